Background: an optimization exercise with open tools, aiming at small area and a short achievable clock period. Do not read the settings as production practice.
Where RTL was checked, it was by simulation tests only, not by an equivalence proof against the original.
Runs are listed by start time; runs that overlapped did not see each other's results, and the first one shown may already differ from the original design.
The series may have gaps, and a smaller design here may also do less where the tests do not look.
No functional check of the RTL was part of runs 3, 4, 10, 16, 20, 22 to 26 and 28 to 30.
Power figures rest on the tool's default switching activity, not on a simulated workload.

==> flow/design.v <==
`timescale 1ns / 1ps
module pcpu(
    input clock,
    input enable,
    input reset,
    input start,
    input [15:0] i_datain,
    input [15:0] d_datain,
    output [7:0] i_addr,
    output [7:0] d_addr,
    output d_we,
    output [15:0] d_dataout
    );
    reg cf_buf;
    reg [15:0] ALUo;
    reg state, next_state;
    reg [7:0] pc1;
    reg zf, nf, cf;
    reg dw;
    reg [15:0] id_ir, ex_ir, mem_ir, wb_ir;
    reg [15:0] reg_A, reg_B, reg_C, reg_C1, smdr, smdr1;
    reg [15:0] gr[0:7];
    wire [7:0] pc;
    wire branch_flag;
    integer i;
    always @(posedge clock)
        begin
            if (reset)
                state <= 1'b0;
            else
                state <= next_state;
        end
    always @(*)
        begin
            case (state)
                1'b0 :
                    if ((enable == 1'b1)
                            && (start == 1'b1))
                        next_state <= 1'b1;
                    else
                        next_state <= 1'b0;
                1'b1 :
                    if ((enable == 1'b0)
                            || (wb_ir[15:11] == 5'b0_0001))
                        next_state <= 1'b0;
                    else
                        next_state <= 1'b1;
            endcase
        end
    always @(posedge clock or posedge reset)
        begin
            if (reset)
                begin
                    id_ir <= {5'b0_0000, 11'b000_0000_0000};
                    pc1 <= 8'b0000_0000;
                end
            else if (state ==1'b1)
                begin
                    id_ir <= i_datain;
                    pc1 <= pc1 + 1'b1;
                    if(branch_flag)
                        pc1 <= reg_C[7:0];
                    else
                        pc1 <= pc + 1'b1;
                end
        end
    always @(posedge clock or posedge reset)
        begin
            if (reset)
                begin
                    ex_ir <= {5'b0_0000, 11'b000_0000_0000};
                    reg_A <= 16'b0000_0000_0000_0000;
                    reg_B <= 16'b0000_0000_0000_0000;
                    smdr <= 16'b0000_0000_0000_0000;
                end
            else if (state == 1'b1)
                begin
                    ex_ir <= id_ir;
                    if (id_ir[15:11] == 5'b0_0011)
                        smdr <= gr[id_ir[10:8]];
                    else
                        smdr <= smdr;
                    if (id_ir[15:11] == 5'b1_1000)
                        reg_A <= 16'b0000_0000_0000_0000;
                    else if (I_R1_TYPE(id_ir[15:11]))
                        reg_A <= gr[id_ir[10:8]];
                    else if (I_R2_TYPE(id_ir[15:11]))
                        reg_A <= gr[id_ir[6:4]];
                    else
                        reg_A <= reg_A;
                    if (I_V3_TYPE(id_ir[15:11]))
                        reg_B <= {12'b0000_0000_0000, id_ir[3:0]};
                    else if (I_ZEROV2V3_TYPE(id_ir[15:11]))
                        reg_B <= {8'b0000_0000, id_ir[7:0]};
                    else if (I_V2V3ZERO_TYPE(id_ir[15:11]))
                        reg_B <= {id_ir[7:0], 8'b0000_0000};
                    else if (I_R3_TYPE(id_ir[15:11]))
                        reg_B <= gr[id_ir[2:0]];
                    else
                        reg_B <= reg_B;
                end
        end
    always @(posedge clock or posedge reset)
        begin
            if (reset)
                begin
                    mem_ir <= {5'b0_0000, 11'b000_0000_0000};
                    reg_C <= 16'b0000_0000_0000_0000;
                    smdr1 <= 16'b0000_0000_0000_0000;
                    dw <= 1'b0;
                    zf <= 1'b0;
                    nf <= 1'b0;
                    cf <= 1'b0;
                end
            else if (state == 1'b1)
                begin
                    reg_C <= ALUo;
                    mem_ir <= ex_ir;
                    if ((ex_ir[15:11] == 5'b1_0000)
                            || (ex_ir[15:11] == 5'b1_0011)
                            || (ex_ir[15:11] == 5'b0_1000)
                            || (ex_ir[15:11] == 5'b0_1001)
                            || (ex_ir[15:11] == 5'b1_0001)
                            || (ex_ir[15:11] == 5'b0_1010)
                            || (ex_ir[15:11] == 5'b0_1011)
                            || (ex_ir[15:11] == 5'b1_0010)
                            || (ex_ir[15:11] == 5'b0_1100)
                            || (ex_ir[15:11] == 5'b0_1101)
                            || (ex_ir[15:11] == 5'b0_1110)
                            || (ex_ir[15:11] == 5'b0_1111)
                            || (ex_ir[15:11] == 5'b0_0100)
                            || (ex_ir[15:11] == 5'b0_0110)
                            || (ex_ir[15:11] == 5'b0_0101)
                            || (ex_ir[15:11] == 5'b0_0111))
                        begin
                            cf <= cf_buf;
                            if (ALUo == 16'b0000_0000_0000_0000)
                                zf <= 1'b1;
                            else
                                zf <= 1'b0;
                            if (ALUo[15] == 1'b1)
                                nf <= 1'b1;
                            else
                                nf <= 1'b0;
                        end
                    else
                        begin
                            zf <= zf;
                            nf <= nf;
                            cf <= cf;
                        end
                    if (ex_ir[15:11] == 5'b0_0011)
                        begin
                            dw <= 1'b1;
                            smdr1 <= smdr;
                        end
                    else
                        begin
                            dw <= 1'b0;
                            smdr1 <= smdr1;
                        end
                end
        end
    always @(*)
        begin
            if (ex_ir[15:11] == 5'b0_1101)
                begin
                    cf_buf <= 1'b0;
                    ALUo <= reg_A & reg_B;
                end
            else if (ex_ir[15:11] == 5'b0_1110)
                begin
                    cf_buf <= 1'b0;
                    ALUo <= reg_A | reg_B;
                end
            else if (ex_ir[15:11] == 5'b0_1111)
                begin
                    cf_buf <= 1'b0;
                    ALUo <= reg_A ^ reg_B;
                end
            else if (ex_ir[15:11] == 5'b0_0100)
                {cf_buf, ALUo[15:0]} <= {cf, reg_A[15:0]} << reg_B[3:0];
            else if (ex_ir[15:11] == 5'b0_0110)
                {ALUo[15:0], cf_buf} <= {reg_A[15:0], cf} >> reg_B[3:0];
            else if (ex_ir[15:11] == 5'b0_0101)
                {cf_buf, ALUo[15:0]} <= {cf, reg_A[15:0]} <<< reg_B[3:0];
            else if (ex_ir[15:11] == 5'b0_0111)
                {ALUo[15:0], cf_buf} <= {reg_A[15:0], cf} >>> reg_B[3:0];
            else if ((ex_ir[15:11] == 5'b0_1010)
                    || (ex_ir[15:11] == 5'b0_1011)
                    || (ex_ir[15:11] == 5'b0_1100)
                    || (ex_ir[15:11] == 5'b1_0011))
                {cf_buf, ALUo} <= reg_A - reg_B;
            else if (ex_ir[15:11] == 5'b1_0010)
                {cf_buf, ALUo} <= reg_A - reg_B - cf;
            else if (ex_ir[15:11] == 5'b1_0001)
                {cf_buf, ALUo} <= reg_A + reg_B + cf;
            else
                {cf_buf, ALUo} <= reg_A + reg_B;
        end
    assign pc=pc1;
    assign i_addr=pc1;
    assign d_addr = reg_C[7:0];
    assign d_we = dw;
    assign d_dataout = smdr1;
    assign branch_flag = ((mem_ir[15:11] == 5'b1_1000)
                        || (mem_ir[15:11] == 5'b1_1001)
                        || ((mem_ir[15:11] == 5'b1_1010) && (zf == 1'b1))
                        || ((mem_ir[15:11] == 5'b1_1011) && (zf == 1'b0))
                        || ((mem_ir[15:11] == 5'b1_1100) && (nf == 1'b1))
                        || ((mem_ir[15:11] == 5'b1_1101) && (nf == 1'b0))
                        || ((mem_ir[15:11] == 5'b1_1110) && (cf == 1'b1))
                        || ((mem_ir[15:11] == 5'b1_1111) && (cf == 1'b0)));
    always @(posedge clock or posedge reset)
		begin	        
            if (reset)
                begin
                    wb_ir <= {5'b0_0000, 11'b000_0000_0000};
                    reg_C1 <= 16'b0000_0000_0000_0000;
                end
            else if (state == 1'b1)
                begin
                    wb_ir <= mem_ir;
                    if (mem_ir[15:11] == 5'b0_0010)
                        reg_C1 <= d_datain;
                    else
                        reg_C1 <= reg_C;
                end
        end
    always @(posedge clock or posedge reset)
        begin
            if (reset)
                begin
                    for (i = 0; i < 8; i = i + 1)
                        gr[i] <= 16'b0000_0000_0000_0000;
                end
            else if (state == 1'b1)
                begin
                    if (I_REG_TYPE(wb_ir[15:11]))
                        gr[wb_ir[10:8]] <= reg_C1;
                end
        end
        function I_REG_TYPE;
            input [4:0] op1;
            begin
                I_REG_TYPE = ((op1 == 5'b0_0010)
                        || (op1 == 5'b1_0000)
                        || (op1 == 5'b0_1000)
                        || (op1 == 5'b0_1001)
                        || (op1 == 5'b1_0001)
                        || (op1 == 5'b1_0011)
                        || (op1 == 5'b0_1010)
                        || (op1 == 5'b0_1011)
                        || (op1 == 5'b1_0010)
                        || (op1 == 5'b0_1101)
                        || (op1 == 5'b0_1110)
                        || (op1 == 5'b0_1111)
                        || (op1 == 5'b0_0100)
                        || (op1 == 5'b0_0110)
                        || (op1 == 5'b0_0101)
                        || (op1 == 5'b0_0111));
            end
        endfunction
        function I_R1_TYPE;
            input [4:0] op1;
            begin
                I_R1_TYPE = ((op1 == 5'b1_0000)
                        || (op1 == 5'b1_0011)
                        || (op1 == 5'b0_1001)
                        || (op1 == 5'b0_1011)
                        || (op1 == 5'b1_1001)
                        || (op1 == 5'b1_1010)
                        || (op1 == 5'b1_1011)
                        || (op1 == 5'b1_1100)
                        || (op1 == 5'b1_1101)
                        || (op1 == 5'b1_1110)
                        || (op1 == 5'b1_1111));
            end
        endfunction
        function I_R2_TYPE;
            input [4:0] op1;
            begin
                I_R2_TYPE = ((op1 == 5'b0_0010)
                        || (op1 == 5'b0_0011)
                        || (op1 == 5'b0_1000)
                        || (op1 == 5'b1_0001)
                        || (op1 == 5'b0_1010)
                        || (op1 == 5'b1_0010)
                        || (op1 == 5'b0_1100)
                        || (op1 == 5'b0_1101)
                        || (op1 == 5'b0_1110)
                        || (op1 == 5'b0_1111)
                        || (op1 == 5'b0_0100)
                        || (op1 == 5'b0_0110)
                        || (op1 == 5'b0_0101)
                        || (op1 == 5'b0_0111));
            end
        endfunction
        function I_R3_TYPE;
            input [4:0] op1;
            begin
                I_R3_TYPE = ((op1 == 5'b0_1000)
                        || (op1 == 5'b1_0001)
                        || (op1 == 5'b0_1010)
                        || (op1 == 5'b1_0010)
                        || (op1 == 5'b0_1100)
                        || (op1 == 5'b0_1101)
                        || (op1 == 5'b0_1110)
                        || (op1 == 5'b0_1111));
            end
        endfunction
        function I_V3_TYPE;
            input [4:0] op1;
            begin
                I_V3_TYPE = ((op1 == 5'b0_0010)
                        || (op1 == 5'b0_0011)
                        || (op1 == 5'b0_0100)
                        || (op1 == 5'b0_0110)
                        || (op1 == 5'b0_0101)
                        || (op1 == 5'b0_0111));
            end
        endfunction
        function I_ZEROV2V3_TYPE;
            input [4:0] op1;
            begin
                I_ZEROV2V3_TYPE = ((op1 == 5'b0_1001)
                        || (op1 == 5'b0_1011)
                        || (op1 == 5'b1_1000)
                        || (op1 == 5'b1_1001)
                        || (op1 == 5'b1_1010)
                        || (op1 == 5'b1_1011)
                        || (op1 == 5'b1_1100)
                        || (op1 == 5'b1_1101)
                        || (op1 == 5'b1_1110)
                        || (op1 == 5'b1_1111));
            end
        endfunction
        function I_V2V3ZERO_TYPE;
            input [4:0] op1;
            begin
                I_V2V3ZERO_TYPE = ((op1 == 5'b1_0000)
                        || (op1 == 5'b1_0011));
            end
        endfunction
endmodule
==> flow/run.sh <==
#!/bin/bash
# synth_recipe.tcl (not shown) runs the flow's synth.tcl, then flattens the netlist and writes it again
# the make line also repeats each setting of config.mk as NAME=value (left out here)
make -C /OpenROAD-flow-scripts/flow DESIGN_CONFIG=/design/flow/config.mk WORK_HOME=/design/flow/orfs CLKGATE_MAP_FILE= SYNTH_SCRIPT=/design/flow/synth_recipe.tcl finish
==> flow/config.mk <==
export PLATFORM = sky130hd
export DESIGN_NAME = pcpu
export DESIGN_NICKNAME = pcpu
export VERILOG_FILES = /design/flow/design.v
export SDC_FILE = /design/flow/constraint.sdc
export NUM_CORES = 4
export LEC_CHECK = 0
export CAP_MARGIN = 20
export CORE_MARGIN = 2
export CORE_UTILIZATION = 40
export SLEW_MARGIN = 20
==> flow/constraint.sdc <==
create_clock -name core_clock -period 5.0 [get_ports {clock}]
set_input_delay 1.0000 -clock core_clock [delete_from_list [all_inputs] [get_ports {clock}]]
set_output_delay 1.0000 -clock core_clock [all_outputs]
set_load 0.01 [all_outputs]
==> run notes, run 1 <==
count of cell types in the netlist 90; unrepaired setup endpoints after global routing no; core area 49900 sq um; Setup Buffers After CTS 0; Synth-to-Final Area Change 13.1%; Inst Count DP 2791; post-DP HPWL 53800 um; worst path arrival time 4.94 ns; Final GP Congestion 1.04; EDFF count, synth 0; PwrDens 701 nW/um^2; clock-pin slew on the worst setup and hold paths 0.06 ns; Yosys reg bits 277; Hold Fails Final Rpt 0; Mapped Cells 2158; largest net degree at the start of global routing 153; Finished Layout Cells 2852; detailed-route via count 18121; worst hold path class reg -> reg; largest fanout on the critical path 13; cts hold-fix bufs 0; area of the multi-input gates 12200 sq um; clock tree sinks 277; initial antenna violation count 1; post-cts resize count 0; Post-Syn Area 20100 sq um; top_reg_cell synth dfrtp_1; Setup WS post-layout 0.537 ns; TritonCTS clock tree built; IO Pins 69; mean area per synthesized cell 9.32 sq um; clk root buf clkbuf_16; fin crit share 89.3%; GRT Total Usage 28.1%; # fillers 4877; IO Port Bufs 68; register area 6940 sq um; Clk Latency, worst-skew pair 0.55 ns; GRT overflow 0; vias per inst 6.35; Remaining DRCs 0; yosys warns 2; antenna diode count 0; type of origin of the critical path flop; Critical Path Sink Type flop; post-synthesis net count 2254; ys async rst share 99.6%; Final nets 2251; Req. time, crit path 5.48 ns; DR WL/cell 26.1 um; Final Max Slew Viols 0; DR iter-0 viols 2241; Final Routed Wirelength 74500 um; Max Clock Freq 0.224 GHz; Routed Antenna Nets 0; Leak Pwr 9.35 nW; Clock Path Buffers 3; measured slew at the worst slew-check pin 1.12 ns; VDD IR max 391 uV; CTS Buf Count 34; H-tree depth 2; Min Clock Period, post-route 4.46 ns; max cap viols 0; Die Y 228 um; WS Path Type reg -> reg; number of global-route vias before repair 17259; Row Count 82; utilization after layout 45.6%; die area 52100 sq um; pre-CTS WS 0.691 ns; register area share after synthesis 34.4%; layout cells sized above 1 18.8%; Initial Util 40.4%; die width 228 um; final setup fails 0; Setup Skew 0.0230 ns; Slew HR 25.3%; TritonRoute pass-1 iters 5; Design Power 0.0160 W; first-pass GRT wire length 113000 um; status complete, no violations
==> synth_stat cells (all sizes together) (19+ instances only) <==
cell / n / area [sq um]
a21oi: 153 / 769
o22ai: 31 / 194
a31oi: 22 / 144
nand2: 164 / 616
nand3: 43 / 215
a211oi: 25 / 198
mux2: 184 / 2070
nor3: 47 / 245
or3: 21 / 131
a22oi: 20 / 150
dfrtp: 276 / 6910
a221oi: 32 / 298
inv: 87 / 327
clkbuf: 124 / 465
ha: 58 / 726
buf: 44 / 238
nor2: 172 / 646
mux2i: 78 / 781
xnor2: 19 / 166
nor2b: 35 / 219
o21ai: 172 / 861
mux4: 63 / 1420
a22o: 34 / 298
==> critical path: stages (launching register included) <==
cell and delay, ns:
dfrtp_1 0.60, inv_1 0.10, ha_1 0.55, inv_1 0.16
or4_1 0.55, a311oi_1 0.41, nand3_1 0.31, nor4_1 0.43
mux2i_1 0.24, o211ai_1 0.23, a21oi_2 0.20, nand4_1 0.12
a2111oi_2 0.30, a32o_2 0.21
==> sequential cells by signal (all words and copies together) (netlist names) <==
register	count
id_ir	16
gr	128
nf	1
smdr	16
pc1	8
zf	1
smdr1	16
reg_C1	16
reg_A	16
dw	1
reg_B	16
wb_ir	8
mem_ir	8
state	1
cf	1
ex_ir	8
reg_C	16
==> per-stage QoR <==
stage | TNS (ns) | area (sq um) | hold slack, ns
floorplan | -0.556 | 20100 | 0.442
global placement | 0 | 21500 | 0.470
detailed placement | 0 | 21500 | 0.481
CTS | 0 | 22800 | 0.493
global route | 0 | 22800 | 0.520
finish | 0 | 22800 | 0.487
==> placed cells by master, fill, tap and decap left out, drive strengths merged, types with 22 or more instances in the layout <==
master         netlist  final
dfrtp              276    276
mux2               184    184
nor2               172    172
o21ai              172    172
nand2              164    164
a21oi              153    153
inv                 87     88
mux2i               78     78
clkdlybuf4s50        0     68
mux4                63     63
buf                 44     61
ha                  58     58
nor3                47     47
nand3               43     43
clkbuf             124     41
nor2b               35     35
a22o                34     34
a221oi              32     32
o22ai               31     31
a211oi              25     25
a31oi               22     22
==> worst paths after layout <==
path	startpoint	to	depth (start not counted)	slack [ns]
min	smdr[1]	smdr[1]	2	0.49
min reg2reg	smdr[1]	smdr[1]	2	0.49
min in group asynchronous	reset	pc1[0]	3	1.04
max in group asynchronous	reset	id_ir[4]	4	3.06
max reg2reg	reg_A[2]	zf	13	0.54
max	reg_A[2]	zf	13	0.54
==> cell families (layout without fill, tap and decap cells) <==
kind of cell    Yosys count  in the layout  synth area share (%)
buf+inv                 259            281                  5.19
flops                   277            277                  34.4
simple gates            591            591                  14.1
mux                     325            325                  21.2
compound gates          613            613                  19.8
fa+ha+maj                60             60                  3.81
xor+xnor                 33             33                  1.44
==> metal layers <==
metal / wire, um / global-route usage, % / vias up
li1: - / - / 7988
met1: 31200 / 37.8 / 9077
met2: 34400 / 44.9 / 847
met3: 5230 / 4.31 / 207
met4: 3720 / 12.4 / 2
met5: 13 / 0 / -
==> power by group <==
| group | internal, W | total (W) | switching [W] |
|---|---|---|---|
| Combinational | 0.00355 | 0.00891 | 0.00537 |
| Sequential | 0.00302 | 0.00421 | 0.00119 |
| Clock | 0.00181 | 0.00283 | 0.00102 |
==> area by class of cell <==
class                      count  area share [%]
clock buffer                  41            4.12
clock inverter                20            1.50
inverter                      91            1.52
multi-input combinational   1622            53.6
sequential                   277            30.5
tap                          672            3.70
timing repair buffer         129            5.06
==> inputs of run 2 (changes only) <==
==> flow/design.v (replaced) <==
`timescale 1ns / 1ps
module pcpu(
    input clock,
    input enable,
    input reset,
    input start,
    input [15:0] i_datain,
    input [15:0] d_datain,
    output [7:0] i_addr,
    output [7:0] d_addr,
    output d_we,
    output [15:0] d_dataout
    );
    reg state;
    wire run = (state == 1'b1);
    reg w_halt;
    always @(posedge clock)
        if (reset)
            state <= 1'b0;
        else if (!run)
            state <= enable & start;
        else
            state <= enable & ~w_halt;
    reg [15:0] gr[0:7];
    reg [15:0] wdata;
    reg w_we;
    reg [2:0] w_dst;
    genvar g;
    generate
        for (g = 0; g < 8; g = g + 1) begin : rf
            always @(posedge clock)
                if (reset | (run & w_we & (w_dst == g)))
                    gr[g] <= wdata;
        end
    endgenerate
    reg [7:0] pc;
    reg [4:0] id_op;
    reg [10:0] id_f;
    reg [15:0] mem_c;
    wire taken;
    always @(posedge clock or posedge reset)
        if (reset) begin
            pc <= 8'b0;
            id_op <= 5'b0_0000;
        end else if (run) begin
            pc <= taken ? mem_c[7:0] : pc + 8'd1;
            id_op <= i_datain[15:11];
        end
    always @(posedge clock)
        if (run)
            id_f <= i_datain[10:0];
    wire [4:0] op = id_op;
    wire [2:0] r1 = id_f[10:8];
    wire [2:0] r2 = id_f[6:4];
    wire [2:0] r3 = id_f[2:0];
    wire [7:0] imm = id_f[7:0];
    wire d_jump  = (op == 5'b1_1000);
    wire d_store = (op == 5'b0_0011);
    wire d_load  = (op == 5'b0_0010);
    wire d_shl   = (op == 5'b0_0100) | (op == 5'b0_0101);
    wire d_shr   = (op == 5'b0_0110) | (op == 5'b0_0111);
    wire d_and   = (op == 5'b0_1101);
    wire d_or    = (op == 5'b0_1110);
    wire d_xor   = (op == 5'b0_1111);
    wire d_subc  = (op == 5'b1_0010);
    wire d_addc  = (op == 5'b1_0001);
    wire d_sub   = (op == 5'b0_1010) | (op == 5'b0_1011) | (op == 5'b0_1100) | (op == 5'b1_0011);
    wire d_r1    = (op == 5'b1_0000) | (op == 5'b1_0011) | (op == 5'b0_1001) | (op == 5'b0_1011)
                 | (op == 5'b1_1001) | (op[4:3] == 2'b11 && op[2:1] != 2'b00);
    wire d_r3    = (op == 5'b0_1000) | (op == 5'b1_0001) | (op == 5'b0_1010) | (op == 5'b1_0010)
                 | (op == 5'b0_1100) | (op == 5'b0_1101) | (op == 5'b0_1110) | (op == 5'b0_1111);
    wire d_hi    = (op == 5'b1_0000) | (op == 5'b1_0011);
    wire d_v3    = d_load | d_store | d_shl | d_shr;
    wire d_fl    = d_shl | d_shr | d_and | d_or | d_xor | d_sub | d_subc | d_addc
                 | (op == 5'b0_1000) | (op == 5'b0_1001) | (op == 5'b1_0000);
    wire d_wr    = d_fl & (op != 5'b0_1100) | d_load;
    wire d_br    = (op[4:3] == 2'b11);
    wire d_halt  = (op == 5'b0_0001);
    wire [2:0] sel_a = d_r1 ? r1 : r2;
    wire [2:0] sel_q = d_store ? r1 : r3;
    wire [15:0] port_a = gr[sel_a];
    wire [15:0] port_q = gr[sel_q];
    wire [15:0] rev_a;
    genvar k;
    generate
        for (k = 0; k < 16; k = k + 1) begin : rv
            assign rev_a[k] = port_a[15 - k];
        end
    endgenerate
    wire [15:0] a_next;
    assign a_next[15:8] = d_shl ? rev_a[15:8] : port_a[15:8];
    assign a_next[7:0]  = d_jump ? 8'b0 : d_shl ? rev_a[7:0] : port_a[7:0];
    wire [15:0] b_val;
    assign b_val[3:0]  = d_r3 ? port_q[3:0] : d_hi ? 4'b0 : imm[3:0];
    assign b_val[7:4]  = d_r3 ? port_q[7:4] : (d_hi | d_v3) ? 4'b0 : imm[7:4];
    assign b_val[15:8] = d_r3 ? port_q[15:8] : d_hi ? imm : 8'b0;
    wire d_neg = d_sub | d_subc;
    reg [15:0] ex_a, ex_b, ex_s;
    reg ex_add, ex_and, ex_or, ex_xor, ex_shl, ex_shr, ex_ca, ex_cb;
    reg ex_ld;
    reg [2:0] ex_brt, ex_dst;
    reg ex_fl, ex_st, ex_br, ex_halt, ex_we;
    always @(posedge clock)
        if (run) begin
            ex_a <= a_next;
            ex_b <= d_neg ? ~b_val : b_val;
            ex_s <= port_q;
            ex_add <= ~(d_and | d_or | d_xor | d_shl | d_shr);
            ex_and <= d_and;
            ex_or <= d_or;
            ex_xor <= d_xor;
            ex_shl <= d_shl;
            ex_shr <= d_shr;
            ex_ca <= d_addc | d_subc;
            ex_cb <= d_neg;
            ex_ld <= d_load;
            ex_brt <= op[2:0];
            ex_dst <= r1;
        end
    always @(posedge clock or posedge reset)
        if (reset) begin
            ex_fl <= 1'b0;
            ex_st <= 1'b0;
            ex_br <= 1'b0;
            ex_halt <= 1'b0;
            ex_we <= 1'b0;
        end else if (run) begin
            ex_fl <= d_fl;
            ex_st <= d_store;
            ex_br <= d_br;
            ex_halt <= d_halt;
            ex_we <= d_wr;
        end
    reg zf, nf, cf;
    wire cin = ex_ca ? (cf ^ ex_cb) : ex_cb;
    wire [17:0] sum18 = {1'b0, ex_a, 1'b1} + {1'b0, ex_b, cin};
    wire [15:0] sum = sum18[16:1];
    wire cout = sum18[17];
    wire [16:0] sh = {ex_a, cf} >> ex_b[3:0];
    reg [15:0] alu;
    integer j;
    always @(*)
        for (j = 0; j < 16; j = j + 1)
            alu[j] = (ex_add & sum[j])
                   | (ex_and & (ex_a[j] & ex_b[j]))
                   | (ex_or  & (ex_a[j] | ex_b[j]))
                   | (ex_xor & (ex_a[j] ^ ex_b[j]))
                   | (ex_shl & sh[16 - j])
                   | (ex_shr & sh[j + 1]);
    wire cf_next = (ex_add & (cout ^ ex_cb)) | ((ex_shl | ex_shr) & sh[0]);
    reg [15:0] smdr1;
    reg m_ld;
    reg [2:0] m_brt, m_dst;
    reg dw, m_fl, m_br, m_halt, m_we;
    always @(posedge clock)
        if (run) begin
            mem_c <= alu;
            smdr1 <= ex_s;
            m_ld <= ex_ld;
            m_brt <= ex_brt;
            m_dst <= ex_dst;
        end
    always @(posedge clock or posedge reset)
        if (reset) begin
            cf <= 1'b0;
            dw <= 1'b0;
            m_fl <= 1'b0;
            m_br <= 1'b0;
            m_halt <= 1'b0;
            m_we <= 1'b0;
        end else if (run) begin
            if (ex_fl)
                cf <= cf_next;
            dw <= ex_st;
            m_fl <= ex_fl;
            m_br <= ex_br;
            m_halt <= ex_halt;
            m_we <= ex_we;
        end
    wire flag = m_brt[2] ? (m_brt[1] ? cf : nf) : zf;
    assign taken = m_br & ((m_brt[2:1] == 2'b00) | (flag ^ m_brt[0]));
    assign i_addr = pc;
    assign d_addr = mem_c[7:0];
    assign d_we = dw;
    assign d_dataout = smdr1;
    always @(posedge clock or posedge reset)
        if (reset) begin
            zf <= 1'b0;
            nf <= 1'b0;
            wdata <= 16'b0;
            w_halt <= 1'b0;
            w_we <= 1'b0;
        end else if (run) begin
            if (m_fl) begin
                zf <= (mem_c == 16'b0);
                nf <= mem_c[15];
            end
            wdata <= m_ld ? d_datain : mem_c;
            w_halt <= m_halt;
            w_we <= m_we;
        end
    always @(posedge clock)
        if (run)
            w_dst <= m_dst;
endmodule
==> run 2 against run 1 <==
Critical path type unchanged. Global-route usage down 4.3 points. Largest power group is now registers. Total power fell by 52%. Fmax rose by 11%. Flip-flop and latch count grew 12. Hold slack lost 0.076 ns. Critical endpoint is now ex_a[13]. Clock skew shrank 0.0047 ns.
==> run notes, run 2 <==
status complete, no violations; area leader, netlist edfxtp_1; Max Clock Freq 0.249 GHz; # fillers 3349; largest fanout on the critical path 24; top_reg_cell synth edfxtp_1; GRT overflow 0; Post-Synth XOR/XNOR Area 1.87%; Finished Layout Cells 1890; Post-Syn Area 15000 sq um; compound-gate portion of the synthesized area 17.9%; Final Max Slew Viols 0; post-DP HPWL 33500 um; Fin Setup TNS 0 ns; PwrDens 444 nW/um^2; Final GP Congestion 0.990; Remaining DRCs 0; register area share after synthesis 56.3%; Final Routed Wirelength 46500 um; Setup Skew 0.0183 ns; dominant combinational cell family by area after synthesis compound AO/OA/AOI/OAI gates; Synth Area in Adders 2.89%; post-cts resize count 0; type of origin of the critical path flop; worst hold path class reg -> reg; Critical Path Sink Type flop; hold path cells 0; TritonRoute pass-1 iters 8; top cells by area, synth edfxtp_1 49%, dfrtp_1 7.3%, nand2_1 3.9%; H-tree depth 1; HP Start ex_s[0]; IO Pins 69; mean area per synthesized cell 11.0 sq um; count of cell types in the netlist 79; CTS Buf Count 31; commonest non-fill, non-tap cells in the layout 244 x edfxtp_1, 157 x nand2_1, 101 x a21oi_1; first-pass GRT wire length 69500 um; Req. time, crit path 5.32 ns; Critical path origin id_op[3]; Min Clock Period, post-route 4.01 ns; Die Y 198 um; Clk Latency, worst-skew pair 0.57 ns; synth cell count leaders 244 x edfxtp_1, 157 x nand2_1, 101 x a21oi_1, 89 x nor2_1, 88 x o21ai_0; unrepaired setup endpoints after global routing no; measured slew at the worst slew-check pin 1.02 ns; reg-to-reg slack, setup 0.99 ns; initial antenna violation count 0; die width 198 um; Slew HR 31.8%; cts hold-fix bufs 0; Synth top area share 48.8%; detailed-route via count 11591; worst path arrival time 4.33 ns; Clock Path Buffers 3; number of global-route vias before repair 10945; ys async rst share 15.2%; Initial Util 40.8%; clock-pin slew on the worst setup and hold paths 0.06 ns; VDD IR max 254 uV; Inst Count DP 1834; Largest register FFs 128; core area 36800 sq um; DR iter-0 viols 1459; die area 39100 sq um; DR WL/cell 24.6 um; Hold EP smdr1[0]; Post-Synth Simple-Gate Area 10.8%; vias per inst 6.13; Setup Buffers After CTS 0; register area 8450 sq um; Mapped Cells 1358; EDFF count, synth 244; post-synthesis mux area share 6.07%; yosys warns 2; Routed Antenna Nets 0; area of the multi-input gates 5960 sq um; final setup fails 0; Reg with most FFs gr; clk root buf clkbuf_16; post-synthesis net count 1428; Hold Fails Final Rpt 0; IO Port Bufs 68; TritonCTS clock tree built; Yosys reg bits 289; WS Path Type reg -> reg; layout cells sized above 1 9.21%; max cap viols 0; Synth-to-Final Area Change 14.4%; GRT Total Usage 23.8%; R2R depth 8; top-count cell post-synth edfxtp_1; antenna diode count 0; fin crit share 80.2%; commonest non-fill, non-tap cell in the layout edfxtp_1; RR Startpoint id_op[3]; Leak Pwr 6.28 nW; Final nets 1469; clock tree sinks 289; Row Count 70; Worst R2R End ex_a[13]; largest net degree at the start of global routing 83
[run 2: cell count changes after synthesis, moves of 28 or more]
| cell | delta |
|---|---|
| mux2_2 | -160 |
| o21ai_0 | -81 |
| edfxtp_1 | +244 |
| mux4_2 | -58 |
| nor2b_1 | -34 |
| nor2_1 | -83 |
| dfrtp_1 | -232 |
| mux2i_1 | -29 |
| inv_1 | -29 |
| nor3_1 | -28 |
| clkbuf_1 | -60 |
| a21oi_1 | -51 |
[run 2: logic make-up (layout without fill, tap and decap cells)]
kind of cell	after synthesis	in the layout
adders and majority gates	34	34
buffers and inverters	151	215
AOI/OAI and AO/OA	404	404
muxes	81	81
and+or+nand+nor	367	367
xor gates and xnor gates	32	32
DFF	289	289
[run 2: stage by stage]
step	utilization, %	total power (W)	hold slack (ns)	setup slack [ns]	area [sq um]
after global routing	46.7	0.00794	0.416	0.783	17200
after floorplan	-	0.00456	0.400	0.642	15000
after detailed placement	43.9	0.00531	0.405	1.12	16100
after CTS	46.7	0.00761	0.410	1.09	17200
after global placement	43.9	0.00529	0.401	1.16	16100
final	46.7	0.00761	0.411	0.990	17200
[run 2: metal layers]
layer	vias up	wire length (um)	GRT usage, %
li1	5229	-	-
met1	5658	18900	32.3
met2	587	21600	38.1
met3	117	3670	3.36
met4	0	2290	10.9
met5	-	0	0
[run 2: worst max-delay path by stage]
stage | cells past startpoint | slack [ns] | end
floorplan | 3 | 0.64 | gr[1][0]
global placement | 9 | 1.16 | ex_a[6]
detailed placement | 9 | 1.12 | ex_a[11]
CTS | 9 | 1.09 | ex_a[9]
global route | 9 | 0.78 | ex_a[9]
finish | 8 | 0.99 | ex_a[13]
[run 2: critical path, cell delays in order, from the launching register on]
cell and delay, ns:
dfrtp_1 0.77, o211ai_1 0.47, mux2_2 0.35, and3_1 0.80, buf_4 0.37, nand2_1 0.33, nor2_1 0.21, a31oi_1 0.13
mux2_2 0.32
[run 2: cell type report]
class | count | area share [%]
well taps | 468 | 3.41
repair buffers | 100 | 5.37
flip-flops and latches | 289 | 49.2
clock inverters | 19 | 1.25
clock buffers | 37 | 4.71
inverters | 59 | 1.29
multi-input cells | 918 | 34.7
[run 2: where the power goes]
group / leakage (nW) / switching [W] / internal, W
sequential: 2.78 / 0.000338 / 0.00301
clock: 0.502 / 0.000944 / 0.00136
combinational: 3.00 / 0.00119 / 0.000762
total: 6.28 / 0.00247 / 0.00514
==> inputs of run 3 (changes only) <==
--- a/flow/design.v
+++ b/flow/design.v
@@ -48,9 +48,15 @@
         end
-    always @(posedge clock)
-        if (run)
+    wire [4:0] f_op = i_datain[15:11];
+    wire f_r1 = (f_op == 5'b1_0000) | (f_op == 5'b1_0011) | (f_op == 5'b0_1001) | (f_op == 5'b0_1011)
+              | (f_op == 5'b1_1001) | (f_op[4:3] == 2'b11 && f_op[2:1] != 2'b00);
+    wire f_store = (f_op == 5'b0_0011);
+    reg [2:0] id_sa, id_sq;
+    always @(posedge clock)
+        if (run) begin
             id_f <= i_datain[10:0];
+            id_sa <= f_r1 ? i_datain[10:8] : i_datain[6:4];
+            id_sq <= f_store ? i_datain[10:8] : i_datain[2:0];
+        end
     wire [4:0] op = id_op;
     wire [2:0] r1 = id_f[10:8];
-    wire [2:0] r2 = id_f[6:4];
-    wire [2:0] r3 = id_f[2:0];
     wire [7:0] imm = id_f[7:0];
@@ -67,4 +73,2 @@
     wire d_sub   = (op == 5'b0_1010) | (op == 5'b0_1011) | (op == 5'b0_1100) | (op == 5'b1_0011);
-    wire d_r1    = (op == 5'b1_0000) | (op == 5'b1_0011) | (op == 5'b0_1001) | (op == 5'b0_1011)
-                 | (op == 5'b1_1001) | (op[4:3] == 2'b11 && op[2:1] != 2'b00);
     wire d_r3    = (op == 5'b0_1000) | (op == 5'b1_0001) | (op == 5'b0_1010) | (op == 5'b1_0010)
@@ -78,6 +82,4 @@
     wire d_halt  = (op == 5'b0_0001);
-    wire [2:0] sel_a = d_r1 ? r1 : r2;
-    wire [2:0] sel_q = d_store ? r1 : r3;
-    wire [15:0] port_a = gr[sel_a];
-    wire [15:0] port_q = gr[sel_q];
+    wire [15:0] port_a = gr[id_sa];
+    wire [15:0] port_q = gr[id_sq];
     wire [15:0] rev_a;
--- a/flow/config.mk
+++ b/flow/config.mk
@@ -7,2 +7,3 @@
 export LEC_CHECK = 0
+export ABC_CLOCK_PERIOD_IN_PS = 2500
 export CAP_MARGIN = 20
@@ -10,2 +11,3 @@
 export CORE_UTILIZATION = 40
+export SETUP_SLACK_MARGIN = 2.0
 export SLEW_MARGIN = 20
==> run 3 against run 2 <==
Critical path depth increased by 2. Global-route usage decreased by 2.1 points. Flip-flop and latch count increased by 6. Critical endpoint is now mem_c[15]. Critical path type unchanged. Combinational power decreased by 33%. Largest power group unchanged. Die area increased by 1.5%.
==> run notes, run 3 <==
status complete, no violations; worst path arrival time 3.18 ns; H-tree depth 1; Slew HR 33.4%; post-route cell area 17300 sq um; TritonRoute pass-1 iters 5; Clk Latency, worst-skew pair 0.56 ns; IO Port Bufs 68; Yosys reg bits 295; first-pass GRT wire length 64400 um; Placed Area 16300 sq um; post-DP HPWL 30100 um; Leak Pwr 6.24 nW; register area share after synthesis 56.6%; top-count cell post-synth edfxtp_1; die width 199 um; ys async rst share 14.9%; Final Routed Wirelength 42600 um; Reg with most FFs gr; post-synthesis net count 1312; cts hold-fix bufs 0; PwrDens 399 nW/um^2; DR WL/cell 23.4 um; commonest non-fill, non-tap cells in the layout 250 x edfxtp_1, 113 x nand2_1, 90 x a21oi_1; Fin Setup TNS 0 ns; Final GP Congestion 0.955; worst hold path class reg -> reg; number of global-route vias before repair 10137; largest net degree at the start of global routing 72; EDFF count, synth 250; Post-Syn Area 15200 sq um; Critical Path Sink Type flop; GRT Total Usage 21.7%; Max Clock Freq 0.346 GHz; Setup Skew 0.0102 ns; Row Count 71; Routed Antenna Nets 0; top cells by area, synth edfxtp_1 49%, dfrtp_1 7.2%, mux4_2 5.5%; Largest register FFs 128; commonest non-fill, non-tap cell in the layout edfxtp_1; max cap viols 0; clock-pin slew on the worst setup and hold paths 0.06 ns; WS Path Type reg -> reg; clock tree sinks 295; top_reg_cell synth edfxtp_1; DR iter-0 viols 820; count of cell types in the netlist 76; detailed-route via count 10484; Req. time, crit path 5.28 ns; initial antenna violation count 1; Clock Path Buffers 3; fin crit share 57.9%; # fillers 3413; clk root buf clkbuf_16; Synth top area share 49.3%; Hold Fails Final Rpt 0; Design Power 0.00692 W; measured slew at the worst slew-check pin 0.998 ns; final setup fails 0; die area 39700 sq um; Final nets 1353; largest fanout on the critical path 4; GRT overflow 0; layout cells sized above 1 12.0%; synth cell count leaders 250 x edfxtp_1, 114 x nand2_1, 90 x a21oi_1, 68 x nor2_1, 63 x mux2i_1; Min Clock Period, post-route 2.89 ns; Synth-to-Final Area Change 13.9%; mean area per synthesized cell 12.3 sq um; TritonCTS clock tree built; yosys warns 2; IO Pins 69; vias per inst 5.77; Final Max Slew Viols 0; VDD IR max 264 uV; Initial Util 40.5%; Remaining DRCs 0; area leader, netlist edfxtp_1; CTS Buf Count 30; core area 37600 sq um; unrepaired setup endpoints after global routing yes; type of origin of the critical path flop; Mapped Cells 1242; Die Y 199 um
## run 3: per-layer routing
metal	up-vias	GRT usage (%)	routed length [um]
met3	77	2.70	2440
li1	4782	-	-
met2	373	34.9	19600
met5	-	0	0
met1	5252	31.1	19300
met4	0	5.89	1250
## run 3: cell families after synthesis
logic type | Yosys count | synth area share (%)
and+or+nand+nor | 304 | 9.49
xor gates and xnor gates | 30 | 1.72
muxes | 131 | 12.0
DFF | 295 | 56.6
adders and majority gates | 34 | 2.84
AOI/OAI and AO/OA | 305 | 13.1
buffers and inverters | 143 | 4.27
## run 3: power by group
part / total, W / internal (W) / leakage, nW / switching (W)
Sequential: 0.00338 / 0.00306 / 2.83 / 0.000326
Clock: 0.00223 / 0.00133 / 0.470 / 0.000906
Combinational: 0.00130 / 0.000586 / 2.94 / 0.000718
## run 3: cell type report
class | count | area (sq um) | area share, %
clock inverters | 9 | 119 | 0.685
repair buffers | 91 | 853 | 4.92
well taps | 511 | 639 | 3.69
multi-input cells | 804 | 6020 | 34.7
clock buffers | 44 | 855 | 4.93
inverters | 61 | 230 | 1.33
flip-flops and latches | 295 | 8630 | 49.8
diodes | 1 | 2.50 | 0.0144
## run 3: final timing paths
path | from | end | slack [ns] | cells past startpoint
worst min-delay path | ex_s[2] | smdr1[2] | 0.42 | 0
max in group asynchronous | reset | cf | 3.47 | 3
worst min register to register | ex_s[2] | smdr1[2] | 0.42 | 0
min in group asynchronous | reset | wdata[6] | 1.09 | 3
worst max register to register | cf | mem_c[15] | 2.11 | 10
worst max-delay path | cf | mem_c[15] | 2.11 | 10
## run 3: timing repair
action | 4_1_cts | 5_1_grt
resized for setup | 1 | 6
cloned | 0 | 0
setup buffers | 1 | 3
pin swaps | 0 | 3
endpoints found under the setup margin | 4 | 7
## run 3: metrics by stage
stage / setup slack, ns / utilization (%) / hold slack (ns) / cells
6_report: 2.11 / 46.2 / 0.418 / 1816
5_1_grt: 1.92 / 46.2 / 0.425 / 1815
4_1_cts: 2.00 / 46.0 / 0.419 / 1812
3_5_place_dp: 1.91 / 43.4 / 0.405 / 1758
3_3_place_gp: 1.94 / 43.4 / 0.402 / 1758
2_1_floorplan: 1.87 / - / 0.400 / 1242
## run 3: critical path: stages, from the launching register on
cell and delay, ns:
dfrtp_2 0.44, nand2_2 0.11, xor2_4 0.20, inv_1 0.08
fa_1 0.42, a211o_1 0.34, a211oi_4 0.30, nor3b_1 0.12
o31ai_1 0.29, xor2_1 0.17, o221ai_1 0.14
==> inputs of run 4 (changes only) <==
--- a/flow/config.mk
+++ b/flow/config.mk
@@ -7,3 +7,2 @@
 export LEC_CHECK = 0
-export ABC_CLOCK_PERIOD_IN_PS = 2500
 export CAP_MARGIN = 20
@@ -11,3 +10,2 @@
 export CORE_UTILIZATION = 40
-export SETUP_SLACK_MARGIN = 2.0
 export SLEW_MARGIN = 20
==> run 4 against run 3 <==
Still clean. Wire length decreased by 1.2%. Total power rose by 1.5%. Clock power rose by 5%. Utilization about the same. Flip-flop and latch count is the same. Synthesized cell count unchanged. Clock-buffer cell count decreased by 3. Die area unchanged. Non-clock buffer count shrank 2. Hold slack got worse by 0.0013 ns. Clock skew up 0.020 ns.
==> run notes, run 4 <==
status complete, no violations; register area 8630 sq um; top-count cell post-synth edfxtp_1; critical path's top delay family compound AO/OA/AOI/OAI gates; commonest non-fill, non-tap cell in the layout edfxtp_1; register area share after synthesis 56.6%; met2 GRT Util 34.7%; Min Clock Period, post-route 3.31 ns; post-DP HPWL 29800 um; yosys warns 2; CP max-delay cell edfxtp_1; H-tree depth 2; unrepaired setup endpoints after global routing no; final setup fails 0; die width 199 um; DR WL/cell 23.1 um; TritonCTS clock tree built; Final Routed Wirelength 42100 um; Post-Syn Area 15200 sq um; Reg with most FFs gr; first-pass GRT wire length 63700 um; Most Crowded Layer GR met2; IO Port Bufs 68; Setup Buffers After CTS 0; # fillers 3343; TritonRoute pass-1 iters 5; Req. time, crit path 5.24 ns; Remaining DRCs 0; Mapped Cells 1242; DR iter-0 viols 976; Die Y 199 um; RR Startpoint ex_b[1]; measured slew at the worst slew-check pin 1.05 ns; fin crit share 66.2%; top_reg_cell synth edfxtp_1; Slew HR 29.7%; worst path arrival time 3.55 ns; clk root buf clkbuf_16; EDFF count, synth 250; HP Start ex_s[14]; WS Path Type reg -> reg; Yosys reg bits 295; mean area per synthesized cell 12.3 sq um; die area 39700 sq um; top cells by area, synth edfxtp_1 49%, dfrtp_1 7.2%, mux4_2 5.5%; worst hold path class reg -> reg; Max Clock Freq 0.302 GHz; type of origin of the critical path flop; Clock Path Buffers 3; PwrDens 405 nW/um^2; area leader, netlist edfxtp_1; vias per inst 5.74; number of global-route vias before repair 10312; post-cts resize count 0; Initial Util 40.5%; Largest register FFs 128; met3 Use GR 3.41%; area of the multi-input gates 5970 sq um; detailed-route via count 10442; post-synthesis net count 1312; layout cells sized above 1 11.8%; Final Max Slew Viols 0; ys async rst share 14.9%; clock-pin slew on the worst setup and hold paths 0.05 ns; Final nets 1355; largest fanout on the critical path 21; IO Pins 69; utilization after layout 46.2%; Critical Path Sink Type flop; commonest non-fill, non-tap cells in the layout 250 x edfxtp_1, 114 x nand2_1, 90 x a21oi_1; initial antenna violation count 1; worst path cell trace inv_1, ha_1, a21oi_1, a2bb2oi_1, o21ai_1, a211oi_1, o41a_1, nand3_1; Setup Skew 0.0303 ns; synth cell count leaders 250 x edfxtp_1, 114 x nand2_1, 90 x a21oi_1, 68 x nor2_1, 63 x mux2i_1; cts hold-fix bufs 0; antenna diode count 0; Clk Latency, worst-skew pair 0.52 ns; count of cell types in the netlist 76; VDD IR max 283 uV; GRT Total Usage 21.7%; CTS Buf Count 34; Routed Antenna Nets 0; Hold Fails Final Rpt 0; Buf/Inv on CP 1; Worst path max stage delay 0.87 ns; Synth-to-Final Area Change 13.9%; max cap viols 0; Leak Pwr 6.27 nW; Fin Setup TNS 0 ns; Synth top area share 49.3%; met1 GRT Util 30.2%; clock tree sinks 295; Final GP Congestion 0.949; GRT overflow 0; core area 37600 sq um; largest net degree at the start of global routing 70; Critical path origin ex_b[1]; Row Count 71
[run 4: cell counts after synthesis]
No cell type changed its count.
[run 4: cell families after synthesis]
| group | synth area share [%] |
|---|---|
| buf+inv | 4.27 |
| mux | 12.0 |
| xor+xnor | 1.72 |
| compound gates | 13.1 |
| simple gates | 9.49 |
| fa+ha+maj | 2.84 |
| flops | 56.6 |
[run 4: path summary, 6_finish.rpt]
path | cells after the start | endpoint | slack (ns)
setup / recovery | 8 | mem_c[14] | 1.69
hold / removal | 0 | smdr1[14] | 0.42
setup reg to reg | 8 | mem_c[14] | 1.69
hold reg to reg | 0 | smdr1[14] | 0.42
max in group asynchronous | 3 | wdata[3] | 3.44
min in group asynchronous | 3 | wdata[5] | 1.16
[run 4: worst register-to-register path: cells and delay by family, from the launching register on]
family                     cells  cell delay, ns
AOI/OAI and AO/OA              5            1.38
and+or+nand+nor                1            0.07
adders and majority gates      1            0.46
DFF                            1            0.87
buffers and inverters          1            0.29
[run 4: layout make-up]
| cell class | count | share of cell area, % |
|---|---|---|
| flip-flops and latches | 295 | 49.7 |
| inverters | 61 | 1.32 |
| clock inverters | 19 | 0.923 |
| repair buffers | 89 | 4.83 |
| clock buffers | 41 | 5.11 |
| well taps | 511 | 3.68 |
| multi-input cells | 804 | 34.4 |
[run 4: per-stage QoR]
step / power [W] / instances / hold WS [ns] / setup slack, ns / area, sq um
2_1_floorplan: 0.00422 / 1242 / 0.400 / 0.833 / 15200
3_3_place_gp: 0.00470 / 1760 / 0.401 / 1.88 / 16300
3_5_place_dp: 0.00472 / 1760 / 0.405 / 1.76 / 16300
4_1_cts: 0.00707 / 1820 / 0.418 / 1.76 / 17400
5_1_grt: 0.00734 / 1820 / 0.429 / 1.36 / 17400
6_report: 0.00702 / 1820 / 0.417 / 1.69 / 17400
[run 4: power by group]
group	internal [W]	leakage (nW)	switching, W	total (W)
clock network	0.00137	0.522	0.000972	0.00235
registers	0.00306	2.83	0.000328	0.00339
logic	0.000580	2.92	0.000710	0.00129
[run 4: layer usage]
metal | up-vias | wire length [um] | part of all wire (%)
met2 | 385 | 19700 | 47
met3 | 64 | 3070 | 7.3
met1 | 5198 | 18200 | 43
li1 | 4795 | - | -
met5 | - | 0 | 0
met4 | 0 | 1160 | 2.7
==> inputs of run 5 (changes only) <==
--- a/flow/design.v
+++ b/flow/design.v
@@ -96,6 +96,6 @@
     assign b_val[3:0]  = d_r3 ? port_q[3:0] : d_hi ? 4'b0 : imm[3:0];
-    assign b_val[7:4]  = d_r3 ? port_q[7:4] : (d_hi | d_v3) ? 4'b0 : imm[7:4];
-    assign b_val[15:8] = d_r3 ? port_q[15:8] : d_hi ? imm : 8'b0;
+    assign b_val[7:4]  = (d_r3 | d_store) ? port_q[7:4] : (d_hi | d_v3) ? 4'b0 : imm[7:4];
+    assign b_val[15:8] = (d_r3 | d_store) ? port_q[15:8] : d_hi ? imm : 8'b0;
     wire d_neg = d_sub | d_subc;
-    reg [15:0] ex_a, ex_b, ex_s;
+    reg [15:0] ex_a, ex_b;
     reg ex_add, ex_and, ex_or, ex_xor, ex_shl, ex_shr, ex_ca, ex_cb;
@@ -108,3 +108,2 @@
             ex_b <= d_neg ? ~b_val : b_val;
-            ex_s <= port_q;
             ex_add <= ~(d_and | d_or | d_xor | d_shl | d_shr);
@@ -118,4 +117,4 @@
             ex_ld <= d_load;
-            ex_brt <= op[2:0];
-            ex_dst <= r1;
+            ex_brt <= {op[2:1], d_store ? port_q[3] : op[0]};
+            ex_dst <= d_store ? port_q[2:0] : r1;
         end
@@ -137,3 +136,4 @@
     wire cin = ex_ca ? (cf ^ ex_cb) : ex_cb;
-    wire [17:0] sum18 = {1'b0, ex_a, 1'b1} + {1'b0, ex_b, cin};
+    wire [15:0] b_add = {ex_b[15:8], ex_b[7:4] & {4{~ex_st}}, ex_b[3:0]};
+    wire [17:0] sum18 = {1'b0, ex_a, 1'b1} + {1'b0, b_add, cin};
     wire [15:0] sum = sum18[16:1];
@@ -152,3 +152,3 @@
     wire cf_next = (ex_add & (cout ^ ex_cb)) | ((ex_shl | ex_shr) & sh[0]);
-    reg [15:0] smdr1;
+    reg [7:0] smdr1;
     reg m_ld;
@@ -158,4 +158,5 @@
         if (run) begin
-            mem_c <= alu;
-            smdr1 <= ex_s;
+            mem_c[7:0] <= alu[7:0];
+            mem_c[15:8] <= ex_st ? ex_b[15:8] : alu[15:8];
+            smdr1 <= {ex_b[7:4], ex_brt[0], ex_dst};
             m_ld <= ex_ld;
@@ -186,3 +187,3 @@
     assign d_we = dw;
-    assign d_dataout = smdr1;
+    assign d_dataout = {mem_c[15:8], smdr1};
     always @(posedge clock or posedge reset)
--- a/flow/config.mk
+++ b/flow/config.mk
@@ -10,2 +10,3 @@
 export CORE_UTILIZATION = 40
+export SETUP_SLACK_MARGIN = 2.6
 export SLEW_MARGIN = 20
==> run 5 against run 4 <==
Global-route usage increased by 1.5 points. Sequential share of layout area decreased by 5.8 points. Fmax rose by 32%. Area after synthesis down 4.6%. Die area fell by 4.5%. Flip-flop and latch count decreased by 28. Cell area grew 2.3%. Final cell count up 1.8%. Non-clock buffer count increased by 88. Clock power is 8.5% lower. Combinational power is 16% higher. Total power is 4.8% lower. Critical endpoint is now mem_c[15]. Largest cell class unchanged. Largest power group unchanged. Highest routed layer unchanged.
==> run notes, run 5 <==
fin crit share 50.0%; HP Start ex_brt[2]; unrepaired setup endpoints after global routing yes; clk root buf clkbuf_16; sequential power share 45.5%; number of global-route vias before repair 10594; DR iter-0 viols 1185; Leak Pwr 6.58 nW; Synth-to-Final Area Change 22.1%; Worst path max stage delay 0.53 ns; status complete, no violations; Row Count 69; clock tree sinks 267; P_sw 0.00197 W; CP max-delay cell edfxtp_1; Slew HR 39.0%; final setup fails 0; Final nets 1449; worst path cell trace clkinv_4, ha_4, o211a_1, o31ai_2, a311o_2, a211oi_2, o31a_1, a22oi_2; DR WL/cell 24.3 um; Hold EP m_brt[2]; CTS Buf Count 29; initial antenna violation count 0; TritonRoute pass-1 iters 8; Remaining DRCs 0; commonest non-fill, non-tap cells in the layout 222 x edfxtp_1, 102 x nand2_1, 90 x buf_4; Final Routed Wirelength 44900 um; post-synthesis net count 1318; yosys warns 2; H-tree depth 1; IO Port Bufs 68; clock-pin slew on the worst setup and hold paths 0.06 ns; register area share after synthesis 53.6%; P_int 0.00472 W; top_reg_cell synth edfxtp_1; Reg with most FFs gr; utilization after layout 49.8%; Min Clock Period, post-route 2.50 ns; # fillers 3137; RR Startpoint ex_b[2]; IO Pins 69; mean area per synthesized cell 11.7 sq um; register area 7790 sq um; worst path arrival time 2.79 ns; Critical Path Sink Type flop; post-DP HPWL 30900 um; first-pass GRT wire length 66500 um; detailed-route via count 11123; VDD IR max 221 uV; EDFF count, synth 222; Clk pwr share 32.2%; synth cell count leaders 222 x edfxtp_1, 104 x nand2_1, 85 x a21oi_1, 71 x nor2_1, 68 x o21ai_0; Yosys reg bits 267; Post-Syn Area 14500 sq um; Clock Path Buffers 3; TritonCTS clock tree built; Max Clock Freq 0.400 GHz; Final Max Slew Viols 0; area leader, netlist edfxtp_1; antenna diode count 0; die width 195 um; Largest register FFs 128; core area 35700 sq um; Req. time, crit path 5.29 ns; commonest non-fill, non-tap cell in the layout edfxtp_1; top-count cell post-synth edfxtp_1; reg-to-reg slack, setup 2.50 ns; count of cell types in the netlist 77; Comb pwr share 22.3%; Setup WS post-layout 2.50 ns; largest fanout on the critical path 10; die area 37900 sq um; largest net degree at the start of global routing 66; R2R depth 8; WS Path Type reg -> reg; PwrDens 377 nW/um^2; Final GP Congestion 0.907; Mapped Cells 1244; Synth top area share 45.9%; Routed Antenna Nets 0; type of origin of the critical path flop; ys async rst share 16.5%; measured slew at the worst slew-check pin 0.915 ns; Die Y 195 um; vias per inst 6.00; Setup Skew 0.0245 ns; Initial Util 40.7%; area of the multi-input gates 6530 sq um; switch share 29.4%; Placed Area 15700 sq um; layout cells sized above 1 20.8%; Clk Latency, worst-skew pair 0.56 ns; post-route cell area 17700 sq um; top cells by area, synth edfxtp_1 46%, dfrtp_1 7.6%, mux4_2 4.5%; max cap viols 0; pre-CTS WS 1.94 ns; Worst R2R End mem_c[15]; Fin Setup TNS 0 ns; hold path cells 0; Hold Fails Final Rpt 0; GRT overflow 0; GRT Total Usage 23.2%; worst hold path class reg -> reg
==> run 5: cell types whose count changed in the layout (fill, tap and decap cells not counted), sizes merged, moves of 7 or more <==
cell and change:
nor2b +7, mux2i -11, buf +86, mux4 -7, inv -7, clkdlybuf4s50 -33, a32oi +8, clkinv -9
nand2 -10, o22ai +8, edfxtp -28, dlygate4sd2 +32, nand3 +24, mux2 +11
==> run 5: final cells by class <==
cell class	count	share of cell area [%]
multi-input combinational	842	36.8
sequential	267	43.9
clock buffer	37	4.49
timing repair buffer	177	9.37
tap	461	3.25
clock inverter	11	0.790
inverter	58	1.35
==> run 5: power groups by stage <==
stage / sequential [W] / clock (W) / combinational, W
after floorplan: 0.00298 / 0 / 0.000919
after global placement: 0.00311 / 0 / 0.00128
after detailed placement: 0.00312 / 0 / 0.00128
after CTS: 0.00304 / 0.00218 / 0.00138
after global routing: 0.00308 / 0.00226 / 0.00163
final: 0.00305 / 0.00215 / 0.00149
==> run 5: worst max-delay path by stage <==
stage                 start         to  cells after the start  slack [ns]
global placement      reset  gr[6][15]                      3        1.94
CTS                   state   gr[4][7]                      2        2.43
finish              ex_b[2]  mem_c[15]                      8        2.50
floorplan             state   gr[0][0]                      4        2.37
global route        ex_b[2]  mem_c[15]                      8        2.40
detailed placement    reset  gr[4][15]                      3        1.94
==> run 5: worst max-delay path: cells and delay by family, from the launching register on <==
| kind | cells | cell delay [ns] |
|---|---|---|
| AOI/OAI and AO/OA | 6 | 1.17 |
| DFF | 1 | 0.53 |
| adders and majority gates | 1 | 0.35 |
| buffers and inverters | 1 | 0.18 |
==> run 5: what timing repair did <==
action / CTS / global route
buffers inserted: 45 / 44
pin swaps: 3 / 21
gates cloned: 0 / 2
gates resized for setup: 69 / 42
endpoints found under the setup margin: 141 / 142
hold buffers: 0 / 0
==> run 5: cell families (layout without fill, tap and decap cells) <==
logic type | Yosys count | after routing | share of synthesized area, %
AO/OA/AOI/OAI | 329 | 329 | 14.8
flip-flops | 267 | 267 | 53.6
AND/OR/NAND/NOR | 324 | 324 | 10.8
XOR/XNOR | 27 | 27 | 1.63
adder cells (fa/ha/maj) | 38 | 38 | 3.32
multiplexers | 124 | 124 | 11.6
buffers and inverters | 135 | 283 | 4.11
==> run 5: layer usage <==
layer	global-route usage, %	routed length, um	vias to the layer above
met5	0	0	-
met4	5.98	1100	0
met3	3.73	3660	83
met2	37.1	21100	514
met1	32.9	19100	5529
li1	-	-	4997
==> run 5: per-stage QoR <==
stage / power, W / std cells / hold WS [ns]
after global routing: 0.00697 / 1853 / 0.425
final: 0.00669 / 1853 / 0.419
after global placement: 0.00439 / 1714 / 0.404
after CTS: 0.00660 / 1807 / 0.420
after detailed placement: 0.00440 / 1714 / 0.405
after floorplan: 0.00390 / 1244 / 0.400
==> inputs of run 6 (changes only) <==
--- a/flow/config.mk
+++ b/flow/config.mk
@@ -10,3 +10,3 @@
 export CORE_UTILIZATION = 40
-export SETUP_SLACK_MARGIN = 2.6
+export SETUP_SLACK_MARGIN = 2.0
 export SLEW_MARGIN = 20
==> run 6 against run 5 <==
Clock power grew 15%. Largest cell class unchanged. Critical path type unchanged. Setup slack lost 0.41 ns. Combinational power is 9% lower. Die area unchanged. Register-to-register slack got worse by 0.41 ns. Critical path depth fell by 2. Fmax is 14% lower. Clock skew hardly changed. Still clean. Hold slack got worse by 0.0017 ns.
==> run notes, run 6 <==
status complete, no violations; IO Pins 69; Slew HR 22.3%; Max Clock Freq 0.344 GHz; number of global-route vias before repair 10287; post-DP HPWL 31300 um; Post-Synth XOR/XNOR Area 1.63%; Min Clock Period, post-route 2.91 ns; Remaining DRCs 0; top cells by area, synth edfxtp_1 46%, dfrtp_1 7.6%, mux4_2 4.5%; Req. time, crit path 5.33 ns; register area share after synthesis 53.6%; Clock Path Buffers 3; Critical Path Sink Type flop; area leader, netlist edfxtp_1; Final Routed Wirelength 44600 um; Min Hold Slack 0.417 ns; antenna diode count 0; TritonRoute pass-1 iters 6; Synth Area in Adders 3.32%; clk root buf clkbuf_16; top_reg_cell synth edfxtp_1; ys async rst share 16.5%; Row Count 69; PwrDens 405 nW/um^2; Yosys reg bits 267; detailed-route via count 10806; layout cells sized above 1 14.4%; reg-to-reg slack, setup 2.09 ns; DR iter-0 viols 1297; Synth top area share 45.9%; clock tree sinks 267; final setup fails 0; post-synthesis net count 1318; type of origin of the critical path flop; TritonCTS clock tree built; Die Y 195 um; Synth-to-Final Area Change 16.9%; Post-Syn Area 14500 sq um; max cap viols 0; vias per inst 5.99; count of cell types in the netlist 77; synth cell count leaders 222 x edfxtp_1, 104 x nand2_1, 85 x a21oi_1, 71 x nor2_1, 68 x o21ai_0; core area 35700 sq um; H-tree depth 1; Leak Pwr 6.26 nW; yosys warns 2; Routed Antenna Nets 0; mean area per synthesized cell 11.7 sq um; Final nets 1393; Initial Util 40.7%; measured slew at the worst slew-check pin 1.15 ns; largest fanout on the critical path 15; die width 195 um; die area 37900 sq um; Hold Fails Final Rpt 0; worst hold path class reg -> reg; top-count cell post-synth edfxtp_1; Mapped Cells 1244; Fin Setup TNS 0 ns; DR WL/cell 24.7 um; GRT Total Usage 23.4%; first-pass GRT wire length 66700 um; CTS Buf Count 30; Largest register FFs 128; commonest non-fill, non-tap cell in the layout edfxtp_1; fin crit share 58.2%; largest net degree at the start of global routing 70; dominant combinational cell family by area after synthesis compound AO/OA/AOI/OAI gates; Reg with most FFs gr; GRT overflow 0; worst path arrival time 3.24 ns; Post-Synth Simple-Gate Area 10.8%; EDFF count, synth 222; Final Max Slew Viols 0; unrepaired setup endpoints after global routing no; WS Path Type reg -> reg; Setup Skew 0.0246 ns; post-synthesis mux area share 11.6%; compound-gate portion of the synthesized area 14.8%; Clk Latency, worst-skew pair 0.57 ns; IO Port Bufs 68; Final GP Congestion 0.945; commonest non-fill, non-tap cells in the layout 222 x edfxtp_1, 104 x nand2_1, 85 x a21oi_1; initial antenna violation count 0; clock-pin slew on the worst setup and hold paths 0.06 ns; VDD IR max 267 uV
run 6: worst paths after layout:
| path | startpoint | end | cells after the start |
|---|---|---|---|
| worst max-delay path | id_sq[0] | ex_b[0] | 6 |
| worst min-delay path | ex_brt[1] | m_brt[1] | 0 |
| worst max register to register | id_sq[0] | ex_b[0] | 6 |
| worst min register to register | ex_brt[1] | m_brt[1] | 0 |
| max in group asynchronous | reset | ex_st | 3 |
| min in group asynchronous | reset | ex_halt | 3 |
run 6: cells by family after synthesis:
group,Yosys count
simple gates,324
xor+xnor,27
mux,124
fa+ha+maj,38
flops,267
compound gates,329
buf+inv,135
run 6: critical path, cell delays in order, from the launching register on:
cell       delay, ns
edfxtp_1        0.56
inv_1           0.54
a2bb2oi_1       0.23
o32ai_1         0.08
o21ai_0         0.66
mux2i_1         0.19
xnor2_1         0.42
run 6: timing repair:
action,CTS,global route
setup buffers,2,23
gates resized for setup,1,2
setup endpoints to repair,5,16
hold buffers,0,0
run 6: stage by stage:
step / instances / setup slack (ns) / power (W) / util (%) / area, sq um
final: 1804 / 2.09 / 0.00689 / 47.6 / 17000
after CTS: 1780 / 2.00 / 0.00689 / 47.1 / 16800
after global placement: 1722 / 1.81 / 0.00440 / 43.9 / 15600
after global routing: 1804 / 2.00 / 0.00716 / 47.6 / 17000
after detailed placement: 1722 / 1.81 / 0.00441 / 43.9 / 15600
after floorplan: 1244 / 1.90 / 0.00388 / - / 14600
run 6: power breakdown:
| group | total [W] | switching (W) | leakage (nW) | internal [W] |
|---|---|---|---|---|
| Clock | 0.00247 | 0.000936 | 0.545 | 0.00153 |
| Sequential | 0.00307 | 0.000306 | 2.57 | 0.00277 |
| Combinational | 0.00135 | 0.000749 | 3.15 | 0.000598 |
| Total | 0.00689 | 0.00199 | 6.26 | 0.00490 |
run 6: per-layer routing:
layer  share of wire, %  vias to the layer above  global-route usage (%)
li1                   -                     4883                       -
met1                 44                     5336                    34.5
met2                 45                      522                    36.4
met3                8.2                       65                    3.14
met4                2.5                        0                    5.98
met5                  0                        -                       0
run 6: cell type report:
cell class | instances | area (sq um)
clock buffer | 36 | 857
clock inverter | 20 | 269
fill | 3181 | 18700
inverter | 58 | 223
multi-input combinational | 842 | 6180
sequential | 267 | 7790
tap | 461 | 577
timing repair buffer | 120 | 1080
==> inputs of run 7 (changes only) <==
--- a/flow/config.mk
+++ b/flow/config.mk
@@ -9,4 +9,5 @@
 export CORE_MARGIN = 2
-export CORE_UTILIZATION = 40
-export SETUP_SLACK_MARGIN = 2.0
+export CORE_UTILIZATION = 60
+export CTS_BUF_LIST = sky130_fd_sc_hd__clkbuf_4 sky130_fd_sc_hd__clkbuf_8
+export SETUP_SLACK_MARGIN = 2.8
 export SLEW_MARGIN = 20
==> run 7 against run 6 <==
Die area fell by 33%. Final cell count fell by 1.1%. Via count rose by 10%. Critical path type unchanged. Flip-flop and latch count did not move. Combinational power rose by 24%. First-iteration DRC count rose by 46%. Clock-buffer cell count rose by 29. Utilization rose by 30 points. Sequential share of layout area fell by 3.5 points. Synthesized cell count did not move. Cell area rose by 8.4%.
==> run notes, run 7 <==
area leader, netlist edfxtp_1; Final nets 1504; Clock Path Buffers 3; Synth-to-Final Area Change 26.7%; Leak Pwr 6.92 nW; DR WL/cell 26.0 um; antenna diode count 0; number of global-route vias before repair 11195; Remaining DRCs 0; ys async rst share 16.5%; IO Port Bufs 68; post-DP HPWL 30100 um; clk root buf clkbuf_8; Clk Latency, worst-skew pair 0.59 ns; clock-pin slew on the worst setup and hold paths 0.06 ns; post-synthesis net count 1318; core area 23600 sq um; commonest non-fill, non-tap cells in the layout 222 x edfxtp_1, 110 x buf_4, 98 x nand2_1; Post-Syn Area 14500 sq um; vias per inst 6.66; register area share after synthesis 53.6%; sequential power share 45.1%; GRT Total Usage 34.6%; Comb pwr share 24.7%; synth cell count leaders 222 x edfxtp_1, 104 x nand2_1, 85 x a21oi_1, 71 x nor2_1, 68 x o21ai_0; P_sw 0.00211 W; CTS Buf Count 45; Worst R2R End mem_c[9]; worst path arrival time 2.83 ns; Synth top area share 45.9%; largest fanout on the critical path 4; area of the multi-input gates 7030 sq um; fin crit share 50.8%; Finished Layout Cells 1785; Routed Antenna Nets 0; unrepaired setup endpoints after global routing yes; mean area per synthesized cell 11.7 sq um; Mapped Cells 1244; Row Count 56; top cells by area, synth edfxtp_1 46%, dfrtp_1 7.6%, mux4_2 4.5%; clock tree sinks 267; IO Pins 69; worst hold path class reg -> reg; Initial Util 61.5%; measured slew at the worst slew-check pin 0.909 ns; initial antenna violation count 1; Max Clock Freq 0.393 GHz; count of cell types in the netlist 77; R2R depth 9; Req. time, crit path 5.29 ns; PwrDens 370 nW/um^2; yosys warns 2; layout cells sized above 1 31.9%; die area 25500 sq um; first-pass GRT wire length 66600 um; commonest non-fill, non-tap cell in the layout edfxtp_1; P_int 0.00470 W; Die Y 160 um; top-count cell post-synth edfxtp_1; status complete, no violations; TritonRoute pass-1 iters 5; Hold Fails Final Rpt 0; Fin Setup TNS 0 ns; DR iter-0 viols 1898; # fillers 1488; Min Hold Slack 0.418 ns; final setup fails 0; top_reg_cell synth edfxtp_1; reg-to-reg slack, setup 2.46 ns; Slew HR 39.4%; TritonCTS clock tree built; Setup Skew 0.0404 ns; Min Clock Period, post-route 2.54 ns; Yosys reg bits 267; CP Capture Point mem_c[9]; Critical path origin ex_cb; EDFF count, synth 222; RR Startpoint ex_cb; Reg with most FFs gr; max cap viols 0; register area 7800 sq um; GRT overflow 0; WS Path Type reg -> reg; H-tree depth 2; detailed-route via count 11888; type of origin of the critical path flop; Clk pwr share 30.2%; Final Max Slew Viols 0; Final Routed Wirelength 46300 um; VDD IR max 396 uV; largest net degree at the start of global routing 67; Critical Path Sink Type flop; die width 160 um; Largest register FFs 128; switch share 30.9%; Inst Count DP 1570; Final GP Congestion 0.996
## run 7: cell counts after synthesis
Identical to the previous run, type by type.
## run 7: power groups by stage
stage          logic (W)  clock network, W  registers [W]
2_1_floorplan   0.000942                 0        0.00298
3_3_place_gp     0.00125                 0        0.00313
3_5_place_dp     0.00127                 0        0.00314
4_1_cts          0.00150           0.00206        0.00305
5_1_grt          0.00180           0.00216        0.00310
6_report         0.00168           0.00206        0.00307
## run 7: cell type report
class                   count  area share (%)
repair buffers            214            10.7
inverters                  58            1.40
clock buffers              65            4.38
multi-input cells         843            38.2
repair inverters            1          0.0408
clock inverters            18           0.782
flip-flops and latches    267            42.4
well taps                 319            2.17
## run 7: logic make-up (layout without fill, tap and decap cells)
| kind of cell | after synthesis | after routing | synth area share (%) |
|---|---|---|---|
| flops | 267 | 267 | 53.6 |
| fa+ha+maj | 38 | 38 | 3.32 |
| buf+inv | 135 | 356 | 4.11 |
| simple gates | 324 | 325 | 10.8 |
| xor+xnor | 27 | 27 | 1.63 |
| compound gates | 329 | 329 | 14.8 |
| mux | 124 | 124 | 11.6 |
## run 7: metal layers
layer	GRT usage [%]	wire length (um)	vias to the layer above
li1	-	-	5139
met1	47.5	17800	5781
met2	53.9	21100	806
met3	8.57	5340	160
met4	12.7	2030	2
met5	0	8	-
## run 7: per-stage QoR
stage               total power [W]  utilization, %  area, sq um  setup slack, ns
CTS                         0.00660            74.5        17600             2.56
detailed placement          0.00441            66.0        15600             2.03
finish                      0.00681            78.0        18400             2.46
global placement            0.00438            66.0        15600             2.05
global route                0.00706            78.0        18400             2.39
floorplan                   0.00393               -        14800             2.37
## run 7: worst min path at each step
stage	from	end	slack [ns]	cells after the start
detailed placement	ex_brt[2]	m_brt[2]	0.40	0
global placement	ex_dst[0]	smdr1[0]	0.40	0
finish	ex_brt[2]	m_brt[2]	0.42	0
global route	ex_dst[0]	smdr1[0]	0.42	0
floorplan	ex_brt[1]	m_brt[1]	0.40	0
CTS	ex_brt[2]	m_brt[2]	0.42	0
## run 7: critical path, stage by stage, from the launching register on
cell and delay (ns):
edfxtp_1 0.50, xor2_4 0.24, fa_2 0.38, nor2b_4 0.15, o31ai_4 0.08, a311o_2 0.41, buf_6 0.15, and3_4 0.14
o21ai_2 0.15, a22oi_2 0.07
## run 7: repair_timing
item | CTS | global route
setup endpoints to repair | 215 | 114
hold buffers | 0 | 0
gates resized for setup | 191 | 123
cloned | 1 | 3
setup buffers | 91 | 37
pin swaps | 22 | 42
==> inputs of run 8 (changes only) <==
--- a/flow/config.mk
+++ b/flow/config.mk
@@ -9,5 +9,4 @@
 export CORE_MARGIN = 2
-export CORE_UTILIZATION = 60
-export CTS_BUF_LIST = sky130_fd_sc_hd__clkbuf_4 sky130_fd_sc_hd__clkbuf_8
-export SETUP_SLACK_MARGIN = 2.8
+export CORE_UTILIZATION = 40
+export SETUP_SLACK_MARGIN = 3.0
 export SLEW_MARGIN = 20
==> run 8 against run 7 <==
Still clean on timing, DRC and antenna. Clock power down 6%. Final cell count is 8.2% higher. Clock-buffer cell count down 25. Largest power group unchanged. Global-route usage fell by 9.7 points. Clock skew fell by 0.029 ns. Highest routed layer unchanged. Total power decreased by 0.11%. Non-clock buffer count rose by 40.
==> run notes, run 8 <==
Clock Path Buffers 3; P_sw 0.00208 W; commonest non-fill, non-tap cells in the layout 222 x edfxtp_1, 115 x buf_4, 93 x nand2_1; detailed-route via count 11587; max cap viols 0; Synth-to-Final Area Change 34.6%; R2R depth 7; RR Startpoint ex_b[3]; Worst R2R End mem_c[10]; Placed Area 15800 sq um; ys async rst share 16.5%; cts hold-fix bufs 0; Min Clock Period, post-route 2.48 ns; top-count cell post-synth edfxtp_1; GRT overflow 0; DR iter-0 viols 1157; Slew HR 37.2%; post-route cell area 19500 sq um; post-DP HPWL 30200 um; area of the multi-input gates 7500 sq um; Routed Antenna Nets 0; DR WL/cell 25.0 um; PwrDens 348 nW/um^2; Die Y 195 um; worst path arrival time 2.77 ns; Largest register FFs 128; largest fanout on the critical path 10; register area share after synthesis 53.6%; post-synthesis net count 1318; core area 35700 sq um; Final Max Slew Viols 0; switch share 30.6%; unrepaired setup endpoints after global routing yes; Final GP Congestion 0.920; worst hold path class reg -> reg; count of cell types in the netlist 77; Yosys reg bits 267; register area 7800 sq um; clk root buf clkbuf_16; final setup fails 0; pre-CTS WS 1.93 ns; synth cell count leaders 222 x edfxtp_1, 104 x nand2_1, 85 x a21oi_1, 71 x nor2_1, 68 x o21ai_0; Fin Setup TNS 0 ns; antenna diode count 0; yosys warns 2; Req. time, crit path 5.29 ns; type of origin of the critical path flop; largest net degree at the start of global routing 59; H-tree depth 1; CP Capture Point mem_c[10]; P_int 0.00472 W; die area 37900 sq um; Final nets 1527; sequential power share 45.0%; die width 195 um; Hold Fails Final Rpt 0; mean area per synthesized cell 11.7 sq um; Synth top area share 45.9%; Setup Skew 0.0113 ns; Clk Latency, worst-skew pair 0.55 ns; Final Routed Wirelength 48400 um; top cells by area, synth edfxtp_1 46%, dfrtp_1 7.6%, mux4_2 4.5%; reg-to-reg slack, setup 2.52 ns; IO Port Bufs 68; Initial Util 40.7%; GRT Total Usage 24.9%; TritonRoute pass-1 iters 6; top_reg_cell synth edfxtp_1; fin crit share 49.5%; TritonCTS clock tree built; Max Clock Freq 0.404 GHz; Reg with most FFs gr; Critical Path Sink Type flop; Row Count 69; area leader, netlist edfxtp_1; Comb pwr share 26.5%; initial antenna violation count 1; WS Path Type reg -> reg; Leak Pwr 7.28 nW; Clk pwr share 28.5%; utilization after layout 54.8%; Remaining DRCs 0; number of global-route vias before repair 11538; layout cells sized above 1 36.6%; Mapped Cells 1244; Setup WS post-layout 2.52 ns; Post-Syn Area 14500 sq um; IO Pins 69; CTS Buf Count 29; measured slew at the worst slew-check pin 0.942 ns; clock tree sinks 267; status complete, no violations; commonest non-fill, non-tap cell in the layout edfxtp_1; first-pass GRT wire length 71700 um; vias per inst 6.00; Critical path origin ex_b[3]; clock-pin slew on the worst setup and hold paths 0.06 ns; VDD IR max 240 uV; # fillers 2887; EDFF count, synth 222
-- run 8: area by class of cell --
type	count	share of cell area, %
flip-flops and latches	267	39.9
multi-input cells	842	38.4
repair buffers	254	13.1
clock buffers	40	4.03
well taps	461	2.95
inverters	58	1.31
clock inverters	9	0.256
repair inverters	1	0.0448
-- run 8: through the flow --
step           power [W]  hold slack, ns  instances
2_1_floorplan    0.00393           0.400       1244
3_3_place_gp     0.00441           0.405       1710
3_5_place_dp     0.00442           0.405       1710
4_1_cts          0.00665           0.418       1904
5_1_grt          0.00708           0.429       1932
6_report         0.00680           0.417       1932
-- run 8: how the worst min path moves through the flow --
stage | from | end | slack, ns | cells past startpoint
after global routing | ex_brt[2] | m_brt[2] | 0.43 | 0
after global placement | ex_brt[0] | smdr1[3] | 0.40 | 0
final | ex_brt[2] | m_brt[2] | 0.42 | 0
after floorplan | ex_brt[1] | m_brt[1] | 0.40 | 0
after CTS | ex_brt[2] | m_brt[2] | 0.42 | 0
after detailed placement | ex_brt[2] | m_brt[2] | 0.40 | 0
-- run 8: critical path, cell delays in order (launching register included) --
cell      delay [ns]
edfxtp_1        0.49
buf_4           0.20
nand2b_1        0.43
nor2_1          0.20
a221oi_2        0.33
o31ai_1         0.14
o31ai_2         0.29
o211ai_1        0.13
-- run 8: layer usage --
| metal | global-route usage (%) | up-vias | part of all wire [%] |
|---|---|---|---|
| li1 | - | 5163 | - |
| met2 | 40.1 | 589 | 46 |
| met5 | 0 | - | 0.027 |
| met3 | 4.13 | 126 | 7.8 |
| met4 | 10.3 | 2 | 4.2 |
| met1 | 33.6 | 5707 | 42 |
-- run 8: power by group through the flow --
stage / Clock (W) / Combinational (W) / Sequential (W)
final: 0.00194 / 0.00180 / 0.00306
after global routing: 0.00206 / 0.00194 / 0.00309
after CTS: 0.00197 / 0.00163 / 0.00304
after detailed placement: 0 / 0.00129 / 0.00314
after global placement: 0 / 0.00128 / 0.00313
after floorplan: 0 / 0.000950 / 0.00298
-- run 8: kinds of logic (layout without fill, tap and decap cells) --
logic type | count (synthesis) | in the layout | synth area share, %
multiplexers | 124 | 124 | 11.6
AO/OA/AOI/OAI | 329 | 329 | 14.8
AND/OR/NAND/NOR | 324 | 324 | 10.8
adder cells (fa/ha/maj) | 38 | 38 | 3.32
XOR/XNOR | 27 | 27 | 1.63
buffers and inverters | 135 | 362 | 4.11
flip-flops | 267 | 267 | 53.6
-- run 8: what timing repair did --
action | 4_1_cts | 5_1_grt
pin swaps | 58 | 68
cloned | 9 | 5
setup endpoints to repair | 236 | 196
setup buffers | 136 | 23
resized for setup | 346 | 111
hold endpoints to repair | 0 | 0
==> inputs of run 9 (changes only) <==
--- a/flow/config.mk
+++ b/flow/config.mk
@@ -10,3 +10,5 @@
 export CORE_UTILIZATION = 40
-export SETUP_SLACK_MARGIN = 3.0
+export CTS_CLUSTER_DIAMETER = 100
+export CTS_CLUSTER_SIZE = 30
+export SETUP_SLACK_MARGIN = 2.6
 export SLEW_MARGIN = 20
==> run 9 against run 8 <==
Critical path depth grew 1. Critical path type unchanged. Sequential share of layout area is 5.6 points higher. Sequential power barely moved. Highest routed layer is now met4. Still clean. Via count fell by 5.8%. Fmax decreased by 2.6%.
==> run notes, run 9 <==
status complete, no violations; post-DP HPWL 30900 um; Clk Latency, worst-skew pair 0.52 ns; synth cell count leaders 222 x edfxtp_1, 104 x nand2_1, 85 x a21oi_1, 71 x nor2_1, 68 x o21ai_0; largest net degree at the start of global routing 66; P_sw 0.00187 W; worst path arrival time 2.94 ns; Final GP Congestion 0.907; register area 7800 sq um; Final nets 1425; Synth Area in Adders 3.32%; Mapped Cells 1244; # fillers 3205; clock-pin slew on the worst setup and hold paths 0.11 ns; Setup WS post-layout 2.46 ns; DR WL/cell 24.5 um; Remaining DRCs 0; top_reg_cell synth edfxtp_1; TritonRoute pass-1 iters 5; Critical Path Sink Type flop; DR iter-0 viols 1206; unrepaired setup endpoints after global routing yes; post-synthesis mux area share 11.6%; die width 195 um; commonest non-fill, non-tap cells in the layout 222 x edfxtp_1, 102 x nand2_1, 83 x buf_4; initial antenna violation count 0; Clock Path Buffers 3; Max Clock Freq 0.393 GHz; area leader, netlist edfxtp_1; PwrDens 345 nW/um^2; Largest register FFs 128; Setup Skew 0.0203 ns; die area 37900 sq um; Synth top area share 45.9%; Req. time, crit path 5.40 ns; IO Port Bufs 68; Comb pwr share 25.7%; first-pass GRT wire length 66400 um; dominant combinational cell family by area after synthesis compound AO/OA/AOI/OAI gates; measured slew at the worst slew-check pin 0.926 ns; Placed Area 15700 sq um; layout cells sized above 1 18.8%; number of global-route vias before repair 10503; H-tree depth 1; Row Count 69; largest fanout on the critical path 7; detailed-route via count 10910; Slew HR 38.3%; EDFF count, synth 222; mean area per synthesized cell 11.7 sq um; Initial Util 40.7%; commonest non-fill, non-tap cell in the layout edfxtp_1; Leak Pwr 6.32 nW; IO Pins 69; switch share 31.6%; WS Path Type reg -> reg; Min Clock Period, post-route 2.54 ns; Fin Setup TNS 0 ns; worst hold path class reg -> reg; GRT Total Usage 23.1%; cts hold-fix bufs 0; final setup fails 0; Yosys reg bits 267; Hold Fails Final Rpt 0; VDD IR max 258 uV; post-synthesis net count 1318; TritonCTS clock tree built; area of the multi-input gates 6490 sq um; pre-CTS WS 1.94 ns; Reg with most FFs gr; Final Max Slew Viols 0; GRT overflow 0; clock tree sinks 267; Post-Synth XOR/XNOR Area 1.63%; Post-Syn Area 14500 sq um; register area share after synthesis 53.6%; core area 35700 sq um; compound-gate portion of the synthesized area 14.8%; max cap viols 0; CTS Buf Count 14; top cells by area, synth edfxtp_1 46%, dfrtp_1 7.6%, mux4_2 4.5%; ys async rst share 16.5%; Final Routed Wirelength 44600 um; utilization after layout 48.0%; yosys warns 2; Post-Synth Simple-Gate Area 10.8%; count of cell types in the netlist 77; clk root buf clkbuf_16; sequential power share 51.3%; vias per inst 6.00; top-count cell post-synth edfxtp_1; P_int 0.00404 W; type of origin of the critical path flop; Die Y 195 um; fin crit share 50.9%; Clk pwr share 23.0%; Synth-to-Final Area Change 17.9%; antenna diode count 0; Routed Antenna Nets 0; post-route cell area 17100 sq um
## run 9: cell types whose count changed in the layout (fill, tap and decap cells not counted), sizes merged
cell,previous run,this run
clkbuf,45,19
dlymetal6s2s,0,3
inv,53,58
dlygate4sd2,6,29
clkinv,10,1
buf,214,98
clkdlybuf4s50,29,36
bufinv,0,1
clkinvlp,5,2
## run 9: final timing paths
path                           start        to  depth (start not counted)  slack [ns]
max                          ex_b[0]        cf                          8        2.46
min                        ex_brt[2]  m_brt[2]                          0        0.43
max reg2reg                  ex_b[0]        cf                          8        2.46
min reg2reg                ex_brt[2]  m_brt[2]                          0        0.43
max in group asynchronous      reset  id_op[3]                          2        3.71
min in group asynchronous      reset     pc[1]                          2        0.91
## run 9: cell type report
type	instances	share of cell area (%)
clock buffer	17	2.24
clock inverter	4	0.424
tap	461	3.37
sequential	267	45.5
inverter	58	1.42
timing repair buffer	168	9.15
multi-input combinational	842	37.9
## run 9: logic make-up after synthesis
family | after synthesis
AOI/OAI and AO/OA | 329
and+or+nand+nor | 324
muxes | 124
adders and majority gates | 38
DFF | 267
xor gates and xnor gates | 27
buffers and inverters | 135
## run 9: timing repair
item	4_1_cts	5_1_grt
setup buffers	57	22
setup endpoints to repair	139	141
resized for setup	68	35
cloned	0	2
pin swaps	9	16
## run 9: power groups by stage
stage | registers [W] | logic, W | clock network, W
2_1_floorplan | 0.00298 | 0.000919 | 0
5_1_grt | 0.00306 | 0.00165 | 0.00145
3_3_place_gp | 0.00311 | 0.00128 | 0
4_1_cts | 0.00302 | 0.00144 | 0.00138
6_report | 0.00303 | 0.00152 | 0.00136
3_5_place_dp | 0.00312 | 0.00128 | 0
## run 9: per-layer routing
layer	up-vias	wire [um]	GRT usage, %	part of all wire, %
li1	4919	-	-	-
met1	5421	19300	33.2	43
met2	503	20700	37.1	47
met3	67	3470	2.95	7.8
met4	0	1100	5.84	2.5
met5	-	0	0	0
## run 9: critical path, stage by stage (launching register included)
cell and delay, ns:
edfxtp_1 0.42, buf_12 0.14, buf_4 0.14, mux4_2 0.54, mux2i_2 0.26, nor2_1 0.07
o22ai_1 0.35, o21ai_1 0.11, or3b_1 0.39
## run 9: through the flow
stage          cells  hold slack, ns  total power, W
3_5_place_dp    1714           0.405         0.00440
4_1_cts         1792           0.433         0.00584
2_1_floorplan   1244           0.400         0.00390
6_report        1817           0.434         0.00590
5_1_grt         1817           0.438         0.00616
3_3_place_gp    1714           0.404         0.00439
==> inputs of run 10 (changes only) <==
--- a/flow/design.v
+++ b/flow/design.v
@@ -106,4 +106,2 @@
         if (run) begin
-            ex_a <= a_next;
-            ex_b <= d_neg ? ~b_val : b_val;
             ex_add <= ~(d_and | d_or | d_xor | d_shl | d_shr);
@@ -120,2 +118,7 @@
         end
+    wire [15:0] b_next = d_neg ? ~b_val : b_val;
+    always @(posedge clock) begin
+        ex_a <= (a_next & {16{run}}) | (ex_a & {16{~run}});
+        ex_b <= (b_next & {16{run}}) | (ex_b & {16{~run}});
+    end
     always @(posedge clock or posedge reset)
==> flow/flow/run.sh (new file) <==
#!/bin/bash
# The standard layout, with the port buffers made of buf_2 cells instead of the
# resizer's default pick; each tool's output is in flow.log here.
set -euo pipefail
bash standard.sh BUFFER_PORTS_ARGS="-buffer_cell sky130_fd_sc_hd__buf_2" finish > flow.log 2>&1
==> flow/standard.sh (new file) <==
#!/bin/bash
# synth_recipe.tcl (not shown) runs the flow's synth.tcl, then flattens the netlist and writes it again
# the make line also repeats each setting of config.mk as NAME=value (left out here)
make -C /OpenROAD-flow-scripts/flow DESIGN_CONFIG=/design/flow/config.mk WORK_HOME=/design/flow/orfs CLKGATE_MAP_FILE= SYNTH_SCRIPT=/design/flow/synth_recipe.tcl "${@:-finish}"
--- a/flow/config.mk
+++ b/flow/config.mk
@@ -11,3 +11,3 @@
 export CTS_CLUSTER_DIAMETER = 100
-export CTS_CLUSTER_SIZE = 30
+export CTS_CLUSTER_SIZE = 20
 export SETUP_SLACK_MARGIN = 2.6
removed: flow/run.sh
==> run 10 against run 9 <==
Still clean. Clock power increased by 4%. Clock-buffer cell count increased by 11. Utilization decreased by 1.5 points. Synthesized cell count increased by 4.4%. Register-to-register slack got worse by 0.16 ns. Die area decreased by 1.4%. Wire length decreased by 0.77%. Total power decreased by 0.62%. Sequential power increased by 1%. Combinational power decreased by 9%.
==> run notes, run 10 <==
layout cells sized above 1 21.3%; synth cell count leaders 222 x edfxtp_1, 125 x nand2_1, 111 x a21oi_1, 105 x nor2_1, 76 x inv_1; type of origin of the critical path flop; Buf/Inv on CP 1; die width 193 um; M1 wire length 19600 um; Die Y 193 um; unrepaired setup endpoints after global routing yes; utilization after layout 46.5%; GRT overflow 0; DR WL/cell 23.9 um; Post-Syn Area 14300 sq um; # fillers 3267; ys async rst share 16.5%; core area 35400 sq um; Leak Pwr 6.29 nW; Comb pwr share 23.6%; first-pass GRT wire length 65700 um; Final Max Slew Viols 0; count of cell types in the netlist 80; largest net degree at the start of global routing 72; critical path's top delay family compound AO/OA/AOI/OAI gates; largest fanout on the critical path 11; Critical Path Sink Type flop; Finished Layout Cells 1849; Mapped Cells 1299; Initial Util 40.4%; post-synthesis net count 1373; TritonRoute pass-1 iters 7; H-tree depth 1; EDFF count, synth 222; Fin Setup TNS 0 ns; Synth top area share 46.6%; WS Path Type reg -> reg; Final nets 1451; mean area per synthesized cell 11.0 sq um; number of global-route vias before repair 10365; CTS Buf Count 17; Min Clock Period, post-route 2.70 ns; P_int 0.00402 W; Setup Skew 0.0171 ns; VDD IR max 294 uV; fin crit share 54.1%; met2 WL 20300 um; highest routed layer met4; clock-pin slew on the worst setup and hold paths 0.08 ns; DR iter-0 viols 1151; Worst path max stage delay 0.51 ns; top cells by area, synth edfxtp_1 47%, dfrtp_1 7.7%, a21oi_1 3.9%; measured slew at the worst slew-check pin 0.973 ns; commonest non-fill, non-tap cells in the layout 222 x edfxtp_1, 122 x nand2_1, 104 x a21oi_1; Clk Latency, worst-skew pair 0.51 ns; Hold Fails Final Rpt 0; Clock Path Buffers 3; P_sw 0.00185 W; post-DP HPWL 30300 um; Final GP Congestion 0.969; Req. time, crit path 5.26 ns; detailed-route via count 11096; vias per inst 6.00; Slew HR 34.4%; Final Routed Wirelength 44200 um; Row Count 69; initial antenna violation count 0; Max Clock Freq 0.370 GHz; Routed Antenna Nets 0; clk root buf clkbuf_16; commonest non-fill, non-tap cell in the layout edfxtp_1; worst path cell trace buf_6, ha_1, a21o_1, a21oi_4, a21oi_2, o41a_1, a221o_1, nor3_2, a211oi_1; register area share after synthesis 54.4%; sequential power share 52.4%; Yosys reg bits 267; worst hold path class reg -> reg; TritonCTS clock tree built; top_reg_cell synth edfxtp_1; PwrDens 356 nW/um^2; yosys warns 2; Remaining DRCs 0; status complete, no violations; DR WL met3 3180 um; die area 37300 sq um; max cap viols 0; area leader, netlist edfxtp_1; Clk pwr share 24.0%; top-count cell post-synth edfxtp_1; switch share 31.6%; worst path arrival time 2.96 ns; Inst Count DP 1767; Synth-to-Final Area Change 15.0%; GRT Total Usage 23.5%; IO Pins 69; IO Port Bufs 68; clock tree sinks 267; final setup fails 0; CP max-delay cell edfxtp_1; antenna diode count 0
## run 10: logic make-up (layout without fill, tap and decap cells)
group	count (synthesis)	count (layout)	share of synthesized area, %
flops	267	267	54.4
mux	100	100	8.05
fa+ha+maj	38	38	3.37
simple gates	346	346	10.9
xor+xnor	28	28	1.71
compound gates	361	361	17.1
buf+inv	159	248	4.46
## run 10: path summary, 6_finish.rpt
kind | to | slack, ns | from | cells after the start
setup / recovery | mem_c[15] | 2.30 | flop | 9
hold / removal | m_ld | 0.43 | ex_ld | 0
setup reg to reg | mem_c[15] | 2.30 | flop | 9
hold reg to reg | m_ld | 0.43 | ex_ld | 0
max in group asynchronous | cf | 3.61 | reset | 3
min in group asynchronous | id_op[2] | 0.88 | reset | 3
## run 10: worst reg2reg max path, delay by kind of cell (launching register included)
family          cells  cell delay, ns
buf+inv             1            0.20
fa+ha+maj           1            0.24
flops               1            0.51
compound gates      6            1.37
simple gates        1            0.13
## run 10: per-stage QoR
step	power [W]	hold WS (ns)	area [sq um]	setup WS, ns
4_1_cts	0.00584	0.436	16200	2.39
2_1_floorplan	0.00388	0.400	14500	2.34
5_1_grt	0.00612	0.445	16500	2.22
3_3_place_gp	0.00431	0.406	15200	1.67
3_5_place_dp	0.00433	0.406	15200	1.70
6_report	0.00587	0.432	16500	2.30
## run 10: layout make-up
cell class	instances	area (sq um)	area share, %
sequential	267	7790	47.3
timing repair buffer	138	937	5.69
clock inverter	2	20.0	0.122
inverter	80	320	1.95
tap	461	577	3.50
clock buffer	28	477	2.89
multi-input combinational	873	6340	38.5
## run 10: metal layers
layer	up-vias	global-route usage, %
met2	527	37.0
met3	72	2.48
li1	5018	-
met1	5479	34.7
met4	0	6.24
met5	-	0
## run 10: repair_timing
| action | in CTS | in global routing |
|---|---|---|
| buffers inserted | 37 | 15 |
| pin swaps | 16 | 14 |
| hold endpoints to repair | 0 | 0 |
| endpoints found under the setup margin | 53 | 32 |
| gates resized for setup | 66 | 35 |
| hold buffers | 0 | 0 |
## run 10: power groups by stage
stage               sequential (W)  clock (W)  combinational, W
finish                     0.00307    0.00141           0.00139
global route               0.00311    0.00150           0.00151
CTS                        0.00307    0.00143           0.00133
detailed placement         0.00314          0           0.00119
global placement           0.00314          0           0.00118
floorplan                  0.00298          0          0.000896
==> inputs of run 11 (changes only) <==
--- a/flow/design.v
+++ b/flow/design.v
@@ -106,2 +106,4 @@
         if (run) begin
+            ex_a <= a_next;
+            ex_b <= d_neg ? ~b_val : b_val;
             ex_add <= ~(d_and | d_or | d_xor | d_shl | d_shr);
@@ -118,7 +120,2 @@
         end
-    wire [15:0] b_next = d_neg ? ~b_val : b_val;
-    always @(posedge clock) begin
-        ex_a <= (a_next & {16{run}}) | (ex_a & {16{~run}});
-        ex_b <= (b_next & {16{run}}) | (ex_b & {16{~run}});
-    end
     always @(posedge clock or posedge reset)
--- a/flow/config.mk
+++ b/flow/config.mk
@@ -11,3 +11,3 @@
 export CTS_CLUSTER_DIAMETER = 100
-export CTS_CLUSTER_SIZE = 20
+export CTS_CLUSTER_SIZE = 30
 export SETUP_SLACK_MARGIN = 2.6
==> run 11 against run 10 <==
Total power shrank 0.17%. Global-route usage down 0.81 points. Critical path depth is 1 lower. Utilization rose by 0.51 points. Critical path type unchanged.
==> run notes, run 11 <==
count of cell types in the netlist 77; vias per inst 6.09; post-synthesis net count 1318; Final GP Congestion 0.943; commonest non-fill, non-tap cell in the layout edfxtp_1; TritonCTS clock tree built; worst hold path class reg -> reg; utilization after layout 47.0%; layout cells sized above 1 23.6%; largest net degree at the start of global routing 60; unrepaired setup endpoints after global routing yes; top_reg_cell synth edfxtp_1; Min Clock Period, post-route 2.56 ns; Setup Skew 0.0383 ns; register area share after synthesis 53.6%; Setup WS post-layout 2.44 ns; final setup fails 0; hold path cells 0; R2R depth 8; Clock Path Buffers 3; VDD IR max 344 uV; commonest non-fill, non-tap cells in the layout 222 x edfxtp_1, 102 x nand2_1, 82 x a21oi_1; Hold EP m_brt[1]; HP Start ex_brt[1]; Mapped Cells 1244; Req. time, crit path 5.27 ns; IO Pins 69; Post-Syn Area 14500 sq um; Row Count 69; Reg with most FFs gr; area leader, netlist edfxtp_1; Initial Util 40.7%; Clk Latency, worst-skew pair 0.53 ns; Synth top area share 45.9%; Routed Antenna Nets 0; Yosys reg bits 267; die width 195 um; Slew HR 40.7%; Hold Fails Final Rpt 0; measured slew at the worst slew-check pin 0.889 ns; top cells by area, synth edfxtp_1 46%, dfrtp_1 7.6%, mux4_2 4.5%; detailed-route via count 11029; GRT overflow 0; fin crit share 51.1%; antenna diode count 0; Final Routed Wirelength 44300 um; H-tree depth 1; Die Y 195 um; Critical Path Sink Type flop; Min Hold Slack 0.430 ns; top-count cell post-synth edfxtp_1; DR iter-0 viols 1198; Critical path origin ex_a[0]; Clk pwr share 23.5%; pre-CTS WS 1.98 ns; clk root buf clkbuf_16; PwrDens 349 nW/um^2; P_int 0.00398 W; status complete, no violations; Comb pwr share 24.2%; P_sw 0.00187 W; sequential power share 52.3%; Remaining DRCs 0; Final Max Slew Viols 0; clock tree sinks 267; type of origin of the critical path flop; largest fanout on the critical path 5; mean area per synthesized cell 11.7 sq um; reg-to-reg slack, setup 2.44 ns; max cap viols 0; number of global-route vias before repair 10543; CTS Buf Count 14; WS Path Type reg -> reg; Final nets 1416; Synth-to-Final Area Change 15.4%; Max Clock Freq 0.391 GHz; clock-pin slew on the worst setup and hold paths 0.12 ns; EDFF count, synth 222; synth cell count leaders 222 x edfxtp_1, 104 x nand2_1, 85 x a21oi_1, 71 x nor2_1, 68 x o21ai_0; Largest register FFs 128; post-DP HPWL 30300 um; Leak Pwr 6.20 nW; Worst R2R End mem_c[15]; TritonRoute pass-1 iters 7; switch share 32.0%; die area 37900 sq um; first-pass GRT wire length 65500 um; initial antenna violation count 0; yosys warns 2; core area 35700 sq um; Fin Setup TNS 0 ns; DR WL/cell 24.5 um; worst path arrival time 2.83 ns; IO Port Bufs 68; GRT Total Usage 22.7%; RR Startpoint ex_a[0]; ys async rst share 16.5%
==> run 11: worst max path at each step <==
stage	to	slack, ns	depth (start not counted)
floorplan	gr[0][0]	2.37	4
global placement	mem_c[11]	2.10	8
detailed placement	mem_c[11]	1.98	8
CTS	mem_c[15]	2.52	9
global route	mem_c[15]	2.38	8
finish	mem_c[15]	2.44	8
==> run 11: kinds of logic (layout without fill, tap and decap cells) <==
kind of cell	count (synthesis)	count (layout)	share of synthesized area [%]
muxes	124	124	11.6
DFF	267	267	53.6
adders and majority gates	38	38	3.32
and+or+nand+nor	324	324	10.8
buffers and inverters	135	241	4.11
xor gates and xnor gates	27	27	1.63
AOI/OAI and AO/OA	329	329	14.8
==> run 11: area by class of cell <==
| cell class | instances | area (sq um) |
|---|---|---|
| Fill cell | 3225 | 18900 |
| Multi-Input combinational cell | 842 | 6520 |
| Inverter | 58 | 239 |
| Timing Repair Buffer | 159 | 1160 |
| Clock inverter | 4 | 78.8 |
| Tap cell | 461 | 577 |
| Sequential cell | 267 | 7790 |
| Clock buffer | 20 | 394 |
==> run 11: worst max-delay path: stages (launching register included) <==
cell and delay [ns]:
edfxtp_1 0.54, inv_1 0.14, fa_2 0.43, nor2b_4 0.14
o31ai_2 0.08, a311o_2 0.45, a211oi_2 0.28, o31a_1 0.18
a22oi_2 0.05
==> run 11: routing by layer <==
layer	vias to the layer above	part of all wire [%]	GRT usage, %
met5	-	0	0
met4	0	3.9	8.60
met3	78	7.2	3.16
met2	499	46	35.6
met1	5536	43	32.1
li1	4916	-	-
==> run 11: stage by stage <==
stage / area, sq um / cells / power [W]
5_1_grt: 16800 / 1811 / 0.00610
3_5_place_dp: 15400 / 1717 / 0.00435
6_report: 16800 / 1811 / 0.00586
2_1_floorplan: 14700 / 1244 / 0.00390
3_3_place_gp: 15400 / 1717 / 0.00433
4_1_cts: 16300 / 1776 / 0.00578
==> run 11: power groups by stage <==
| stage | registers [W] | logic, W | clock network [W] |
|---|---|---|---|
| 2_1_floorplan | 0.00298 | 0.000919 | 0 |
| 3_3_place_gp | 0.00312 | 0.00121 | 0 |
| 3_5_place_dp | 0.00313 | 0.00122 | 0 |
| 4_1_cts | 0.00306 | 0.00132 | 0.00140 |
| 5_1_grt | 0.00310 | 0.00155 | 0.00146 |
| 6_report | 0.00306 | 0.00142 | 0.00138 |
==> run 11: what timing repair did <==
item / CTS / global route
gates resized for setup: 36 / 41
hold buffers: 0 / 0
buffers inserted: 35 / 32
cloned: 0 / 3
endpoints found under the setup margin: 143 / 36
pin swaps: 8 / 13
==> inputs of run 12 (changes only) <==
--- a/flow/config.mk
+++ b/flow/config.mk
@@ -7,3 +7,3 @@
 export LEC_CHECK = 0
-export CAP_MARGIN = 20
+export CAP_MARGIN = 0
 export CORE_MARGIN = 2
@@ -11,4 +11,4 @@
 export CTS_CLUSTER_DIAMETER = 100
-export CTS_CLUSTER_SIZE = 30
+export CTS_CLUSTER_SIZE = 20
 export SETUP_SLACK_MARGIN = 2.6
-export SLEW_MARGIN = 20
+export SLEW_MARGIN = 0
==> run 12 against run 11 <==
Hold slack worse by 0.0086 ns. Area after synthesis unchanged. Sequential share of layout area down 0.14 points. Critical endpoint unchanged. Largest cell class unchanged.
==> run notes, run 12 <==
clock tree sinks 267; measured slew at the worst slew-check pin 0.871 ns; Hold Fails Final Rpt 0; pre-CTS WS 1.98 ns; Comb pwr share 23.3%; synth cell count leaders 222 x edfxtp_1, 104 x nand2_1, 85 x a21oi_1, 71 x nor2_1, 68 x o21ai_0; Critical Path Sink Type flop; largest net degree at the start of global routing 60; # fillers 3246; Hold EP m_brt[1]; commonest non-fill, non-tap cells in the layout 222 x edfxtp_1, 102 x nand2_1, 82 x a21oi_1; P_sw 0.00186 W; detailed-route via count 10895; Clock Path Buffers 3; Row Count 69; worst path arrival time 2.80 ns; PwrDens 359 nW/um^2; register area share after synthesis 53.6%; Final GP Congestion 0.943; top-count cell post-synth edfxtp_1; unrepaired setup endpoints after global routing yes; Reg with most FFs gr; DR WL/cell 24.2 um; post-synthesis net count 1318; Synth top area share 45.9%; clk root buf clkbuf_16; P_int 0.00417 W; layout cells sized above 1 23.8%; final setup fails 0; compound-gate portion of the synthesized area 14.8%; Routed Antenna Nets 0; EDFF count, synth 222; reg-to-reg slack, setup 2.47 ns; Req. time, crit path 5.27 ns; utilization after layout 47.2%; dominant combinational cell family by area after synthesis compound AO/OA/AOI/OAI gates; Finished Layout Cells 1812; Max Clock Freq 0.395 GHz; GRT overflow 0; fin crit share 50.6%; area leader, netlist edfxtp_1; Final Max Slew Viols 0; HP Start ex_brt[1]; post-synthesis mux area share 11.6%; Yosys reg bits 267; commonest non-fill, non-tap cell in the layout edfxtp_1; Post-Synth XOR/XNOR Area 1.63%; H-tree depth 1; CTS Buf Count 18; IO Port Bufs 68; switch share 30.9%; hold path cells 0; die width 195 um; Final Routed Wirelength 43800 um; status complete, no violations; cts hold-fix bufs 0; Inst Count DP 1717; Worst R2R End mem_c[15]; initial antenna violation count 0; WS Path Type reg -> reg; Final nets 1418; VDD IR max 249 uV; Clk pwr share 26.0%; die area 37900 sq um; Mapped Cells 1244; TritonCTS clock tree built; first-pass GRT wire length 65400 um; Initial Util 40.7%; max cap viols 0; sequential power share 50.7%; Leak Pwr 6.23 nW; Synth Area in Adders 3.32%; number of global-route vias before repair 10433; largest fanout on the critical path 4; top_reg_cell synth edfxtp_1; vias per inst 6.01; Fin Setup TNS 0 ns; Largest register FFs 128; TritonRoute pass-1 iters 5; IO Pins 69; antenna diode count 0; Post-Synth Simple-Gate Area 10.8%; Clk Latency, worst-skew pair 0.52 ns; yosys warns 2; Post-Syn Area 14500 sq um; clock-pin slew on the worst setup and hold paths 0.09 ns; core area 35700 sq um; R2R depth 8; Min Clock Period, post-route 2.53 ns; Die Y 195 um; worst hold path class reg -> reg; mean area per synthesized cell 11.7 sq um; Setup Skew 0.0166 ns; DR iter-0 viols 1326; Slew HR 41.7%; RR Startpoint ex_cb; Synth-to-Final Area Change 15.8%; top cells by area, synth edfxtp_1 46%, dfrtp_1 7.6%, mux4_2 4.5%; Setup WS post-layout 2.47 ns; GRT Total Usage 22.7%; count of cell types in the netlist 77; type of origin of the critical path flop; Remaining DRCs 0; ys async rst share 16.5%; post-DP HPWL 30300 um
[run 12: per-stage QoR]
| step | cell area [sq um] | hold slack, ns | power [W] |
|---|---|---|---|
| after floorplan | 14700 | 0.400 | 0.00390 |
| after global placement | 15400 | 0.404 | 0.00433 |
| after detailed placement | 15400 | 0.406 | 0.00435 |
| after CTS | 16400 | 0.422 | 0.00596 |
| after global routing | 16800 | 0.439 | 0.00630 |
| final | 16800 | 0.422 | 0.00603 |
[run 12: power groups by stage]
stage	clock network (W)	logic (W)	registers (W)
2_1_floorplan	0	0.000919	0.00298
5_1_grt	0.00167	0.00153	0.00310
4_1_cts	0.00159	0.00132	0.00306
3_5_place_dp	0	0.00122	0.00313
6_report	0.00157	0.00140	0.00306
3_3_place_gp	0	0.00121	0.00312
[run 12: worst max-delay path by stage]
stage          startpoint   endpoint  slack (ns)  depth (start not counted)
6_report            ex_cb  mem_c[15]        2.47                          8
4_1_cts                cf  mem_c[15]        2.51                          9
2_1_floorplan       state   gr[0][0]        2.37                          4
3_5_place_dp      ex_b[1]  mem_c[11]        1.98                          8
5_1_grt           ex_b[0]   mem_c[9]        2.41                         10
3_3_place_gp      ex_b[1]  mem_c[11]        2.10                          8
[run 12: worst max-delay path: stages, from the launching register on]
cell and delay [ns]:
edfxtp_1 0.49, xor2_4 0.22, fa_2 0.39, nor2b_4 0.14
o31ai_2 0.07, a311o_2 0.44, a211oi_2 0.29, o31a_1 0.18
a22oi_2 0.06
[run 12: repair_timing]
item / 4_1_cts / 5_1_grt
setup endpoints to repair: 159 / 33
gates resized for setup: 32 / 46
pin swaps: 7 / 15
setup buffers: 35 / 32
gates cloned: 0 / 1
[run 12: final cells by class]
class	count	area, sq um	share of cell area (%)
clock buffer	23	512	3.04
tap	461	577	3.43
inverter	58	239	1.42
multi-input combinational	842	6510	38.7
timing repair buffer	157	1130	6.70
clock inverter	4	61.3	0.365
sequential	267	7790	46.3
[run 12: layer usage]
metal | part of all wire [%] | wire length, um | up-vias | GRT usage (%)
met5 | 0 | 0 | - | 0
li1 | - | - | 4924 | -
met1 | 43 | 18900 | 5413 | 31.9
met3 | 7.6 | 3330 | 101 | 4.08
met2 | 45 | 19700 | 457 | 35.5
met4 | 4.2 | 1840 | 0 | 8.23
[run 12: cells by family (layout without fill, tap and decap cells)]
logic type                 count (synthesis)  in the layout
AOI/OAI and AO/OA                        329            329
xor gates and xnor gates                  27             27
adders and majority gates                 38             38
buffers and inverters                    135            242
DFF                                      267            267
muxes                                    124            124
and+or+nand+nor                          324            324
==> inputs of run 13 (changes only) <==
--- a/flow/config.mk
+++ b/flow/config.mk
@@ -7,5 +7,5 @@
 export LEC_CHECK = 0
-export CAP_MARGIN = 0
+export CAP_MARGIN = 20
 export CORE_MARGIN = 2
-export CORE_UTILIZATION = 40
+export CORE_UTILIZATION = 55
 export CTS_CLUSTER_DIAMETER = 100
@@ -13,2 +13,2 @@
 export SETUP_SLACK_MARGIN = 2.6
-export SLEW_MARGIN = 0
+export SLEW_MARGIN = 20
==> run 13 against run 12 <==
Utilization is 17 points higher. First-iteration DRC count is 6.0% higher. Synthesized cell count stayed put. Sequential share of layout area is 0.50 points higher. Still clean. Clock power is 11% lower. Setup slack worse by 0.039 ns. Sequential power hardly changed. Global-route usage is 7.6 points higher. Final cell count is 7.3% lower. Combinational power hardly changed. Critical path depth is 1 higher. Hold slack better by 0.0013 ns.
==> run notes, run 13 <==
Worst R2R End mem_c[13]; reg-to-reg slack, setup 2.43 ns; Inst Count DP 1589; hold path cells 0; layout cells sized above 1 23.1%; largest net degree at the start of global routing 65; Clock Path Buffers 3; Req. time, crit path 5.26 ns; Finished Layout Cells 1679; M1 wire length 18600 um; worst path arrival time 2.83 ns; fin crit share 51.4%; clk root buf clkbuf_16; synth cell count leaders 222 x edfxtp_1, 104 x nand2_1, 85 x a21oi_1, 71 x nor2_1, 68 x o21ai_0; Synth top area share 45.9%; measured slew at the worst slew-check pin 0.934 ns; Placed Area 15200 sq um; worst path cell trace xor2_4, fa_2, nor2b_4, o31ai_4, a311o_1, buf_4, a21oi_2, or4_1, nand3_2; Slew HR 37.7%; IO Pins 69; TritonCTS clock tree built; GRT overflow 0; Leak Pwr 6.19 nW; mean area per synthesized cell 11.7 sq um; Synth-to-Final Area Change 14.6%; ys async rst share 16.5%; commonest non-fill, non-tap cell in the layout edfxtp_1; TritonRoute pass-1 iters 6; Yosys reg bits 267; R2R depth 9; met2 WL 19600 um; Worst path max stage delay 0.51 ns; Row Count 59; highest routed layer met5; RR Startpoint ex_cb; clock tree sinks 267; post-synthesis net count 1318; WS Path Type reg -> reg; # fillers 2111; post-route cell area 16600 sq um; Final nets 1407; CP max-delay cell edfxtp_1; Max Clock Freq 0.389 GHz; worst hold path class reg -> reg; first-pass GRT wire length 63600 um; Initial Util 55.9%; HP Start ex_brt[0]; DR iter-0 viols 1405; H-tree depth 1; core area 26000 sq um; die area 27700 sq um; PwrDens 352 nW/um^2; largest fanout on the critical path 5; Die Y 167 um; IO Port Bufs 68; Min Clock Period, post-route 2.57 ns; Mapped Cells 1244; DR WL met3 3660 um; Final Max Slew Viols 0; type of origin of the critical path flop; yosys warns 2; initial antenna violation count 1; antenna diode count 0; register area share after synthesis 53.6%; area leader, netlist edfxtp_1; commonest non-fill, non-tap cells in the layout 222 x edfxtp_1, 100 x nand2_1, 82 x a21oi_1; Routed Antenna Nets 0; unrepaired setup endpoints after global routing yes; Hold EP smdr1[3]; final setup fails 0; top_reg_cell synth edfxtp_1; max cap viols 0; Largest register FFs 128; vias per inst 6.54; CTS Buf Count 17; top-count cell post-synth edfxtp_1; die width 167 um; clock-pin slew on the worst setup and hold paths 0.09 ns; Hold Fails Final Rpt 0; EDFF count, synth 222; Post-Syn Area 14500 sq um; Reg with most FFs gr; Remaining DRCs 0; DR WL/cell 25.8 um; cts hold-fix bufs 0; GRT Total Usage 30.4%; detailed-route via count 10981; VDD IR max 357 uV; Fin Setup TNS 0 ns; count of cell types in the netlist 77; top cells by area, synth edfxtp_1 46%, dfrtp_1 7.6%, mux4_2 4.5%; number of global-route vias before repair 10239; Clk Latency, worst-skew pair 0.53 ns; post-DP HPWL 29600 um; Critical Path Sink Type flop; status complete, no violations; Setup Skew 0.0353 ns; Final GP Congestion 0.961; Final Routed Wirelength 43300 um
run 13: cell counts after synthesis:
No cell type changed its count.
run 13: timing repair:
action / 4_1_cts / 5_1_grt
setup endpoints to repair: 98 / 53
buffers inserted: 31 / 26
gates cloned: 1 / 2
gates resized for setup: 41 / 45
pin swaps: 13 / 16
run 13: cell families (layout without fill, tap and decap cells):
logic type	count (synthesis)	count (layout)	synth area share [%]
buf+inv	135	235	4.11
xor+xnor	27	27	1.63
mux	124	124	11.6
fa+ha+maj	38	38	3.32
compound gates	329	329	14.8
simple gates	324	324	10.8
flops	267	267	53.6
run 13: how the worst max path moves through the flow:
stage | startpoint | end | slack, ns | cells after the start
2_1_floorplan | state | gr[0][0] | 2.37 | 4
3_3_place_gp | cf | mem_c[11] | 2.15 | 9
3_5_place_dp | cf | mem_c[11] | 2.09 | 9
4_1_cts | ex_ca | mem_c[11] | 2.49 | 9
5_1_grt | ex_cb | mem_c[13] | 2.36 | 9
6_report | ex_cb | mem_c[13] | 2.43 | 9
run 13: power breakdown:
group          internal [W]  leakage, nW  total [W]  switching (W)
clock network      0.000655        0.234    0.00140       0.000747
logic              0.000626         3.39    0.00141       0.000784
registers           0.00276         2.57    0.00305       0.000292
run 13: per-stage QoR:
step	utilization (%)	worst slack (ns)	hold slack (ns)	power [W]
final	64.0	2.43	0.423	0.00587
after global routing	64.0	2.36	0.437	0.00612
after CTS	62.4	2.49	0.424	0.00580
after detailed placement	58.6	2.09	0.405	0.00433
after floorplan	-	2.37	0.400	0.00390
after global placement	58.5	2.15	0.403	0.00431
run 13: layer usage:
metal,global-route usage (%),up-vias
met4,10.1,2
met3,4.37,85
met2,46.6,553
met1,44.8,5444
met5,0,-
li1,-,4897
run 13: cell type report:
| type | instances | area (sq um) | area share, % |
|---|---|---|---|
| Multi-Input combinational cell | 842 | 6550 | 39.4 |
| Clock inverter | 2 | 25.0 | 0.150 |
| Inverter | 58 | 236 | 1.42 |
| Clock buffer | 28 | 467 | 2.80 |
| Timing Repair Buffer | 147 | 1150 | 6.89 |
| Sequential cell | 267 | 7800 | 46.8 |
| Tap cell | 335 | 419 | 2.52 |
run 13: worst max-delay path: cells and delay by family, from the launching register on:
kind / cells / cell delay (ns)
compound gates: 3 / 0.66
xor+xnor: 1 / 0.22
fa+ha+maj: 1 / 0.39
buf+inv: 1 / 0.17
flops: 1 / 0.51
simple gates: 3 / 0.35
==> inputs of run 14 (changes only) <==
--- a/flow/config.mk
+++ b/flow/config.mk
@@ -7,8 +7,9 @@
 export LEC_CHECK = 0
-export CAP_MARGIN = 20
+export ABC_AREA = 1
+export CAP_MARGIN = 0
 export CORE_MARGIN = 2
-export CORE_UTILIZATION = 55
+export CORE_UTILIZATION = 40
 export CTS_CLUSTER_DIAMETER = 100
 export CTS_CLUSTER_SIZE = 20
-export SETUP_SLACK_MARGIN = 2.6
-export SLEW_MARGIN = 20
+export SETUP_SLACK_MARGIN = 2.8
+export SLEW_MARGIN = 0
==> run 14 against run 13 <==
Clock-buffer cell count fell by 1. Total power up 1.2%. Setup slack better by 0.20 ns. Non-clock buffer count grew 13. Fmax up 8.5%. Utilization shrank 16 points. Register-to-register slack gained 0.20 ns. Largest power group unchanged. Highest routed layer is now met4.
==> run notes, run 14 <==
Mapped Cells 1699; largest net degree at the start of global routing 55; Req. time, crit path 5.21 ns; mean area per synthesized cell 8.58 sq um; Hold EP m_brt[1]; PwrDens 346 nW/um^2; hold path cells 0; Final GP Congestion 0.943; clock-pin slew on the worst setup and hold paths 0.09 ns; commonest non-fill, non-tap cells in the layout 337 x nand2_1, 236 x inv_1, 222 x edfxtp_1; Routed Antenna Nets 0; detailed-route via count 12807; Final nets 1894; post-route cell area 17200 sq um; core area 35700 sq um; vias per inst 5.59; Initial Util 40.8%; fin crit share 47.4%; final setup fails 0; Largest register FFs 128; clock tree sinks 267; area of the multi-input gates 6080 sq um; WS Path Type reg -> reg; initial antenna violation count 0; reg-to-reg slack, setup 2.63 ns; clk root buf clkbuf_16; area leader, netlist edfxtp_1; # fillers 3427; IO Port Bufs 68; CTS Buf Count 17; ys async rst share 16.5%; worst path arrival time 2.58 ns; commonest non-fill, non-tap cell in the layout nand2_1; Min Clock Period, post-route 2.37 ns; Yosys reg bits 267; H-tree depth 1; Post-Syn Area 14600 sq um; cts hold-fix bufs 0; first-pass GRT wire length 71800 um; max cap viols 0; Final Routed Wirelength 48100 um; TritonRoute pass-1 iters 8; Clock Path Buffers 3; RR Startpoint ex_ca; layout cells sized above 1 15.8%; count of cell types in the netlist 44; Worst R2R End mem_c[7]; EDFF count, synth 222; synth cell count leaders 352 x nand2_1, 244 x inv_1, 222 x edfxtp_1, 199 x nor2_1, 159 x nand3_1; R2R depth 12; worst hold path class reg -> reg; measured slew at the worst slew-check pin 0.746 ns; register area 7800 sq um; Placed Area 15400 sq um; Fin Setup TNS 0 ns; post-synthesis net count 1773; largest fanout on the critical path 4; top-count cell post-synth nand2_1; Setup Skew 0.0147 ns; DR iter-0 viols 1595; TritonCTS clock tree built; DR WL/cell 21.0 um; die width 195 um; Leak Pwr 7.40 nW; Synth-to-Final Area Change 17.8%; GRT overflow 0; top cells by area, synth edfxtp_1 46%, nand2_1 9.1%, dfrtp_1 7.6%; register area share after synthesis 53.4%; Synth top area share 45.7%; VDD IR max 253 uV; unrepaired setup endpoints after global routing yes; Remaining DRCs 0; Min Hold Slack 0.418 ns; Row Count 69; IO Pins 69; yosys warns 2; HP Start ex_brt[1]; number of global-route vias before repair 11949; Clk Latency, worst-skew pair 0.52 ns; Slew HR 49.8%; Max Clock Freq 0.422 GHz; Critical Path Sink Type flop; Final Max Slew Viols 0; Reg with most FFs gr; GRT Total Usage 24.7%; status complete, no violations; die area 38000 sq um; type of origin of the critical path flop; top_reg_cell synth edfxtp_1; Die Y 195 um; Hold Fails Final Rpt 0; post-DP HPWL 33400 um
run 14: metrics by stage:
stage	util [%]	total power, W	setup slack (ns)	instances
after global placement	43.0	0.00430	2.16	2174
final	48.1	0.00594	2.63	2293
after floorplan	-	0.00386	2.62	1699
after global routing	48.1	0.00623	2.58	2292
after detailed placement	43.0	0.00433	2.09	2174
after CTS	46.7	0.00583	2.68	2260
run 14: worst max-delay path, stage by stage, from the launching register on:
cell,delay (ns)
edfxtp_1,0.44
nand2_1,0.08
nand2_1,0.07
nand2_2,0.11
inv_2,0.05
fa_2,0.35
nand3b_1,0.20
nand2_2,0.14
nand3_2,0.08
nand2_2,0.09
a21oi_1,0.06
o21ai_1,0.14
nand4_1,0.24
run 14: cell type report:
type,instances,share of cell area (%)
inverter,251,5.61
clock buffer,27,2.70
multi-input combinational,1121,35.4
clock inverter,3,0.146
antenna,1,0.0146
sequential,267,45.4
timing repair inverter,2,0.0583
tap,461,3.36
timing repair buffer,160,7.34
run 14: cell families (layout without fill, tap and decap cells):
family,count (synthesis),count (layout),synth area share (%)
compound gates,308,308,12.2
xor+xnor,8,8,0.481
fa+ha+maj,38,38,3.31
buf+inv,311,443,8.32
flops,267,267,53.4
other cells,0,1,0
simple gates,767,767,22.3
run 14: where the power goes:
part,internal [W],leakage [nW],switching (W)
Clock,0.000650,0.236,0.000764
Sequential,0.00277,2.69,0.000252
Combinational,0.000549,4.47,0.000953
Total,0.00397,7.40,0.00197
run 14: per-layer routing:
metal / vias up / GRT usage, % / share of wire, %
li1: 5989 / - / -
met3: 122 / 2.59 / 7.6
met2: 602 / 38.8 / 44
met5: - / 0 / 0
met4: 0 / 9.25 / 4.2
met1: 6094 / 35.5 / 44
run 14: what timing repair did:
item,CTS,global route
setup endpoints to repair,224,82
resized for setup,58,58
hold endpoints to repair,0,0
setup buffers,52,32
pin swaps,12,29
cloned,4,0
run 14: how the worst max path moves through the flow:
stage                 start       end  slack (ns)  cells after the start
detailed placement  ex_b[2]  mem_c[7]        2.09                      8
finish                ex_ca  mem_c[7]        2.63                     12
floorplan             state  gr[0][0]        2.62                      3
CTS                 ex_b[3]  mem_c[7]        2.68                      8
global route          ex_ca  mem_c[7]        2.58                     12
global placement    ex_b[3]  mem_c[6]        2.16                      9
==> inputs of run 15 (changes only) <==
--- a/flow/config.mk
+++ b/flow/config.mk
@@ -13,3 +13,3 @@
 export CTS_CLUSTER_SIZE = 20
-export SETUP_SLACK_MARGIN = 2.8
+export SETUP_SLACK_MARGIN = 2.6
 export SLEW_MARGIN = 0
==> run 15 against run 14 <==
Still clean. Synthesized cell count is the same. Setup slack worse by 0.00061 ns. Clock-buffer cell count rose by 2. Utilization is 1.7 points lower. Total power is 0.15% higher. Area after synthesis unchanged. Hold slack gained 0.0072 ns. Sequential power barely moved. Largest cell class unchanged.
==> run notes, run 15 <==
status complete, no violations; die width 195 um; yosys warns 2; top cells by area, synth edfxtp_1 46%, nand2_1 9.1%, dfrtp_1 7.6%; DR iter-0 viols 1203; Fin Setup TNS 0 ns; max cap viols 0; worst hold path class reg -> reg; measured slew at the worst slew-check pin 0.768 ns; Max Clock Freq 0.422 GHz; commonest non-fill, non-tap cell in the layout nand2_1; # fillers 3562; Setup Skew 0.0201 ns; post-DP HPWL 34400 um; fin crit share 47.4%; GRT overflow 0; reg-to-reg slack, setup 2.63 ns; number of global-route vias before repair 11585; Reg with most FFs gr; detailed-route via count 12483; final setup fails 0; top-count cell post-synth nand2_1; vias per inst 5.57; synth cell count leaders 352 x nand2_1, 244 x inv_1, 222 x edfxtp_1, 199 x nor2_1, 159 x nand3_1; EDFF count, synth 222; pre-CTS WS 2.01 ns; Remaining DRCs 0; Synth Area in Adders 3.31%; Die Y 195 um; layout cells sized above 1 10.9%; post-synthesis mux area share 0%; clock-pin slew on the worst setup and hold paths 0.09 ns; H-tree depth 1; type of origin of the critical path flop; register area share after synthesis 53.4%; Post-Synth XOR/XNOR Area 0.481%; Clock Path Buffers 3; Initial Util 40.8%; IO Port Bufs 68; dominant combinational cell family by area after synthesis simple AND/OR/NAND/NOR gates; RR Startpoint state; Synth top area share 45.7%; Finished Layout Cells 2242; count of cell types in the netlist 44; clock tree sinks 267; Final Max Slew Viols 0; Slew HR 48.8%; Post-Synth Simple-Gate Area 22.3%; mean area per synthesized cell 8.58 sq um; initial antenna violation count 1; DR WL/cell 20.9 um; largest net degree at the start of global routing 57; Req. time, crit path 5.16 ns; Final GP Congestion 0.976; TritonCTS clock tree built; Synth-to-Final Area Change 13.7%; Min Clock Period, post-route 2.37 ns; die area 38000 sq um; GRT Total Usage 24.1%; Largest register FFs 128; WS Path Type reg -> reg; Yosys reg bits 267; VDD IR max 241 uV; TritonRoute pass-1 iters 6; Mapped Cells 1699; Row Count 69; largest fanout on the critical path 56; Post-Syn Area 14600 sq um; clk root buf clkbuf_16; Critical path origin state; cts hold-fix bufs 0; Final nets 1843; first-pass GRT wire length 69700 um; worst path arrival time 2.53 ns; PwrDens 359 nW/um^2; compound-gate portion of the synthesized area 12.2%; commonest non-fill, non-tap cells in the layout 348 x nand2_1, 238 x inv_1, 222 x edfxtp_1; unrepaired setup endpoints after global routing yes; Leak Pwr 7.12 nW; core area 35700 sq um; Routed Antenna Nets 0; Hold Fails Final Rpt 0; ys async rst share 16.5%; Setup WS post-layout 2.63 ns; top_reg_cell synth edfxtp_1; IO Pins 69; Inst Count DP 2175; Final Routed Wirelength 46900 um; CTS Buf Count 18; area leader, netlist edfxtp_1; antenna diode count 0; post-synthesis net count 1773; Critical Path Sink Type flop; Clk Latency, worst-skew pair 0.52 ns; HP Start ex_brt[1]
==> run 15: worst max-delay path, stage by stage, from the launching register on <==
cell and delay, ns:
dfxtp_4 0.79, nand3b_1 0.48, o21ai_4 0.69
==> run 15: report_power, final <==
group	leakage [nW]	total (W)	switching [W]	internal (W)
Sequential	2.70	0.00303	0.000265	0.00277
Combinational	4.15	0.00136	0.000900	0.000455
Clock	0.276	0.00156	0.000805	0.000751
==> run 15: logic make-up after synthesis <==
family,after synthesis
buffers and inverters,311
and+or+nand+nor,767
DFF,267
adders and majority gates,38
AOI/OAI and AO/OA,308
xor gates and xnor gates,8
==> run 15: per-stage QoR <==
step / utilization [%] / power (W) / hold WS, ns / cell area (sq um)
after detailed placement: 42.8 / 0.00433 / 0.406 / 15300
after global routing: 46.4 / 0.00623 / 0.437 / 16600
after global placement: 42.8 / 0.00431 / 0.403 / 15300
after floorplan: - / 0.00386 / 0.400 / 14600
after CTS: 44.9 / 0.00588 / 0.427 / 16100
final: 46.4 / 0.00594 / 0.425 / 16600
==> run 15: repair_timing <==
action | CTS | global route
pin swaps | 0 | 11
endpoints found under the setup margin | 188 | 140
hold endpoints to repair | 0 | 0
buffers inserted | 6 | 25
cloned | 2 | 2
gates resized for setup | 23 | 38
==> run 15: per-layer routing <==
metal	global-route usage [%]	part of all wire [%]
met1	33.4	43
met2	38.1	46
met3	4.30	8.2
met4	8.14	3.6
met5	0	0
==> run 15: path summary, 6_finish.rpt <==
kind | endpoint | cells after the start
worst min register to register | m_brt[1] | 0
worst min-delay path | m_brt[1] | 0
min in group asynchronous | pc[1] | 2
worst max register to register | gr[1][6] | 2
max in group asynchronous | ex_st | 2
worst max-delay path | gr[1][6] | 2
==> run 15: area by class of cell <==
type                            count  area [sq um]  area share [%]
Multi-Input combinational cell   1121          5850            35.3
Inverter                          251           962            5.80
Timing Repair inverter              2          10.0          0.0604
Tap cell                          461           577            3.48
Sequential cell                   267          7790            47.0
Clock buffer                       29           533            3.22
Clock inverter                      3          33.8           0.204
Timing Repair Buffer              108           817            4.93
==> inputs of run 16 (changes only) <==
--- a/flow/design.v
+++ b/flow/design.v
@@ -92,3 +92,3 @@
     wire [15:0] a_next;
-    assign a_next[15:8] = d_shl ? rev_a[15:8] : port_a[15:8];
+    assign a_next[15:8] = d_shl ? rev_a[15:8] : d_store ? port_q[7:0] : port_a[15:8];
     assign a_next[7:0]  = d_jump ? 8'b0 : d_shl ? rev_a[7:0] : port_a[7:0];
@@ -96,3 +96,3 @@
     assign b_val[3:0]  = d_r3 ? port_q[3:0] : d_hi ? 4'b0 : imm[3:0];
-    assign b_val[7:4]  = (d_r3 | d_store) ? port_q[7:4] : (d_hi | d_v3) ? 4'b0 : imm[7:4];
+    assign b_val[7:4]  = d_r3 ? port_q[7:4] : (d_hi | d_v3) ? 4'b0 : imm[7:4];
     assign b_val[15:8] = (d_r3 | d_store) ? port_q[15:8] : d_hi ? imm : 8'b0;
@@ -117,4 +117,4 @@
             ex_ld <= d_load;
-            ex_brt <= {op[2:1], d_store ? port_q[3] : op[0]};
-            ex_dst <= d_store ? port_q[2:0] : r1;
+            ex_brt <= op[2:0];
+            ex_dst <= r1;
         end
@@ -136,4 +136,3 @@
     wire cin = ex_ca ? (cf ^ ex_cb) : ex_cb;
-    wire [15:0] b_add = {ex_b[15:8], ex_b[7:4] & {4{~ex_st}}, ex_b[3:0]};
-    wire [17:0] sum18 = {1'b0, ex_a, 1'b1} + {1'b0, b_add, cin};
+    wire [17:0] sum18 = {1'b0, ex_a, 1'b1} + {1'b0, ex_b, cin};
     wire [15:0] sum = sum18[16:1];
@@ -160,3 +159,3 @@
             mem_c[15:8] <= ex_st ? ex_b[15:8] : alu[15:8];
-            smdr1 <= {ex_b[7:4], ex_brt[0], ex_dst};
+            smdr1 <= ex_a[15:8];
             m_ld <= ex_ld;
==> run 16 against run 15 <==
Global-route usage up 1.7 points. Largest power group unchanged. Hold slack about the same. Utilization down 0.28 points. Sequential power up 2%. Register-to-register slack worse by 0.02 ns. Still clean. Critical endpoint is now ex_a[5]. Largest cell class unchanged. Clock-buffer cell count unchanged. Sequential share of layout area up 1.1 points.
==> run notes, run 16 <==
commonest non-fill, non-tap cells in the layout 333 x nand2_1, 226 x edfxtp_1, 216 x inv_1; die area 37800 sq um; commonest non-fill, non-tap cell in the layout nand2_1; Mapped Cells 1667; final setup fails 0; Req. time, crit path 5.28 ns; Final Routed Wirelength 49700 um; Post-Syn Area 14500 sq um; first-pass GRT wire length 74300 um; Min Clock Period, post-route 2.39 ns; GRT overflow 0; ys async rst share 16.2%; Largest register FFs 128; top cells by area, synth edfxtp_1 47%, nand2_1 8.8%, dfrtp_1 7.6%; clk root buf clkbuf_16; Placed Area 15300 sq um; Final nets 1816; max cap viols 0; cts hold-fix bufs 0; Clk pwr share 25.6%; register area share after synthesis 54.5%; Inst Count DP 2150; Clk Latency, worst-skew pair 0.52 ns; detailed-route via count 12680; Slew HR 14.5%; Synth top area share 46.8%; TritonRoute pass-1 iters 17; PwrDens 360 nW/um^2; largest net degree at the start of global routing 86; count of cell types in the netlist 42; met3 Use GR 3.61%; top-count cell post-synth nand2_1; Clock Path Buffers 3; vias per inst 5.71; switch share 32.9%; area leader, netlist edfxtp_1; top_reg_cell synth edfxtp_1; Final GP Congestion 0.927; WS Path Type reg -> reg; Routed Antenna Nets 0; P_sw 0.00195 W; fin crit share 47.9%; area of the multi-input gates 5740 sq um; layout cells sized above 1 12.0%; Setup Skew 0.0297 ns; worst path arrival time 2.67 ns; status complete, no violations; yosys warns 2; post-route cell area 16400 sq um; Comb pwr share 22.4%; measured slew at the worst slew-check pin 1.28 ns; largest fanout on the critical path 16; Fin Setup TNS 0 ns; IO Port Bufs 68; Final Max Slew Viols 0; GRT Total Usage 25.8%; P_int 0.00398 W; pre-CTS WS 1.61 ns; Finished Layout Cells 2220; Most Crowded Layer GR met2; Initial Util 40.7%; Hold Fails Final Rpt 0; Die Y 194 um; post-DP HPWL 34800 um; Row Count 69; EDFF count, synth 226; Leak Pwr 7.04 nW; clock-pin slew on the worst setup and hold paths 0.09 ns; die width 194 um; mean area per synthesized cell 8.70 sq um; Reg with most FFs gr; Remaining DRCs 0; number of global-route vias before repair 12039; utilization after layout 46.1%; Synth-to-Final Area Change 13.3%; initial antenna violation count 1; register area 7910 sq um; Critical Path Sink Type flop; core area 35700 sq um; met1 GRT Util 36.3%; # fillers 3414; post-synthesis net count 1737; clock tree sinks 271; DR WL/cell 22.4 um; sequential power share 52.0%; unrepaired setup endpoints after global routing yes; type of origin of the critical path flop; met2 GRT Util 41.5%; VDD IR max 265 uV; synth cell count leaders 341 x nand2_1, 226 x edfxtp_1, 221 x inv_1, 181 x nand3_1, 175 x nor2_1; IO Pins 69; Yosys reg bits 271; DR iter-0 viols 1477; CTS Buf Count 18; TritonCTS clock tree built; H-tree depth 1; Max Clock Freq 0.418 GHz; Setup WS post-layout 2.61 ns; worst hold path class reg -> reg
==> run 16: cell types whose count changed in the layout (fill, tap and decap cells not counted), sizes merged, moves of 14 or more <==
| cell | delta |
|---|---|
| nor2 | -25 |
| nand3 | +22 |
| inv | -19 |
| o22ai | +15 |
| a21oi | +14 |
==> run 16: logic make-up (layout without fill, tap and decap cells) <==
| group | after synthesis | after routing | synth area share, % |
|---|---|---|---|
| XOR/XNOR | 7 | 7 | 0.423 |
| buffers and inverters | 292 | 383 | 7.74 |
| AND/OR/NAND/NOR | 747 | 747 | 21.8 |
| AO/OA/AOI/OAI | 316 | 316 | 12.5 |
| flip-flops | 271 | 271 | 54.5 |
| adder cells (fa/ha/maj) | 34 | 34 | 2.98 |
| other | 0 | 1 | 0 |
==> run 16: what timing repair did <==
action                                  in CTS  in global routing
pin swaps                                    0                  2
endpoints found under the setup margin     112                 36
buffers inserted                             9                 26
gates resized for setup                     25                 40
hold endpoints to repair                     0                  0
cloned                                       1                  1
==> run 16: path summary, 6_finish.rpt <==
check	startpoint	end	slack, ns	cells past startpoint
hold reg to reg	ex_brt[1]	m_brt[1]	0.42	0
min in group asynchronous	reset	pc[7]	0.53	2
setup / recovery	id_sa[1]	ex_a[5]	2.61	8
max in group asynchronous	reset	cf	4.06	2
hold / removal	ex_brt[1]	m_brt[1]	0.42	0
setup reg to reg	id_sa[1]	ex_a[5]	2.61	8
==> run 16: per-layer routing <==
metal / wire, um / vias to the layer above
met3: 4370 / 117
li1: - / 5848
met5: 0 / -
met2: 22600 / 649
met4: 1540 / 0
met1: 21100 / 6066
==> run 16: critical path, stage by stage, from the launching register on <==
cell	delay, ns
edfxtp_1	0.51
buf_4	0.21
inv_1	0.16
nand3_4	0.30
o22ai_1	0.26
nor2_1	0.07
o211ai_1	0.21
nor2_1	0.08
nor2_1	0.36
==> run 16: area by class of cell <==
type,count,area share [%]
clock inverter,3,0.206
sequential,271,48.1
timing repair buffer,116,4.57
timing repair inverter,1,0.0304
tap,461,3.51
multi-input combinational,1104,34.9
inverter,234,5.52
antenna,1,0.0152
clock buffer,29,3.12
==> run 16: metrics by stage <==
step                      power (W)  hold WS (ns)
after CTS                   0.00589         0.426
final                       0.00592         0.425
after global placement      0.00434         0.403
after detailed placement    0.00436         0.406
after floorplan             0.00386         0.400
after global routing        0.00621         0.430
==> run 16: power groups by stage <==
stage	combinational [W]	sequential (W)	clock (W)
floorplan	0.000843	0.00302	0
global placement	0.00120	0.00314	0
detailed placement	0.00122	0.00314	0
CTS	0.00127	0.00308	0.00154
global route	0.00148	0.00311	0.00162
finish	0.00133	0.00308	0.00152
==> inputs of run 17 (changes only) <==
--- a/flow/design.v
+++ b/flow/design.v
@@ -100,5 +100,5 @@
     reg [15:0] ex_a, ex_b;
-    reg ex_add, ex_and, ex_or, ex_xor, ex_shl, ex_shr, ex_ca, ex_cb;
+    reg ex_and, ex_or, ex_xor, ex_shl, ex_shr, ex_ca, ex_cb;
     reg ex_ld;
-    reg [2:0] ex_brt, ex_dst;
+    reg [2:0] ex_dst;
     reg ex_fl, ex_st, ex_br, ex_halt, ex_we;
@@ -108,3 +108,2 @@
             ex_b <= d_neg ? ~b_val : b_val;
-            ex_add <= ~(d_and | d_or | d_xor | d_shl | d_shr);
             ex_and <= d_and;
@@ -117,4 +116,3 @@
             ex_ld <= d_load;
-            ex_brt <= op[2:0];
-            ex_dst <= r1;
+            ex_dst <= d_br ? op[2:0] : r1;
         end
@@ -135,2 +133,3 @@
     reg zf, nf, cf;
+    wire ex_add = ~(ex_and | ex_or | ex_xor | ex_shl | ex_shr);
     wire cin = ex_ca ? (cf ^ ex_cb) : ex_cb;
@@ -153,3 +152,3 @@
     reg m_ld;
-    reg [2:0] m_brt, m_dst;
+    reg [2:0] m_dst;
     reg dw, m_fl, m_br, m_halt, m_we;
@@ -161,3 +160,2 @@
             m_ld <= ex_ld;
-            m_brt <= ex_brt;
             m_dst <= ex_dst;
@@ -181,4 +179,4 @@
         end
-    wire flag = m_brt[2] ? (m_brt[1] ? cf : nf) : zf;
-    assign taken = m_br & ((m_brt[2:1] == 2'b00) | (flag ^ m_brt[0]));
+    wire flag = m_dst[2] ? (m_dst[1] ? cf : nf) : zf;
+    assign taken = m_br & ((m_dst[2:1] == 2'b00) | (flag ^ m_dst[0]));
     assign i_addr = pc;
==> run 17 against run 16 <==
Still clean on timing, DRC and antenna. Non-clock buffer count grew 10. Clock power is 9% lower. Global-route usage decreased by 0.56 points. Die area decreased by 0.69%. Synthesized cell count is 0.12% lower. Total power down 2.7%. Fmax grew 2.1%. Clock-buffer cell count shrank 8. Setup slack better by 0.049 ns. Clock skew is 0.0031 ns lower.
==> run notes, run 17 <==
status complete, no violations; post-synthesis net count 1735; Req. time, crit path 5.28 ns; highest routed layer met4; area of the multi-input gates 5780 sq um; P_int 0.00383 W; worst hold path class reg -> reg; commonest non-fill, non-tap cells in the layout 365 x nand2_1, 219 x edfxtp_1, 195 x inv_1; type of origin of the critical path flop; Initial Util 40.6%; number of global-route vias before repair 11579; TritonRoute pass-1 iters 6; GRT overflow 0; mean area per synthesized cell 8.65 sq um; register area 7700 sq um; Hold Fails Final Rpt 0; Reg with most FFs gr; M1 wire length 21200 um; post-DP HPWL 35000 um; Largest register FFs 128; GRT Total Usage 25.2%; Leak Pwr 6.88 nW; die width 194 um; Placed Area 15100 sq um; clk root buf clkbuf_16; final setup fails 0; DR WL/cell 21.8 um; Final Max Slew Viols 0; initial antenna violation count 0; register area share after synthesis 53.4%; CTS Buf Count 17; Max Clock Freq 0.426 GHz; Remaining DRCs 0; detailed-route via count 12451; top cells by area, synth edfxtp_1 46%, nand2_1 9.6%, dfrtp_1 7.6%; Synth-to-Final Area Change 12.6%; commonest non-fill, non-tap cell in the layout nand2_1; cts hold-fix bufs 0; Clk Latency, worst-skew pair 0.53 ns; measured slew at the worst slew-check pin 1.19 ns; Synth top area share 45.7%; Row Count 69; DR iter-0 viols 1155; Fin Setup TNS 0 ns; Setup Skew 0.0266 ns; met2 WL 22000 um; Slew HR 20.6%; clock tree sinks 264; vias per inst 5.62; Routed Antenna Nets 0; Post-Syn Area 14400 sq um; EDFF count, synth 219; Clk pwr share 24.0%; Critical Path Sink Type flop; DR WL met3 3830 um; clock-pin slew on the worst setup and hold paths 0.10 ns; top-count cell post-synth nand2_1; VDD IR max 228 uV; unrepaired setup endpoints after global routing yes; Mapped Cells 1665; Final Routed Wirelength 48400 um; Clock Path Buffers 3; Final GP Congestion 0.942; IO Port Bufs 68; antenna diode count 0; yosys warns 2; Yosys reg bits 264; ys async rst share 16.7%; core area 35500 sq um; synth cell count leaders 369 x nand2_1, 219 x edfxtp_1, 201 x inv_1, 180 x nand3_1, 140 x nor2_1; Final nets 1820; first-pass GRT wire length 72200 um; # fillers 3518; Comb pwr share 23.5%; PwrDens 355 nW/um^2; die area 37500 sq um; top_reg_cell synth edfxtp_1; IO Pins 69; Die Y 194 um; WS Path Type reg -> reg; H-tree depth 1; P_sw 0.00194 W; largest net degree at the start of global routing 56; fin crit share 46.9%; sequential power share 52.5%; post-route cell area 16200 sq um; area leader, netlist edfxtp_1; count of cell types in the netlist 46; largest fanout on the critical path 6; max cap viols 0; switch share 33.6%; worst path arrival time 2.63 ns; layout cells sized above 1 12.4%; TritonCTS clock tree built; Min Clock Period, post-route 2.34 ns
==> run 17: cell count changes after synthesis, sizes merged, moves of 16 or more <==
| cell | delta |
|---|---|
| nand4 | +23 |
| nor2 | -33 |
| a21oi | +25 |
| o22ai | -29 |
| nand2 | +29 |
| inv | -22 |
| o21ai | +16 |
==> run 17: routing by layer <==
layer / up-vias / GRT usage, %
met5: - / 0
met4: 0 / 7.32
li1: 5854 / -
met3: 79 / 3.46
met2: 532 / 40.4
met1: 5986 / 35.8
==> run 17: logic make-up after synthesis <==
logic type	synth area share, %
compound gates	12.6
xor+xnor	0.486
fa+ha+maj	3.01
buf+inv	7.56
flops	53.4
simple gates	23.0
==> run 17: area by class of cell <==
| cell class | count | area share, % |
|---|---|---|
| clock buffer | 21 | 2.72 |
| clock inverter | 4 | 0.201 |
| inverter | 211 | 5.06 |
| multi-input combinational | 1128 | 35.7 |
| sequential | 264 | 47.5 |
| tap | 461 | 3.56 |
| timing repair buffer | 126 | 5.25 |
| timing repair inverter | 2 | 0.0771 |
==> run 17: stage by stage <==
stage | total power, W | setup WS, ns | util [%] | std cells | hold slack, ns
after floorplan | 0.00382 | 2.63 | - | 1665 | 0.400
after global placement | 0.00430 | 1.94 | 42.6 | 2137 | 0.403
after detailed placement | 0.00432 | 1.94 | 42.6 | 2137 | 0.405
after CTS | 0.00571 | 2.38 | 44.4 | 2176 | 0.422
after global routing | 0.00605 | 2.52 | 45.7 | 2217 | 0.429
final | 0.00576 | 2.66 | 45.7 | 2217 | 0.424
==> run 17: final timing paths <==
path                            startpoint   endpoint  slack (ns)  cells past startpoint
worst max-delay path              ex_a[11]  mem_c[12]        2.66                      9
worst min-delay path             ex_dst[1]   m_dst[1]        0.42                      0
worst max register to register    ex_a[11]  mem_c[12]        2.66                      9
worst min register to register   ex_dst[1]   m_dst[1]        0.42                      0
max in group asynchronous            reset         cf        4.04                      2
min in group asynchronous            reset      pc[7]        0.52                      2
==> run 17: worst max-delay path, cell delays in order, from the launching register on <==
cell and delay [ns]:
edfxtp_1 0.49, inv_1 0.16, ha_1 0.49, nand2_1 0.18, o21ai_0 0.37, a21oi_1 0.12
nand2_1 0.09, nand2_1 0.05, nand3_1 0.07, a21oi_1 0.08
==> run 17: power by group through the flow <==
stage / Combinational (W) / Sequential [W] / Clock (W)
6_report: 0.00135 / 0.00303 / 0.00138
5_1_grt: 0.00150 / 0.00306 / 0.00149
4_1_cts: 0.00126 / 0.00303 / 0.00141
3_5_place_dp: 0.00123 / 0.00309 / 0
3_3_place_gp: 0.00122 / 0.00308 / 0
2_1_floorplan: 0.000863 / 0.00296 / 0
==> run 17: timing repair <==
action                                  in CTS  in global routing
setup buffers                               12                 41
gates resized for setup                     15                 27
pin swaps                                    0                 10
endpoints found under the setup margin     153                132
endpoints found under the hold margin        0                  0
cloned                                       2                  0
==> inputs of run 18 (changes only) <==
--- a/flow/config.mk
+++ b/flow/config.mk
@@ -13,3 +13,3 @@
 export CTS_CLUSTER_SIZE = 20
-export SETUP_SLACK_MARGIN = 2.6
+export SETUP_SLACK_MARGIN = 2.7
 export SLEW_MARGIN = 0
==> run 18 against run 17 <==
Wire length grew 0.59%. Setup slack improved by 0.085 ns. Flip-flop and latch count unchanged. Largest cell class unchanged. Highest routed layer unchanged.
==> run notes, run 18 <==
unrepaired setup endpoints after global routing yes; VDD IR max 225 uV; Setup WS post-layout 2.74 ns; Remaining DRCs 0; die width 194 um; count of cell types in the netlist 46; Min Hold Slack 0.422 ns; number of global-route vias before repair 11675; most used cell, CP inv_1; detailed-route via count 12643; Fin Setup TNS 0 ns; dominant combinational cell family by area after synthesis simple AND/OR/NAND/NOR gates; Clock Path Buffers 3; Die Y 194 um; GRT Total Usage 25.3%; Max Clock Freq 0.443 GHz; commonest non-fill, non-tap cells in the layout 362 x nand2_1, 219 x edfxtp_1, 190 x inv_1; Post-Syn Area 14400 sq um; Mapped Cells 1665; cts hold-fix bufs 0; Synth top area share 45.7%; antenna diode count 0; max cap viols 0; core area 35500 sq um; Leak Pwr 6.98 nW; Worst R2R End mem_c[12]; WS Path Type reg -> reg; reg-to-reg slack, setup 2.74 ns; RR Startpoint ex_a[12]; Placed Area 15100 sq um; largest net degree at the start of global routing 56; Min Clock Period, post-route 2.26 ns; Req. time, crit path 5.28 ns; Post-Synth XOR/XNOR Area 0.486%; Largest register FFs 128; status complete, no violations; final setup fails 0; post-route cell area 16600 sq um; H-tree depth 1; Hold Fails Final Rpt 0; GRT overflow 0; pre-CTS WS 1.94 ns; worst hold path class reg -> reg; CTS Buf Count 17; PwrDens 350 nW/um^2; top_reg_cell synth edfxtp_1; yosys warns 2; ys async rst share 16.7%; Critical Path Sink Type flop; # fillers 3471; area leader, netlist edfxtp_1; post-synthesis mux area share 0%; Final nets 1841; Final Routed Wirelength 48700 um; DR iter-0 viols 1332; synth cell count leaders 369 x nand2_1, 219 x edfxtp_1, 201 x inv_1, 180 x nand3_1, 140 x nor2_1; IO Pins 69; TritonRoute pass-1 iters 5; mean area per synthesized cell 8.65 sq um; EDFF count, synth 219; first-pass GRT wire length 72500 um; worst path arrival time 2.54 ns; CP max-delay cell a211oi_1; commonest non-fill, non-tap cell in the layout nand2_1; largest fanout on the critical path 6; Synth Area in Adders 3.01%; Critical path origin ex_a[12]; Routed Antenna Nets 0; clock tree sinks 264; top cells by area, synth edfxtp_1 46%, nand2_1 9.6%, dfrtp_1 7.6%; Synth-to-Final Area Change 15.1%; initial antenna violation count 0; DR WL/cell 21.7 um; CP Capture Point mem_c[12]; IO Port Bufs 68; fin crit share 45.2%; R2R depth 8; Slew HR 20.3%; Final GP Congestion 0.942; worst path cell trace inv_1, ha_1, a211oi_1, nand2_1, inv_1, nand2_1, inv_1, a21oi_1; Initial Util 40.6%; Clk Latency, worst-skew pair 0.52 ns; clock-pin slew on the worst setup and hold paths 0.10 ns; top-count cell post-synth nand2_1; Yosys reg bits 264; clk root buf clkbuf_16; layout cells sized above 1 14.8%; Setup Skew 0.0266 ns; post-synthesis net count 1735; compound-gate portion of the synthesized area 12.6%; measured slew at the worst slew-check pin 1.19 ns; Reg with most FFs gr; Buf/Inv on CP 3; die area 37500 sq um; post-DP HPWL 35000 um; vias per inst 5.65; Row Count 69; Post-Synth Simple-Gate Area 23.0%; Worst path max stage delay 0.52 ns; Final Max Slew Viols 0; WP depth 8; TritonCTS clock tree built; critical path's top delay family compound AO/OA/AOI/OAI gates; type of origin of the critical path flop; register area share after synthesis 53.4%
## run 18: cell counts after synthesis
No cell type changed its count.
## run 18: power by group
| group | internal [W] | total [W] | switching, W |
|---|---|---|---|
| combinational | 0.000479 | 0.00140 | 0.000917 |
| sequential | 0.00274 | 0.00303 | 0.000286 |
| clock | 0.000634 | 0.00138 | 0.000744 |
## run 18: how the worst min path moves through the flow
stage	slack (ns)	cells past startpoint	end	from
4_1_cts	0.42	0	m_dst[2]	ex_dst[2]
3_5_place_dp	0.40	0	m_dst[1]	ex_dst[1]
5_1_grt	0.43	0	m_dst[1]	ex_dst[1]
3_3_place_gp	0.40	0	m_ld	ex_ld
2_1_floorplan	0.40	0	m_dst[0]	ex_dst[0]
6_report	0.42	0	m_dst[1]	ex_dst[1]
## run 18: cell type report
class | instances | area (sq um) | area share [%]
Clock buffer | 21 | 440 | 2.66
Clock inverter | 4 | 32.5 | 0.196
Inverter | 211 | 837 | 5.05
Multi-Input combinational cell | 1128 | 5900 | 35.6
Sequential cell | 264 | 7700 | 46.5
Tap cell | 461 | 577 | 3.48
Timing Repair Buffer | 146 | 1070 | 6.45
Timing Repair inverter | 3 | 17.5 | 0.106
## run 18: cells by family after synthesis
kind of cell	after synthesis
compound gates	323
xor+xnor	8
fa+ha+maj	34
buf+inv	273
flops	264
simple gates	763
## run 18: metrics by stage
stage | cells | total power, W | utilization, %
2_1_floorplan | 1665 | 0.00382 | -
3_3_place_gp | 2137 | 0.00430 | 42.6
3_5_place_dp | 2137 | 0.00432 | 42.6
4_1_cts | 2190 | 0.00574 | 44.9
5_1_grt | 2238 | 0.00609 | 46.7
6_report | 2238 | 0.00580 | 46.7
## run 18: worst register-to-register path, delay by kind of cell (launching register included)
| family | cells | cell delay [ns] |
|---|---|---|
| buffers and inverters | 3 | 0.34 |
| adder cells (fa/ha/maj) | 1 | 0.41 |
| AND/OR/NAND/NOR | 2 | 0.18 |
| flip-flops | 1 | 0.51 |
| AO/OA/AOI/OAI | 2 | 0.60 |
## run 18: what timing repair did
item                                    4_1_cts  5_1_grt
gates cloned                                  2        1
resized for setup                            20       57
endpoints found under the setup margin      172      110
setup buffers                                26       47
pin swaps                                     6       16
## run 18: metal layers
metal	vias to the layer above	GRT usage, %	wire, um
met4	0	7.32	1470
met5	-	0	0
li1	5905	-	-
met3	90	3.48	3800
met1	6099	35.8	21200
met2	549	40.7	22200
==> inputs of run 19 (changes only) <==
--- a/flow/config.mk
+++ b/flow/config.mk
@@ -13,3 +13,4 @@
 export CTS_CLUSTER_SIZE = 20
-export SETUP_SLACK_MARGIN = 2.7
+export SETUP_SLACK_MARGIN = 2.6
 export SLEW_MARGIN = 0
+export TNS_END_PERCENT = 5
==> run 19 against run 18 <==
Total power decreased by 1.6%. Clock-buffer cell count stayed put. Register-to-register slack worse by 0.22 ns. Via count decreased by 2.0%. Final cell count shrank 2.4%. Utilization shrank 2.1 points. Fmax shrank 8.9%. Setup slack lost 0.22 ns. Clock skew is 0.0017 ns higher. Critical endpoint is now ex_a[3]. Largest cell class unchanged.
==> run notes, run 19 <==
type of origin of the critical path flop; IO Port Bufs 68; layout cells sized above 1 9.69%; commonest non-fill, non-tap cell in the layout nand2_1; TritonCTS clock tree built; hold path cells 0; ys async rst share 16.7%; Yosys reg bits 264; number of global-route vias before repair 11573; final setup fails 0; status complete, no violations; Most Crowded Layer GR met2; Req. time, crit path 5.28 ns; Clock Path Buffers 3; WS Path Type reg -> reg; Min Hold Slack 0.424 ns; Worst R2R End ex_a[3]; Critical Path Sink Type flop; clk root buf clkbuf_16; DR WL/cell 21.9 um; Initial Util 40.6%; clock tree sinks 264; Finished Layout Cells 2184; clock-pin slew on the worst setup and hold paths 0.08 ns; Remaining DRCs 0; max cap viols 0; reg-to-reg slack, setup 2.52 ns; Synth-to-Final Area Change 9.82%; Fin Setup TNS 0 ns; register area 7700 sq um; TritonRoute pass-1 iters 6; CTS Buf Count 17; GRT overflow 0; Hold Fails Final Rpt 0; met3 Use GR 3.51%; VDD IR max 240 uV; antenna diode count 0; Clk Latency, worst-skew pair 0.53 ns; largest fanout on the critical path 16; largest net degree at the start of global routing 56; initial antenna violation count 0; fin crit share 49.6%; utilization after layout 44.6%; Row Count 69; mean area per synthesized cell 8.65 sq um; top-count cell post-synth nand2_1; Slew HR 19.5%; Reg with most FFs gr; PwrDens 361 nW/um^2; Min Clock Period, post-route 2.48 ns; top cells by area, synth edfxtp_1 46%, nand2_1 9.6%, dfrtp_1 7.6%; Buf/Inv on CP 1; Inst Count DP 2137; most used cell, CP nand3_1; die area 37500 sq um; Final GP Congestion 0.942; Largest register FFs 128; count of cell types in the netlist 46; Hold EP m_dst[1]; register area share after synthesis 53.4%; commonest non-fill, non-tap cells in the layout 367 x nand2_1, 219 x edfxtp_1, 198 x inv_1; post-DP HPWL 35000 um; area of the multi-input gates 5700 sq um; H-tree depth 1; # fillers 3538; DR iter-0 viols 1333; worst hold path class reg -> reg; Final Routed Wirelength 47800 um; area leader, netlist edfxtp_1; Mapped Cells 1665; core area 35500 sq um; top_reg_cell synth edfxtp_1; Setup Skew 0.0283 ns; Leak Pwr 6.71 nW; yosys warns 2; R2R depth 7; Worst path max stage delay 0.64 ns; critical path's top delay family simple AND/OR/NAND/NOR gates; Final Max Slew Viols 0; first-pass GRT wire length 72100 um; HP Start ex_dst[1]; RR Startpoint id_sa[0]; Synth top area share 45.7%; Die Y 194 um; Final nets 1787; Post-Syn Area 14400 sq um; cts hold-fix bufs 0; detailed-route via count 12389; worst path cell trace inv_1, nand3_1, o22ai_1, a21oi_1, nand3_1, o21ai_0, nor2_1; GRT Total Usage 25.2%; EDFF count, synth 219; Max Clock Freq 0.403 GHz; measured slew at the worst slew-check pin 1.21 ns; worst path arrival time 2.76 ns; synth cell count leaders 369 x nand2_1, 219 x edfxtp_1, 201 x inv_1, 180 x nand3_1, 140 x nor2_1; IO Pins 69; CP max-delay cell nand3_1; met2 GRT Util 40.3%; die width 194 um; unrepaired setup endpoints after global routing yes; post-synthesis net count 1735; vias per inst 5.67; Routed Antenna Nets 0; met1 GRT Util 35.7%
[run 19: layer usage]
metal | vias to the layer above | share of wire, %
met5 | - | 0
met4 | 0 | 2.9
met1 | 6021 | 45
met3 | 80 | 7.4
li1 | 5784 | -
met2 | 504 | 45
[run 19: worst max path at each step]
stage,cells after the start,to,start
2_1_floorplan,3,gr[4][0],state
3_3_place_gp,9,mem_c[7],ex_b[1]
3_5_place_dp,9,mem_c[5],ex_b[1]
4_1_cts,2,gr[5][8],state
5_1_grt,2,gr[3][8],state
6_report,7,ex_a[3],id_sa[0]
[run 19: cell type report]
class | instances | area share (%)
Clock inverter | 4 | 0.206
Timing Repair Buffer | 93 | 3.42
Tap cell | 461 | 3.65
Sequential cell | 264 | 48.7
Timing Repair inverter | 2 | 0.0633
Multi-Input combinational cell | 1128 | 36.1
Inverter | 211 | 5.13
Clock buffer | 21 | 2.78
[run 19: timing repair]
item                       CTS  global route
pin swaps                    0             3
setup buffers                9            11
resized for setup            9             8
cloned                       2             0
setup endpoints to repair  153           169
[run 19: power by group]
group	switching [W]	internal, W
sequential	0.000294	0.00274
clock	0.000749	0.000633
combinational	0.000876	0.000411
[run 19: cell families after synthesis]
logic type	Yosys count	synth area share, %
AND/OR/NAND/NOR	763	23.0
AO/OA/AOI/OAI	323	12.6
buffers and inverters	273	7.56
flip-flops	264	53.4
adder cells (fa/ha/maj)	34	3.01
XOR/XNOR	8	0.486
[run 19: worst register-to-register path: stages, from the launching register on]
cell	delay, ns
edfxtp_1	0.47
inv_1	0.11
nand3_1	0.64
o22ai_1	0.13
a21oi_1	0.29
nand3_1	0.24
o21ai_0	0.27
nor2_1	0.08
[run 19: stage by stage]
step	power [W]	worst slack (ns)	instance area, sq um
floorplan	0.00382	2.63	14400
global placement	0.00430	1.94	15100
detailed placement	0.00432	1.94	15100
CTS	0.00571	2.36	15700
global route	0.00599	2.38	15800
finish	0.00570	2.52	15800
==> inputs of run 20 (changes only) <==
--- a/flow/design.v
+++ b/flow/design.v
@@ -79,5 +79,6 @@
                  | (op == 5'b0_1000) | (op == 5'b0_1001) | (op == 5'b1_0000);
-    wire d_wr    = d_fl & (op != 5'b0_1100) | d_load;
     wire d_br    = (op[4:3] == 2'b11);
     wire d_halt  = (op == 5'b0_0001);
+    wire [2:0] d_kind = d_load ? 3'd3 : d_store ? 3'd4 : d_br ? 3'd5 : d_halt ? 3'd6
+                      : (op == 5'b0_1100) ? 3'd2 : d_fl ? 3'd1 : 3'd0;
     wire [15:0] port_a = gr[id_sa];
@@ -101,5 +102,4 @@
     reg ex_and, ex_or, ex_xor, ex_shl, ex_shr, ex_ca, ex_cb;
-    reg ex_ld;
     reg [2:0] ex_dst;
-    reg ex_fl, ex_st, ex_br, ex_halt, ex_we;
+    reg [2:0] ex_k;
     always @(posedge clock)
@@ -115,3 +115,2 @@
             ex_cb <= d_neg;
-            ex_ld <= d_load;
             ex_dst <= d_br ? op[2:0] : r1;
@@ -120,15 +119,9 @@
         if (reset) begin
-            ex_fl <= 1'b0;
-            ex_st <= 1'b0;
-            ex_br <= 1'b0;
-            ex_halt <= 1'b0;
-            ex_we <= 1'b0;
+            ex_k <= 3'd0;
         end else if (run) begin
-            ex_fl <= d_fl;
-            ex_st <= d_store;
-            ex_br <= d_br;
-            ex_halt <= d_halt;
-            ex_we <= d_wr;
+            ex_k <= d_kind;
         end
     reg zf, nf, cf;
+    wire ex_fl = (ex_k == 3'd1) | (ex_k == 3'd2);
+    wire ex_st = (ex_k == 3'd4);
     wire ex_add = ~(ex_and | ex_or | ex_xor | ex_shl | ex_shr);
@@ -151,5 +144,5 @@
     reg [7:0] smdr1;
-    reg m_ld;
     reg [2:0] m_dst;
-    reg dw, m_fl, m_br, m_halt, m_we;
+    reg dw;
+    reg [2:0] m_k;
     always @(posedge clock)
@@ -159,3 +152,2 @@
             smdr1 <= ex_a[15:8];
-            m_ld <= ex_ld;
             m_dst <= ex_dst;
@@ -166,6 +158,3 @@
             dw <= 1'b0;
-            m_fl <= 1'b0;
-            m_br <= 1'b0;
-            m_halt <= 1'b0;
-            m_we <= 1'b0;
+            m_k <= 3'd0;
         end else if (run) begin
@@ -174,7 +163,9 @@
             dw <= ex_st;
-            m_fl <= ex_fl;
-            m_br <= ex_br;
-            m_halt <= ex_halt;
-            m_we <= ex_we;
+            m_k <= ex_k;
         end
+    wire m_fl = (m_k == 3'd1) | (m_k == 3'd2);
+    wire m_we = (m_k == 3'd1) | (m_k == 3'd3);
+    wire m_ld = (m_k == 3'd3);
+    wire m_br = (m_k == 3'd5);
+    wire m_halt = (m_k == 3'd6);
     wire flag = m_dst[2] ? (m_dst[1] ? cf : nf) : zf;
--- a/flow/config.mk
+++ b/flow/config.mk
@@ -13,4 +13,3 @@
 export CTS_CLUSTER_SIZE = 20
-export SETUP_SLACK_MARGIN = 2.6
+export SETUP_SLACK_MARGIN = 2.7
 export SLEW_MARGIN = 0
-export TNS_END_PERCENT = 5
==> run 20 against run 19 <==
Area after synthesis down 0.17%. Clock skew shrank 0.0041 ns. Clock-buffer cell count unchanged. Non-clock buffer count up 34. Register-to-register slack improved by 0.23 ns. Final cell count up 2.0%. Clock power barely moved. Critical path type unchanged. Critical path depth grew 1. Wire length is essentially flat. Sequential share of layout area decreased by 2.4 points. Largest cell class unchanged. Total power up 4.7%. Hold slack improved by 0.0056 ns. Highest routed layer unchanged.
==> run notes, run 20 <==
Clock Path Buffers 3; Clk Latency, worst-skew pair 0.52 ns; reg-to-reg slack, setup 2.75 ns; Largest register FFs 128; Remaining DRCs 0; core area 35500 sq um; IO Pins 69; Clk pwr share 23.2%; area leader, netlist edfxtp_1; Row Count 69; Buf/Inv on CP 2; Setup Skew 0.0242 ns; Slew HR 19.6%; commonest non-fill, non-tap cell in the layout nand2_1; unrepaired setup endpoints after global routing yes; fin crit share 45.0%; Setup WS post-layout 2.75 ns; Synth top area share 45.3%; PwrDens 365 nW/um^2; Leak Pwr 6.91 nW; commonest non-fill, non-tap cells in the layout 320 x nand2_1, 217 x edfxtp_1, 215 x inv_1; clock-pin slew on the worst setup and hold paths 0.09 ns; type of origin of the critical path flop; mean area per synthesized cell 8.61 sq um; clk root buf clkbuf_16; top cells by area, synth edfxtp_1 45%, nand2_1 8.6%, dfrtp_1 7.1%; clock tree sinks 259; TritonCTS clock tree built; top_reg_cell synth edfxtp_1; Final nets 1831; antenna diode count 0; detailed-route via count 12590; H-tree depth 1; final setup fails 0; Min Hold Slack 0.429 ns; VDD IR max 205 uV; register area share after synthesis 52.6%; WS Path Type reg -> reg; DR iter-0 viols 1372; yosys warns 2; sequential power share 51.3%; Mapped Cells 1671; post-synthesis net count 1741; Worst path max stage delay 0.47 ns; max cap viols 0; Fin Setup TNS 0 ns; IO Port Bufs 68; Min Clock Period, post-route 2.25 ns; Max Clock Freq 0.444 GHz; # fillers 3416; measured slew at the worst slew-check pin 1.21 ns; Routed Antenna Nets 0; GRT overflow 0; TritonRoute pass-1 iters 5; Comb pwr share 25.5%; vias per inst 5.65; Yosys reg bits 259; Req. time, crit path 5.27 ns; largest net degree at the start of global routing 87; Synth-to-Final Area Change 13.8%; worst path cell trace clkinvlp_4, nand3_4, clkinvlp_4, o2bb2ai_1, nor2_1, nand3_1, o21ai_0, nor2_1; layout cells sized above 1 14.2%; CTS Buf Count 17; initial antenna violation count 0; count of cell types in the netlist 53; worst hold path class reg -> reg; DR WL/cell 21.5 um; die width 194 um; Design Power 0.00597 W; P_sw 0.00207 W; Final Max Slew Viols 0; switch share 34.6%; Critical Path Sink Type flop; synth cell count leaders 328 x nand2_1, 226 x inv_1, 217 x edfxtp_1, 176 x nand3_1, 169 x nor2_1; largest fanout on the critical path 7; Initial Util 40.5%; Worst R2R End ex_a[4]; hold path cells 0; R2R depth 8; top-count cell post-synth nand2_1; Final Routed Wirelength 47900 um; critical path's top delay family simple AND/OR/NAND/NOR gates; worst path arrival time 2.52 ns; die area 37500 sq um; GRT Total Usage 24.7%; pre-CTS WS 2.05 ns; Die Y 194 um; RR Startpoint id_sa[0]; P_int 0.00390 W; first-pass GRT wire length 70700 um; Reg with most FFs gr; Post-Syn Area 14400 sq um; Hold EP m_dst[1]; Hold Fails Final Rpt 0; number of global-route vias before repair 11630; CP max-delay cell edfxtp_1; status complete, no violations; Final GP Congestion 0.957; post-DP HPWL 34700 um; ys async rst share 15.8%; EDFF count, synth 217; HP Start ex_dst[1]
==> run 20: metal layers <==
| metal | GRT usage, % | wire length [um] |
|---|---|---|
| met5 | 0 | 0 |
| met4 | 8.03 | 1630 |
| met3 | 2.56 | 3600 |
| met2 | 39.3 | 21700 |
| met1 | 35.6 | 21000 |
==> run 20: power groups by stage <==
stage          logic, W  registers, W  clock network, W
2_1_floorplan  0.000970       0.00300                 0
3_3_place_gp    0.00137       0.00312                 0
3_5_place_dp    0.00138       0.00313                 0
4_1_cts         0.00144       0.00306           0.00141
5_1_grt         0.00169       0.00310           0.00147
6_report        0.00152       0.00306           0.00138
==> run 20: worst max path at each step <==
stage,startpoint,end,depth (start not counted)
4_1_cts,ex_a[9],mem_c[11],11
3_5_place_dp,ex_b[1],mem_c[9],12
3_3_place_gp,ex_b[3],mem_c[8],10
6_report,id_sa[0],ex_a[4],8
2_1_floorplan,state,gr[0][0],3
5_1_grt,ex_b[2],mem_c[12],11
==> run 20: cell type report <==
type / instances / area, sq um / share of cell area, %
clock buffer: 21 / 440 / 2.69
timing repair buffer: 127 / 842 / 5.15
sequential: 259 / 7570 / 46.2
tap: 461 / 577 / 3.53
timing repair inverter: 2 / 10.0 / 0.0612
multi-input combinational: 1116 / 5960 / 36.4
inverter: 238 / 935 / 5.71
clock inverter: 3 / 36.3 / 0.222
==> run 20: cells by family (layout without fill, tap and decap cells) <==
family / after synthesis / count (layout) / share of synthesized area, %
DFF: 259 / 259 / 52.6
and+or+nand+nor: 758 / 758 / 23.3
buffers and inverters: 296 / 391 / 8.03
xor gates and xnor gates: 8 / 8 / 0.487
adders and majority gates: 34 / 34 / 3.01
AOI/OAI and AO/OA: 315 / 315 / 12.5
muxes: 1 / 1 / 0.0783
==> run 20: what timing repair did <==
action,CTS,global route
pin swaps,1,8
gates cloned,2,1
buffers inserted,17,36
hold buffers,0,0
resized for setup,26,46
endpoints found under the setup margin,49,95
==> run 20: through the flow <==
| step | cell area (sq um) | instances | utilization, % |
|---|---|---|---|
| 2_1_floorplan | 14500 | 1671 | - |
| 3_3_place_gp | 15100 | 2147 | 42.7 |
| 3_5_place_dp | 15100 | 2147 | 42.7 |
| 4_1_cts | 15900 | 2190 | 44.8 |
| 5_1_grt | 16400 | 2227 | 46.1 |
| 6_report | 16400 | 2227 | 46.1 |
==> inputs of run 21 (changes only) <==
--- a/flow/design.v
+++ b/flow/design.v
@@ -79,6 +79,5 @@
                  | (op == 5'b0_1000) | (op == 5'b0_1001) | (op == 5'b1_0000);
+    wire d_wr    = d_fl & (op != 5'b0_1100) | d_load;
     wire d_br    = (op[4:3] == 2'b11);
     wire d_halt  = (op == 5'b0_0001);
-    wire [2:0] d_kind = d_load ? 3'd3 : d_store ? 3'd4 : d_br ? 3'd5 : d_halt ? 3'd6
-                      : (op == 5'b0_1100) ? 3'd2 : d_fl ? 3'd1 : 3'd0;
     wire [15:0] port_a = gr[id_sa];
@@ -102,4 +101,5 @@
     reg ex_and, ex_or, ex_xor, ex_shl, ex_shr, ex_ca, ex_cb;
+    reg ex_ld;
     reg [2:0] ex_dst;
-    reg [2:0] ex_k;
+    reg ex_fl, ex_st, ex_br, ex_halt, ex_we;
     always @(posedge clock)
@@ -115,2 +115,3 @@
             ex_cb <= d_neg;
+            ex_ld <= d_load;
             ex_dst <= d_br ? op[2:0] : r1;
@@ -119,9 +120,15 @@
         if (reset) begin
-            ex_k <= 3'd0;
-        end else if (run) begin
-            ex_k <= d_kind;
+            ex_fl <= 1'b0;
+            ex_st <= 1'b0;
+            ex_br <= 1'b0;
+            ex_halt <= 1'b0;
+            ex_we <= 1'b0;
+        end else if (run) begin
+            ex_fl <= d_fl;
+            ex_st <= d_store;
+            ex_br <= d_br;
+            ex_halt <= d_halt;
+            ex_we <= d_wr;
         end
     reg zf, nf, cf;
-    wire ex_fl = (ex_k == 3'd1) | (ex_k == 3'd2);
-    wire ex_st = (ex_k == 3'd4);
     wire ex_add = ~(ex_and | ex_or | ex_xor | ex_shl | ex_shr);
@@ -144,5 +151,5 @@
     reg [7:0] smdr1;
+    reg m_ld;
     reg [2:0] m_dst;
-    reg dw;
-    reg [2:0] m_k;
+    reg dw, m_fl, m_br, m_halt, m_we;
     always @(posedge clock)
@@ -152,2 +159,3 @@
             smdr1 <= ex_a[15:8];
+            m_ld <= ex_ld;
             m_dst <= ex_dst;
@@ -158,3 +166,6 @@
             dw <= 1'b0;
-            m_k <= 3'd0;
+            m_fl <= 1'b0;
+            m_br <= 1'b0;
+            m_halt <= 1'b0;
+            m_we <= 1'b0;
         end else if (run) begin
@@ -163,9 +174,7 @@
             dw <= ex_st;
-            m_k <= ex_k;
-        end
-    wire m_fl = (m_k == 3'd1) | (m_k == 3'd2);
-    wire m_we = (m_k == 3'd1) | (m_k == 3'd3);
-    wire m_ld = (m_k == 3'd3);
-    wire m_br = (m_k == 3'd5);
-    wire m_halt = (m_k == 3'd6);
+            m_fl <= ex_fl;
+            m_br <= ex_br;
+            m_halt <= ex_halt;
+            m_we <= ex_we;
+        end
     wire flag = m_dst[2] ? (m_dst[1] ? cf : nf) : zf;
--- a/flow/config.mk
+++ b/flow/config.mk
@@ -13,3 +13,3 @@
 export CTS_CLUSTER_SIZE = 20
-export SETUP_SLACK_MARGIN = 2.7
+export SETUP_SLACK_MARGIN = 2.8
 export SLEW_MARGIN = 0
==> run 21 against run 20 <==
Flip-flop and latch count grew 5. Critical endpoint is now ex_a[14]. Final cell count grew 0.90%. Cell area grew 2.7%. Non-clock buffer count grew 30. First-iteration DRC count grew 3.4%. Global-route usage grew 0.59 points. Via count grew 1.7%. Highest routed layer unchanged.
==> run notes, run 21 <==
status complete, no violations; antenna diode count 0; Design Power 0.00582 W; count of cell types in the netlist 46; Clk Latency, worst-skew pair 0.52 ns; die area 37500 sq um; critical path's top delay family simple AND/OR/NAND/NOR gates; clock-pin slew on the worst setup and hold paths 0.08 ns; Hold Fails Final Rpt 0; layout cells sized above 1 16.9%; CP Capture Point ex_a[14]; core area 35500 sq um; unrepaired setup endpoints after global routing yes; Min Clock Period, post-route 2.23 ns; vias per inst 5.70; CP max-delay cell edfxtp_1; Buf/Inv on CP 3; Mapped Cells 1665; EDFF count, synth 219; Finished Layout Cells 2247; IO Pins 69; Synth-to-Final Area Change 16.6%; DR WL/cell 21.7 um; Final nets 1851; post-DP HPWL 34400 um; Largest register FFs 128; Final GP Congestion 0.964; H-tree depth 1; Min Hold Slack 0.432 ns; top cells by area, synth edfxtp_1 46%, nand2_1 9.6%, dfrtp_1 7.6%; final setup fails 0; top_reg_cell synth edfxtp_1; # fillers 3363; commonest non-fill, non-tap cells in the layout 360 x nand2_1, 219 x edfxtp_1, 187 x inv_1; Synth top area share 45.7%; TritonCTS clock tree built; reg-to-reg slack, setup 2.77 ns; Setup Skew 0.0177 ns; Reg with most FFs gr; largest net degree at the start of global routing 56; register area share after synthesis 53.4%; Req. time, crit path 5.27 ns; worst path cell trace inv_1, nand3_2, clkinvlp_4, buf_12, nand2_1, o21ai_0, a21oi_1, nand4_1, nand3_1, nand2_1; commonest non-fill, non-tap cell in the layout nand2_1; PwrDens 346 nW/um^2; max cap viols 0; GRT overflow 0; Post-Syn Area 14400 sq um; first-pass GRT wire length 72900 um; Final Routed Wirelength 48700 um; post-synthesis mux area share 0%; Remaining DRCs 0; Clock Path Buffers 3; clk root buf clkbuf_16; measured slew at the worst slew-check pin 1.20 ns; worst hold path class reg -> reg; synth cell count leaders 369 x nand2_1, 219 x edfxtp_1, 201 x inv_1, 180 x nand3_1, 140 x nor2_1; detailed-route via count 12799; R2R depth 10; post-synthesis net count 1735; Slew HR 19.7%; Fin Setup TNS 0 ns; most used cell, CP nand2_1; DR iter-0 viols 1419; dominant combinational cell family by area after synthesis simple AND/OR/NAND/NOR gates; top-count cell post-synth nand2_1; Row Count 69; VDD IR max 185 uV; Max Clock Freq 0.449 GHz; Post-Synth XOR/XNOR Area 0.486%; GRT Total Usage 25.3%; Post-Synth Simple-Gate Area 23.0%; Synth Area in Adders 3.01%; WP depth 10; yosys warns 2; worst path arrival time 2.50 ns; Critical path origin id_sa[2]; TritonRoute pass-1 iters 8; Routed Antenna Nets 0; cts hold-fix bufs 0; WS Path Type reg -> reg; Die Y 194 um; ys async rst share 16.7%; IO Port Bufs 68; Final Max Slew Viols 0; clock tree sinks 264; number of global-route vias before repair 11843; compound-gate portion of the synthesized area 12.6%; Yosys reg bits 264; fin crit share 44.6%; Leak Pwr 7.07 nW; Inst Count DP 2138; CTS Buf Count 17; RR Startpoint id_sa[2]; initial antenna violation count 0; area leader, netlist edfxtp_1; largest fanout on the critical path 13; Worst path max stage delay 0.54 ns; type of origin of the critical path flop; mean area per synthesized cell 8.65 sq um; Worst R2R End ex_a[14]; die width 194 um; Critical Path Sink Type flop; Initial Util 40.6%
-- run 21: cell count changes after synthesis, moves of 5 or more --
cell / delta
o22ai_1: -29
nand2_2: -5
inv_1: -25
nand4_1: +5
o211ai_1: -8
o21ai_1: -11
a21oi_1: +22
nand2_1: +41
nor2_1: -29
o21bai_1: +5
o21ai_0: +27
-- run 21: worst min-delay path by stage --
stage | startpoint | to | slack [ns] | depth (start not counted)
after detailed placement | ex_dst[2] | m_dst[2] | 0.41 | 0
after global routing | ex_dst[1] | m_dst[1] | 0.45 | 0
after floorplan | ex_dst[0] | m_dst[0] | 0.40 | 0
final | ex_dst[0] | m_dst[0] | 0.43 | 0
after CTS | ex_dst[0] | m_dst[0] | 0.44 | 0
after global placement | ex_dst[0] | m_dst[0] | 0.40 | 0
-- run 21: where the power goes --
part	leakage, nW	total (W)	switching (W)	internal [W]
Clock	0.226	0.00137	0.000736	0.000630
Combinational	4.17	0.00144	0.000942	0.000503
Sequential	2.67	0.00301	0.000267	0.00274
Total	7.07	0.00582	0.00195	0.00387
-- run 21: final cells by class --
class | instances | area, sq um | share of cell area (%)
Timing Repair Buffer | 157 | 1150 | 6.87
Sequential cell | 264 | 7710 | 45.9
Clock inverter | 3 | 21.3 | 0.127
Clock buffer | 21 | 440 | 2.62
Multi-Input combinational cell | 1128 | 6050 | 36.0
Timing Repair inverter | 2 | 10.0 | 0.0596
Tap cell | 461 | 577 | 3.43
Inverter | 211 | 838 | 4.99
-- run 21: cells by family (layout without fill, tap and decap cells) --
group,Yosys count,count (layout)
compound gates,323,323
xor+xnor,8,8
fa+ha+maj,34,34
buf+inv,273,394
flops,264,264
simple gates,763,763
-- run 21: timing repair --
item                                   CTS  global route
cloned                                   2             0
setup buffers                           44            39
pin swaps                                9            10
setup endpoints to repair              135           100
gates resized for setup                 34            74
endpoints found under the hold margin    0             0
-- run 21: through the flow --
step / utilization (%) / instance area (sq um) / setup slack, ns
2_1_floorplan: - / 14500 / 2.66
3_3_place_gp: 42.8 / 15200 / 2.01
3_5_place_dp: 42.8 / 15200 / 1.99
4_1_cts: 45.7 / 16200 / 2.71
5_1_grt: 47.3 / 16800 / 2.74
6_report: 47.3 / 16800 / 2.77
-- run 21: metal layers --
metal / share of wire (%) / vias up / GRT usage [%] / wire, um
met3: 8.9 / 110 / 3.65 / 4330
met5: 0 / - / 0 / 0
met1: 43 / 6107 / 36.7 / 21100
met2: 44 / 662 / 38.7 / 21300
met4: 4.0 / 0 / 9.22 / 1950
li1: - / 5920 / - / -
-- run 21: worst reg2reg max path, delay by kind of cell, from the launching register on --
| kind | cells | cell delay, ns |
|---|---|---|
| simple gates | 5 | 0.71 |
| flops | 1 | 0.54 |
| buf+inv | 3 | 0.47 |
| compound gates | 2 | 0.28 |
==> inputs of run 22 (changes only) <==
--- a/flow/design.v
+++ b/flow/design.v
@@ -79,5 +79,6 @@
                  | (op == 5'b0_1000) | (op == 5'b0_1001) | (op == 5'b1_0000);
-    wire d_wr    = d_fl & (op != 5'b0_1100) | d_load;
     wire d_br    = (op[4:3] == 2'b11);
     wire d_halt  = (op == 5'b0_0001);
+    wire [2:0] d_kind = d_load ? 3'd3 : d_store ? 3'd4 : d_br ? 3'd5 : d_halt ? 3'd6
+                      : (op == 5'b0_1100) ? 3'd2 : d_fl ? 3'd1 : 3'd0;
     wire [15:0] port_a = gr[id_sa];
@@ -101,5 +102,4 @@
     reg ex_and, ex_or, ex_xor, ex_shl, ex_shr, ex_ca, ex_cb;
-    reg ex_ld;
     reg [2:0] ex_dst;
-    reg ex_fl, ex_st, ex_br, ex_halt, ex_we;
+    reg [2:0] ex_k;
     always @(posedge clock)
@@ -115,3 +115,2 @@
             ex_cb <= d_neg;
-            ex_ld <= d_load;
             ex_dst <= d_br ? op[2:0] : r1;
@@ -120,15 +119,9 @@
         if (reset) begin
-            ex_fl <= 1'b0;
-            ex_st <= 1'b0;
-            ex_br <= 1'b0;
-            ex_halt <= 1'b0;
-            ex_we <= 1'b0;
+            ex_k <= 3'd0;
         end else if (run) begin
-            ex_fl <= d_fl;
-            ex_st <= d_store;
-            ex_br <= d_br;
-            ex_halt <= d_halt;
-            ex_we <= d_wr;
+            ex_k <= d_kind;
         end
     reg zf, nf, cf;
+    wire ex_fl = (ex_k == 3'd1) | (ex_k == 3'd2);
+    wire ex_st = (ex_k == 3'd4);
     wire ex_add = ~(ex_and | ex_or | ex_xor | ex_shl | ex_shr);
@@ -151,5 +144,5 @@
     reg [7:0] smdr1;
-    reg m_ld;
     reg [2:0] m_dst;
-    reg dw, m_fl, m_br, m_halt, m_we;
+    reg dw;
+    reg [2:0] m_k;
     always @(posedge clock)
@@ -159,3 +152,2 @@
             smdr1 <= ex_a[15:8];
-            m_ld <= ex_ld;
             m_dst <= ex_dst;
@@ -166,6 +158,3 @@
             dw <= 1'b0;
-            m_fl <= 1'b0;
-            m_br <= 1'b0;
-            m_halt <= 1'b0;
-            m_we <= 1'b0;
+            m_k <= 3'd0;
         end else if (run) begin
@@ -174,7 +163,9 @@
             dw <= ex_st;
-            m_fl <= ex_fl;
-            m_br <= ex_br;
-            m_halt <= ex_halt;
-            m_we <= ex_we;
+            m_k <= ex_k;
         end
+    wire m_fl = (m_k == 3'd1) | (m_k == 3'd2);
+    wire m_we = (m_k == 3'd1) | (m_k == 3'd3);
+    wire m_ld = (m_k == 3'd3);
+    wire m_br = (m_k == 3'd5);
+    wire m_halt = (m_k == 3'd6);
     wire flag = m_dst[2] ? (m_dst[1] ? cf : nf) : zf;
--- a/flow/config.mk
+++ b/flow/config.mk
@@ -13,3 +13,4 @@
 export CTS_CLUSTER_SIZE = 20
-export SETUP_SLACK_MARGIN = 2.8
+export PLACE_DENSITY = 0.75
+export SETUP_SLACK_MARGIN = 2.7
 export SLEW_MARGIN = 0
==> run 22 against run 21 <==
Setup slack worse by 0.036 ns. Synthesized cell count increased by 0.36%. Final cell count hardly changed. Utilization fell by 0.46 points. Clock skew fell by 0.0025 ns. Largest cell class unchanged. Sequential share of layout area shrank 0.39 points. Die area decreased by 0.17%. Clock power about the same. Via count up 2.3%. Area after synthesis is 0.17% lower. Sequential power grew 2%.
==> run notes, run 22 <==
Final GP Congestion 0.946; max cap viols 0; Row Count 69; top-count cell post-synth nand2_1; GRT Total Usage 24.7%; measured slew at the worst slew-check pin 0.754 ns; yosys warns 2; Worst path max stage delay 0.55 ns; Final Routed Wirelength 48600 um; Clk Latency, worst-skew pair 0.51 ns; CP max-delay cell edfxtp_1; post-synthesis net count 1741; Routed Antenna Nets 0; area leader, netlist edfxtp_1; commonest non-fill, non-tap cells in the layout 323 x nand2_1, 217 x edfxtp_1, 215 x inv_1; TritonRoute pass-1 iters 9; Reg with most FFs gr; vias per inst 5.83; Fin Setup TNS 0 ns; die width 194 um; detailed-route via count 13087; ys async rst share 15.8%; Remaining DRCs 0; layout cells sized above 1 14.7%; Mapped Cells 1671; pre-CTS WS 2.18 ns; DR iter-0 viols 1787; Slew HR 49.6%; Setup Skew 0.0153 ns; GRT overflow 0; Initial Util 40.5%; Largest register FFs 128; R2R depth 10; largest net degree at the start of global routing 85; clock tree sinks 259; PwrDens 362 nW/um^2; hold path cells 0; type of origin of the critical path flop; Inst Count DP 2148; CTS Buf Count 17; reg-to-reg slack, setup 2.75 ns; top_reg_cell synth edfxtp_1; final setup fails 0; Synth top area share 45.3%; worst path arrival time 1.26 ns; worst path cell trace buf_2; Hold Fails Final Rpt 0; Die Y 194 um; H-tree depth 1; Clock Path Buffers 3; Max Clock Freq 0.442 GHz; clock-pin slew on the worst setup and hold paths 0.08 ns; Yosys reg bits 259; count of cell types in the netlist 53; initial antenna violation count 2; TritonCTS clock tree built; Synth-to-Final Area Change 15.7%; mean area per synthesized cell 8.61 sq um; Leak Pwr 7.04 nW; clk root buf clkbuf_16; die area 37500 sq um; Req. time, crit path 4.00 ns; IO Port Bufs 68; largest fanout on the critical path 3; Finished Layout Cells 2246; VDD IR max 274 uV; Final nets 1849; critical path's top delay family flip-flops; number of global-route vias before repair 12212; Min Clock Period, post-route 2.26 ns; post-DP HPWL 32900 um; WP depth 1; fin crit share 45.3%; status complete, no violations; Critical Path Sink Type primary output; antenna diode count 0; Setup WS post-layout 2.74 ns; worst hold path class reg -> reg; DR WL/cell 21.6 um; Buf/Inv on CP 1; # fillers 3250; commonest non-fill, non-tap cell in the layout nand2_1; Post-Syn Area 14400 sq um; first-pass GRT wire length 71700 um; synth cell count leaders 328 x nand2_1, 226 x inv_1, 217 x edfxtp_1, 176 x nand3_1, 169 x nor2_1; EDFF count, synth 217; Final Max Slew Viols 0; unrepaired setup endpoints after global routing yes; core area 35500 sq um; register area share after synthesis 52.6%; top cells by area, synth edfxtp_1 45%, nand2_1 8.6%, dfrtp_1 7.1%; IO Pins 69; WS Path Type reg -> out; cts hold-fix bufs 0; Design Power 0.00602 W
-- run 22: changes by cell type after synthesis, sizes merged, moves of 4 or more --
cell,delta
o22ai,+29
o21bai,-5
nand4,-4
nor2,+32
inv,+27
o211ai,+8
nor3,+4
nand2,-35
a21oi,-22
o21ai,-20
-- run 22: cell families after synthesis --
group	share of synthesized area (%)
compound gates	12.5
xor+xnor	0.487
fa+ha+maj	3.01
buf+inv	8.03
flops	52.6
mux	0.0783
simple gates	23.3
-- run 22: cell type report --
class,instances,area (sq um),share of cell area [%]
Timing Repair inverter,2,10.0,0.0602
Sequential cell,259,7570,45.5
Timing Repair Buffer,145,1090,6.56
Multi-Input combinational cell,1116,5990,36.0
Clock buffer,21,440,2.65
Tap cell,461,577,3.47
Clock inverter,4,36.3,0.218
Inverter,238,930,5.59
-- run 22: report_power, final --
group / total, W / internal, W / switching [W] / leakage (nW)
Combinational: 0.00157 / 0.000530 / 0.00104 / 4.19
Sequential: 0.00307 / 0.00276 / 0.000302 / 2.62
Clock: 0.00138 / 0.000637 / 0.000745 / 0.229
-- run 22: metal layers --
layer	part of all wire, %	vias up	wire length (um)	track usage, %
met5	0.027	-	13	0
met4	3.8	2	1840	10.2
met3	10	142	5090	3.94
met2	46	866	22200	39.1
met1	40	6145	19500	33.9
li1	-	5932	-	-
-- run 22: path summary, 6_finish.rpt --
path | startpoint | to
worst max-delay path | mem_c[6] | d_addr[6]
worst min-delay path | ex_dst[1] | m_dst[1]
worst max register to register | id_sa[0] | ex_a[13]
worst min register to register | ex_dst[1] | m_dst[1]
max in group asynchronous | reset | id_op[1]
min in group asynchronous | reset | pc[0]
-- run 22: timing repair --
item / 4_1_cts / 5_1_grt
gates cloned: 2 / 0
pin swaps: 4 / 9
gates resized for setup: 29 / 42
endpoints found under the setup margin: 188 / 150
buffers inserted: 18 / 53
-- run 22: per-stage QoR --
stage                     area [sq um]  utilization [%]  hold WS [ns]
after global placement           15200             42.7         0.411
after global routing             16600             46.9         0.439
after CTS                        16000             45.0         0.435
final                            16600             46.9         0.429
after detailed placement         15200             42.7         0.411
after floorplan                  14500                -         0.400
==> inputs of run 23 (changes only) <==
--- a/flow/design.v
+++ b/flow/design.v
@@ -83,4 +83,12 @@
                       : (op == 5'b0_1100) ? 3'd2 : d_fl ? 3'd1 : 3'd0;
-    wire [15:0] port_a = gr[id_sa];
-    wire [15:0] port_q = gr[id_sq];
+    reg [15:0] port_a, port_q;
+    integer r;
+    always @(*) begin
+        port_a = 16'b0;
+        port_q = 16'b0;
+        for (r = 0; r < 8; r = r + 1) begin
+            port_a = port_a | (gr[r] & {16{(id_sa == r) & ~d_jump}});
+            port_q = port_q | (gr[r] & {16{id_sq == r}});
+        end
+    end
     wire [15:0] rev_a;
@@ -94,3 +102,3 @@
     assign a_next[15:8] = d_shl ? rev_a[15:8] : d_store ? port_q[7:0] : port_a[15:8];
-    assign a_next[7:0]  = d_jump ? 8'b0 : d_shl ? rev_a[7:0] : port_a[7:0];
+    assign a_next[7:0]  = d_shl ? rev_a[7:0] : port_a[7:0];
     wire [15:0] b_val;
--- a/flow/config.mk
+++ b/flow/config.mk
@@ -13,4 +13,3 @@
 export CTS_CLUSTER_SIZE = 20
-export PLACE_DENSITY = 0.75
-export SETUP_SLACK_MARGIN = 2.7
+export SETUP_SLACK_MARGIN = 2.8
 export SLEW_MARGIN = 0
==> run 23 against run 22 <==
Clock-buffer cell count fell by 1. Flip-flop and latch count did not move. Clock skew rose by 0.015 ns. Hold slack got worse by 0.0051 ns. Still clean. Fmax fell by 2.5%. Critical endpoint is now d_addr[4]. Highest routed layer is now met4.
==> run notes, run 23 <==
unrepaired setup endpoints after global routing yes; antenna diode count 0; CTS Buf Count 17; synth cell count leaders 442 x nand2_1, 217 x edfxtp_1, 192 x inv_1, 162 x nand3_1, 150 x nor2_1; EDFF count, synth 217; Placed Area 15100 sq um; ys async rst share 15.8%; Critical Path Sink Type primary output; register area 7570 sq um; Min Clock Period, post-route 2.32 ns; Leak Pwr 7.26 nW; top-count cell post-synth nand2_1; yosys warns 2; DR WL/cell 21.8 um; Fin Setup TNS 0 ns; reg-to-reg slack, setup 2.70 ns; Req. time, crit path 4.00 ns; clk root buf clkbuf_16; Final Routed Wirelength 49800 um; Synth-to-Final Area Change 20.3%; Setup WS post-layout 2.68 ns; area leader, netlist edfxtp_1; Initial Util 40.3%; IO Pins 69; Row Count 69; clock tree sinks 259; Setup Skew 0.0304 ns; WP depth 1; HP Start ex_dst[2]; core area 35300 sq um; worst hold path class reg -> reg; Largest register FFs 128; Min Hold Slack 0.424 ns; die width 193 um; Yosys reg bits 259; Final GP Congestion 0.945; vias per inst 5.64; max cap viols 0; worst path cell trace buf_2; worst path arrival time 1.32 ns; post-synthesis net count 1734; Clk Latency, worst-skew pair 0.54 ns; top_reg_cell synth edfxtp_1; IO Port Bufs 68; Buf/Inv on CP 1; post-route cell area 17100 sq um; status complete, no violations; Reg with most FFs gr; Worst path max stage delay 0.57 ns; top cells by area, synth edfxtp_1 46%, nand2_1 12%, dfrtp_1 7.2%; detailed-route via count 12887; PwrDens 350 nW/um^2; type of origin of the critical path flop; VDD IR max 305 uV; R2R depth 7; critical path's top delay family flip-flops; register area share after synthesis 53.1%; measured slew at the worst slew-check pin 0.927 ns; # fillers 3370; H-tree depth 1; number of global-route vias before repair 11907; area of the multi-input gates 6250 sq um; Post-Syn Area 14200 sq um; GRT overflow 0; GRT Total Usage 26.6%; Critical path origin mem_c[4]; TritonCTS clock tree built; WS Path Type reg -> out; Remaining DRCs 0; first-pass GRT wire length 73300 um; DR iter-0 viols 1410; Final Max Slew Viols 0; Max Clock Freq 0.431 GHz; initial antenna violation count 1; Final nets 1890; CP max-delay cell edfxtp_1; RR Startpoint ex_shr; die area 37100 sq um; commonest non-fill, non-tap cells in the layout 419 x nand2_1, 217 x edfxtp_1, 171 x inv_1; largest net degree at the start of global routing 100; layout cells sized above 1 19.5%; CP Capture Point d_addr[4]; Die Y 193 um; TritonRoute pass-1 iters 5; commonest non-fill, non-tap cell in the layout nand2_1; Mapped Cells 1664; Synth top area share 45.8%; mean area per synthesized cell 8.55 sq um; Slew HR 38.2%; Hold Fails Final Rpt 0; Clock Path Buffers 3; count of cell types in the netlist 54; post-DP HPWL 34300 um; largest fanout on the critical path 3; Worst R2R End mem_c[1]; clock-pin slew on the worst setup and hold paths 0.10 ns; final setup fails 0; fin crit share 46.4%; Routed Antenna Nets 0; pre-CTS WS 2.16 ns
## run 23: through the flow
step                instances  total power [W]  utilization, %
floorplan                1664          0.00386               -
global placement         2150          0.00437            42.7
detailed placement       2150          0.00438            42.7
CTS                      2231          0.00584            46.0
global route             2286          0.00628            48.5
finish                   2286          0.00599            48.5
## run 23: cells by family (layout without fill, tap and decap cells)
group,count (synthesis),in the layout,share of synthesized area [%]
DFF,259,259,53.1
xor gates and xnor gates,11,11,0.677
buffers and inverters,252,413,6.93
muxes,1,1,0.0791
AOI/OAI and AO/OA,290,290,11.6
and+or+nand+nor,817,817,24.5
adders and majority gates,34,34,3.04
## run 23: cell type report
cell class                      instances  area share (%)
Timing Repair inverter                  2          0.0585
Multi-Input combinational cell       1153            36.5
Clock inverter                          4           0.219
Clock buffer                           20            2.55
Inverter                              205            4.92
Timing Repair Buffer                  182            8.16
Sequential cell                       259            44.2
Tap cell                              461            3.37
## run 23: worst min path at each step
stage | end | slack [ns] | cells after the start
detailed placement | m_dst[2] | 0.40 | 0
CTS | m_dst[2] | 0.42 | 0
finish | m_dst[2] | 0.42 | 0
global placement | m_dst[0] | 0.40 | 0
global route | m_dst[2] | 0.45 | 0
floorplan | m_dst[0] | 0.40 | 0
## run 23: power by group
part / leakage (nW) / total [W] / internal (W) / switching [W]
Clock: 0.231 / 0.00140 / 0.000635 / 0.000767
Combinational: 4.41 / 0.00153 / 0.000549 / 0.000980
Sequential: 2.62 / 0.00306 / 0.00276 / 0.000304
## run 23: metal layers
metal	routed length, um	track usage, %
met1	21300	38.1
met2	21900	40.6
met3	4400	4.40
met4	2180	10.0
met5	0	0
## run 23: timing repair
action                     in CTS  in global routing
hold buffers                    0                  0
setup buffers                  54                 54
cloned                          3                  1
hold endpoints to repair        0                  0
gates resized for setup        49                108
pin swaps                       7                 39
setup endpoints to repair     106                 97
==> inputs of run 24 (changes only) <==
--- a/flow/design.v
+++ b/flow/design.v
@@ -109,3 +109,3 @@
     reg [15:0] ex_a, ex_b;
-    reg ex_and, ex_or, ex_xor, ex_shl, ex_shr, ex_ca, ex_cb;
+    reg ex_sg, ex_sp, ex_shl, ex_shr, ex_ca, ex_cb;
     reg [2:0] ex_dst;
@@ -116,5 +116,4 @@
             ex_b <= d_neg ? ~b_val : b_val;
-            ex_and <= d_and;
-            ex_or <= d_or;
-            ex_xor <= d_xor;
+            ex_sg <= d_and | d_or;
+            ex_sp <= d_xor | d_or;
             ex_shl <= d_shl;
@@ -134,3 +133,5 @@
     wire ex_st = (ex_k == 3'd4);
-    wire ex_add = ~(ex_and | ex_or | ex_xor | ex_shl | ex_shr);
+    wire ex_add = ~(ex_sg | ex_sp | ex_shl | ex_shr);
+    wire [15:0] ex_g = ex_a & ex_b;
+    wire [15:0] ex_p = ex_a ^ ex_b;
     wire cin = ex_ca ? (cf ^ ex_cb) : ex_cb;
@@ -145,5 +146,4 @@
             alu[j] = (ex_add & sum[j])
-                   | (ex_and & (ex_a[j] & ex_b[j]))
-                   | (ex_or  & (ex_a[j] | ex_b[j]))
-                   | (ex_xor & (ex_a[j] ^ ex_b[j]))
+                   | (ex_sg & ex_g[j])
+                   | (ex_sp & ex_p[j])
                    | (ex_shl & sh[16 - j])
==> run 24 against run 23 <==
Cell area down 4.1%. First-iteration DRC count up 0.43%. Clock power about the same. Total power down 1.5%. Register-to-register slack better by 0.08 ns. Synthesized cell count down 3.2%. Sequential power about the same. Setup slack better by 0.070 ns. Die area down 2.2%. Critical endpoint is now d_addr[1]. Utilization down 0.70 points. Hold slack better by 0.0024 ns.
==> run notes, run 24 <==
status complete, no violations; Worst R2R End ex_b[0]; die width 190 um; Remaining DRCs 0; commonest non-fill, non-tap cell in the layout nand2_1; post-DP HPWL 32800 um; Largest register FFs 128; EDFF count, synth 216; GRT Total Usage 25.5%; ys async rst share 15.9%; first-pass GRT wire length 69600 um; Mapped Cells 1610; Leak Pwr 7.00 nW; H-tree depth 1; Buf/Inv on CP 1; DR iter-0 viols 1416; Routed Antenna Nets 0; post-synthesis net count 1664; met2 WL 21300 um; PwrDens 359 nW/um^2; Min Hold Slack 0.427 ns; IO Port Bufs 68; largest fanout on the critical path 2; fin crit share 45.0%; Final nets 1791; max cap viols 0; critical path's top delay family flip-flops; Setup WS post-layout 2.75 ns; P_sw 0.00201 W; Clk Latency, worst-skew pair 0.53 ns; commonest non-fill, non-tap cells in the layout 373 x nand2_1, 216 x edfxtp_1, 183 x nand3_1; Die Y 190 um; clock-pin slew on the worst setup and hold paths 0.08 ns; core area 34400 sq um; Final Max Slew Viols 0; Slew HR 56.9%; type of origin of the critical path flop; R2R depth 12; CTS Buf Count 17; DR WL/cell 21.6 um; Yosys reg bits 258; VDD IR max 232 uV; Req. time, crit path 4.00 ns; M1 wire length 20500 um; Fin Setup TNS 0 ns; Row Count 68; CP max-delay cell edfxtp_1; number of global-route vias before repair 11370; Clk pwr share 23.6%; RR Startpoint id_sq[1]; IO Pins 69; Initial Util 40.5%; antenna diode count 0; count of cell types in the netlist 46; unrepaired setup endpoints after global routing yes; largest net degree at the start of global routing 75; clock tree sinks 258; mean area per synthesized cell 8.64 sq um; cts hold-fix bufs 0; Setup Skew 0.0264 ns; reg-to-reg slack, setup 2.78 ns; Final Routed Wirelength 47500 um; register area share after synthesis 54.2%; worst hold path class reg -> reg; detailed-route via count 12418; worst path cell trace buf_2; highest routed layer met4; P_int 0.00390 W; yosys warns 2; top_reg_cell synth edfxtp_1; GRT overflow 0; Final GP Congestion 0.948; Critical Path Sink Type primary output; switch share 34.0%; hold path cells 0; die area 36300 sq um; Synth-to-Final Area Change 18.1%; DR WL met3 4030 um; TritonRoute pass-1 iters 6; clk root buf clkbuf_16; pre-CTS WS 2.39 ns; sequential power share 51.5%; Synth top area share 46.6%; Hold EP m_dst[1]; initial antenna violation count 0; top cells by area, synth edfxtp_1 47%, nand2_1 10%, dfrtp_1 7.4%; Worst path max stage delay 0.53 ns; Reg with most FFs gr; WS Path Type reg -> out; worst path arrival time 1.25 ns; measured slew at the worst slew-check pin 0.647 ns; utilization after layout 47.8%; synth cell count leaders 387 x nand2_1, 216 x edfxtp_1, 192 x nand3_1, 191 x inv_1, 144 x nor2_1; TritonCTS clock tree built; top-count cell post-synth nand2_1; final setup fails 0; vias per inst 5.64; HP Start ex_dst[1]; Max Clock Freq 0.444 GHz; Post-Syn Area 13900 sq um; Clock Path Buffers 3; Hold Fails Final Rpt 0; area leader, netlist edfxtp_1; Comb pwr share 24.8%; Min Clock Period, post-route 2.25 ns; layout cells sized above 1 16.7%; # fillers 3277
-- run 24: changes by cell type after synthesis, moves of 6 or more --
cell / before / now
ha_1: 33 / 17
nand2_1: 442 / 387
nand2_4: 6 / 0
nand3_1: 162 / 192
nor2_1: 150 / 144
o211ai_1: 18 / 27
o21ai_0: 138 / 89
o21ai_1: 7 / 18
o22ai_1: 43 / 76
-- run 24: final cells by class --
class                           instances  area [sq um]  area share, %
Clock buffer                           23           448           2.73
Clock inverter                          4          37.5          0.228
Inverter                              203           792           4.82
Multi-Input combinational cell       1096          5780           35.2
Sequential cell                       258          7540           45.9
Tap cell                              455           569           3.47
Timing Repair Buffer                  160          1250           7.62
Timing Repair inverter                  1          7.51         0.0457
-- run 24: cells by family (layout without fill, tap and decap cells) --
family	count (synthesis)	after routing	share of synthesized area [%]
AOI/OAI and AO/OA	290	290	12.2
xor gates and xnor gates	10	10	0.630
adders and majority gates	18	18	1.67
buffers and inverters	257	391	7.48
DFF	258	258	54.2
muxes	1	1	0.0810
and+or+nand+nor	776	777	23.8
-- run 24: through the flow --
step	instances	cell area [sq um]	power [W]
final	2200	16400	0.00590
after global routing	2200	16400	0.00620
after CTS	2151	15800	0.00581
after detailed placement	2086	14700	0.00437
after global placement	2086	14700	0.00436
after floorplan	1610	14000	0.00388
-- run 24: timing repair --
item | CTS | global route
endpoints found under the setup margin | 199 | 116
endpoints found under the hold margin | 0 | 0
pin swaps | 9 | 15
gates cloned | 1 | 2
buffers inserted | 37 | 47
resized for setup | 56 | 56
-- run 24: power by group through the flow --
| stage | clock network, W | registers [W] | logic [W] |
|---|---|---|---|
| 2_1_floorplan | 0 | 0.00297 | 0.000909 |
| 5_1_grt | 0.00149 | 0.00308 | 0.00163 |
| 4_1_cts | 0.00141 | 0.00304 | 0.00135 |
| 3_3_place_gp | 0 | 0.00309 | 0.00127 |
| 3_5_place_dp | 0 | 0.00310 | 0.00127 |
| 6_report | 0.00140 | 0.00304 | 0.00147 |
-- run 24: per-layer routing --
| layer | GRT usage, % | vias to the layer above |
|---|---|---|
| li1 | - | 5766 |
| met3 | 3.66 | 102 |
| met5 | 0 | - |
| met4 | 7.84 | 0 |
| met2 | 39.9 | 649 |
| met1 | 36.6 | 5901 |
-- run 24: worst max path at each step --
stage	startpoint	to	slack (ns)	cells after the start
finish	mem_c[1]	d_addr[1]	2.75	1
global placement	id_op[1]	ex_a[15]	2.43	11
CTS	mem_c[1]	d_addr[1]	2.76	1
global route	ex_cb	mem_c[9]	2.68	17
detailed placement	id_op[1]	ex_a[15]	2.39	11
floorplan	state	gr[0][0]	2.68	3
==> inputs of run 25 (changes only) <==
--- a/flow/design.v
+++ b/flow/design.v
@@ -89,3 +89,3 @@
         for (r = 0; r < 8; r = r + 1) begin
-            port_a = port_a | (gr[r] & {16{(id_sa == r) & ~d_jump}});
+            port_a = port_a | (gr[r] & {16{id_sa == r}});
             port_q = port_q | (gr[r] & {16{id_sq == r}});
@@ -102,3 +102,3 @@
     assign a_next[15:8] = d_shl ? rev_a[15:8] : d_store ? port_q[7:0] : port_a[15:8];
-    assign a_next[7:0]  = d_shl ? rev_a[7:0] : port_a[7:0];
+    assign a_next[7:0]  = d_jump ? 8'b0 : d_shl ? rev_a[7:0] : port_a[7:0];
     wire [15:0] b_val;
==> run 25 against run 24 <==
Clock power increased by 6%. Cell area decreased by 1.2%. Area after synthesis decreased by 0.75%. Critical endpoint is now d_addr[4]. Clock skew decreased by 0.0023 ns. Hold slack about the same. Clock-buffer cell count decreased by 2. Still clean. Wire length decreased by 1.4%. Total power decreased by 1.3%. Largest cell class unchanged. Global-route usage decreased by 0.11 points. Critical path depth unchanged.
==> run notes, run 25 <==
Final GP Congestion 0.925; clk root buf clkbuf_16; GRT overflow 0; Remaining DRCs 0; CP max-delay cell edfxtp_1; post-synthesis net count 1623; final setup fails 0; DR WL/cell 21.8 um; Critical Path Sink Type primary output; IO Port Bufs 68; max cap viols 0; EDFF count, synth 216; Req. time, crit path 4.00 ns; Final Routed Wirelength 46800 um; Synth-to-Final Area Change 17.5%; Fin Setup TNS 0 ns; critical path's top delay family flip-flops; Yosys reg bits 258; largest fanout on the critical path 3; mean area per synthesized cell 8.80 sq um; Max Clock Freq 0.442 GHz; GRT Total Usage 25.4%; worst hold path class reg -> reg; Mapped Cells 1569; Die Y 190 um; count of cell types in the netlist 53; Clock Path Buffers 3; first-pass GRT wire length 68600 um; Reg with most FFs gr; number of global-route vias before repair 11294; register area share after synthesis 54.6%; yosys warns 2; H-tree depth 1; clock tree sinks 258; Synth top area share 47.0%; Row Count 68; commonest non-fill, non-tap cell in the layout nand2_1; core area 34300 sq um; ys async rst share 15.9%; TritonRoute pass-1 iters 6; Slew HR 47.0%; fin crit share 45.2%; Post-Syn Area 13800 sq um; commonest non-fill, non-tap cells in the layout 305 x nand2_1, 216 x edfxtp_1, 203 x inv_1; Leak Pwr 6.88 nW; initial antenna violation count 1; type of origin of the critical path flop; Min Hold Slack 0.426 ns; IO Pins 69; WS Path Type reg -> out; die width 190 um; worst path cell trace buf_2; status complete, no violations; worst path arrival time 1.26 ns; Initial Util 40.3%; die area 36000 sq um; top_reg_cell synth edfxtp_1; Worst path max stage delay 0.54 ns; post-DP HPWL 31800 um; largest net degree at the start of global routing 85; top cells by area, synth edfxtp_1 47%, nand2_1 8.6%, dfrtp_1 7.4%; Routed Antenna Nets 0; VDD IR max 204 uV; Min Clock Period, post-route 2.26 ns; clock-pin slew on the worst setup and hold paths 0.08 ns; measured slew at the worst slew-check pin 0.795 ns; Final nets 1738; layout cells sized above 1 16.6%; area leader, netlist edfxtp_1; synth cell count leaders 316 x nand2_1, 216 x edfxtp_1, 213 x inv_1, 161 x nand3_1, 156 x nor2_1; DR iter-0 viols 1430; PwrDens 359 nW/um^2; antenna diode count 0; detailed-route via count 12202; Largest register FFs 128; TritonCTS clock tree built; CTS Buf Count 17; Setup Skew 0.0241 ns; unrepaired setup endpoints after global routing yes; Hold Fails Final Rpt 0; Buf/Inv on CP 1; Final Max Slew Viols 0; Clk Latency, worst-skew pair 0.52 ns; vias per inst 5.69; top-count cell post-synth nand2_1
[run 25: cell count changes after synthesis, moves of 9 or more]
| cell | change |
|---|---|
| nand3_1 | -31 |
| o21ai_1 | -9 |
| clkbuf_1 | -13 |
| o21ai_0 | +16 |
| inv_1 | +22 |
| nor2_1 | +12 |
| nand2_1 | -71 |
| o211ai_1 | -11 |
[run 25: final timing paths]
check | start | endpoint | slack (ns) | cells past startpoint
hold / removal | ex_dst[0] | m_dst[0] | 0.43 | 0
setup / recovery | mem_c[4] | d_addr[4] | 2.74 | 1
max in group asynchronous | reset | id_op[0] | 4.10 | 2
hold reg to reg | ex_dst[0] | m_dst[0] | 0.43 | 0
min in group asynchronous | reset | pc[2] | 0.52 | 2
setup reg to reg | id_sq[0] | ex_b[15] | 2.79 | 10
[run 25: final cells by class]
class | count | area (sq um)
clock buffer | 21 | 440
clock inverter | 4 | 81.3
fill | 3189 | 18100
inverter | 230 | 903
multi-input combinational | 1032 | 5530
sequential | 258 | 7540
tap | 455 | 569
timing repair buffer | 144 | 1150
timing repair inverter | 1 | 5.00
[run 25: cells by family after synthesis]
logic type	after synthesis	synth area share (%)
simple gates	694	21.7
compound gates	305	13.1
mux	1	0.0816
fa+ha+maj	18	1.69
buf+inv	279	8.00
xor+xnor	14	0.888
flops	258	54.6
[run 25: what timing repair did]
item,4_1_cts,5_1_grt
gates cloned,2,0
hold endpoints to repair,0,0
resized for setup,30,66
setup buffers,38,31
pin swaps,8,13
hold buffers,0,0
endpoints found under the setup margin,196,50
[run 25: power by group]
part	internal [W]	switching, W
logic	0.000476	0.000886
clock network	0.000735	0.000747
registers	0.00271	0.000277
[run 25: layer usage]
| metal | track usage [%] | up-vias | wire length [um] |
|---|---|---|---|
| met5 | 0 | - | 0 |
| met4 | 8.88 | 0 | 1650 |
| met3 | 3.78 | 109 | 3870 |
| met2 | 40.6 | 626 | 21500 |
| met1 | 35.3 | 5838 | 19700 |
| li1 | - | 5629 | - |
[run 25: worst register-to-register path, cell delays in order, from the launching register on]
cell,delay (ns)
edfxtp_1,0.54
nor2_2,0.29
nand2_2,0.34
o22ai_1,0.27
nor2_1,0.06
nand3_1,0.16
nand2_1,0.09
inv_2,0.06
nor2_1,0.03
nand2_1,0.05
nand2_1,0.05
[run 25: metrics by stage]
stage               instances  util, %  worst slack (ns)  power (W)  cell area (sq um)
global placement         2049     42.6              2.51    0.00422              14600
floorplan                1569        -              2.69    0.00376              13900
finish                   2145     47.3              2.74    0.00583              16200
detailed placement       2049     42.6              2.48    0.00424              14600
global route             2145     47.3              2.68    0.00611              16200
CTS                      2114     45.9              2.74    0.00577              15700
==> inputs of run 26 (changes only) <==
--- a/flow/design.v
+++ b/flow/design.v
@@ -156,3 +156,9 @@
     always @(posedge clock)
-        if (run) begin
+        if (run)
+            m_dst <= ex_dst;
+    always @(posedge clock or posedge reset)
+        if (reset) begin
+            mem_c <= 16'b0;
+            smdr1 <= 8'b0;
+        end else if (run) begin
             mem_c[7:0] <= alu[7:0];
@@ -160,3 +166,2 @@
             smdr1 <= ex_a[15:8];
-            m_dst <= ex_dst;
         end
==> run 26 against run 25 <==
Still clean on timing, DRC and antenna. Wire length grew 17%. Register-to-register slack is essentially flat. Clock power is essentially flat. Global-route usage grew 4.0 points. Area after synthesis grew 0.98%. Via count grew 6.8%. Final cell count grew 5.2%. First-iteration DRC count grew 25%. Clock-buffer cell count grew 6. Synthesized cell count grew 4.5%. Non-clock buffer count grew 41. Utilization grew 1.7 points. Largest power group unchanged.
==> run notes, run 26 <==
area of the multi-input gates 6120 sq um; top cells by area, synth edfxtp_1 41%, nand2_1 12%, dfrtp_1 12%; Row Count 68; DR iter-0 viols 1784; Reg with most FFs gr; # fillers 3326; clock tree sinks 258; Clk Latency, worst-skew pair 0.54 ns; Hold Fails Final Rpt 0; post-route cell area 16900 sq um; Mapped Cells 1640; largest fanout on the critical path 7; status complete, no violations; top-count cell post-synth nand2_1; Fin Setup TNS 0 ns; Final Routed Wirelength 54500 um; Placed Area 14700 sq um; post-synthesis net count 1694; first-pass GRT wire length 78200 um; Critical Path Sink Type flop; PwrDens 385 nW/um^2; synth cell count leaders 439 x nand2_1, 192 x edfxtp_1, 177 x inv_1, 157 x nand3_1, 144 x o21ai_0; fin crit share 44.4%; commonest non-fill, non-tap cell in the layout nand2_1; clk root buf clkbuf_16; Req. time, crit path 5.31 ns; vias per inst 5.78; Buf/Inv on CP 4; unrepaired setup endpoints after global routing yes; reg-to-reg slack, setup 2.78 ns; Setup Skew 0.0437 ns; clock-pin slew on the worst setup and hold paths 0.09 ns; type of origin of the critical path flop; VDD IR max 314 uV; mean area per synthesized cell 8.50 sq um; commonest non-fill, non-tap cells in the layout 421 x nand2_1, 192 x edfxtp_1, 160 x inv_1; Slew HR 44.1%; Final Max Slew Viols 0; Worst path max stage delay 0.57 ns; measured slew at the worst slew-check pin 0.832 ns; largest net degree at the start of global routing 72; die width 191 um; top_reg_cell synth edfxtp_1; post-DP HPWL 39100 um; Largest register FFs 128; register area share after synthesis 53.2%; critical path's top delay family simple AND/OR/NAND/NOR gates; Post-Syn Area 13900 sq um; Synth-to-Final Area Change 21.2%; Leak Pwr 7.14 nW; H-tree depth 1; register area 7440 sq um; TritonRoute pass-1 iters 7; ys async rst share 25.2%; Yosys reg bits 258; EDFF count, synth 192; Final GP Congestion 1.01; CTS Buf Count 18; count of cell types in the netlist 52; Routed Antenna Nets 0; Min Hold Slack 0.426 ns; worst path arrival time 2.53 ns; GRT overflow 0; Die Y 191 um; IO Port Bufs 68; Initial Util 40.5%; Clock Path Buffers 3; DR WL/cell 24.2 um; IO Pins 69; Remaining DRCs 0; max cap viols 0; initial antenna violation count 1; WS Path Type reg -> reg; area leader, netlist edfxtp_1; final setup fails 0; layout cells sized above 1 20.5%; Max Clock Freq 0.450 GHz; CP max-delay cell edfxtp_1; Synth top area share 41.4%; worst path cell trace inv_2, nand3_1, buf_6, clkinvlp_4, buf_4, a22oi_2, nand2_2, nor3_4, nand2_1, nand3_1, nand2_1; GRT Total Usage 29.3%; worst hold path class reg -> reg; die area 36400 sq um; Min Clock Period, post-route 2.22 ns; yosys warns 2; antenna diode count 0; core area 34500 sq um; TritonCTS clock tree built; Final nets 1843; detailed-route via count 13030; number of global-route vias before repair 11724
## run 26: logic make-up after synthesis
family,count (synthesis),synth area share (%)
xor gates and xnor gates,9,0.566
adders and majority gates,18,1.67
muxes,1,0.0808
DFF,258,53.2
and+or+nand+nor,784,24.0
buffers and inverters,252,6.94
AOI/OAI and AO/OA,318,13.6
## run 26: layout make-up
cell class              instances  area share, %
clock buffers                  27           2.87
clock inverters                 5          0.437
repair buffers                185           8.36
inverters                     196           4.70
well taps                     455           3.37
multi-input cells            1130           36.2
flip-flops and latches        258           44.0
## run 26: worst paths after layout
path                            from        end  cells after the start
setup reg to reg            id_sq[1]    ex_b[8]                     11
hold reg to reg            ex_dst[2]   m_dst[2]                      0
setup / recovery            id_sq[1]    ex_b[8]                     11
max in group asynchronous      reset  mem_c[12]                      3
min in group asynchronous      reset   smdr1[7]                      2
hold / removal             ex_dst[2]   m_dst[2]                      0
## run 26: through the flow
| step | instances | utilization [%] | total power (W) | setup WS, ns |
|---|---|---|---|---|
| final | 2256 | 49.0 | 0.00650 | 2.78 |
| after global routing | 2256 | 49.0 | 0.00680 | 2.71 |
| after CTS | 2183 | 45.8 | 0.00631 | 2.45 |
| after detailed placement | 2118 | 42.8 | 0.00476 | 2.23 |
| after global placement | 2118 | 42.8 | 0.00476 | 2.22 |
| after floorplan | 1640 | - | 0.00403 | 2.79 |
## run 26: routing by layer
layer  global-route usage, %  vias to the layer above  wire [um]
met4                    12.3                        2       2840
met3                    4.67                      145       5390
met2                    42.5                      767      22900
met5                       0                        -         13
met1                    43.3                     6182      23400
li1                        -                     5934          -
## run 26: timing repair
action                                  CTS  global route
hold buffers                              0             0
endpoints found under the setup margin  202           183
pin swaps                                 7            33
buffers inserted                         33            72
gates resized for setup                  45           135
gates cloned                              0             1
## run 26: power breakdown
| group | total, W | internal [W] | switching [W] |
|---|---|---|---|
| registers | 0.00332 | 0.00281 | 0.000515 |
| logic | 0.00168 | 0.000601 | 0.00108 |
| clock network | 0.00150 | 0.000699 | 0.000801 |
| total | 0.00650 | 0.00411 | 0.00239 |
==> inputs of run 27 (changes only) <==
--- a/flow/design.v
+++ b/flow/design.v
@@ -109,3 +109,3 @@
     reg [15:0] ex_a, ex_b;
-    reg ex_sg, ex_sp, ex_shl, ex_shr, ex_ca, ex_cb;
+    reg ex_and, ex_or, ex_xor, ex_shl, ex_shr, ex_ca, ex_cb;
     reg [2:0] ex_dst;
@@ -116,4 +116,5 @@
             ex_b <= d_neg ? ~b_val : b_val;
-            ex_sg <= d_and | d_or;
-            ex_sp <= d_xor | d_or;
+            ex_and <= d_and;
+            ex_or <= d_or;
+            ex_xor <= d_xor;
             ex_shl <= d_shl;
@@ -133,5 +134,3 @@
     wire ex_st = (ex_k == 3'd4);
-    wire ex_add = ~(ex_sg | ex_sp | ex_shl | ex_shr);
-    wire [15:0] ex_g = ex_a & ex_b;
-    wire [15:0] ex_p = ex_a ^ ex_b;
+    wire ex_add = ~(ex_and | ex_or | ex_xor | ex_shl | ex_shr);
     wire cin = ex_ca ? (cf ^ ex_cb) : ex_cb;
@@ -146,4 +145,5 @@
             alu[j] = (ex_add & sum[j])
-                   | (ex_sg & ex_g[j])
-                   | (ex_sp & ex_p[j])
+                   | (ex_and & (ex_a[j] & ex_b[j]))
+                   | (ex_or  & (ex_a[j] | ex_b[j]))
+                   | (ex_xor & (ex_a[j] ^ ex_b[j]))
                    | (ex_shl & sh[16 - j])
@@ -156,9 +156,3 @@
     always @(posedge clock)
-        if (run)
-            m_dst <= ex_dst;
-    always @(posedge clock or posedge reset)
-        if (reset) begin
-            mem_c <= 16'b0;
-            smdr1 <= 8'b0;
-        end else if (run) begin
+        if (run) begin
             mem_c[7:0] <= alu[7:0];
@@ -166,2 +160,3 @@
             smdr1 <= ex_a[15:8];
+            m_dst <= ex_dst;
         end
==> run 27 against run 26 <==
Clock-buffer cell count down 5. Synthesized cell count decreased by 4.3%. Non-clock buffer count down 39. First-iteration DRC count down 16%. Total power is 11% lower. Flip-flop and latch count is 1 higher. Sequential share of layout area grew 2.1 points. Global-route usage is 3.6 points lower. Wire length is 13% lower. Clock skew is 0.018 ns lower. Hold slack lost 0.0023 ns. Combinational power shrank 16%.
==> run notes, run 27 <==
ys async rst share 15.8%; Slew HR 48.8%; IO Port Bufs 68; VDD IR max 210 uV; Max Clock Freq 0.446 GHz; Setup WS post-layout 2.76 ns; largest fanout on the critical path 2; Worst R2R End mem_c[11]; Final GP Congestion 0.968; yosys warns 2; TritonCTS clock tree built; layout cells sized above 1 16.3%; Synth-to-Final Area Change 17.0%; post-DP HPWL 31600 um; Yosys reg bits 259; IO Pins 69; unrepaired setup endpoints after global routing yes; Finished Layout Cells 2147; pre-CTS WS 2.07 ns; top_reg_cell synth edfxtp_1; Post-Syn Area 14000 sq um; CTS Buf Count 17; DR iter-0 viols 1498; antenna diode count 0; EDFF count, synth 217; CP max-delay cell edfxtp_1; critical path's top delay family flip-flops; hold path cells 0; type of origin of the critical path flop; Remaining DRCs 0; Reg with most FFs gr; count of cell types in the netlist 49; measured slew at the worst slew-check pin 0.764 ns; Min Hold Slack 0.423 ns; first-pass GRT wire length 70300 um; Clock Path Buffers 3; HP Start ex_dst[0]; TritonRoute pass-1 iters 6; clk root buf clkbuf_16; Fin Setup TNS 0 ns; top cells by area, synth edfxtp_1 46%, dfrtp_1 7.3%, nand2_1 7.0%; Row Count 68; initial antenna violation count 0; Final Max Slew Viols 0; WS Path Type reg -> out; reg-to-reg slack, setup 2.82 ns; post-synthesis net count 1640; detailed-route via count 12318; fin crit share 44.8%; Final Routed Wirelength 47300 um; worst hold path class reg -> reg; worst path arrival time 1.24 ns; # fillers 3339; register area share after synthesis 53.9%; clock-pin slew on the worst setup and hold paths 0.08 ns; DR WL/cell 22.0 um; die area 36600 sq um; status complete, no violations; Min Clock Period, post-route 2.24 ns; Inst Count DP 2043; H-tree depth 1; final setup fails 0; commonest non-fill, non-tap cell in the layout nand2_1; Critical Path Sink Type primary output; die width 191 um; Routed Antenna Nets 0; core area 34500 sq um; Req. time, crit path 4.00 ns; R2R depth 17; Hold Fails Final Rpt 0; number of global-route vias before repair 11729; top-count cell post-synth nand2_1; Leak Pwr 6.88 nW; Worst path max stage delay 0.53 ns; max cap viols 0; Die Y 191 um; PwrDens 352 nW/um^2; worst path cell trace buf_2; Mapped Cells 1570; Initial Util 40.6%; RR Startpoint ex_cb; mean area per synthesized cell 8.94 sq um; area leader, netlist edfxtp_1; Synth top area share 46.5%; Clk Latency, worst-skew pair 0.52 ns; synth cell count leaders 262 x nand2_1, 242 x inv_1, 217 x edfxtp_1, 162 x nor2_1, 160 x nand3_1; commonest non-fill, non-tap cells in the layout 246 x nand2_1, 227 x inv_1, 217 x edfxtp_1; Setup Skew 0.0260 ns; vias per inst 5.74; largest net degree at the start of global routing 67; Final nets 1756; Buf/Inv on CP 1; clock tree sinks 259; Largest register FFs 128; GRT overflow 0; GRT Total Usage 25.8%; Hold EP m_dst[0]
-- run 27: changes by cell type after synthesis, moves of 24 or more --
| cell | before | now |
|---|---|---|
| inv_1 | 177 | 242 |
| nand2_1 | 439 | 262 |
| o21ai_0 | 144 | 98 |
| o22ai_1 | 32 | 124 |
| nor2_1 | 112 | 162 |
| edfxtp_1 | 192 | 217 |
| dfrtp_1 | 65 | 41 |
-- run 27: power by group --
group / switching [W] / internal, W / leakage, nW
Clock: 0.000739 / 0.000639 / 0.232
Combinational: 0.000923 / 0.000486 / 4.03
Sequential: 0.000266 / 0.00273 / 2.62
Total: 0.00193 / 0.00386 / 6.88
-- run 27: cell families after synthesis --
logic type | after synthesis | synth area share (%)
xor+xnor | 24 | 1.50
flops | 259 | 53.9
simple gates | 626 | 19.1
compound gates | 325 | 13.9
buf+inv | 301 | 8.42
mux | 1 | 0.0803
fa+ha+maj | 34 | 3.09
-- run 27: through the flow --
step	instance area [sq um]	utilization, %	power (W)
2_1_floorplan	14100	-	0.00380
3_3_place_gp	14800	42.9	0.00426
3_5_place_dp	14800	42.9	0.00428
4_1_cts	15800	45.9	0.00570
5_1_grt	16400	47.5	0.00605
6_report	16400	47.5	0.00578
-- run 27: worst max path at each step --
stage	startpoint	end	slack [ns]	cells after the start
floorplan	state	gr[0][0]	2.66	3
global placement	ex_b[1]	mem_c[11]	2.11	13
detailed placement	ex_b[0]	mem_c[11]	2.07	14
CTS	mem_c[13]	d_dataout[13]	2.75	1
global route	ex_cb	mem_c[9]	2.72	17
finish	mem_c[12]	d_dataout[12]	2.76	1
-- run 27: timing repair --
| action | 4_1_cts | 5_1_grt |
|---|---|---|
| pin swaps | 7 | 19 |
| hold buffers | 0 | 0 |
| cloned | 3 | 0 |
| buffers inserted | 34 | 42 |
| setup endpoints to repair | 206 | 108 |
| gates resized for setup | 48 | 66 |
| hold endpoints to repair | 0 | 0 |
-- run 27: layout make-up --
class                   instances  area, sq um  area share [%]
inverters                     249          973            5.93
flip-flops and latches        259         7570            46.1
repair buffers                146         1060            6.46
clock inverters                 3         31.3           0.191
multi-input cells            1010         5750            35.1
clock buffers                  22          444            2.71
well taps                     455          569            3.47
repair inverters                3         17.5           0.107
-- run 27: worst reg2reg max path, delay by kind of cell, from the launching register on --
kind,cells,cell delay (ns)
and+or+nand+nor,13,0.91
DFF,1,0.44
adders and majority gates,1,0.36
buffers and inverters,3,0.21
-- run 27: metal layers --
layer  share of wire (%)  global-route usage, %
met5                   0                      0
met4                 3.1                   8.93
met3                 9.4                   4.63
met2                  45                   40.5
met1                  42                   35.8
==> inputs of run 28 (changes only) <==
--- a/flow/design.v
+++ b/flow/design.v
@@ -109,3 +109,3 @@
     reg [15:0] ex_a, ex_b;
-    reg ex_and, ex_or, ex_xor, ex_shl, ex_shr, ex_ca, ex_cb;
+    reg ex_sg, ex_sp, ex_shl, ex_shr, ex_ca, ex_cb;
     reg [2:0] ex_dst;
@@ -116,5 +116,4 @@
             ex_b <= d_neg ? ~b_val : b_val;
-            ex_and <= d_and;
-            ex_or <= d_or;
-            ex_xor <= d_xor;
+            ex_sg <= d_and | d_or;
+            ex_sp <= d_xor | d_or;
             ex_shl <= d_shl;
@@ -134,3 +133,5 @@
     wire ex_st = (ex_k == 3'd4);
-    wire ex_add = ~(ex_and | ex_or | ex_xor | ex_shl | ex_shr);
+    wire ex_add = ~(ex_sg | ex_sp | ex_shl | ex_shr);
+    wire [15:0] ex_g = ex_a & ex_b;
+    wire [15:0] ex_p = ex_a ^ ex_b;
     wire cin = ex_ca ? (cf ^ ex_cb) : ex_cb;
@@ -145,5 +146,4 @@
             alu[j] = (ex_add & sum[j])
-                   | (ex_and & (ex_a[j] & ex_b[j]))
-                   | (ex_or  & (ex_a[j] | ex_b[j]))
-                   | (ex_xor & (ex_a[j] ^ ex_b[j]))
+                   | (ex_sg & ex_g[j])
+                   | (ex_sp & ex_p[j])
                    | (ex_shl & sh[16 - j])
--- a/flow/config.mk
+++ b/flow/config.mk
@@ -13,2 +13,3 @@
 export CTS_CLUSTER_SIZE = 20
+export GPL_ROUTABILITY_DRIVEN = 0
 export SETUP_SLACK_MARGIN = 2.8
==> run 28 against run 27 <==
Flip-flop and latch count is 1 lower. Clock skew is 0.0055 ns lower. Utilization is 0.56 points lower. Clock-buffer cell count is 3 higher. Area after synthesis is 1.6% lower. Hold slack better by 0.010 ns. Via count is 1.0% lower. Synthesized cell count hardly changed. Clock power hardly changed. Critical path type unchanged. Critical endpoint is now d_dataout[13]. Largest power group unchanged.
==> run notes, run 28 <==
Buf/Inv on CP 1; clk root buf clkbuf_16; fin crit share 45.0%; antenna diode count 0; TritonCTS clock tree built; Routed Antenna Nets 0; worst path cell trace buf_2; critical path's top delay family flip-flops; top_reg_cell synth edfxtp_1; max cap viols 0; hold path cells 0; yosys warns 2; Mapped Cells 1569; TritonRoute pass-1 iters 5; clock tree sinks 258; Synth-to-Final Area Change 16.6%; PwrDens 357 nW/um^2; Yosys reg bits 258; Slew HR 46.4%; top cells by area, synth edfxtp_1 47%, nand2_1 8.6%, dfrtp_1 7.4%; register area share after synthesis 54.6%; commonest non-fill, non-tap cells in the layout 305 x nand2_1, 216 x edfxtp_1, 205 x inv_1; die area 36000 sq um; commonest non-fill, non-tap cell in the layout nand2_1; reg-to-reg slack, setup 2.75 ns; Synth top area share 47.0%; largest net degree at the start of global routing 94; Final Routed Wirelength 44800 um; VDD IR max 229 uV; unrepaired setup endpoints after global routing yes; DR iter-0 viols 1596; largest fanout on the critical path 3; Worst R2R End mem_c[3]; EDFF count, synth 216; Reg with most FFs gr; core area 34300 sq um; area leader, netlist edfxtp_1; die width 190 um; worst hold path class reg -> reg; Hold Fails Final Rpt 0; final setup fails 0; Setup Skew 0.0205 ns; DR WL/cell 20.8 um; GRT Total Usage 24.3%; Min Hold Slack 0.434 ns; vias per inst 5.66; layout cells sized above 1 16.1%; Initial Util 40.3%; Largest register FFs 128; Hold EP m_dst[1]; worst path arrival time 1.25 ns; detailed-route via count 12192; Worst path max stage delay 0.53 ns; H-tree depth 1; IO Pins 69; Remaining DRCs 0; number of global-route vias before repair 11082; Leak Pwr 6.85 nW; post-DP HPWL 30100 um; Req. time, crit path 4.00 ns; Clk Latency, worst-skew pair 0.53 ns; Clock Path Buffers 3; Row Count 68; ys async rst share 15.9%; top-count cell post-synth nand2_1; Post-Syn Area 13800 sq um; Critical Path Sink Type primary output; # fillers 3238; count of cell types in the netlist 53; synth cell count leaders 316 x nand2_1, 216 x edfxtp_1, 213 x inv_1, 161 x nand3_1, 156 x nor2_1; IO Port Bufs 68; type of origin of the critical path flop; measured slew at the worst slew-check pin 0.804 ns; RR Startpoint ex_ca; WS Path Type reg -> out; clock-pin slew on the worst setup and hold paths 0.08 ns; initial antenna violation count 0; first-pass GRT wire length 66100 um; CP max-delay cell edfxtp_1; status complete, no violations; CTS Buf Count 17; mean area per synthesized cell 8.80 sq um; Min Clock Period, post-route 2.25 ns; Die Y 190 um; cts hold-fix bufs 0; post-synthesis net count 1623; Final nets 1741; Fin Setup TNS 0 ns; HP Start ex_dst[1]; R2R depth 14; Max Clock Freq 0.444 GHz; GRT overflow 0; Final Max Slew Viols 0
run 28: cell count changes in the layout (fill, tap and decap cells not counted), moves of 10 or more:
cell / delta
a21oi_1: +19
o22ai_1: -43
ha_1: -12
nand2_1: +59
xor2_1: -10
inv_1: -22
run 28: worst max path at each step:
stage	slack, ns	to	from	cells after the start
after detailed placement	2.01	mem_c[9]	ex_b[0]	14
after global placement	2.14	mem_c[9]	ex_b[0]	14
after floorplan	2.69	gr[0][0]	state	3
after global routing	2.61	mem_c[9]	ex_ca	17
after CTS	2.74	mem_c[9]	ex_cb	17
final	2.75	d_dataout[13]	mem_c[13]	1
run 28: final cells by class:
cell class	count	area [sq um]	area share, %
clock buffers	25	455	2.83
clock inverters	5	38.8	0.241
inverters	230	883	5.49
multi-input cells	1032	5570	34.6
flip-flops and latches	258	7540	46.8
well taps	455	569	3.54
repair buffers	148	1050	6.52
run 28: repair_timing:
action / CTS / global route
gates resized for setup: 21 / 66
buffers inserted: 29 / 46
endpoints found under the setup margin: 117 / 124
pin swaps: 6 / 21
run 28: per-layer routing:
layer / global-route usage [%] / vias up / wire length [um]
met5: 0 / - / 0
met4: 9.42 / 0 / 1790
met3: 3.63 / 132 / 4260
met2: 38.2 / 714 / 20300
met1: 34.0 / 5713 / 18500
li1: - / 5633 / -
run 28: through the flow:
| step | total power [W] | std cells | area (sq um) | util (%) | worst slack (ns) |
|---|---|---|---|---|---|
| 6_report | 0.00574 | 2153 | 16100 | 47.0 | 2.75 |
| 2_1_floorplan | 0.00376 | 1569 | 13900 | - | 2.69 |
| 5_1_grt | 0.00601 | 2153 | 16100 | 47.0 | 2.61 |
| 3_5_place_dp | 0.00422 | 2048 | 14600 | 42.6 | 2.01 |
| 4_1_cts | 0.00564 | 2107 | 15500 | 45.1 | 2.74 |
| 3_3_place_gp | 0.00420 | 2048 | 14600 | 42.6 | 2.14 |
run 28: power by group:
| group | internal (W) | switching (W) | total, W |
|---|---|---|---|
| clock | 0.000649 | 0.000765 | 0.00141 |
| sequential | 0.00271 | 0.000267 | 0.00298 |
| combinational | 0.000468 | 0.000883 | 0.00135 |
run 28: logic make-up after synthesis:
| family | synth area share [%] |
|---|---|
| AND/OR/NAND/NOR | 21.7 |
| AO/OA/AOI/OAI | 13.1 |
| buffers and inverters | 8.00 |
| flip-flops | 54.6 |
| adder cells (fa/ha/maj) | 1.69 |
| XOR/XNOR | 0.888 |
| multiplexers | 0.0816 |
==> inputs of run 29 (changes only) <==
--- a/flow/config.mk
+++ b/flow/config.mk
@@ -13,4 +13,3 @@
 export CTS_CLUSTER_SIZE = 20
-export GPL_ROUTABILITY_DRIVEN = 0
-export SETUP_SLACK_MARGIN = 2.8
+export SETUP_SLACK_MARGIN = 2.9
 export SLEW_MARGIN = 0
==> run 29 against run 28 <==
Wire length rose by 5.4%. Still clean. Die area did not move. Utilization rose by 2.3 points. Sequential power barely moved. Setup slack improved by 0.0083 ns. Hold slack got worse by 0.015 ns.
==> run notes, run 29 <==
yosys warns 2; top-count cell post-synth nand2_1; Post-Syn Area 13800 sq um; synth cell count leaders 316 x nand2_1, 216 x edfxtp_1, 213 x inv_1, 161 x nand3_1, 156 x nor2_1; GRT Total Usage 25.5%; Mapped Cells 1569; GRT overflow 0; Min Clock Period, post-route 2.24 ns; Worst path max stage delay 0.54 ns; post-DP HPWL 30900 um; Buf/Inv on CP 1; switch share 33.5%; TritonCTS clock tree built; CP max-delay cell edfxtp_1; CTS Buf Count 17; Routed Antenna Nets 0; P_int 0.00392 W; Slew HR 48.5%; detailed-route via count 12480; Final nets 1798; first-pass GRT wire length 69600 um; Clk pwr share 24.2%; P_sw 0.00198 W; Hold Fails Final Rpt 0; PwrDens 349 nW/um^2; sequential power share 50.2%; ys async rst share 15.9%; Setup Skew 0.0160 ns; top_reg_cell synth edfxtp_1; RR Startpoint ex_cb; clk root buf clkbuf_16; Yosys reg bits 258; vias per inst 5.65; IO Port Bufs 68; Reg with most FFs gr; Remaining DRCs 0; EDFF count, synth 216; clock-pin slew on the worst setup and hold paths 0.09 ns; largest fanout on the critical path 2; worst path cell trace buf_6; largest net degree at the start of global routing 77; area leader, netlist edfxtp_1; Initial Util 40.3%; Largest register FFs 128; number of global-route vias before repair 11859; die area 36000 sq um; Comb pwr share 25.6%; post-route cell area 16900 sq um; Synth-to-Final Area Change 22.4%; unrepaired setup endpoints after global routing yes; measured slew at the worst slew-check pin 0.770 ns; Max Clock Freq 0.446 GHz; Placed Area 14600 sq um; Clock Path Buffers 3; Row Count 68; layout cells sized above 1 20.6%; Fin Setup TNS 0 ns; commonest non-fill, non-tap cells in the layout 300 x nand2_1, 216 x edfxtp_1, 201 x inv_1; mean area per synthesized cell 8.80 sq um; Leak Pwr 7.16 nW; post-synthesis net count 1623; Critical Path Sink Type primary output; Critical path origin mem_c[15]; core area 34300 sq um; commonest non-fill, non-tap cell in the layout nand2_1; antenna diode count 0; max cap viols 0; TritonRoute pass-1 iters 7; DR iter-0 viols 1435; final setup fails 0; # fillers 3204; VDD IR max 238 uV; type of origin of the critical path flop; die width 190 um; status complete, no violations; initial antenna violation count 0; clock tree sinks 258; fin crit share 44.9%; critical path's top delay family flip-flops; register area share after synthesis 54.6%; Final Routed Wirelength 47200 um; Clk Latency, worst-skew pair 0.52 ns; worst path arrival time 1.24 ns; HP Start ex_dst[1]; IO Pins 69; Die Y 190 um; Req. time, crit path 4.00 ns; Final Max Slew Viols 0; top cells by area, synth edfxtp_1 47%, nand2_1 8.6%, dfrtp_1 7.4%; worst hold path class reg -> reg; count of cell types in the netlist 53; WS Path Type reg -> out; Final GP Congestion 0.929; DR WL/cell 21.4 um; Synth top area share 47.0%; H-tree depth 1
-- run 29: cell count changes in the layout (fill, tap and decap cells not counted), moves of 5 or more --
cell / before / now
buf_4: 68 / 111
buf_6: 3 / 13
o21ai_1: 13 / 20
o21ai_0: 93 / 83
ha_4: 2 / 9
nand2_1: 305 / 300
ha_1: 10 / 4
-- run 29: path summary, 6_finish.rpt --
| check | endpoint | slack [ns] | cells past startpoint |
|---|---|---|---|
| min | m_dst[1] | 0.42 | 0 |
| min in group asynchronous | pc[2] | 0.51 | 2 |
| max | d_dataout[15] | 2.76 | 1 |
| min reg2reg | m_dst[1] | 0.42 | 0 |
| max in group asynchronous | id_op[1] | 4.08 | 2 |
| max reg2reg | mem_c[3] | 2.81 | 14 |
-- run 29: what timing repair did --
action                                  CTS  global route
pin swaps                                10            43
cloned                                    0             1
hold buffers                              0             0
endpoints found under the setup margin  212           113
hold endpoints to repair                  0             0
buffers inserted                         72            59
gates resized for setup                  53           112
-- run 29: kinds of logic (layout without fill, tap and decap cells) --
kind of cell	count (synthesis)	count (layout)	share of synthesized area, %
buffers and inverters	279	464	8.00
xor gates and xnor gates	14	14	0.888
muxes	1	1	0.0816
DFF	258	258	54.6
AOI/OAI and AO/OA	305	305	13.1
and+or+nand+nor	694	695	21.7
adders and majority gates	18	18	1.69
-- run 29: per-layer routing --
metal	up-vias	part of all wire, %	GRT usage [%]
li1	5761	-	-
met1	5919	42	35.1
met2	659	45	40.5
met3	141	8.9	3.65
met4	0	4.7	10.8
met5	-	0	0
-- run 29: area by class of cell --
cell class | count | area (sq um) | share of cell area, %
tap | 455 | 569 | 3.37
inverter | 230 | 913 | 5.40
sequential | 258 | 7540 | 44.6
clock inverter | 4 | 36.3 | 0.215
clock buffer | 26 | 459 | 2.72
multi-input combinational | 1033 | 5830 | 34.5
timing repair buffer | 204 | 1560 | 9.20
-- run 29: through the flow --
stage                     utilization [%]  total power, W  hold WS [ns]  setup slack (ns)  cells
after global placement               42.6         0.00421         0.404              2.14   2048
final                                49.3         0.00590         0.418              2.76   2210
after floorplan                         -         0.00376         0.400              2.69   1569
after CTS                            46.5         0.00574         0.419              2.74   2150
after detailed placement             42.6         0.00423         0.405              2.10   2048
after global routing                 49.3         0.00618         0.429              2.69   2210
-- run 29: power by group through the flow --
stage	clock, W	sequential (W)	combinational (W)
after floorplan	0	0.00293	0.000835
after CTS	0.00145	0.00295	0.00133
after global routing	0.00152	0.00299	0.00167
after detailed placement	0	0.00305	0.00118
after global placement	0	0.00304	0.00117
final	0.00143	0.00296	0.00151
==> inputs of run 30 (changes only) <==
--- a/flow/config.mk
+++ b/flow/config.mk
@@ -13,3 +13,3 @@
 export CTS_CLUSTER_SIZE = 20
-export SETUP_SLACK_MARGIN = 2.9
+export SETUP_SLACK_MARGIN = 2.72
 export SLEW_MARGIN = 0
==> run 30 against run 29 <==
Clock power grew 4%. Total power decreased by 1.4%. Non-clock buffer count down 75. Wire length fell by 3.3%. Clock-buffer cell count down 2. Sequential power about the same. Largest cell class unchanged. Setup slack got worse by 0.066 ns. Global-route usage down 0.61 points. Utilization shrank 2.6 points. Clock skew is 0.012 ns higher.
==> run notes, run 30 <==
status complete, no violations; Synth-to-Final Area Change 15.9%; ys async rst share 15.9%; Leak Pwr 6.78 nW; R2R depth 11; vias per inst 5.65; pre-CTS WS 2.12 ns; Initial Util 40.3%; yosys warns 2; number of global-route vias before repair 11172; Final Max Slew Viols 0; Clock Path Buffers 3; post-route cell area 16000 sq um; Inst Count DP 2047; die width 190 um; Yosys reg bits 258; clk root buf clkbuf_16; top_reg_cell synth edfxtp_1; worst path arrival time 2.59 ns; Fin Setup TNS 0 ns; Largest register FFs 128; H-tree depth 1; worst hold path class reg -> reg; hold path cells 0; GRT Total Usage 24.9%; WS Path Type reg -> reg; Hold EP m_dst[0]; largest fanout on the critical path 11; max cap viols 0; Worst R2R End ex_b[15]; antenna diode count 0; TritonRoute pass-1 iters 6; PwrDens 363 nW/um^2; GRT overflow 0; core area 34300 sq um; clock-pin slew on the worst setup and hold paths 0.10 ns; DR WL/cell 21.4 um; count of cell types in the netlist 53; Min Hold Slack 0.422 ns; Reg with most FFs gr; Final nets 1724; final setup fails 0; Remaining DRCs 0; HP Start ex_dst[0]; top-count cell post-synth nand2_1; Mapped Cells 1569; post-DP HPWL 31200 um; layout cells sized above 1 14.8%; register area share after synthesis 54.6%; reg-to-reg slack, setup 2.69 ns; area of the multi-input gates 5520 sq um; Critical Path Sink Type flop; IO Pins 69; TritonCTS clock tree built; CTS Buf Count 18; # fillers 3242; largest net degree at the start of global routing 60; Min Clock Period, post-route 2.31 ns; EDFF count, synth 216; RR Startpoint id_sq[2]; top cells by area, synth edfxtp_1 47%, nand2_1 8.6%, dfrtp_1 7.4%; register area 7540 sq um; Synth top area share 47.0%; Post-Syn Area 13800 sq um; Slew HR 49.0%; Finished Layout Cells 2132; post-synthesis net count 1623; IO Port Bufs 68; first-pass GRT wire length 67600 um; Setup Skew 0.0285 ns; initial antenna violation count 0; DR iter-0 viols 1369; detailed-route via count 12044; commonest non-fill, non-tap cells in the layout 309 x nand2_1, 216 x edfxtp_1, 206 x inv_1; Placed Area 14600 sq um; Routed Antenna Nets 0; Hold Fails Final Rpt 0; commonest non-fill, non-tap cell in the layout nand2_1; synth cell count leaders 316 x nand2_1, 216 x edfxtp_1, 213 x inv_1, 161 x nand3_1, 156 x nor2_1; Final Routed Wirelength 45600 um; Row Count 68; Setup WS post-layout 2.69 ns; mean area per synthesized cell 8.80 sq um; VDD IR max 214 uV; Die Y 190 um; area leader, netlist edfxtp_1; type of origin of the critical path flop; fin crit share 46.2%; Final GP Congestion 0.925; clock tree sinks 258; unrepaired setup endpoints after global routing yes; die area 36000 sq um; Clk Latency, worst-skew pair 0.52 ns; Max Clock Freq 0.433 GHz; Req. time, crit path 5.28 ns; cts hold-fix bufs 0; measured slew at the worst slew-check pin 0.764 ns
run 30: cell type report:
| cell class | instances | share of cell area (%) |
|---|---|---|
| flip-flops and latches | 258 | 47.1 |
| multi-input cells | 1032 | 34.5 |
| repair buffers | 129 | 5.78 |
| inverters | 230 | 5.60 |
| well taps | 455 | 3.56 |
| clock buffers | 24 | 3.09 |
| clock inverters | 3 | 0.305 |
| repair inverters | 1 | 0.0313 |
run 30: through the flow:
step / total power (W) / utilization (%)
finish: 0.00581 / 46.6
floorplan: 0.00376 / -
global placement: 0.00421 / 42.5
CTS: 0.00573 / 45.0
global route: 0.00610 / 46.6
detailed placement: 0.00423 / 42.5
run 30: timing repair:
action / in CTS / in global routing
cloned: 1 / 0
setup buffers: 17 / 40
setup endpoints to repair: 183 / 112
gates resized for setup: 22 / 57
pin swaps: 5 / 6
run 30: power breakdown:
part / internal, W / leakage (nW) / total (W) / switching, W
clock network: 0.000716 / 0.262 / 0.00149 / 0.000774
logic: 0.000458 / 3.90 / 0.00134 / 0.000881
registers: 0.00271 / 2.62 / 0.00298 / 0.000275
total: 0.00388 / 6.78 / 0.00581 / 0.00193
run 30: cells by family after synthesis:
| group | synth area share [%] |
|---|---|
| fa+ha+maj | 1.69 |
| buf+inv | 8.00 |
| compound gates | 13.1 |
| xor+xnor | 0.888 |
| simple gates | 21.7 |
| flops | 54.6 |
| mux | 0.0816 |
run 30: critical path: stages, from the launching register on:
cell and delay [ns]:
edfxtp_1 0.52, inv_2 0.17, nand3_1 0.15, buf_6 0.22, clkinvlp_4 0.20, buf_4 0.18, a21oi_1 0.12, nand3_1 0.18
nand2_1 0.13, inv_2 0.04, o21ai_1 0.11, nand2_1 0.07
run 30: routing by layer:
layer	GRT usage, %	wire, um	part of all wire (%)
met1	35.0	19400	42
met2	38.9	20200	44
met3	4.02	4280	9.4
met4	9.51	1820	4.0
met5	0	0	0
run 30: how the worst max path moves through the flow:
stage / startpoint / endpoint / slack (ns)
detailed placement: ex_b[0] / mem_c[9] / 2.12
floorplan: state / gr[0][0] / 2.69
finish: id_sq[2] / ex_b[15] / 2.69
CTS: ex_cb / mem_c[9] / 2.68
global placement: ex_b[0] / mem_c[9] / 2.14
global route: id_sq[2] / ex_b[9] / 2.64
==> inputs of run 31 (changes only) <==
--- a/flow/design.v
+++ b/flow/design.v
@@ -109,3 +109,3 @@
     reg [15:0] ex_a, ex_b;
-    reg ex_sg, ex_sp, ex_shl, ex_shr, ex_ca, ex_cb;
+    reg ex_and, ex_or, ex_xor, ex_shl, ex_shr, ex_ca, ex_cb;
     reg [2:0] ex_dst;
@@ -116,4 +116,5 @@
             ex_b <= d_neg ? ~b_val : b_val;
-            ex_sg <= d_and | d_or;
-            ex_sp <= d_xor | d_or;
+            ex_and <= d_and;
+            ex_or <= d_or;
+            ex_xor <= d_xor;
             ex_shl <= d_shl;
@@ -133,5 +134,3 @@
     wire ex_st = (ex_k == 3'd4);
-    wire ex_add = ~(ex_sg | ex_sp | ex_shl | ex_shr);
-    wire [15:0] ex_g = ex_a & ex_b;
-    wire [15:0] ex_p = ex_a ^ ex_b;
+    wire ex_add = ~(ex_and | ex_or | ex_xor | ex_shl | ex_shr);
     wire cin = ex_ca ? (cf ^ ex_cb) : ex_cb;
@@ -146,4 +145,5 @@
             alu[j] = (ex_add & sum[j])
-                   | (ex_sg & ex_g[j])
-                   | (ex_sp & ex_p[j])
+                   | (ex_and & (ex_a[j] & ex_b[j]))
+                   | (ex_or  & (ex_a[j] | ex_b[j]))
+                   | (ex_xor & (ex_a[j] ^ ex_b[j]))
                    | (ex_shl & sh[16 - j])
--- a/flow/config.mk
+++ b/flow/config.mk
@@ -10,6 +10,6 @@
 export CORE_MARGIN = 2
-export CORE_UTILIZATION = 40
+export CORE_UTILIZATION = 50
 export CTS_CLUSTER_DIAMETER = 100
 export CTS_CLUSTER_SIZE = 20
-export SETUP_SLACK_MARGIN = 2.72
+export SETUP_SLACK_MARGIN = 2.8
 export SLEW_MARGIN = 0
==> run 31 against run 30 <==
Still clean on timing, DRC and antenna. Flip-flop and latch count up 1. Utilization up 13 points. Wire length up 4.0%. Clock skew down 0.0051 ns. Register-to-register slack better by 0.07 ns. Sequential power about the same. Final cell count down 1.3%. Critical path depth down 10. Clock-buffer cell count down 1. Global-route usage up 7.3 points. Sequential share of layout area down 1.7 points. Critical path type is now reg -> out. Highest routed layer is now met5.
==> run notes, run 31 <==
status complete, no violations; core area 27700 sq um; area leader, netlist edfxtp_1; commonest non-fill, non-tap cells in the layout 249 x nand2_1, 227 x inv_1, 217 x edfxtp_1; initial antenna violation count 1; P_int 0.00393 W; Inst Count DP 1967; Fin Setup TNS 0 ns; Largest register FFs 128; Finished Layout Cells 2105; Min Clock Period, post-route 2.28 ns; post-synthesis mux area share 0.0803%; ys async rst share 15.8%; Final nets 1790; detailed-route via count 12367; Final GP Congestion 0.954; max cap viols 0; clock-pin slew on the worst setup and hold paths 0.10 ns; clk root buf clkbuf_16; post-DP HPWL 32100 um; layout cells sized above 1 17.8%; Die Y 172 um; Remaining DRCs 0; first-pass GRT wire length 69400 um; GRT Total Usage 32.2%; critical path's top delay family flip-flops; Reg with most FFs gr; final setup fails 0; worst path cell trace buf_2; Post-Synth Simple-Gate Area 19.1%; IO Pins 69; antenna diode count 0; top-count cell post-synth nand2_1; Yosys reg bits 259; EDFF count, synth 217; Synth-to-Final Area Change 18.7%; Slew HR 52.8%; fin crit share 45.7%; largest fanout on the critical path 3; largest net degree at the start of global routing 70; PwrDens 353 nW/um^2; top cells by area, synth edfxtp_1 46%, dfrtp_1 7.3%, nand2_1 7.0%; top_reg_cell synth edfxtp_1; H-tree depth 1; DR iter-0 viols 1561; Final Routed Wirelength 47500 um; Final Max Slew Viols 0; number of global-route vias before repair 11533; sequential power share 51.1%; TritonRoute pass-1 iters 7; Mapped Cells 1570; Clk Latency, worst-skew pair 0.52 ns; Synth Area in Adders 3.09%; Setup Skew 0.0234 ns; Row Count 61; die width 172 um; Max Clock Freq 0.438 GHz; Routed Antenna Nets 0; Comb pwr share 24.2%; CP max-delay cell edfxtp_1; register area share after synthesis 53.9%; register area 7570 sq um; IO Port Bufs 68; worst path arrival time 1.28 ns; Synth top area share 46.5%; dominant combinational cell family by area after synthesis simple AND/OR/NAND/NOR gates; count of cell types in the netlist 49; DR WL/cell 22.5 um; P_sw 0.00194 W; worst hold path class reg -> reg; clock tree sinks 259; VDD IR max 347 uV; type of origin of the critical path flop; vias per inst 5.88; compound-gate portion of the synthesized area 13.9%; Worst path max stage delay 0.55 ns; measured slew at the worst slew-check pin 0.706 ns; yosys warns 2; CTS Buf Count 17; Clk pwr share 24.7%; mean area per synthesized cell 8.94 sq um; Req. time, crit path 4.00 ns; Initial Util 50.6%; die area 29400 sq um; area of the multi-input gates 5740 sq um; commonest non-fill, non-tap cell in the layout nand2_1; Leak Pwr 7.07 nW; GRT overflow 0; Buf/Inv on CP 1; cts hold-fix bufs 0; WS Path Type reg -> out; Hold Fails Final Rpt 0; switch share 33.1%; Critical Path Sink Type primary output; Post-Synth XOR/XNOR Area 1.50%; TritonCTS clock tree built; Clock Path Buffers 3; post-synthesis net count 1640; unrepaired setup endpoints after global routing yes; synth cell count leaders 262 x nand2_1, 242 x inv_1, 217 x edfxtp_1, 162 x nor2_1, 160 x nand3_1; # fillers 2463; Post-Syn Area 14000 sq um
[run 31: cell types whose count changed in the layout (fill, tap and decap cells not counted), moves of 6 or more]
cell	before	now
a211oi_1	0	6
a211oi_2	7	0
a21oi_1	55	36
buf_4	49	89
buf_6	1	10
ha_1	7	20
inv_1	206	227
nand2_1	309	249
nand3_1	153	140
nand4_1	20	14
nor2_1	152	158
o22ai_1	81	124
xor2_1	11	21
[run 31: layer usage]
layer  wire length [um]  vias up  global-route usage (%)
met5                 10        -                       0
met4               1970        2                    12.7
li1                   -     5719                       -
met1              19900     5877                    45.1
met2              21200      645                    49.2
met3               4390      124                    6.72
[run 31: kinds of logic (layout without fill, tap and decap cells)]
kind of cell | Yosys count | after routing
DFF | 259 | 259
buffers and inverters | 301 | 458
adders and majority gates | 34 | 34
xor gates and xnor gates | 24 | 24
AOI/OAI and AO/OA | 325 | 325
muxes | 1 | 1
and+or+nand+nor | 626 | 626
[run 31: final timing paths]
path	startpoint	endpoint	slack, ns	cells after the start
setup / recovery	mem_c[10]	d_dataout[10]	2.72	1
hold / removal	ex_dst[2]	m_dst[2]	0.43	0
setup reg to reg	ex_cb	mem_c[11]	2.76	17
hold reg to reg	ex_dst[2]	m_dst[2]	0.43	0
max in group asynchronous	reset	cf	4.08	2
min in group asynchronous	reset	pc[5]	0.52	2
[run 31: stage by stage]
step	power [W]	area (sq um)	util (%)	setup slack, ns	hold WS (ns)
global placement	0.00426	14700	53.1	2.06	0.404
floorplan	0.00380	14100	-	2.66	0.400
global route	0.00615	16700	60.1	2.63	0.435
CTS	0.00576	15900	57.4	2.73	0.425
detailed placement	0.00428	14700	53.1	2.04	0.405
finish	0.00587	16700	60.1	2.72	0.426
[run 31: timing repair]
item                                    CTS  global route
endpoints found under the setup margin  207            85
buffers inserted                         44            62
resized for setup                        52            63
pin swaps                                 9            10
cloned                                    3             3
[run 31: power by group through the flow]
stage	clock, W	sequential (W)	combinational [W]
2_1_floorplan	0	0.00295	0.000848
3_3_place_gp	0	0.00306	0.00120
3_5_place_dp	0	0.00306	0.00121
4_1_cts	0.00147	0.00301	0.00128
5_1_grt	0.00154	0.00304	0.00158
6_report	0.00145	0.00300	0.00142
[run 31: layout make-up]
cell class / instances / share of cell area (%)
multi-input combinational: 1010 / 34.5
clock buffer: 23 / 2.69
sequential: 259 / 45.4
clock inverter: 3 / 0.353
tap: 378 / 2.84
timing repair inverter: 4 / 0.135
inverter: 249 / 5.84
timing repair buffer: 179 / 8.23
==> inputs of run 32 (changes only) <==
==> flow/flow/run.sh (replaced) <==
#!/bin/bash
# The standard layout, with the port buffers made of buf_4 cells instead of the
# resizer's default pick; each tool's output is in flow.log here.
set -euo pipefail
bash standard.sh BUFFER_PORTS_ARGS="-buffer_cell sky130_fd_sc_hd__buf_4" finish > flow.log 2>&1
--- a/flow/config.mk
+++ b/flow/config.mk
@@ -10,3 +10,3 @@
 export CORE_MARGIN = 2
-export CORE_UTILIZATION = 50
+export CORE_UTILIZATION = 40
 export CTS_CLUSTER_DIAMETER = 100
==> run 32 against run 31 <==
Sequential share of layout area decreased by 0.75 points. Die area increased by 24%. Register-to-register slack got worse by 0.05 ns. Final cell count is 3.1% higher. Largest cell class unchanged. Sequential power hardly changed. Flip-flop and latch count unchanged. Wire length rose by 0.88%. Fmax is 0.23% lower. Global-route usage is 6.3 points lower. Highest routed layer unchanged. Cell area is 1.7% higher. Clock skew grew 0.0083 ns. Clock-buffer cell count down 1.
==> run notes, run 32 <==
Placed Area 15000 sq um; H-tree depth 1; top-count cell post-synth nand2_1; Final Max Slew Viols 0; yosys warns 2; IO Port Bufs 68; Clock Path Buffers 3; antenna diode count 0; measured slew at the worst slew-check pin 0.751 ns; clock tree sinks 259; Row Count 68; clk root buf clkbuf_16; Yosys reg bits 259; Critical Path Sink Type flop; DR WL met3 4330 um; largest fanout on the critical path 2; top cells by area, synth edfxtp_1 46%, dfrtp_1 7.3%, nand2_1 7.0%; vias per inst 5.72; Mapped Cells 1570; WS Path Type reg -> reg; post-route cell area 16900 sq um; core area 34500 sq um; initial antenna violation count 2; Largest register FFs 128; number of global-route vias before repair 11759; Slew HR 49.8%; Initial Util 40.6%; Synth top area share 46.5%; post-DP HPWL 31900 um; Hold Fails Final Rpt 0; first-pass GRT wire length 70900 um; Min Clock Period, post-route 2.29 ns; count of cell types in the netlist 49; hold path cells 0; met2 WL 21800 um; DR iter-0 viols 1512; DR WL/cell 22.1 um; register area share after synthesis 53.9%; ys async rst share 15.8%; die width 191 um; VDD IR max 219 uV; layout cells sized above 1 18.0%; worst path arrival time 2.71 ns; Final nets 1780; final setup fails 0; fin crit share 45.8%; Design Power 0.00586 W; TritonRoute pass-1 iters 5; detailed-route via count 12423; Leak Pwr 7.10 nW; M1 wire length 20200 um; clock-pin slew on the worst setup and hold paths 0.08 ns; Req. time, crit path 5.43 ns; Reg with most FFs gr; die area 36600 sq um; highest routed layer met5; status complete, no violations; largest net degree at the start of global routing 66; worst hold path class reg -> reg; TritonCTS clock tree built; Synth-to-Final Area Change 20.7%; Final Routed Wirelength 47900 um; CTS Buf Count 17; commonest non-fill, non-tap cell in the layout nand2_1; top_reg_cell synth edfxtp_1; Final GP Congestion 0.963; mean area per synthesized cell 8.94 sq um; unrepaired setup endpoints after global routing yes; EDFF count, synth 217; GRT overflow 0; PwrDens 346 nW/um^2; utilization after layout 49.0%; Remaining DRCs 0; Post-Syn Area 14000 sq um; Max Clock Freq 0.437 GHz; Setup Skew 0.0317 ns; Clk Latency, worst-skew pair 0.52 ns; Fin Setup TNS 0 ns; R2R depth 18; area leader, netlist edfxtp_1; IO Pins 69; GRT Total Usage 25.9%; type of origin of the critical path flop; post-synthesis net count 1640; max cap viols 0; synth cell count leaders 262 x nand2_1, 242 x inv_1, 217 x edfxtp_1, 162 x nor2_1, 160 x nand3_1; commonest non-fill, non-tap cells in the layout 246 x nand2_1, 226 x inv_1, 217 x edfxtp_1; Die Y 191 um; Routed Antenna Nets 0
-- run 32: cell types whose count changed in the layout (fill, tap and decap cells not counted), moves of 3 or more --
cell and change:
nor2_1 -3, a21oi_1 -4, buf_6 +13, buf_4 +43, nand2_1 -3, buf_2 -66, a21oi_2 +3
-- run 32: final timing paths --
check                            to  slack (ns)      start
max                              cf        2.71      ex_cb
min                        m_dst[0]        0.43  ex_dst[0]
max reg2reg                      cf        2.71      ex_cb
min reg2reg                m_dst[0]        0.43  ex_dst[0]
max in group asynchronous        cf        4.05      reset
min in group asynchronous     pc[7]        0.51      reset
-- run 32: power breakdown --
| group | leakage, nW | internal, W | switching (W) | total [W] |
|---|---|---|---|---|
| Sequential | 2.62 | 0.00273 | 0.000268 | 0.00300 |
| Clock | 0.231 | 0.000638 | 0.000739 | 0.00138 |
| Combinational | 4.25 | 0.000545 | 0.000942 | 0.00149 |
| Total | 7.10 | 0.00391 | 0.00195 | 0.00586 |
-- run 32: cell type report --
cell class / instances / area [sq um]
Clock inverter: 3 / 33.8
Clock buffer: 22 / 444
Sequential cell: 259 / 7570
Inverter: 249 / 973
Timing Repair inverter: 3 / 17.5
Timing Repair Buffer: 170 / 1530
Tap cell: 455 / 569
Multi-Input combinational cell: 1010 / 5800
Fill cell: 3308 / 17600
-- run 32: cells by family (layout without fill, tap and decap cells) --
family	after synthesis	in the layout	share of synthesized area, %
compound gates	325	325	13.9
xor+xnor	24	24	1.50
fa+ha+maj	34	34	3.09
buf+inv	301	447	8.42
flops	259	259	53.9
mux	1	1	0.0803
simple gates	626	626	19.1
-- run 32: critical path, cell delays in order, from the launching register on --
cell and delay, ns:
edfxtp_1 0.40, inv_2 0.06, buf_4 0.13, buf_6 0.10, buf_6 0.10, buf_6 0.10
buf_6 0.11, buf_6 0.10, buf_6 0.10, buf_6 0.11, buf_6 0.10, buf_6 0.10
buf_4 0.12, buf_6 0.10, buf_6 0.10, buf_6 0.10, nand3_2 0.06, nand3_2 0.06
a21boi_1 0.14
-- run 32: per-stage QoR --
step,hold WS (ns),std cells,worst slack [ns]
global placement,0.404,2044,2.09
detailed placement,0.406,2044,2.06
floorplan,0.400,1570,2.66
global route,0.436,2171,2.66
CTS,0.427,2121,2.78
finish,0.426,2171,2.71
-- run 32: metal layers --
metal,vias up,track usage [%]
li1,5706,-
met1,5935,36.6
met2,665,40.7
met3,113,3.62
met4,4,8.93
met5,-,0
-- run 32: timing repair --
item                                   CTS  global route
buffers inserted                        49            48
endpoints found under the hold margin    0             0
hold buffers                             0             0
gates cloned                             3             2
pin swaps                                9            22
setup endpoints to repair              208           100
gates resized for setup                 60            83
==> inputs of run 33 (changes only) <==
==> flow/flow/run.sh (replaced) <==
#!/bin/bash
# The standard layout, with the port buffers made of buf_2 cells instead of the
# resizer's default pick; each tool's output is in flow.log here.
set -euo pipefail
bash standard.sh BUFFER_PORTS_ARGS="-buffer_cell sky130_fd_sc_hd__buf_2" finish > flow.log 2>&1
--- a/flow/config.mk
+++ b/flow/config.mk
@@ -11,2 +11,3 @@
 export CORE_UTILIZATION = 40
+export CTS_BUF_LIST = sky130_fd_sc_hd__clkbuf_8 sky130_fd_sc_hd__clkbuf_16
 export CTS_CLUSTER_DIAMETER = 100
==> run 33 against run 32 <==
Final cell count fell by 1.2%. Clock power is essentially flat. Critical path type is now reg -> out. Hold slack worse by 0.0028 ns.
==> run notes, run 33 <==
status complete, no violations; VDD IR max 206 uV; hold path cells 0; Req. time, crit path 4.00 ns; Post-Syn Area 14000 sq um; TritonCTS clock tree built; DR iter-0 viols 1291; Final Routed Wirelength 47300 um; Final nets 1755; WP depth 1; Max Clock Freq 0.449 GHz; Buf/Inv on CP 1; GRT Total Usage 25.8%; Worst R2R End mem_c[11]; worst path arrival time 1.23 ns; IO Pins 69; top cells by area, synth edfxtp_1 46%, dfrtp_1 7.3%, nand2_1 7.0%; die area 36600 sq um; ys async rst share 15.8%; top_reg_cell synth edfxtp_1; RR Startpoint ex_cb; Hold EP m_dst[0]; IO Port Bufs 68; yosys warns 2; core area 34500 sq um; R2R depth 17; Row Count 68; Initial Util 40.6%; vias per inst 5.75; clock tree sinks 259; detailed-route via count 12341; Hold Fails Final Rpt 0; initial antenna violation count 0; Reg with most FFs gr; H-tree depth 1; worst hold path class reg -> reg; Slew HR 52.4%; CP max-delay cell edfxtp_1; Clk Latency, worst-skew pair 0.52 ns; number of global-route vias before repair 11726; register area 7570 sq um; Yosys reg bits 259; first-pass GRT wire length 70300 um; commonest non-fill, non-tap cell in the layout nand2_1; clk root buf clkbuf_16; post-synthesis net count 1640; Clock Path Buffers 3; PwrDens 351 nW/um^2; WS Path Type reg -> out; post-DP HPWL 31600 um; GRT overflow 0; antenna diode count 0; reg-to-reg slack, setup 2.82 ns; Die Y 191 um; die width 191 um; Synth-to-Final Area Change 17.0%; Setup Skew 0.0215 ns; critical path's top delay family flip-flops; register area share after synthesis 53.9%; largest net degree at the start of global routing 67; largest fanout on the critical path 2; Setup WS post-layout 2.77 ns; top-count cell post-synth nand2_1; clock-pin slew on the worst setup and hold paths 0.08 ns; Inst Count DP 2043; Worst path max stage delay 0.53 ns; area leader, netlist edfxtp_1; Mapped Cells 1570; HP Start ex_dst[0]; final setup fails 0; Critical Path Sink Type primary output; mean area per synthesized cell 8.94 sq um; synth cell count leaders 262 x nand2_1, 242 x inv_1, 217 x edfxtp_1, 162 x nor2_1, 160 x nand3_1; Final GP Congestion 0.968; fin crit share 44.6%; Synth top area share 46.5%; worst path cell trace buf_2; Finished Layout Cells 2146; Min Clock Period, post-route 2.23 ns; layout cells sized above 1 16.3%; CTS Buf Count 17; Largest register FFs 128; pre-CTS WS 2.07 ns; unrepaired setup endpoints after global routing yes; commonest non-fill, non-tap cells in the layout 246 x nand2_1, 232 x inv_1, 217 x edfxtp_1; TritonRoute pass-1 iters 6; Routed Antenna Nets 0; area of the multi-input gates 5750 sq um; DR WL/cell 22.0 um; Final Max Slew Viols 0; Remaining DRCs 0; type of origin of the critical path flop; max cap viols 0; # fillers 3338; Placed Area 14800 sq um; EDFF count, synth 217; Leak Pwr 6.90 nW; measured slew at the worst slew-check pin 0.710 ns; post-route cell area 16400 sq um; count of cell types in the netlist 49; Fin Setup TNS 0 ns
-- run 33: worst register-to-register path: stages (launching register included) --
cell	delay, ns
edfxtp_1	0.44
inv_2	0.09
nand3_2	0.08
nand2_4	0.10
inv_2	0.05
fa_2	0.36
inv_2	0.07
nand3_2	0.08
nand2_4	0.11
nand2_2	0.07
nand2_4	0.09
nand2_2	0.05
nand2_2	0.07
nand2_1	0.05
nand2_1	0.05
nor2_1	0.05
nor2_1	0.09
nor2_1	0.05
-- run 33: cell families (layout without fill, tap and decap cells) --
kind of cell	after synthesis	in the layout	share of synthesized area, %
AND/OR/NAND/NOR	626	626	19.1
AO/OA/AOI/OAI	325	325	13.9
buffers and inverters	301	422	8.42
adder cells (fa/ha/maj)	34	34	3.09
flip-flops	259	259	53.9
multiplexers	1	1	0.0803
XOR/XNOR	24	24	1.50
-- run 33: stage by stage --
| step | util [%] | hold slack [ns] | total power [W] |
|---|---|---|---|
| 5_1_grt | 47.5 | 0.428 | 0.00604 |
| 6_report | 47.5 | 0.423 | 0.00577 |
| 2_1_floorplan | - | 0.400 | 0.00380 |
| 4_1_cts | 45.9 | 0.423 | 0.00569 |
| 3_3_place_gp | 42.9 | 0.401 | 0.00426 |
| 3_5_place_dp | 42.9 | 0.405 | 0.00428 |
-- run 33: cell type report --
class                   instances  share of cell area, %
flip-flops and latches        259                   46.1
repair buffers                145                   6.42
well taps                     455                   3.47
clock inverters                 8                  0.305
multi-input cells            1010                   35.1
clock buffers                  17                   2.59
repair inverters                3                  0.107
inverters                     249                   5.93
-- run 33: repair_timing --
| action | CTS | global route |
|---|---|---|
| setup endpoints to repair | 206 | 109 |
| gates cloned | 3 | 0 |
| pin swaps | 7 | 19 |
| hold endpoints to repair | 0 | 0 |
| setup buffers | 34 | 41 |
| resized for setup | 48 | 66 |
| hold buffers | 0 | 0 |
-- run 33: worst max-delay path by stage --
| stage | endpoint | from |
|---|---|---|
| 6_report | d_dataout[12] | mem_c[12] |
| 5_1_grt | mem_c[9] | ex_cb |
| 4_1_cts | d_dataout[13] | mem_c[13] |
| 3_5_place_dp | mem_c[11] | ex_b[0] |
| 3_3_place_gp | mem_c[11] | ex_b[1] |
| 2_1_floorplan | gr[0][0] | state |
-- run 33: routing by layer --
metal	part of all wire, %	track usage, %
met5	0	0
met4	3.2	8.82
met3	9.2	4.50
met2	45	40.5
met1	42	35.9
-- run 33: report_power, final --
| part | internal [W] | switching [W] |
|---|---|---|
| Sequential | 0.00273 | 0.000265 |
| Combinational | 0.000485 | 0.000925 |
| Clock | 0.000629 | 0.000731 |

afterwards: timing with drivers on the ports:
The results above use ideal ports. As a check the final layouts listed here were re-extracted and re-timed, cells and wires unchanged. Step 1 (the two cells are an assumption about what drives the block):
set clk [get_ports {clock}]
set_driving_cell -lib_cell sky130_fd_sc_hd__clkbuf_16 $clk
set_driving_cell -lib_cell sky130_fd_sc_hd__buf_2 [delete_from_list [all_inputs] $clk]
Step 2 moves the port delays by t, midway between the first and last clock arrival at a register: inputs arrive t later, outputs are due t later. That takes back most of the time a late clock gives input paths. Slacks: no drivers / after step 1 / after step 2; pairs: no drivers / after step 1.
| run | t (ns) | slack for setup (ns) | hold slack, ns | clock arrival spread, ns | slew at the worst register clock pin (ns) |
|---|---|---|---|---|---|
| run 1 | 0.597 | 0.537 / 0.537 / 0.537 | 0.487 / 0.487 / 0.487 | 0.024 / 0.024 | 0.06 / 0.06 |
| run 2 | 0.608 | 0.990 / 0.990 / 0.990 | 0.411 / 0.411 / 0.411 | 0.020 / 0.020 | 0.07 / 0.07 |
| run 3 | 0.605 | 2.107 / 2.107 / 2.107 | 0.418 / 0.418 / 0.418 | 0.013 / 0.013 | 0.07 / 0.07 |
| run 4 | 0.557 | 1.692 / 1.692 / 1.692 | 0.417 / 0.417 / 0.417 | 0.031 / 0.031 | 0.06 / 0.06 |
| run 5 | 0.594 | 2.499 / 2.499 / 2.185 | 0.419 / 0.419 / 0.419 | 0.026 / 0.026 | 0.07 / 0.07 |
| run 6 | 0.609 | 2.090 / 2.090 / 2.036 | 0.417 / 0.417 / 0.417 | 0.025 / 0.025 | 0.07 / 0.07 |
| run 7 | 0.609 | 2.458 / 2.458 / 2.274 | 0.418 / 0.418 / 0.418 | 0.044 / 0.045 | 0.07 / 0.07 |
| run 8 | 0.599 | 2.523 / 2.523 / 2.484 | 0.417 / 0.417 / 0.417 | 0.012 / 0.013 | 0.06 / 0.06 |
| run 9 | 0.561 | 2.456 / 2.456 / 2.193 | 0.434 / 0.434 / 0.434 | 0.025 / 0.025 | 0.12 / 0.12 |
| run 10 | 0.551 | 2.297 / 2.297 / 2.297 | 0.432 / 0.432 / 0.432 | 0.022 / 0.023 | 0.09 / 0.09 |
| run 11 | 0.559 | 2.443 / 2.443 / 2.409 | 0.430 / 0.430 / 0.430 | 0.042 / 0.042 | 0.12 / 0.12 |
| run 12 | 0.560 | 2.468 / 2.468 / 2.393 | 0.422 / 0.422 / 0.422 | 0.020 / 0.020 | 0.09 / 0.09 |
| run 13 | 0.564 | 2.429 / 2.429 / 2.318 | 0.423 / 0.423 / 0.423 | 0.036 / 0.035 | 0.09 / 0.09 |
| run 14 | 0.566 | 2.630 / 2.630 / 2.527 | 0.418 / 0.418 / 0.418 | 0.017 / 0.017 | 0.09 / 0.09 |
| run 15 | 0.561 | 2.629 / 2.629 / 2.518 | 0.425 / 0.425 / 0.425 | 0.020 / 0.020 | 0.09 / 0.09 |
| run 16 | 0.555 | 2.606 / 2.597 / 2.430 | 0.425 / 0.425 / 0.425 | 0.031 / 0.031 | 0.09 / 0.09 |
| run 17 | 0.573 | 2.655 / 2.655 / 2.532 | 0.424 / 0.424 / 0.424 | 0.027 / 0.026 | 0.10 / 0.10 |
| run 18 | 0.568 | 2.740 / 2.694 / 2.676 | 0.422 / 0.422 / 0.422 | 0.027 / 0.027 | 0.10 / 0.10 |
| run 19 | 0.570 | 2.521 / 2.521 / 2.378 | 0.424 / 0.424 / 0.424 | 0.030 / 0.030 | 0.10 / 0.10 |
| run 20 | 0.561 | 2.749 / 2.704 / 2.451 | 0.429 / 0.429 / 0.429 | 0.024 / 0.024 | 0.10 / 0.10 |
| run 21 | 0.557 | 2.772 / 2.772 / 2.652 | 0.432 / 0.432 / 0.432 | 0.019 / 0.018 | 0.09 / 0.09 |
| run 22 | 0.554 | 2.737 / 2.690 / 2.618 | 0.429 / 0.429 / 0.429 | 0.016 / 0.016 | 0.09 / 0.09 |
| run 23 | 0.577 | 2.679 / 2.622 / 2.524 | 0.424 / 0.424 / 0.424 | 0.031 / 0.031 | 0.10 / 0.10 |
| run 24 | 0.563 | 2.748 / 2.699 / 2.693 | 0.427 / 0.427 / 0.427 | 0.027 / 0.028 | 0.09 / 0.09 |
| run 25 | 0.563 | 2.739 / 2.687 / 2.581 | 0.426 / 0.426 / 0.426 | 0.024 / 0.024 | 0.09 / 0.09 |
| run 26 | 0.571 | 2.778 / 2.751 / 2.559 | 0.426 / 0.426 / 0.426 | 0.046 / 0.046 | 0.10 / 0.10 |
| run 27 | 0.558 | 2.760 / 2.711 / 2.640 | 0.423 / 0.423 / 0.423 | 0.026 / 0.026 | 0.09 / 0.09 |
| run 28 | 0.567 | 2.748 / 2.699 / 2.569 | 0.434 / 0.434 / 0.434 | 0.021 / 0.021 | 0.09 / 0.09 |
| run 29 | 0.570 | 2.757 / 2.700 / 2.574 | 0.418 / 0.418 / 0.418 | 0.016 / 0.016 | 0.09 / 0.09 |
| run 30 | 0.562 | 2.691 / 2.685 / 2.609 | 0.422 / 0.422 / 0.422 | 0.031 / 0.030 | 0.10 / 0.10 |
| run 31 | 0.563 | 2.717 / 2.665 / 2.648 | 0.426 / 0.426 / 0.426 | 0.026 / 0.026 | 0.10 / 0.10 |
| run 32 | 0.559 | 2.712 / 2.712 / 2.650 | 0.426 / 0.426 / 0.426 | 0.032 / 0.032 | 0.09 / 0.09 |
| run 33 | 0.553 | 2.771 / 2.724 / 2.649 | 0.423 / 0.423 / 0.423 | 0.021 / 0.022 | 0.09 / 0.09 |
After both steps setup and hold are still met in every run listed. The setup slack of run 5, which loses most, moves by 0.000 ns with the drivers and by -0.314 ns with both steps.
